Source: an optimization exercise on an open RTL-to-GDS flow (aim: small area). Production flows keep margins and buffers that such runs may drop. At most, simulation tests tie the RTL to the original design; equivalence was not proved. Order is by start time. A run may have started before the one above it ended, and the first run may already hold edits. Some runs may be left out. An edit can pass the tests and still lose a function that they never use. The RTL of runs 2 to 8 was laid out without a check of its function. Power figures rest on the tool's default switching activity, not on a simulated workload.

### flow/design.v
`timescale 1ns / 1ps
module L1_L2_Cache_System (
  input clk, reset,
  input cpu_req, cpu_write,
  input [31:0] cpu_addr,
  input [31:0] cpu_write_data,
  output reg [31:0] cpu_read_data,
  output reg L1_hit, L1_miss,
  output reg L2_hit, L2_miss,
  output reg [31:0] L1_hit_count,
  output reg [31:0] L1_miss_count,
  output reg [31:0] L2_hit_count,
  output reg [31:0] L2_miss_count,
  output reg mem_req_to_main,
  output reg mem_write_to_main,
  output reg [31:0] mem_addr_to_main,
  output reg [31:0] mem_write_data_to_main,
  input [31:0] mem_read_data_from_main
);
  reg [26*64-1:0] l2_tag;    
  reg [32*64-1:0] l2_data;   
  reg [3*16-1:0]  l2_st;     
  reg [2*16-1:0]  l1_way;    
  reg [32*16-1:0] l1_data;
  reg [31:0]      l2_rd;     
  reg        p_req, p_write, p_hit;
  reg [1:0]  p_way;
  reg [31:0] p_addr, p_wdata;
  wire [3:0]  c_idx = cpu_addr[5:2];
  wire [25:0] c_tag = cpu_addr[31:6];
  wire [3:0]  p_idx = p_addr[5:2];
  wire [25:0] p_tag = p_addr[31:6];
  wire [2:0] c_st = l2_st[c_idx*3 +: 3];
  wire [2:0] p_st = l2_st[p_idx*3 +: 3];
  wire [3:0] c_valid = {c_st[2],
                        c_st[2] | (c_st[1:0] == 2'd3),
                        c_st[2] | c_st[1],
                        c_st[2] | (c_st[1:0] != 2'd0)};
  wire [3:0] cmp;
  genvar w;
  generate
    for (w = 0; w < 4; w = w + 1) begin : g_cmp
      assign cmp[w] = c_valid[w] && (l2_tag[({c_idx, w[1:0]})*26 +: 26] == c_tag);
    end
  endgenerate
  wire       p_miss = p_req & ~p_hit;
  wire       p_at   = p_req && (p_idx == c_idx);
  wire       same   = p_at && (p_tag == c_tag);
  wire [1:0] victim = p_st[1:0];
  wire       alloc_here = p_miss && (p_idx == c_idx);
  wire [3:0] kill   = alloc_here ? (4'b0001 << victim) : 4'b0000;
  wire [3:0] hitv   = cmp & ~kill;
  wire       new_hit = same & p_miss;
  wire       l2e_hit = new_hit | (|hitv);
  wire [1:0] l2e_way = new_hit ? victim : {hitv[3] | hitv[2], hitv[3] | hitv[1]};
  wire [1:0] c_l1way = l1_way[c_idx*2 +: 2];
  wire       l1hit   = p_at ? same : cmp[c_l1way];
  wire       issue   = cpu_req & (cpu_write | ~l1hit);
  always @(posedge clk or posedge reset) begin
    if (reset) begin
      L1_hit <= 1'b0;
      L1_miss <= 1'b0;
      L1_hit_count <= 32'd0;
      L1_miss_count <= 32'd0;
      cpu_read_data <= 32'd0;
      p_req <= 1'b0;
      p_write <= 1'b0;
    end else begin
      L1_hit <= cpu_req & l1hit;
      L1_miss <= cpu_req & ~l1hit;
      L1_hit_count <= L1_hit_count + {31'd0, cpu_req & l1hit};
      L1_miss_count <= L1_miss_count + {31'd0, cpu_req & ~l1hit};
      if (cpu_req & ~cpu_write)
        cpu_read_data <= l1hit ? l1_data[c_idx*32 +: 32] : l2_rd;
      p_req <= issue;
      p_write <= cpu_req & cpu_write;
    end
  end
  always @(posedge clk) begin
    if (issue) begin
      p_addr <= {cpu_addr[31:2], l1hit ? cpu_addr[1:0] : 2'b00};
      p_hit <= l2e_hit;
      p_way <= l2e_way;
    end
    if (cpu_req & cpu_write)
      p_wdata <= cpu_write_data;
  end
  genvar i;
  generate
    for (i = 0; i < 16; i = i + 1) begin : g_l1
      always @(posedge clk)
        if (issue && c_idx == i)
          l1_data[i*32 +: 32] <= cpu_write ? cpu_write_data : l2_rd;
    end
  endgenerate
  wire [1:0] u = p_hit ? p_way : victim;
  wire       l2_issue = p_req & (p_write | ~p_hit);
  wire [31:0] l2_wdata = p_write ? p_wdata : mem_read_data_from_main;
  always @(posedge clk or posedge reset) begin
    if (reset) begin
      L2_hit <= 1'b0;
      L2_miss <= 1'b0;
      L2_hit_count <= 32'd0;
      L2_miss_count <= 32'd0;
      mem_req_to_main <= 1'b0;
      mem_write_to_main <= 1'b0;
      mem_addr_to_main <= 32'd0;
      mem_write_data_to_main <= 32'd0;
      l2_rd <= 32'd0;
    end else begin
      L2_hit <= p_req & p_hit;
      L2_miss <= p_miss;
      L2_hit_count <= L2_hit_count + {31'd0, p_req & p_hit};
      L2_miss_count <= L2_miss_count + {31'd0, p_miss};
      mem_req_to_main <= l2_issue;
      mem_write_to_main <= p_write;
      if (l2_issue)
        mem_addr_to_main <= p_addr;
      if (p_write)
        mem_write_data_to_main <= p_wdata;
      if (p_req & ~p_write)
        l2_rd <= p_hit ? l2_data[{p_idx, p_way}*32 +: 32] : mem_read_data_from_main;
    end
  end
  genvar s;
  generate
    for (s = 0; s < 16; s = s + 1) begin : g_set
      always @(posedge clk or posedge reset) begin
        if (reset)
          l2_st[s*3 +: 3] <= 3'd0;
        else if (p_miss && p_idx == s)
          l2_st[s*3 +: 3] <= {l2_st[s*3+2] | (l2_st[s*3 +: 2] == 2'd3), l2_st[s*3 +: 2] + 2'd1};
      end
      always @(posedge clk)
        if (p_req && p_idx == s)
          l1_way[s*2 +: 2] <= u;
      for (w = 0; w < 4; w = w + 1) begin : g_way
        always @(posedge clk) begin
          if (p_miss && p_idx == s && u == w)
            l2_tag[(s*4+w)*26 +: 26] <= p_tag;
          if (l2_issue && p_idx == s && u == w)
            l2_data[(s*4+w)*32 +: 32] <= l2_wdata;
        end
      end
    end
  endgenerate
endmodule
### flow/run.sh
#!/bin/bash
# synth_recipe.tcl (not shown) runs the flow's synth.tcl, then flattens the netlist and writes it again
# the make line also repeats each setting of config.mk as NAME=value (left out here)
make -C /OpenROAD-flow-scripts/flow DESIGN_CONFIG=/design/flow/config.mk WORK_HOME=/design/flow/orfs CLKGATE_MAP_FILE= SYNTH_SCRIPT=/design/flow/synth_recipe.tcl finish
### flow/config.mk
export PLATFORM = sky130hd
export DESIGN_NAME = L1_L2_Cache_System
export DESIGN_NICKNAME = L1_L2_Cache_System
export VERILOG_FILES = /design/flow/design.v
export SDC_FILE = /design/flow/constraint.sdc
export NUM_CORES = 8
export LEC_CHECK = 0
export CAP_MARGIN = 20
export CORE_MARGIN = 2
export CORE_UTILIZATION = 35
export PLACE_DENSITY = 0.4
export SLEW_MARGIN = 20
### flow/constraint.sdc
create_clock -name core_clock -period 12.0 [get_ports {clk}]
set_input_delay 2.4000 -clock core_clock [delete_from_list [all_inputs] [get_ports {clk}]]
set_output_delay 2.4000 -clock core_clock [all_outputs]
set_load 0.01 [all_outputs]
==> results of run 1 <==
layout make-up:
| class | count | area share |
|---|---|---|
| inverters | 98 | 0.00176 |
| flip-flops and latches | 4635 | 0.641 |
| clock buffers | 711 | 0.0687 |
| clock inverters | 255 | 0.0103 |
| multi-input cells | 3941 | 0.207 |
| diodes | 19 | 0.000221 |
| well taps | 6942 | 0.0405 |
| repair buffers | 729 | 0.0310 |
final timing paths:
path | from | to | slack (ns)
min | L1_hit_count[31] | L1_hit_count[31] | 0.47
max reg2reg | l2_st[10] | L1_miss_count[31] | 5.28
max in group asynchronous | reset | mem_req_to_main | 8.73
min in group asynchronous | reset | L1_hit_count[16] | 1.83
max | cpu_addr[3] | L1_miss_count[31] | 3.10
min reg2reg | L1_hit_count[31] | L1_hit_count[31] | 0.47
cell usage in the layout (no fill, tap or decap), types with 180 or more instances in the layout:
cell type,synthesis,layout
edfxtp_1,4323,4323
mux4_2,946,946
clkbuf_16,0,564
mux2i_1,518,517
buf_4,65,371
nand2_1,341,339
clkdlybuf4s50_1,0,322
dfrtp_1,312,311
a22oi_1,214,214
xnor2_1,183,183
mux2_2,180,180
power groups by stage:
| stage | registers [uW] | clock network [uW] | logic (uW) |
|---|---|---|---|
| after floorplan | 18800 | 0 | 1390 |
| after global placement | 18700 | 0 | 3050 |
| after detailed placement | 18700 | 0 | 3100 |
| after CTS | 18400 | 16400 | 3100 |
| after global routing | 18400 | 17000 | 3210 |
| final | 18400 | 16000 | 3050 |
per-stage QoR:
| step | worst slack, ns | std cells | utilization | hold slack, ns | instance area, sq um |
|---|---|---|---|---|---|
| 5_1_grt | 2.60 | 17317 | 0.412 | 0.476 | 215000 |
| 3_3_place_gp | 1.77 | 16334 | 0.379 | 0.457 | 197000 |
| 2_1_floorplan | 0.971 | 9188 | - | 0.352 | 183000 |
| 6_report | 3.10 | 17330 | 0.412 | 0.473 | 215000 |
| 4_1_cts | 3.08 | 17311 | 0.412 | 0.475 | 215000 |
| 3_5_place_dp | 1.90 | 16345 | 0.379 | 0.462 | 198000 |
cell families (layout without fill, tap and decap cells):
kind of cell | count (synthesis) | in the layout | synth area share
AO/OA/AOI/OAI | 906 | 906 | 0.0345
adder cells (fa/ha/maj) | 24 | 24 | 0.00164
other | 0 | 19 | 0
flip-flops | 4635 | 4635 | 0.751
AND/OR/NAND/NOR | 1108 | 1108 | 0.0289
XOR/XNOR | 259 | 259 | 0.0124
buffers and inverters | 612 | 1793 | 0.0161
multiplexers | 1644 | 1644 | 0.156
flip-flops by register name (all words and copies together), names as in the netlist, 2 cells and up:
name                    count
L2_hit_count               32
mem_addr_to_main           32
l2_st                      48
l2_tag                   1664
L1_hit_count               32
p_addr                     32
L1_miss_count              32
p_way                       2
p_wdata                    32
L2_miss_count              32
l1_data                   512
mem_write_data_to_main     32
l2_data                  2048
l1_way                     32
l2_rd                      32
cpu_read_data              32
per-layer routing:
metal / part of all wire / vias to the layer above / global-route usage / wire, microns
li1: - / 39355 / - / -
met1: 0.43 / 53486 / 0.329 / 277000
met2: 0.49 / 3151 / 0.394 / 311000
met3: 0.051 / 751 / 0.0317 / 32700
met4: 0.029 / 4 / 0.0640 / 18600
met5: 0.000036 / - / 0 / 23
==> impl_metrics.py, run 1 <==
metrics = {
    "timing": {
        "fin_skew_ns": 0.0486,
        "fin_tns_setup_ns": 0,
        "fmax_mhz": 112,
        "fin_crit_ns": 8.90,
        "max_slew_margin": 0.206,
        "hold_viol_final": 0,
        "drv_slew": 0,
        "layout_worst_path_cycle_share": 0.742,
        "finalSetupViolCount": 0,
        "rsz0062_at_grt": "no",
        "tightestPinTransition_ns": 1.19,
    },
    "clock_network": {
        "clock-sinks": 4635,
        "htree_levels": 6,
        "clockBufferDepth": 4,
        "hold_buffers": 0,
        "cts_setup_buffers": 0,
        "ctsResizeCount": 0,
        "root_buffer": "clkbuf_16",
        "cts_tree": "yes",
        "cts.clk_slew.worst_paths_ns": 0.05,
        "numCtsBuffers": 545,
        "clock_latency_ns": 1.07,
    },
    "setup_path": {
        "crit_path_start_kind": "input pin",
        "path_delay_family": "simple AND/OR/NAND/NOR gates",
        "critPathBufInv": 4,
        "crit_fanout": 53,
        "path_class": "in -> reg",
        "cp_cell_sequence": "buf_8, buf_4, buf_4, mux4_2, and3_1, nor4_1, nand3_1, nand4_1, nor4_1, nand4_1, o2111ai_4, a21boi_2, and2_1, ha_1, and3_1, and3_1, and4_1, nor2b_1, inv_1, nor2_1, and4_1, nand4_1, xnor2_1",
        "reg2regPathDepth": 19,
        "cp.arrival_ns": 9.83,
        "cpMaxStageDelayCell": "a21boi_2",
        "cp-end-kind": "register",
        "critPathMaxStageDelay_ns": 0.82,
        "cp.required_ns": 12.94,
        "cp.depth": 23,
    },
    "grt": {
        "grt_max_degree": 114,
        "grt_pass1_vias": 98563,
        "grt_pass1_wl_microns": 865000,
        "antenna_found_initial": 47,
        "grt.total_usage": 0.237,
        "overflow": 0,
    },
    "place": {
        "routabilityCongestion": 0.838,
        "dp_hpwl_microns": 375000,
        "port_buffers": 329,
    },
    "run_status": {
        "outcome": "finished clean",
    },
    "logic_synthesis": {
        "synth_top_area_share": 0.708,
        "synth.area.top_cells": "edfxtp_1, mux4_2, dfrtp_1",
        "synth_cell_types": 89,
        "synthCells": 9188,
        "synth_most_common_cell": "edfxtp_1",
        "postSynthAreaPerCell_sq_um": 19.9,
        "synth_largest_area_cell": "edfxtp_1",
        "seq_area_frac_synth": 0.751,
        "synth.ff_latch_count": 4635,
        "synth_area_sq_um": 183000,
        "synth_ff_type": "edfxtp_1",
        "synthArstFlopShare": 0.0673,
        "synth_common_cells": "edfxtp_1, mux4_2, mux2i_1, nand2_1, dfrtp_1",
        "syn_nets": 9312,
        "synth-edff-count": 4323,
        "ys_warn_count": 1,
    },
    "min_path": {
        "min_path_cells": 1,
        "min_path_type": "reg -> reg",
    },
    "drt": {
        "vias_per_cell": 5.58,
        "avgRoutedWirePerCell_microns": 36.9,
        "drcViolationCount": 0,
        "ant_nets": 0,
        "wirelength_microns": 639000,
        "dr.pass1.iters": 6,
        "vias": 96747,
        "drt-initial-drc-count": 10610,
    },
    "die": {
        "fp.coreArea_sq_um": 521000,
        "placementRows": 265,
        "io_pins": 330,
        "initial_core_util": 0.352,
        "die_h_microns": 728,
        "die-area_sq_um": 529000,
        "die_w_microns": 728,
    },
    "power_and_ir_drop": {
        "irDropWorstVdd_v": 0.000170,
        "power.density_nw_per_um2": 174,
        "power_uw": 37400,
        "switching_share": 0.240,
        "switchingPower_uw": 8980,
        "p_comb_frac": 0.082,
        "p_int_uw": 28400,
        "power_frac_seq": 0.491,
        "p_leak_uw": 0.0695,
        "p_clk_frac": 0.427,
    },
    "layout": {
        "drive_above_1_share": 0.245,
        "multi_input_area_sq_um": 44300,
        "area_growth_pct": 17.1,
        "final-seq-area_sq_um": 138000,
        "nNetsFinal": 10074,
        "fillers": 46349,
    },
    "run": {
        "cap_violations": 0,
    },
}
==> inputs of run 2 (changes only) <==
--- a/flow/design.v
+++ b/flow/design.v
@@ -32,2 +32,5 @@
   wire [25:0] p_tag = p_addr[31:6];
+  wire [15:0] c_sel = 16'd1 << c_idx;
+  wire [15:0] p_sel = 16'd1 << p_idx;
+  wire [3:0]  pw_sel = 4'd1 << p_way;
   wire [2:0] c_st = l2_st[c_idx*3 +: 3];
@@ -42,3 +45,10 @@
     for (w = 0; w < 4; w = w + 1) begin : g_cmp
-      assign cmp[w] = c_valid[w] && (l2_tag[({c_idx, w[1:0]})*26 +: 26] == c_tag);
+      reg [25:0] t;
+      integer k;
+      always @* begin
+        t = 26'd0;
+        for (k = 0; k < 16; k = k + 1)
+          t = t | (l2_tag[(k*4+w)*26 +: 26] & {26{c_sel[k]}});
+      end
+      assign cmp[w] = c_valid[w] && (t == c_tag);
     end
@@ -58,2 +68,9 @@
   wire       issue   = cpu_req & (cpu_write | ~l1hit);
+  reg [31:0] l1_rdata;
+  integer k1;
+  always @* begin
+    l1_rdata = 32'd0;
+    for (k1 = 0; k1 < 16; k1 = k1 + 1)
+      l1_rdata = l1_rdata | (l1_data[k1*32 +: 32] & {32{c_sel[k1]}});
+  end
   always @(posedge clk or posedge reset) begin
@@ -73,3 +90,3 @@
       if (cpu_req & ~cpu_write)
-        cpu_read_data <= l1hit ? l1_data[c_idx*32 +: 32] : l2_rd;
+        cpu_read_data <= l1hit ? l1_rdata : l2_rd;
       p_req <= issue;
@@ -98,2 +115,9 @@
   wire [31:0] l2_wdata = p_write ? p_wdata : mem_read_data_from_main;
+  reg [31:0] l2_rdata;
+  integer k2;
+  always @* begin
+    l2_rdata = 32'd0;
+    for (k2 = 0; k2 < 64; k2 = k2 + 1)
+      l2_rdata = l2_rdata | (l2_data[k2*32 +: 32] & {32{p_sel[k2/4] & pw_sel[k2%4]}});
+  end
   always @(posedge clk or posedge reset) begin
@@ -121,3 +145,3 @@
       if (p_req & ~p_write)
-        l2_rd <= p_hit ? l2_data[{p_idx, p_way}*32 +: 32] : mem_read_data_from_main;
+        l2_rd <= p_hit ? l2_rdata : mem_read_data_from_main;
     end
==> impl_metrics.py, run 2 <==
metrics = {
    "power_and_ir_drop": {
        "p_leak_uw": 0.0666,
        "power.density_nw_per_um2": 179,
        "irDropWorstVdd_v": 0.000165,
        "power_uw": 37300,
    },
    "clock_network": {
        "root_buffer": "clkbuf_16",
        "clockBufferDepth": 4,
        "cts.clk_slew.worst_paths_ns": 0.06,
        "hold_buffers": 0,
        "ctsResizeCount": 0,
        "clock-sinks": 4635,
        "numCtsBuffers": 535,
        "cts_setup_buffers": 0,
        "cts_tree": "yes",
        "htree_levels": 6,
        "clock_latency_ns": 1.09,
    },
    "timing": {
        "finalSetupViolCount": 0,
        "fmax_mhz": 111,
        "max_slew_margin": 0.163,
        "hold_viol_final": 0,
        "fin_crit_ns": 9.04,
        "rsz0062_at_grt": "no",
        "drv_slew": 0,
        "fin_skew_ns": 0.0598,
        "fin_tns_setup_ns": 0,
        "layout_worst_path_cycle_share": 0.753,
        "tightestPinTransition_ns": 1.25,
    },
    "drt": {
        "avgRoutedWirePerCell_microns": 47.6,
        "ant_nets": 0,
        "dr.pass1.iters": 7,
        "drt-initial-drc-count": 18593,
        "wirelength_microns": 853000,
        "vias_per_cell": 6.31,
        "vias": 113185,
        "drcViolationCount": 0,
    },
    "setup_path": {
        "timing.rr.start": "l2_tag[414]",
        "critPathMaxStageDelay_ns": 0.95,
        "crit_start": "cpu_addr[4]",
        "cp.depth": 25,
        "crit_top_cell": "nor2_1",
        "reg2regPathDepth": 22,
        "crit_path_start_kind": "input pin",
        "path_delay_family": "simple AND/OR/NAND/NOR gates",
        "path_class": "in -> reg",
        "ff2ff_setup_slack_ns": 5.52,
        "cp.arrival_ns": 10.00,
        "reg2reg_to": "L1_hit_count[30]",
        "cp-end-kind": "register",
        "critPathBufInv": 5,
        "cp.required_ns": 12.96,
        "cpMaxStageDelayCell": "a2111oi_0",
        "crit_fanout": 52,
    },
    "min_path": {
        "min_path_type": "reg -> reg",
        "min_path_cells": 1,
        "min_to": "l2_st[35]",
        "hold_start": "l2_st[35]",
    },
    "grt": {
        "antenna_found_initial": 73,
        "grt_pass1_vias": 107264,
        "grt_pass1_wl_microns": 1100000,
        "grt_max_degree": 123,
        "grt.total_usage": 0.328,
        "overflow": 0,
    },
    "layout": {
        "postLayoutCoreUtil": 0.417,
        "fin_area_sq_um": 208000,
        "largest_reg_flops": 2048,
        "area_growth_pct": 18.7,
        "largestRegisters": "l2_data (2048), l2_tag (1664), l1_data (512)",
        "regMostFlops": "l2_data",
        "nNetsFinal": 10947,
        "layout_common_cells": "edfxtp_1, a22oi_1, buf_4",
        "layout_commonest_cell": "edfxtp_1",
        "drive_above_1_share": 0.169,
    },
    "logic_synthesis": {
        "synth_cell_types": 90,
        "synth.ff_latch_count": 4635,
        "synth_ff_type": "edfxtp_1",
        "synth_area_sq_um": 175000,
        "synthCells": 10014,
        "synthArstFlopShare": 0.0673,
        "postSynthAreaPerCell_sq_um": 17.5,
        "ys_warn_count": 1,
        "synth_top_area_share": 0.741,
        "synth-edff-count": 4323,
        "synth_most_common_cell": "edfxtp_1",
        "seq_area_frac_synth": 0.786,
        "synth_largest_area_cell": "edfxtp_1",
        "synth_common_cells": "edfxtp_1, a22oi_1, clkbuf_1, nor2_1, a221oi_1",
        "syn_nets": 10138,
        "synth.area.top_cells": "edfxtp_1, dfrtp_1, a22oi_1",
    },
    "die": {
        "fp.coreArea_sq_um": 498000,
        "die-area_sq_um": 506000,
        "io_pins": 330,
        "placementRows": 259,
        "die_h_microns": 711,
        "initial_core_util": 0.352,
        "die_w_microns": 711,
    },
    "run_status": {
        "outcome": "finished clean",
    },
    "run": {
        "cap_violations": 0,
    },
    "place": {
        "port_buffers": 329,
        "dp_hpwl_microns": 499000,
        "place_area_sq_um": 191000,
        "routabilityCongestion": 0.928,
    },
}
run 2: report_power, final:
| group | leakage [uW] | internal (uW) | switching, uW | total (uW) |
|---|---|---|---|---|
| combinational | 0.0154 | 748 | 2180 | 2930 |
| sequential | 0.0430 | 18200 | 233 | 18400 |
| clock | 0.00815 | 9070 | 6900 | 16000 |
| total | 0.0666 | 28000 | 9320 | 37300 |
run 2: final cells by class:
type,count,area [sq um]
sequential,4635,138000
multi-input combinational,4657,36900
clock inverter,286,2500
clock buffer,671,14200
timing repair buffer,901,7850
inverter,93,357
tap,6655,8330
antenna,30,75.1
fill,44460,290000
run 2: cell families (layout without fill, tap and decap cells):
kind of cell,count (synthesis),after routing,synth area share
other,0,30,0
AOI/OAI and AO/OA,2319,2319,0.104
xor gates and xnor gates,267,267,0.0133
buffers and inverters,722,1951,0.0180
muxes,430,430,0.0289
adders and majority gates,24,24,0.00171
DFF,4635,4635,0.786
and+or+nand+nor,1617,1617,0.0484
run 2: routing by layer:
metal / GRT usage / part of all wire
met5: 0 / 0.00020
met4: 0.138 / 0.050
met3: 0.0645 / 0.088
met1: 0.434 / 0.39
met2: 0.527 / 0.47
run 2: stage by stage:
stage	hold slack (ns)	std cells	worst slack [ns]
finish	0.462	17928	2.96
global route	0.485	17902	2.77
CTS	0.466	17898	3.23
detailed placement	0.453	16941	2.11
global placement	0.446	16937	1.93
floorplan	0.352	10014	0.971
run 2: worst max path at each step:
stage / to / slack, ns
6_report: L1_hit_count[30] / 2.96
5_1_grt: L1_hit_count[30] / 2.77
4_1_cts: L1_hit_count[30] / 3.23
3_5_place_dp: L1_hit_count[30] / 2.11
3_3_place_gp: L1_hit_count[28] / 1.93
2_1_floorplan: L1_hit / 0.97
==> inputs of run 3 (changes only) <==
--- a/flow/config.mk
+++ b/flow/config.mk
@@ -9,4 +9,7 @@
 export CORE_MARGIN = 2
-export CORE_UTILIZATION = 35
-export PLACE_DENSITY = 0.4
+export CORE_UTILIZATION = 55
+export CTS_BUF_LIST = sky130_fd_sc_hd__clkbuf_16
+export CTS_CLUSTER_DIAMETER = 60
+export CTS_CLUSTER_SIZE = 30
+export PLACE_DENSITY = 0.65
 export SLEW_MARGIN = 20
==> impl_metrics.py, run 3 <==
metrics = {
    "run_status": {
        "outcome": "finished clean",
    },
    "layout": {
        "drive_above_1_share": 0.153,
        "regMostFlops": "l2_data",
        "fillers": 22095,
        "largestRegisters": "l2_data (2048), l2_tag (1664), l1_data (512)",
        "layout_common_cells": "edfxtp_1, a22oi_1, buf_4",
        "nNetsFinal": 10675,
        "multi_input_area_sq_um": 36800,
        "final-seq-area_sq_um": 138000,
        "final_cell_count_no_fill": 15022,
        "layout_commonest_cell": "edfxtp_1",
        "area_growth_pct": 13.7,
        "largest_reg_flops": 2048,
    },
    "setup_path": {
        "path_class": "in -> reg",
        "cp.required_ns": 12.83,
        "cp.arrival_ns": 10.20,
        "cp-end-kind": "register",
        "crit_path_start_kind": "input pin",
        "crit_fanout": 66,
    },
    "logic_synthesis": {
        "postSynthAreaPerCell_sq_um": 17.5,
        "synth.area.top_cells": "edfxtp_1, dfrtp_1, a22oi_1",
        "syn_nets": 10138,
        "synth_cell_types": 90,
        "seq_area_frac_synth": 0.786,
        "synth_most_common_cell": "edfxtp_1",
        "synth-edff-count": 4323,
        "synthCells": 10014,
        "synth_top_area_share": 0.741,
        "synth.ff_latch_count": 4635,
        "synth_ff_type": "edfxtp_1",
        "synthArstFlopShare": 0.0673,
        "synth_common_cells": "edfxtp_1, a22oi_1, clkbuf_1, nor2_1, a221oi_1",
        "synth_area_sq_um": 175000,
        "synth_largest_area_cell": "edfxtp_1",
        "ys_warn_count": 1,
    },
    "grt": {
        "grt_pass1_wl_microns": 941000,
        "grt_max_degree": 137,
        "gr-usage-met2": 0.633,
        "overflow": 0,
        "grt_pass1_vias": 105435,
        "use_met1": 0.545,
        "grt.total_usage": 0.435,
        "grtUsageMet3": 0.157,
        "antenna_found_initial": 49,
        "grt-busiest-layer": "met2",
    },
    "place": {
        "routabilityCongestion": 0.995,
        "dp_hpwl_microns": 407000,
        "port_buffers": 329,
        "placedCellCount": 14413,
    },
    "timing": {
        "max_slew_margin": 0.0898,
        "finalSetupViolCount": 0,
        "fin_crit_ns": 9.37,
        "fin_skew_ns": 0.0942,
        "hold_viol_final": 0,
        "rsz0062_at_grt": "no",
        "tightestPinTransition_ns": 1.36,
        "layout_worst_path_cycle_share": 0.781,
        "holdWs_ns": 0.463,
        "drv_slew": 0,
        "fin_tns_setup_ns": 0,
        "fmax_mhz": 107,
    },
    "clock_network": {
        "cts_setup_buffers": 0,
        "cts.clk_slew.worst_paths_ns": 0.06,
        "hold_buffers": 0,
        "root_buffer": "clkbuf_16",
        "clock_latency_ns": 1.00,
        "numCtsBuffers": 305,
        "ctsResizeCount": 0,
        "clock-sinks": 4635,
        "clockBufferDepth": 4,
        "htree_levels": 5,
        "cts_tree": "yes",
    },
    "power_and_ir_drop": {
        "power_uw": 32900,
        "irDropWorstVdd_v": 0.000212,
        "p_leak_uw": 0.0636,
        "power.density_nw_per_um2": 165,
    },
    "drt": {
        "dr.pass1.iters": 9,
        "ant_nets": 0,
        "vias_per_cell": 7.59,
        "vias": 113985,
        "avgRoutedWirePerCell_microns": 47.4,
        "wirelength_microns": 712000,
        "drcViolationCount": 0,
        "drt-initial-drc-count": 24088,
    },
    "die": {
        "placementRows": 207,
        "io_pins": 330,
        "die_h_microns": 568,
        "die-area_sq_um": 323000,
        "initial_core_util": 0.552,
        "die_w_microns": 568,
        "fp.coreArea_sq_um": 318000,
    },
    "min_path": {
        "min_path_type": "reg -> reg",
    },
    "run": {
        "cap_violations": 0,
    },
}
## run 3: cell families after synthesis
logic type / after synthesis / synth area share
adders and majority gates: 24 / 0.00171
AOI/OAI and AO/OA: 2319 / 0.104
and+or+nand+nor: 1617 / 0.0484
buffers and inverters: 722 / 0.0180
muxes: 430 / 0.0289
xor gates and xnor gates: 267 / 0.0133
DFF: 4635 / 0.786
## run 3: metal layers
metal / vias to the layer above / share of wire / wire length [microns]
li1: 42224 / - / -
met1: 57106 / 0.32 / 227000
met2: 11664 / 0.43 / 305000
met3: 2953 / 0.16 / 115000
met4: 38 / 0.090 / 63800
met5: - / 0.00049 / 346
## run 3: worst paths after layout
path	from	slack [ns]	endpoint	depth (start not counted)
min	L1_miss_count[31]	0.46	L1_miss_count[31]	1
min in group asynchronous	reset	2.02	L1_hit_count[13]	2
min reg2reg	L1_miss_count[31]	0.46	L1_miss_count[31]	1
max reg2reg	p_addr[4]	5.33	L1_hit_count[30]	21
max	cpu_addr[5]	2.63	L1_hit_count[30]	24
max in group asynchronous	reset	8.61	L2_hit_count[23]	3
## run 3: final cells by class
class                           count  share of cell area
Antenna cell                       34            0.000427
Multi-Input combinational cell   4657               0.185
Inverter                           93             0.00179
Clock inverter                    250              0.0159
Tap cell                         4180              0.0263
Timing Repair Buffer              859              0.0400
Sequential cell                  4635               0.691
Clock buffer                      314              0.0395
## run 3: per-stage QoR
stage | util | setup WS [ns] | cell area (sq um)
after CTS | 0.626 | 2.97 | 199000
after detailed placement | 0.591 | 2.04 | 188000
after global routing | 0.627 | 2.47 | 199000
after global placement | 0.589 | 1.89 | 187000
after floorplan | - | 0.971 | 175000
final | 0.627 | 2.63 | 199000
## run 3: where the power goes
group | switching [uW] | internal (uW)
Combinational | 2030 | 748
Sequential | 210 | 18200
Clock | 6300 | 5460
Total | 8550 | 24400
## run 3: critical path, cell delays in order
cell and delay (ns):
buf_8 0.41, buf_12 0.40, buf_4 0.47, nor4bb_4 0.10, buf_4 0.30, o2bb2ai_1 0.23, nor4b_1 0.96, o21ai_0 0.32
xor2_1 0.27, nor4_1 0.57, a32o_2 0.52, nor3_1 0.20, nor2_1 0.57, ha_1 0.32, ha_1 0.19, nand3_1 0.13
nor2_1 0.20, and3_1 0.23, and2_1 0.24, inv_1 0.06, nor2_1 0.25, nand3_1 0.19, nor2_1 0.16, xor2_1 0.17
==> inputs of run 4 (changes only) <==
--- a/flow/config.mk
+++ b/flow/config.mk
@@ -9,7 +9,7 @@
 export CORE_MARGIN = 2
-export CORE_UTILIZATION = 55
+export CORE_UTILIZATION = 62
 export CTS_BUF_LIST = sky130_fd_sc_hd__clkbuf_16
-export CTS_CLUSTER_DIAMETER = 60
-export CTS_CLUSTER_SIZE = 30
-export PLACE_DENSITY = 0.65
+export CTS_CLUSTER_DIAMETER = 90
+export CTS_CLUSTER_SIZE = 26
+export PLACE_DENSITY = 0.72
 export SLEW_MARGIN = 20
==> impl_metrics.py, run 4 <==
metrics = {
    "power_and_ir_drop": {
        "p_int_uw": 22100,
        "switching_share": 0.244,
        "irDropWorstVdd_v": 0.000163,
        "p_comb_frac": 0.094,
        "power_frac_seq": 0.628,
        "switchingPower_uw": 7130,
        "p_leak_uw": 0.0612,
        "p_clk_frac": 0.278,
        "power.density_nw_per_um2": 151,
    },
    "setup_path": {
        "crit_fanout": 71,
        "cp_cell_sequence": "buf_8, inv_2, nand2_1, o22ai_1, nor4_1, xnor2_1, or4_1, or3_1, o31ai_4, nor3_1, nor2_1, ha_1, ha_1, nand3_1, nor2_1, and3_1, and2_1, inv_1, nor2_1, nand3_1, nor2_1, xor2_1",
        "cpMaxStageDelayCell": "nand2_1",
        "ff2ff_setup_slack_ns": 5.42,
        "crit_top_cell": "nor2_1",
        "path_delay_family": "simple AND/OR/NAND/NOR gates",
        "cp.required_ns": 12.85,
        "critPathBufInv": 3,
        "critPathMaxStageDelay_ns": 1.06,
        "cp.arrival_ns": 10.22,
        "path_class": "in -> reg",
        "crit_path_start_kind": "input pin",
        "cp-end-kind": "register",
    },
    "min_path": {
        "min_path_type": "reg -> reg",
    },
    "die": {
        "initial_core_util": 0.622,
        "fp.coreArea_sq_um": 282000,
        "placementRows": 195,
        "die_h_microns": 536,
        "die_w_microns": 536,
        "io_pins": 330,
        "die-area_sq_um": 287000,
    },
    "drt": {
        "avgRoutedWirePerCell_microns": 47.9,
        "vias": 113741,
        "dr.pass1.iters": 14,
        "wirelength_microns": 684000,
        "drcViolationCount": 0,
        "vias_per_cell": 7.97,
        "ant_nets": 0,
        "drt-initial-drc-count": 24270,
    },
    "timing": {
        "drv_slew": 0,
        "tightestPinTransition_ns": 1.34,
        "fin_crit_ns": 9.37,
        "finalSetupViolCount": 0,
        "max_slew_margin": 0.105,
        "fmax_mhz": 107,
        "holdWs_ns": 0.473,
        "fin_tns_setup_ns": 0,
        "layout_worst_path_cycle_share": 0.781,
        "rsz0062_at_grt": "no",
        "hold_viol_final": 0,
        "fin_skew_ns": 0.0669,
    },
    "logic_synthesis": {
        "synth_most_common_cell": "edfxtp_1",
        "syn_nets": 10138,
        "postSynthAreaPerCell_sq_um": 17.5,
        "synth.area.top_cells": "edfxtp_1, dfrtp_1, a22oi_1",
        "ys_warn_count": 1,
        "synth_top_area_share": 0.741,
        "synth_largest_area_cell": "edfxtp_1",
        "seq_area_frac_synth": 0.786,
        "synth_cell_types": 90,
        "synth_common_cells": "edfxtp_1, a22oi_1, clkbuf_1, nor2_1, a221oi_1",
        "synth.ff_latch_count": 4635,
        "synth_area_sq_um": 175000,
        "synth_ff_type": "edfxtp_1",
        "synthCells": 10014,
        "synthArstFlopShare": 0.0673,
        "synth-edff-count": 4323,
    },
    "clock_network": {
        "ctsResizeCount": 0,
        "clockBufferDepth": 4,
        "cts_tree": "yes",
        "clock-sinks": 4635,
        "cts.clk_slew.worst_paths_ns": 0.10,
        "root_buffer": "clkbuf_16",
        "numCtsBuffers": 205,
        "hold_buffers": 0,
        "htree_levels": 4,
        "clock_latency_ns": 0.99,
        "cts_setup_buffers": 0,
    },
    "grt": {
        "grt_pass1_wl_microns": 906000,
        "grt_pass1_vias": 104621,
        "grt_max_degree": 137,
        "grt.total_usage": 0.472,
        "antenna_found_initial": 49,
        "overflow": 0,
    },
    "place": {
        "port_buffers": 329,
        "routabilityCongestion": 1.03,
        "dp_hpwl_microns": 388000,
    },
    "layout": {
        "regMostFlops": "l2_data",
        "largestRegisters": "l2_data (2048), l2_tag (1664), l1_data (512)",
        "nNetsFinal": 10533,
        "layout_commonest_cell": "edfxtp_1",
        "largest_reg_flops": 2048,
        "area_growth_pct": 10.3,
        "layout_common_cells": "edfxtp_1, a22oi_1, buf_4",
        "drive_above_1_share": 0.125,
    },
    "run": {
        "cap_violations": 0,
    },
    "run_status": {
        "outcome": "finished clean",
    },
}
run 4: area by class of cell:
cell class	count	area, sq um
Sequential cell	4635	138000
Fill cell	18106	88400
Multi-Input combinational cell	4657	36800
Timing Repair Buffer	817	7820
Clock buffer	209	5230
Tap cell	3743	4680
Clock inverter	86	524
Inverter	93	362
Antenna cell	38	95.1
run 4: cells by family (layout without fill, tap and decap cells):
family | after synthesis | in the layout | share of synthesized area
other | 0 | 38 | 0
and+or+nand+nor | 1617 | 1617 | 0.0484
AOI/OAI and AO/OA | 2319 | 2319 | 0.104
muxes | 430 | 430 | 0.0289
adders and majority gates | 24 | 24 | 0.00171
xor gates and xnor gates | 267 | 267 | 0.0133
buffers and inverters | 722 | 1205 | 0.0180
DFF | 4635 | 4635 | 0.786
run 4: final timing paths:
check | from | end | cells past startpoint
worst min register to register | L1_miss_count[31] | L1_miss_count[31] | 1
min in group asynchronous | reset | cpu_read_data[1] | 2
worst max register to register | p_addr[4] | L1_miss_count[28] | 21
worst max-delay path | cpu_addr[2] | L1_hit_count[30] | 22
max in group asynchronous | reset | L2_hit_count[20] | 4
worst min-delay path | L1_miss_count[31] | L1_miss_count[31] | 1
run 4: per-stage QoR:
step	instance area (sq um)	utilization	power, uW	worst slack (ns)	std cells
final	193000	0.686	29200	2.63	14278
after floorplan	175000	-	19900	0.971	10014
after CTS	193000	0.684	29000	3.05	14229
after global placement	186000	0.661	21200	2.10	13899
after detailed placement	187000	0.664	21300	2.10	13934
after global routing	193000	0.686	29700	2.52	14245
run 4: routing by layer:
metal | vias to the layer above | part of all wire | wire [microns] | global-route usage
met1 | 55954 | 0.30 | 206000 | 0.581
li1 | 41659 | - | - | -
met2 | 12677 | 0.42 | 286000 | 0.671
met4 | 44 | 0.10 | 68300 | 0.353
met5 | - | 0.00062 | 422 | 0.00283
met3 | 3407 | 0.18 | 124000 | 0.196
run 4: worst register-to-register path, cell delays in order (launching register included):
cell	delay (ns)
edfxtp_1	0.72
xor2_1	0.28
nor3_1	0.18
nand3_1	0.70
nand2_1	0.24
nor2_1	0.14
inv_1	0.33
nor4_1	0.13
buf_4	0.18
a32o_2	0.37
buf_4	0.34
nor4_2	0.82
ha_1	0.35
ha_1	0.24
nand3_1	0.17
nor2_1	0.21
and2_1	0.21
nand4_1	0.18
nor2_1	0.32
nand2_1	0.09
nor2_1	0.15
xnor2_1	0.13
run 4: power by group through the flow:
stage	Sequential, uW	Clock (uW)	Combinational, uW
finish	18300	8140	2760
global route	18400	8530	2770
detailed placement	18700	0	2590
CTS	18300	8020	2600
floorplan	18800	0	1090
global placement	18700	0	2530
==> inputs of run 5 (changes only) <==
==> flow/flow/run.sh (new file) <==
#!/bin/bash
# Own layout flow: the standard flow (standard.sh, all steps) with two changes:
#  - Yosys's ABC technology mapping uses an area-oriented script (flow/abc_area.script, delay
#    relaxed) in place of ORFS's abc_speed.script; the rest of synthesis, and so every register's
#    name and cell type, is unchanged.
#  - the port buffers inserted by buffer_ports are sky130_fd_sc_hd__buf_1.
# Each tool's output is in ORFS's own logs (orfs/logs/...); make's output is in flow_make.log.
set -euo pipefail
W=$PWD
rm -rf "$W/scripts_own"
cp -r "$FLOW_HOME/scripts" "$W/scripts_own"
cp "$W/flow/abc_area.script" "$W/scripts_own/abc_speed.script"
export SCRIPTS_DIR="$W/scripts_own"
export BUFFER_PORTS_ARGS="-buffer_cell sky130_fd_sc_hd__buf_1"
bash "$W/standard.sh" > "$W/flow_make.log" 2>&1
==> flow/flow/abc_area.script (new file) <==
&get -n
&st
&dch -f
&nf -a -R 1000
&st
&dch -f
&nf -a -R 1000
&st
&dch -f
&nf -a -R 1000
&put
topo
==> flow/standard.sh (new file) <==
#!/bin/bash
# synth_recipe.tcl (not shown) runs the flow's synth.tcl, then flattens the netlist and writes it again
# the make line also repeats each setting of config.mk as NAME=value (left out here)
make -C /OpenROAD-flow-scripts/flow DESIGN_CONFIG=/design/flow/config.mk WORK_HOME=/design/flow/orfs CLKGATE_MAP_FILE= SYNTH_SCRIPT=/design/flow/synth_recipe.tcl "${@:-finish}"
--- a/flow/config.mk
+++ b/flow/config.mk
@@ -9,7 +9,7 @@
 export CORE_MARGIN = 2
-export CORE_UTILIZATION = 62
+export CORE_UTILIZATION = 55
 export CTS_BUF_LIST = sky130_fd_sc_hd__clkbuf_16
-export CTS_CLUSTER_DIAMETER = 90
-export CTS_CLUSTER_SIZE = 26
-export PLACE_DENSITY = 0.72
+export CTS_CLUSTER_DIAMETER = 60
+export CTS_CLUSTER_SIZE = 30
+export PLACE_DENSITY = 0.65
 export SLEW_MARGIN = 20
removed: flow/run.sh
==> impl_metrics.py, run 5 <==
metrics = {
    "run_status": {
        "outcome": "finished clean",
    },
    "grt": {
        "antenna_found_initial": 26,
        "grt_max_degree": 106,
        "grt_pass1_vias": 99637,
        "overflow": 0,
        "grt_pass1_wl_microns": 830000,
        "grt.total_usage": 0.396,
    },
    "min_path": {
        "min_path_type": "reg -> reg",
        "hold_start": "cpu_read_data[16]",
    },
    "clock_network": {
        "htree_levels": 5,
        "hold_buffers": 0,
        "cts.clk_slew.worst_paths_ns": 0.09,
        "root_buffer": "clkbuf_16",
        "numCtsBuffers": 285,
        "clock-sinks": 4635,
        "cts_setup_buffers": 0,
        "clock_latency_ns": 0.98,
        "ctsResizeCount": 0,
        "cts_tree": "yes",
        "clockBufferDepth": 4,
    },
    "setup_path": {
        "critPathMaxStageDelay_ns": 0.78,
        "cp.required_ns": 12.86,
        "timing.rr.start": "l2_tag[1234]",
        "reg2regPathDepth": 28,
        "cp.arrival_ns": 11.39,
        "ff2ff_setup_slack_ns": 4.71,
        "critPathBufInv": 4,
        "path_delay_family": "simple AND/OR/NAND/NOR gates",
        "crit_path_start_kind": "input pin",
        "cp.depth": 33,
        "crit_path_end": "L1_hit_count[30]",
        "crit_start": "cpu_addr[2]",
        "reg2reg_to": "L1_hit_count[30]",
        "path_class": "in -> reg",
        "cpMaxStageDelayCell": "nor4_2",
        "crit_fanout": 39,
        "cp-end-kind": "register",
    },
    "logic_synthesis": {
        "ys_warn_count": 1,
        "postSynthAreaPerCell_sq_um": 18.8,
        "synth_largest_area_cell": "edfxtp_1",
        "synth.area.top_cells": "edfxtp_1, dfrtp_1, a22oi_1",
        "synthCells": 8805,
        "seq_area_frac_synth": 0.830,
        "synth_common_cells": "edfxtp_1, a22oi_1, a222oi_1, nand2_1, nor2_1",
        "synth_cell_types": 43,
        "synth_top_area_share": 0.783,
        "synth.ff_latch_count": 4635,
        "synth_most_common_cell": "edfxtp_1",
        "synthArstFlopShare": 0.0673,
        "synth-edff-count": 4323,
        "synth_area_sq_um": 166000,
        "synth_ff_type": "edfxtp_1",
        "syn_nets": 8929,
    },
    "timing": {
        "fin_tns_setup_ns": 0,
        "rsz0062_at_grt": "no",
        "hold_viol_final": 0,
        "max_slew_margin": 0.124,
        "fin_skew_ns": 0.0733,
        "finalSetupViolCount": 0,
        "tightestPinTransition_ns": 1.31,
        "drv_slew": 0,
        "fin_crit_ns": 10.53,
        "fmax_mhz": 95.0,
        "layout_worst_path_cycle_share": 0.878,
    },
    "drt": {
        "vias": 105793,
        "wirelength_microns": 614000,
        "avgRoutedWirePerCell_microns": 43.6,
        "dr.pass1.iters": 10,
        "ant_nets": 0,
        "drt-initial-drc-count": 23551,
        "vias_per_cell": 7.52,
        "drcViolationCount": 0,
    },
    "place": {
        "dp_hpwl_microns": 326000,
        "port_buffers": 329,
        "routabilityCongestion": 0.885,
    },
    "die": {
        "die-area_sq_um": 306000,
        "placementRows": 201,
        "initial_core_util": 0.553,
        "io_pins": 330,
        "fp.coreArea_sq_um": 300000,
        "die_h_microns": 553,
        "die_w_microns": 553,
    },
    "layout": {
        "nNetsFinal": 9972,
        "area_growth_pct": 14.0,
        "layout_common_cells": "edfxtp_1, a22oi_1, a222oi_1",
        "layout_commonest_cell": "edfxtp_1",
        "largestRegisters": "l2_data (2048), l2_tag (1664), l1_data (512)",
        "largest_reg_flops": 2048,
        "fillers": 20653,
        "drive_above_1_share": 0.120,
        "regMostFlops": "l2_data",
    },
    "run": {
        "cap_violations": 0,
    },
    "power_and_ir_drop": {
        "irDropWorstVdd_v": 0.000161,
        "p_leak_uw": 0.0595,
        "power.density_nw_per_um2": 170,
        "power_uw": 32200,
    },
}
[run 5: changes by cell type after synthesis, moves of 87 or more]
cell,delta
a22o_1,-223
clkbuf_1,-406
buf_2,-97
clkinv_1,+90
mux2_2,-143
a221oi_1,-234
o22ai_1,-116
inv_1,-91
nand3_1,-87
a222oi_1,+524
nand2_1,+204
mux2i_1,-237
nand4_1,+158
[run 5: cells by family after synthesis]
family / Yosys count / share of synthesized area
buf+inv: 91 / 0.00206
xor+xnor: 169 / 0.00893
compound gates: 2144 / 0.104
flops: 4635 / 0.830
mux: 75 / 0.00509
simple gates: 1667 / 0.0485
fa+ha+maj: 24 / 0.00181
[run 5: tightest hold or removal path: cells and delay by family, from the launching register on]
| kind | cells | cell delay [ns] |
|---|---|---|
| flops | 1 | 0.34 |
| simple gates | 2 | 0.10 |
[run 5: area by class of cell]
class	instances	area [sq um]	area share
clock inverter	230	3120	0.0165
tap	3958	4950	0.0262
multi-input combinational	4079	30000	0.158
sequential	4635	138000	0.728
inverter	91	349	0.00185
timing repair buffer	756	5640	0.0298
antenna	27	67.6	0.000357
clock buffer	296	7410	0.0392
[run 5: routing by layer]
| metal | track usage | up-vias | wire length [microns] | part of all wire |
|---|---|---|---|---|
| met4 | 0.242 | 12 | 47700 | 0.078 |
| li1 | - | 39985 | - | - |
| met1 | 0.504 | 53123 | 196000 | 0.32 |
| met2 | 0.598 | 10257 | 273000 | 0.44 |
| met5 | 0.00406 | - | 138 | 0.00022 |
| met3 | 0.125 | 2416 | 97400 | 0.16 |
[run 5: worst min path at each step]
stage,endpoint,cells past startpoint
6_report,cpu_read_data[16],2
4_1_cts,cpu_read_data[16],2
5_1_grt,L2_hit_count[31],1
3_3_place_gp,l2_st[35],1
3_5_place_dp,cpu_read_data[16],2
2_1_floorplan,l2_st[8],1
[run 5: power by group]
group | switching [uW] | internal [uW] | total, uW
clock network | 6120 | 5320 | 11400
logic | 1730 | 518 | 2250
registers | 273 | 18200 | 18500
total | 8120 | 24100 | 32200
[run 5: through the flow]
stage | setup slack [ns] | instance area, sq um | std cells | hold slack [ns] | utilization
after floorplan | 0.640 | 166000 | 8805 | 0.437 | -
after global placement | 0.836 | 177000 | 13465 | 0.448 | 0.591
after detailed placement | 0.676 | 178000 | 13508 | 0.454 | 0.594
after CTS | 1.67 | 189000 | 14034 | 0.472 | 0.629
after global routing | 1.20 | 189000 | 14047 | 0.490 | 0.630
final | 1.47 | 189000 | 14072 | 0.470 | 0.630
==> inputs of run 6 (changes only) <==
--- a/flow/design.v
+++ b/flow/design.v
@@ -19,2 +19,12 @@
 );
+  function [31:0] count_up(input [31:0] c, input en);
+    reg [31:0] t;
+    integer b;
+    begin
+      t[0] = 1'b1;
+      for (b = 1; b < 32; b = b + 1)
+        t[b] = t[b-1] & c[b-1];
+      count_up = c ^ (t & {32{en}});
+    end
+  endfunction
   reg [26*64-1:0] l2_tag;    
@@ -66,3 +76,3 @@
   wire [1:0] c_l1way = l1_way[c_idx*2 +: 2];
-  wire       l1hit   = p_at ? same : cmp[c_l1way];
+  wire       l1hit   = p_at ? same : |(cmp & (4'd1 << c_l1way));
   wire       issue   = cpu_req & (cpu_write | ~l1hit);
@@ -87,4 +97,4 @@
       L1_miss <= cpu_req & ~l1hit;
-      L1_hit_count <= L1_hit_count + {31'd0, cpu_req & l1hit};
-      L1_miss_count <= L1_miss_count + {31'd0, cpu_req & ~l1hit};
+      L1_hit_count <= count_up(L1_hit_count, cpu_req & l1hit);
+      L1_miss_count <= count_up(L1_miss_count, cpu_req & ~l1hit);
       if (cpu_req & ~cpu_write)
@@ -136,4 +146,4 @@
       L2_miss <= p_miss;
-      L2_hit_count <= L2_hit_count + {31'd0, p_req & p_hit};
-      L2_miss_count <= L2_miss_count + {31'd0, p_miss};
+      L2_hit_count <= count_up(L2_hit_count, p_req & p_hit);
+      L2_miss_count <= count_up(L2_miss_count, p_miss);
       mem_req_to_main <= l2_issue;
--- a/flow/flow/run.sh
+++ b/flow/flow/run.sh
@@ -6,2 +6,3 @@
 #  - the port buffers inserted by buffer_ports are sky130_fd_sc_hd__buf_1.
+#  - RECOVER_POWER=100: after global routing, cells on paths with positive slack are downsized.
 # Each tool's output is in ORFS's own logs (orfs/logs/...); make's output is in flow_make.log.
@@ -14,2 +15,3 @@
 export BUFFER_PORTS_ARGS="-buffer_cell sky130_fd_sc_hd__buf_1"
+export RECOVER_POWER=100
 bash "$W/standard.sh" > "$W/flow_make.log" 2>&1
--- a/flow/config.mk
+++ b/flow/config.mk
@@ -9,7 +9,7 @@
 export CORE_MARGIN = 2
-export CORE_UTILIZATION = 55
+export CORE_UTILIZATION = 62
 export CTS_BUF_LIST = sky130_fd_sc_hd__clkbuf_16
-export CTS_CLUSTER_DIAMETER = 60
-export CTS_CLUSTER_SIZE = 30
-export PLACE_DENSITY = 0.65
+export CTS_CLUSTER_DIAMETER = 90
+export CTS_CLUSTER_SIZE = 26
+export PLACE_DENSITY = 0.72
 export SLEW_MARGIN = 20
==> impl_metrics.py, run 6 <==
metrics = {
    "power_and_ir_drop": {
        "p_int_uw": 22000,
        "p_seq_uw": 18600,
        "switchingPower_uw": 6810,
        "switching_share": 0.236,
        "p_clk_frac": 0.282,
        "p_leak_uw": 0.0564,
        "p_comb_frac": 0.073,
        "power_uw": 28800,
        "power.density_nw_per_um2": 159,
        "clock_power_uw": 8120,
        "irDropWorstVdd_v": 0.000150,
        "power_frac_seq": 0.645,
        "power-top-group": "registers",
        "pg_comb_uw": 2110,
    },
    "setup_path": {
        "cp_cell_sequence": "nand2b_1, and2_2, clkbuf_1, nand2_1, nor2_1, clkbuf_1",
        "crit_start": "p_write",
        "path_class": "reg -> reg",
        "cp.required_ns": 12.50,
        "cp-end-kind": "register",
        "critPathMaxStageDelay_ns": 2.97,
        "timing.rr.start": "p_write",
        "reg2reg_to": "l2_data[1540]",
        "path_delay_family": "buffers and inverters",
        "cp.arrival_ns": 11.39,
        "crit_path_end": "l2_data[1540]",
        "critPathBufInv": 2,
        "crit_top_cell": "clkbuf_1",
        "crit_fanout": 48,
        "cp.depth": 6,
        "crit_path_start_kind": "register",
        "reg2regPathDepth": 6,
        "cpMaxStageDelayCell": "nor2_1",
        "ff2ff_setup_slack_ns": 1.12,
    },
    "timing": {
        "fmax_mhz": 91.9,
        "tightestPinTransition_ns": 5.55,
        "fin_skew_ns": 0.0855,
        "finalSetupViolCount": 0,
        "drv_slew": 7301,
        "fin_tns_setup_ns": 0,
        "setup_ws_ns": 1.12,
        "hold_viol_final": 0,
        "layout_worst_path_cycle_share": 0.907,
        "rsz0062_at_grt": "no",
        "fin_crit_ns": 10.88,
        "max_slew_margin": -2.70,
    },
    "logic_synthesis": {
        "ys_warn_count": 1,
        "synth_mux_area_frac": 0.00523,
        "synth.area.top_cells": "edfxtp_1, dfrtp_1, a222oi_1",
        "synthCells": 8815,
        "synth_area_sq_um": 166000,
        "synth_xor_area_frac": 0.0103,
        "seq_area_frac_synth": 0.830,
        "synth_common_cells": "edfxtp_1, a22oi_1, a222oi_1, nand2_1, nor2_1",
        "synth-adder-area-share": 0.00151,
        "synthArstFlopShare": 0.0673,
        "syn_nets": 8935,
        "synth-compound-area-share": 0.101,
        "synth_top_family_by_area": "compound AO/OA/AOI/OAI gates",
        "synth_ff_type": "edfxtp_1",
        "synth.ff_latch_count": 4635,
        "postSynthAreaPerCell_sq_um": 18.8,
        "synth-edff-count": 4323,
        "synth-simple-area-share": 0.0503,
        "synth_cell_types": 47,
        "synth_top_area_share": 0.783,
        "synth_largest_area_cell": "edfxtp_1",
        "synth_most_common_cell": "edfxtp_1",
    },
    "drt": {
        "drcViolationCount": 0,
        "vias": 106266,
        "drt-initial-drc-count": 24739,
        "dr.pass1.iters": 13,
        "vias_per_cell": 7.89,
        "wirelength_microns": 598000,
        "avgRoutedWirePerCell_microns": 44.4,
        "ant_nets": 0,
    },
    "die": {
        "die_w_microns": 521,
        "placementRows": 189,
        "die-area_sq_um": 272000,
        "fp.coreArea_sq_um": 266000,
        "io_pins": 330,
        "initial_core_util": 0.625,
        "die_h_microns": 521,
    },
    "run": {
        "cap_violations": 234,
    },
    "min_path": {
        "hold_start": "p_addr[0]",
        "min_to": "mem_addr_to_main[0]",
        "min_path_type": "reg -> reg",
        "min_path_cells": 1,
    },
    "grt": {
        "grt_pass1_vias": 99343,
        "grt.total_usage": 0.435,
        "grt_pass1_wl_microns": 804000,
        "overflow": 0,
        "antenna_found_initial": 39,
        "grt_max_degree": 140,
    },
    "clock_network": {
        "cts_tree": "yes",
        "cts_setup_buffers": 0,
        "clock_latency_ns": 1.00,
        "numCtsBuffers": 208,
        "cts.clk_slew.worst_paths_ns": 0.10,
        "clockBufferDepth": 4,
        "hold_buffers": 0,
        "root_buffer": "clkbuf_16",
        "clock-sinks": 4635,
        "ctsResizeCount": 0,
        "htree_levels": 4,
    },
    "layout": {
        "final_cell_count_no_fill": 13460,
        "layout_commonest_cell": "edfxtp_1",
        "drive_above_1_share": 0.0548,
        "layout_common_cells": "edfxtp_1, a22oi_1, a222oi_1",
        "largest_reg_flops": 2048,
        "area_growth_pct": 9.15,
        "nNetsFinal": 9866,
        "regMostFlops": "l2_data",
        "largestRegisters": "l2_data (2048), l2_tag (1664), l1_data (512)",
    },
    "place": {
        "place_ws_ns": 2.49,
        "routabilityCongestion": 0.902,
        "dp_hpwl_microns": 307000,
        "placedCellCount": 13033,
        "port_buffers": 329,
    },
    "run_status": {
        "outcome": "finished with violations",
        "so_faults": "max-capacitance violations, max-slew violations",
    },
}
[run 6: cell types whose count changed after synthesis, sizes merged, moves of 38 or more]
| cell | change |
|---|---|
| o21ai | -53 |
| nand2 | +64 |
| and3 | -42 |
| nand3 | +63 |
| nand4 | -41 |
| nor3 | +38 |
| a22oi | -104 |
| a222oi | +51 |
[run 6: worst min-delay path by stage]
stage / cells past startpoint / from / to / slack, ns
4_1_cts: 1 / l2_st[29] / l2_st[29] / 0.48
3_5_place_dp: 1 / p_addr[0] / mem_addr_to_main[0] / 0.45
3_3_place_gp: 1 / l2_st[35] / l2_st[35] / 0.45
2_1_floorplan: 1 / l2_st[2] / l2_st[2] / 0.44
[run 6: final cells by class]
| class | count | area (sq um) |
|---|---|---|
| antenna | 35 | 87.6 |
| clock buffer | 212 | 5310 |
| clock inverter | 144 | 672 |
| fill | 16953 | 84500 |
| inverter | 101 | 380 |
| multi-input combinational | 4079 | 28900 |
| sequential | 4635 | 138000 |
| tap | 3533 | 4420 |
| timing repair buffer | 721 | 3650 |
[run 6: cells by family after synthesis]
group	count (synthesis)
and+or+nand+nor	1762
buffers and inverters	101
AOI/OAI and AO/OA	2024
muxes	77
DFF	4635
adders and majority gates	20
xor gates and xnor gates	196
[run 6: metrics by stage]
step / utilization / hold slack, ns / instance area (sq um)
2_1_floorplan: - / 0.437 / 166000
3_3_place_gp: 0.664 / 0.448 / 176000
3_5_place_dp: 0.667 / 0.455 / 177000
4_1_cts: 0.689 / 0.477 / 183000
5_1_grt: 0.682 / 0.499 / 181000
6_report: 0.682 / 0.474 / 181000
[run 6: power by group through the flow]
stage	combinational [uW]	sequential, uW	clock, uW
after floorplan	888	18900	0
after global placement	2040	18900	0
after detailed placement	2120	18900	0
after CTS	2130	18500	8040
[run 6: routing by layer]
metal  global-route usage  up-vias  routed length (microns)
met1                0.548    52014                   177000
met5              0.00193        -                      703
li1                     -    39430                        -
met2                0.634    11810                   255000
met4                0.288       42                    54900
met3                0.168     2970                   110000
==> inputs of run 7 (changes only) <==
--- a/flow/flow/run.sh
+++ b/flow/flow/run.sh
@@ -6,3 +6,2 @@
 #  - the port buffers inserted by buffer_ports are sky130_fd_sc_hd__buf_1.
-#  - RECOVER_POWER=100: after global routing, cells on paths with positive slack are downsized.
 # Each tool's output is in ORFS's own logs (orfs/logs/...); make's output is in flow_make.log.
@@ -15,3 +14,2 @@
 export BUFFER_PORTS_ARGS="-buffer_cell sky130_fd_sc_hd__buf_1"
-export RECOVER_POWER=100
 bash "$W/standard.sh" > "$W/flow_make.log" 2>&1
==> impl_metrics.py, run 7 <==
metrics = {
    "setup_path": {
        "crit_path_start_kind": "input pin",
        "critPathBufInv": 3,
        "ff2ff_setup_slack_ns": 5.67,
        "cp_cell_sequence": "buf_1, nand2_1, nor2_4, buf_12, a22oi_1, and4_1, nand4_1, xor2_1, nor4_1, nand3_1, nor3_1, nand4_1, o21ai_0, nand3_1, o21ai_4, and2_0, buf_4, and3_1, and2_0, nand3_1, nor2_1, and2_0, nand4_1, xnor2_1",
        "path_delay_family": "simple AND/OR/NAND/NOR gates",
        "reg2reg_to": "l2_data[1636]",
        "path_class": "in -> reg",
        "crit_fanout": 53,
        "reg2regPathDepth": 10,
        "critPathMaxStageDelay_ns": 0.89,
        "cp.required_ns": 12.78,
        "cpMaxStageDelayCell": "nor2_4",
        "cp.arrival_ns": 9.55,
        "timing.rr.start": "p_addr[3]",
        "cp-end-kind": "register",
    },
    "logic_synthesis": {
        "synth.ff_latch_count": 4635,
        "synthCells": 8815,
        "synth_cell_types": 47,
        "synth_largest_area_cell": "edfxtp_1",
        "synth_common_cells": "edfxtp_1, a22oi_1, a222oi_1, nand2_1, nor2_1",
        "synth_area_sq_um": 166000,
        "seq_area_frac_synth": 0.830,
        "ys_warn_count": 1,
        "postSynthAreaPerCell_sq_um": 18.8,
        "synth.area.top_cells": "edfxtp_1, dfrtp_1, a222oi_1",
        "synth_ff_type": "edfxtp_1",
        "synthArstFlopShare": 0.0673,
        "synth_most_common_cell": "edfxtp_1",
        "synth-edff-count": 4323,
        "synth_top_area_share": 0.783,
        "syn_nets": 8935,
    },
    "place": {
        "port_buffers": 329,
        "routabilityCongestion": 0.902,
        "dp_hpwl_microns": 307000,
    },
    "layout": {
        "area_growth_pct": 11.0,
        "largestRegisters": "l2_data (2048), l2_tag (1664), l1_data (512)",
        "layout_commonest_cell": "edfxtp_1",
        "regMostFlops": "l2_data",
        "drive_above_1_share": 0.0905,
        "layout_common_cells": "edfxtp_1, a22oi_1, a222oi_1",
        "nNetsFinal": 9866,
        "postLayoutCoreUtil": 0.693,
        "largest_reg_flops": 2048,
    },
    "run": {
        "cap_violations": 0,
    },
    "timing": {
        "fin_skew_ns": 0.0819,
        "drv_slew": 0,
        "max_slew_margin": 0.106,
        "holdWs_ns": 0.474,
        "tightestPinTransition_ns": 1.34,
        "fin_tns_setup_ns": 0,
        "fmax_mhz": 114,
        "layout_worst_path_cycle_share": 0.731,
        "finalSetupViolCount": 0,
        "fin_crit_ns": 8.77,
        "rsz0062_at_grt": "no",
        "hold_viol_final": 0,
    },
    "die": {
        "die_h_microns": 521,
        "die-area_sq_um": 272000,
        "initial_core_util": 0.625,
        "placementRows": 189,
        "die_w_microns": 521,
        "io_pins": 330,
        "fp.coreArea_sq_um": 266000,
    },
    "power_and_ir_drop": {
        "irDropWorstVdd_v": 0.000153,
        "p_leak_uw": 0.0577,
        "power.density_nw_per_um2": 157,
    },
    "clock_network": {
        "cts_tree": "yes",
        "cts_setup_buffers": 0,
        "clock_latency_ns": 0.96,
        "numCtsBuffers": 208,
        "htree_levels": 4,
        "cts.clk_slew.worst_paths_ns": 0.10,
        "ctsResizeCount": 0,
        "root_buffer": "clkbuf_16",
        "hold_buffers": 0,
        "clock-sinks": 4635,
        "clockBufferDepth": 4,
    },
    "drt": {
        "drt-initial-drc-count": 26120,
        "drcViolationCount": 0,
        "dr.pass1.iters": 14,
        "wl_met3_microns": 109000,
        "wl_met1_microns": 179000,
        "vias_per_cell": 7.91,
        "wirelength_microns": 598000,
        "dr_wl_met2_microns": 257000,
        "avgRoutedWirePerCell_microns": 44.4,
        "vias": 106413,
        "topRoutingLayerUsed": "met5",
        "ant_nets": 0,
    },
    "grt": {
        "grt_pass1_wl_microns": 804000,
        "grt_pass1_vias": 99343,
        "antenna_found_initial": 34,
        "grt_max_degree": 140,
        "overflow": 0,
        "grt.total_usage": 0.435,
    },
    "min_path": {
        "min_path_type": "reg -> reg",
        "hold_start": "p_addr[0]",
        "min_path_cells": 1,
        "min_to": "mem_addr_to_main[0]",
    },
    "run_status": {
        "outcome": "finished clean",
    },
}
-- run 7: changes by cell type in the layout (fill, tap and decap cells not counted), moves of 3 or more --
cell	delta
buf_12	+17
o21ai_0	-30
buf_8	+4
nor3_1	-12
buf_16	+44
nor2b_4	+3
nor3_2	+12
o21ai_4	+29
nor2_1	-84
clkbuf_1	-245
nor2_4	+83
buf_4	+152
buf_1	+27
nor2b_1	-3
-- run 7: worst max path at each step --
stage                           start          endpoint  slack (ns)  cells past startpoint
after floorplan           cpu_addr[4]      l1_data[100]        0.02                     17
after global placement    cpu_addr[5]  L1_hit_count[30]        2.67                     26
after detailed placement  cpu_addr[2]  L1_hit_count[30]        2.49                     24
after CTS                 cpu_addr[2]  L1_hit_count[31]        3.46                     24
after global routing      cpu_addr[3]  L1_hit_count[31]        2.94                     25
final                     cpu_addr[2]  L1_hit_count[31]        3.23                     24
-- run 7: cell families (layout without fill, tap and decap cells) --
| family | after synthesis | after routing | synth area share |
|---|---|---|---|
| flops | 4635 | 4635 | 0.830 |
| other cells | 0 | 33 | 0 |
| simple gates | 1762 | 1762 | 0.0503 |
| buf+inv | 101 | 1178 | 0.00229 |
| mux | 77 | 77 | 0.00523 |
| xor+xnor | 196 | 196 | 0.0103 |
| fa+ha+maj | 20 | 20 | 0.00151 |
| compound gates | 2024 | 2024 | 0.101 |
-- run 7: layout make-up --
cell class | count | area (sq um)
Inverter | 101 | 387
Clock buffer | 212 | 5310
Timing Repair Buffer | 721 | 5590
Fill cell | 16428 | 81500
Tap cell | 3533 | 4420
Antenna cell | 33 | 82.6
Multi-Input combinational cell | 4079 | 30000
Clock inverter | 144 | 672
Sequential cell | 4635 | 138000
-- run 7: routing by layer --
layer / global-route usage / up-vias
met5: 0.00193 / -
met4: 0.288 / 38
met3: 0.168 / 2914
met2: 0.634 / 11914
met1: 0.548 / 52084
li1: - / 39463
-- run 7: where the power goes --
part           switching (uW)  internal [uW]  total, uW
clock network            4890           3250       8140
logic                    1710            537       2240
registers                 299          18200      18500
-- run 7: stage by stage --
step | cell area, sq um | setup WS [ns] | instances | total power [uW]
global placement | 176000 | 2.67 | 13002 | 20900
finish | 184000 | 3.23 | 13458 | 28900
CTS | 183000 | 3.46 | 13389 | 28700
global route | 184000 | 2.94 | 13436 | 29400
detailed placement | 177000 | 2.49 | 13033 | 21000
floorplan | 166000 | 0.0203 | 8815 | 19800
==> inputs of run 8 (changes only) <==
--- a/flow/flow/run.sh
+++ b/flow/flow/run.sh
@@ -1,3 +1,3 @@
 #!/bin/bash
-# Own layout flow: the standard flow (standard.sh, all steps) with two changes:
+# Own layout flow: the standard flow (standard.sh, all steps) with these changes:
 #  - Yosys's ABC technology mapping uses an area-oriented script (flow/abc_area.script, delay
@@ -6,2 +6,5 @@
 #  - the port buffers inserted by buffer_ports are sky130_fd_sc_hd__buf_1.
+#  - RECOVER_POWER=100: after global routing, cells on paths with positive slack are downsized;
+#    repair_design then runs again (and detailed placement) to fix any slew or capacitance
+#    violation the downsizing made.
 # Each tool's output is in ORFS's own logs (orfs/logs/...); make's output is in flow_make.log.
@@ -12,4 +15,7 @@
 cp "$W/flow/abc_area.script" "$W/scripts_own/abc_speed.script"
+sed -i 's/^  recover_power_helper$/  recover_power_helper\n  if { $::env(RECOVER_POWER) != 0 } {\n    repair_design_helper\n    log_cmd detailed_placement\n  }/' "$W/scripts_own/global_route.tcl"
+grep -q "repair_design_helper" "$W/scripts_own/global_route.tcl"
 export SCRIPTS_DIR="$W/scripts_own"
 export BUFFER_PORTS_ARGS="-buffer_cell sky130_fd_sc_hd__buf_1"
+export RECOVER_POWER=100
 bash "$W/standard.sh" > "$W/flow_make.log" 2>&1
==> impl_metrics.py, run 8 <==
metrics = {
    "run_status": {
        "outcome": "finished clean",
    },
    "drt": {
        "ant_nets": 0,
        "dr.pass1.iters": 13,
        "vias_per_cell": 7.89,
        "dr_wl_met2_microns": 256000,
        "drt-initial-drc-count": 25854,
        "topRoutingLayerUsed": "met5",
        "wl_met1_microns": 177000,
        "drcViolationCount": 0,
        "wirelength_microns": 599000,
        "avgRoutedWirePerCell_microns": 43.9,
        "vias": 107418,
        "wl_met3_microns": 111000,
    },
    "logic_synthesis": {
        "postSynthAreaPerCell_sq_um": 18.8,
        "synth_ff_type": "edfxtp_1",
        "synth_common_cells": "edfxtp_1, a22oi_1, a222oi_1, nand2_1, nor2_1",
        "syn_nets": 8935,
        "synth_area_sq_um": 166000,
        "synth_most_common_cell": "edfxtp_1",
        "synth.ff_latch_count": 4635,
        "synth_cell_types": 47,
        "synth.area.top_cells": "edfxtp_1, dfrtp_1, a222oi_1",
        "seq_area_frac_synth": 0.830,
        "synth_top_area_share": 0.783,
        "ys_warn_count": 1,
        "synthCells": 8815,
        "synthArstFlopShare": 0.0673,
        "synth-edff-count": 4323,
        "synth_largest_area_cell": "edfxtp_1",
    },
    "power_and_ir_drop": {
        "switchingPower_uw": 6880,
        "p_clk_frac": 0.282,
        "p_comb_frac": 0.078,
        "power.density_nw_per_um2": 156,
        "power_frac_seq": 0.640,
        "irDropWorstVdd_v": 0.000149,
        "switching_share": 0.238,
        "p_leak_uw": 0.0586,
        "p_int_uw": 22000,
    },
    "grt": {
        "antenna_found_initial": 41,
        "grt_pass1_vias": 99343,
        "overflow": 0,
        "grt.total_usage": 0.435,
        "grt_pass1_wl_microns": 804000,
        "grt_max_degree": 140,
    },
    "layout": {
        "nNetsFinal": 10025,
        "drive_above_1_share": 0.0982,
        "largestRegisters": "l2_data (2048), l2_tag (1664), l1_data (512)",
        "area_growth_pct": 11.8,
        "regMostFlops": "l2_data",
        "layout_commonest_cell": "edfxtp_1",
        "layout_common_cells": "edfxtp_1, a22oi_1, a222oi_1",
        "fillers": 16308,
        "postLayoutCoreUtil": 0.698,
        "largest_reg_flops": 2048,
    },
    "setup_path": {
        "cp-end-kind": "register",
        "critPathMaxStageDelay_ns": 0.85,
        "crit_path_start_kind": "input pin",
        "cp_cell_sequence": "clkbuf_1, nand2_1, nor2_4, buf_4, a222oi_1, and3_1, nand4_1, xnor2_1, nor4_1, nand3_1, nor3_1, nand4_1, o21ai_0, nand3_1, o21ai_4, nor2_1, clkbuf_2, and3_1, nand3_1, clkinv_1, and3_1, and3_1, a31oi_1, nor2b_1",
        "cp.required_ns": 12.80,
        "crit_fanout": 22,
        "cpMaxStageDelayCell": "nor2_4",
        "ff2ff_setup_slack_ns": 4.17,
        "crit_top_cell": "and3_1",
        "path_class": "in -> reg",
        "cp.arrival_ns": 9.56,
    },
    "place": {
        "routabilityCongestion": 0.902,
        "dp_hpwl_microns": 307000,
        "port_buffers": 329,
    },
    "die": {
        "initial_core_util": 0.625,
        "die-area_sq_um": 272000,
        "die_w_microns": 521,
        "placementRows": 189,
        "fp.coreArea_sq_um": 266000,
        "die_h_microns": 521,
        "io_pins": 330,
    },
    "clock_network": {
        "ctsResizeCount": 0,
        "cts.clk_slew.worst_paths_ns": 0.10,
        "clockBufferDepth": 4,
        "cts_setup_buffers": 0,
        "cts_tree": "yes",
        "hold_buffers": 0,
        "clock-sinks": 4635,
        "htree_levels": 4,
        "clock_latency_ns": 0.96,
        "numCtsBuffers": 208,
        "root_buffer": "clkbuf_16",
    },
    "timing": {
        "hold_viol_final": 0,
        "finalSetupViolCount": 0,
        "max_slew_margin": 0.0889,
        "rsz0062_at_grt": "no",
        "fin_skew_ns": 0.0812,
        "drv_slew": 0,
        "fin_crit_ns": 8.76,
        "fmax_mhz": 114,
        "tightestPinTransition_ns": 1.37,
        "layout_worst_path_cycle_share": 0.730,
        "fin_tns_setup_ns": 0,
    },
    "min_path": {
        "min_path_type": "reg -> reg",
    },
    "run": {
        "cap_violations": 0,
    },
}
## run 8: changes by cell type in the layout (fill, tap and decap cells not counted), moves of 27 or more
cell / delta
buf_12: +45
buf_1: -27
buf_4: -152
nor2_2: +37
buf_6: +27
nor2_4: -52
clkbuf_1: +58
clkbuf_4: +80
clkbuf_2: +91
## run 8: worst paths after layout
kind                             startpoint                   to  depth (start not counted)
worst max-delay path            cpu_addr[3]    L1_miss_count[30]                         24
worst min-delay path              p_addr[0]  mem_addr_to_main[0]                          1
worst max register to register    p_addr[3]          l2_tag[188]                         13
worst min register to register    p_addr[0]  mem_addr_to_main[0]                          1
max in group asynchronous             reset     L2_hit_count[18]                          7
min in group asynchronous             reset            l2_rd[10]                          2
## run 8: critical path: cells and delay by family
kind,cells,cell delay (ns)
and+or+nand+nor,15,4.51
buffers and inverters,4,1.53
AOI/OAI and AO/OA,4,0.97
xor gates and xnor gates,1,0.08
## run 8: power groups by stage
stage / clock, uW / combinational, uW / sequential, uW
after global routing: 8550 / 2320 / 18500
after detailed placement: 0 / 2120 / 18900
after floorplan: 0 / 888 / 18900
after global placement: 0 / 2040 / 18900
final: 8140 / 2250 / 18500
after CTS: 8040 / 2130 / 18500
## run 8: cell type report
class | instances | area (sq um) | share of cell area
inverters | 101 | 383 | 0.00206
flip-flops and latches | 4635 | 138000 | 0.742
clock inverters | 144 | 672 | 0.00362
clock buffers | 212 | 5310 | 0.0286
well taps | 3533 | 4420 | 0.0238
diodes | 37 | 92.6 | 0.000499
multi-input cells | 4079 | 29400 | 0.159
repair buffers | 880 | 7500 | 0.0405
## run 8: routing by layer
metal	vias up	GRT usage
met5	-	0.00193
met4	41	0.288
met3	2999	0.168
met2	12138	0.634
met1	52437	0.548
li1	39803	-
## run 8: cells by family (layout without fill, tap and decap cells)
| kind of cell | count (synthesis) | count (layout) | synth area share |
|---|---|---|---|
| AO/OA/AOI/OAI | 2024 | 2024 | 0.101 |
| XOR/XNOR | 196 | 196 | 0.0103 |
| adder cells (fa/ha/maj) | 20 | 20 | 0.00151 |
| buffers and inverters | 101 | 1337 | 0.00229 |
| flip-flops | 4635 | 4635 | 0.830 |
| multiplexers | 77 | 77 | 0.00523 |
| other | 0 | 37 | 0 |
| AND/OR/NAND/NOR | 1762 | 1762 | 0.0503 |
## run 8: per-stage QoR
step | std cells | hold slack (ns) | setup slack, ns | area (sq um) | total power [uW]
5_1_grt | 13597 | 0.490 | 3.04 | 185000 | 29400
3_5_place_dp | 13033 | 0.455 | 2.49 | 177000 | 21000
2_1_floorplan | 8815 | 0.437 | 0.0203 | 166000 | 19800
6_report | 13621 | 0.474 | 3.24 | 185000 | 28900
3_3_place_gp | 13002 | 0.448 | 2.67 | 176000 | 20900
4_1_cts | 13389 | 0.477 | 3.46 | 183000 | 28700
==> inputs of run 9 (changes only) <==
--- a/flow/design.v
+++ b/flow/design.v
@@ -171,8 +171,7 @@
       for (w = 0; w < 4; w = w + 1) begin : g_way
-        always @(posedge clk) begin
-          if (p_miss && p_idx == s && u == w)
+        always @(posedge clk)
+          if (l2_issue && p_idx == s && u == w) begin
             l2_tag[(s*4+w)*26 +: 26] <= p_tag;
-          if (l2_issue && p_idx == s && u == w)
             l2_data[(s*4+w)*32 +: 32] <= l2_wdata;
-        end
+          end
       end
==> flow/flow/run.sh (replaced) <==
#!/bin/bash
# Own layout flow: the standard flow (standard.sh, all steps) with two changes:
#  - Yosys's ABC technology mapping uses an area-oriented script (flow/abc_area.script, delay
#    relaxed) in place of ORFS's abc_speed.script; the rest of synthesis, and so every register's
#    name and cell type, is unchanged.
#  - the port buffers inserted by buffer_ports are sky130_fd_sc_hd__buf_1.
# Each tool's output is in ORFS's own logs (orfs/logs/...); make's output is in flow_make.log.
set -euo pipefail
W=$PWD
rm -rf "$W/scripts_own"
cp -r "$FLOW_HOME/scripts" "$W/scripts_own"
cp "$W/flow/abc_area.script" "$W/scripts_own/abc_speed.script"
export SCRIPTS_DIR="$W/scripts_own"
export BUFFER_PORTS_ARGS="-buffer_cell sky130_fd_sc_hd__buf_1"
bash "$W/standard.sh" > "$W/flow_make.log" 2>&1
==> impl_metrics.py, run 9 <==
metrics = {
    "place": {
        "routabilityCongestion": 0.951,
        "dp_hpwl_microns": 339000,
        "port_buffers": 329,
    },
    "clock_network": {
        "root_buffer": "clkbuf_16",
        "cts_setup_buffers": 0,
        "numCtsBuffers": 198,
        "clock_latency_ns": 0.94,
        "clockBufferDepth": 3,
        "htree_levels": 4,
        "clock-sinks": 4635,
        "ctsResizeCount": 0,
        "cts_tree": "yes",
        "cts.clk_slew.worst_paths_ns": 0.10,
        "hold_buffers": 0,
    },
    "min_path": {
        "min_path_type": "reg -> reg",
    },
    "grt": {
        "grt_pass1_vias": 99291,
        "overflow": 0,
        "grt_pass1_wl_microns": 831000,
        "antenna_found_initial": 39,
        "grt_max_degree": 101,
        "grt.total_usage": 0.454,
    },
    "logic_synthesis": {
        "synth_area_sq_um": 166000,
        "seq_area_frac_synth": 0.831,
        "synth.ff_latch_count": 4635,
        "synth_cell_types": 49,
        "synth_largest_area_cell": "edfxtp_1",
        "synth_common_cells": "edfxtp_1, a22oi_1, a222oi_1, nand2_1, nor2_1",
        "syn_nets": 8893,
        "ys_warn_count": 1,
        "synthArstFlopShare": 0.0673,
        "synth_top_area_share": 0.784,
        "synth_ff_type": "edfxtp_1",
        "postSynthAreaPerCell_sq_um": 18.9,
        "synth-edff-count": 4323,
        "synth.area.top_cells": "edfxtp_1, dfrtp_1, a222oi_1",
        "synthCells": 8773,
        "synth_most_common_cell": "edfxtp_1",
    },
    "timing": {
        "fin_crit_ns": 10.02,
        "hold_viol_final": 0,
        "fin_skew_ns": 0.0442,
        "tightestPinTransition_ns": 1.37,
        "finalSetupViolCount": 0,
        "rsz0062_at_grt": "no",
        "drv_slew": 0,
        "max_slew_margin": 0.0860,
        "layout_worst_path_cycle_share": 0.835,
        "fmax_mhz": 99.8,
        "fin_tns_setup_ns": 0,
        "holdWs_ns": 0.477,
    },
    "layout": {
        "layout_commonest_cell": "edfxtp_1",
        "largest_reg_flops": 2048,
        "nNetsFinal": 9850,
        "regMostFlops": "l2_data",
        "layout_common_cells": "edfxtp_1, a22oi_1, a222oi_1",
        "largestRegisters": "l2_data (2048), l2_tag (1664), l1_data (512)",
        "area_growth_pct": 10.5,
        "drive_above_1_share": 0.0876,
    },
    "die": {
        "die-area_sq_um": 271000,
        "die_w_microns": 521,
        "io_pins": 330,
        "placementRows": 189,
        "fp.coreArea_sq_um": 265000,
        "initial_core_util": 0.624,
        "die_h_microns": 521,
    },
    "setup_path": {
        "crit_path_start_kind": "input pin",
        "crit_fanout": 60,
        "cp.arrival_ns": 10.82,
        "cp-end-kind": "register",
        "path_class": "in -> reg",
        "cp.required_ns": 12.80,
    },
    "drt": {
        "avgRoutedWirePerCell_microns": 46.2,
        "wirelength_microns": 622000,
        "drcViolationCount": 0,
        "ant_nets": 0,
        "dr.pass1.iters": 14,
        "drt-initial-drc-count": 28188,
        "vias_per_cell": 8.03,
        "vias": 108193,
    },
    "power_and_ir_drop": {
        "irDropWorstVdd_v": 0.000175,
        "power.density_nw_per_um2": 158,
        "power_uw": 28900,
        "p_leak_uw": 0.0578,
    },
    "run_status": {
        "outcome": "finished clean",
    },
    "run": {
        "cap_violations": 0,
    },
}
run 9: changes by cell type in the layout (fill, tap and decap cells not counted), moves of 20 or more:
| cell | delta |
|---|---|
| clkbuf_4 | -80 |
| o21ai_4 | +20 |
| inv_1 | +21 |
| buf_4 | +222 |
| buf_1 | +27 |
| buf_6 | -27 |
| clkbuf_1 | -58 |
| clkbuf_2 | -91 |
| buf_12 | -56 |
| nor2_2 | -38 |
| buf_16 | -42 |
run 9: metal layers:
layer / vias up / wire length [microns] / GRT usage
met4: 32 / 59300 / 0.319
met5: - / 243 / 0.00193
met1: 52559 / 185000 / 0.581
li1: 39426 / - / -
met3: 3193 / 119000 / 0.178
met2: 12983 / 259000 / 0.643
run 9: cell type report:
class                           count  area, sq um
Sequential cell                  4635       138000
Fill cell                       16807        82300
Multi-Input combinational cell   4037        29300
Timing Repair Buffer              757         5300
Clock buffer                      205         5130
Tap cell                         3533         4420
Clock inverter                    167          777
Inverter                          101          387
Antenna cell                       44          110
run 9: kinds of logic after synthesis:
family,synth area share
compound gates,0.100
xor+xnor,0.0100
fa+ha+maj,0.00151
buf+inv,0.00229
flops,0.831
mux,0.00517
simple gates,0.0497
run 9: metrics by stage:
stage	std cells	setup slack, ns	area, sq um	util
global route	13439	1.81	183000	0.689
floorplan	8773	0.501	166000	-
global placement	13033	1.57	176000	0.664
detailed placement	13051	1.55	177000	0.666
finish	13479	1.98	183000	0.690
CTS	13423	2.48	183000	0.688
run 9: power breakdown:
part           internal (uW)  switching [uW]  total [uW]
sequential             18300             350       18600
clock                   3170            4850        8020
combinational            535            1760        2300
run 9: critical path, cell delays in order:
cell and delay [ns]:
buf_1 0.63, clkinv_1 0.35, nand2_1 0.65, nor2_4 0.33
buf_12 0.36, buf_4 0.27, a222oi_1 0.36, nand3_1 0.13
nor2_1 0.46, o22ai_1 0.25, nor4_1 0.81, nand4_1 0.24
nor4_1 0.32, a211o_1 0.26, a32o_4 0.73, and2_0 0.45
nand4_1 0.37, nor2_1 0.25, and2_0 0.25, and3_1 0.22
and2_0 0.28, nand4_1 0.18, nor2b_1 0.16
run 9: path summary, 6_finish.rpt:
path	startpoint	to	slack [ns]	cells past startpoint
worst max-delay path	cpu_addr[3]	L1_hit_count[30]	1.98	23
worst min-delay path	l2_st[44]	l2_st[44]	0.48	1
worst max register to register	p_addr[2]	l2_data[2001]	4.79	9
worst min register to register	l2_st[44]	l2_st[44]	0.48	1
max in group asynchronous	reset	p_write	8.69	4
min in group asynchronous	reset	L1_hit_count[24]	1.61	2
==> inputs of run 10 (changes only) <==
==> flow/flow/abc_area.script (replaced) <==
&get -n
&st
&deepsyn -T 120
&dch -f
&nf -a -R 1000 -F 10 -A 10
&put
topo
--- a/flow/config.mk
+++ b/flow/config.mk
@@ -9,7 +9,7 @@
 export CORE_MARGIN = 2
-export CORE_UTILIZATION = 62
+export CORE_UTILIZATION = 66
 export CTS_BUF_LIST = sky130_fd_sc_hd__clkbuf_16
-export CTS_CLUSTER_DIAMETER = 90
-export CTS_CLUSTER_SIZE = 26
-export PLACE_DENSITY = 0.72
+export CTS_CLUSTER_DIAMETER = 80
+export CTS_CLUSTER_SIZE = 22
+export PLACE_DENSITY = 0.76
 export SLEW_MARGIN = 20
==> impl_metrics.py, run 10 <==
metrics = {
    "logic_synthesis": {
        "postSynthAreaPerCell_sq_um": 19.1,
        "synth_cell_types": 40,
        "synth-edff-count": 4323,
        "synth_xor_area_frac": 0.00893,
        "synth_area_sq_um": 165000,
        "synth-simple-area-share": 0.0478,
        "synth.area.top_cells": "edfxtp_1, dfrtp_1, a222oi_1",
        "seq_area_frac_synth": 0.835,
        "synth_ff_type": "edfxtp_1",
        "synth-adder-area-share": 0.00152,
        "ys_warn_count": 1,
        "synth_common_cells": "edfxtp_1, a222oi_1, a22oi_1, nor2_1, nand2_1",
        "synthArstFlopShare": 0.0673,
        "synth_largest_area_cell": "edfxtp_1",
        "syn_nets": 8736,
        "synth_mux_area_frac": 0.00383,
        "synthCells": 8616,
        "synth-compound-area-share": 0.101,
        "synth.ff_latch_count": 4635,
        "synth_most_common_cell": "edfxtp_1",
        "synth_top_family_by_area": "compound AO/OA/AOI/OAI gates",
        "synth_top_area_share": 0.788,
    },
    "drt": {
        "avgRoutedWirePerCell_microns": 46.2,
        "wirelength_microns": 611000,
        "dr.pass1.iters": 17,
        "ant_nets": 1,
        "vias": 109986,
        "drcViolationCount": 0,
        "drt-initial-drc-count": 29696,
        "vias_per_cell": 8.31,
    },
    "layout": {
        "nNetsFinal": 9787,
        "final_cell_count_no_fill": 13238,
        "fin_area_sq_um": 183000,
        "largest_reg_flops": 2048,
        "regMostFlops": "l2_data",
        "drive_above_1_share": 0.0973,
        "area_growth_pct": 11.2,
        "largestRegisters": "l2_data (2048), l2_tag (1664), l1_data (512)",
        "layout_commonest_cell": "edfxtp_1",
        "layout_common_cells": "edfxtp_1, a222oi_1, a22oi_1",
    },
    "timing": {
        "rsz0062_at_grt": "no",
        "fin_tns_setup_ns": 0,
        "fin_skew_ns": 0.0586,
        "finalSetupViolCount": 0,
        "fmax_mhz": 90.0,
        "layout_worst_path_cycle_share": 0.926,
        "tightestPinTransition_ns": 1.34,
        "drv_slew": 0,
        "fin_crit_ns": 11.11,
        "hold_viol_final": 0,
        "max_slew_margin": 0.105,
    },
    "clock_network": {
        "numCtsBuffers": 231,
        "cts_setup_buffers": 0,
        "clock-sinks": 4635,
        "clock_latency_ns": 0.96,
        "root_buffer": "clkbuf_16",
        "cts.clk_slew.worst_paths_ns": 0.09,
        "ctsResizeCount": 0,
        "htree_levels": 4,
        "hold_buffers": 0,
        "cts_tree": "yes",
        "clockBufferDepth": 3,
    },
    "run": {
        "cap_violations": 0,
    },
    "setup_path": {
        "cp.required_ns": 12.84,
        "path_delay_family": "simple AND/OR/NAND/NOR gates",
        "cp.arrival_ns": 11.95,
        "ff2ff_setup_slack_ns": 3.80,
        "path_class": "in -> reg",
        "cpMaxStageDelayCell": "nor4_1",
        "crit_fanout": 52,
        "critPathBufInv": 5,
        "cp-end-kind": "register",
        "cp.depth": 38,
        "crit_top_cell": "and3_1",
        "reg2regPathDepth": 34,
        "critPathMaxStageDelay_ns": 0.97,
        "crit_path_start_kind": "input pin",
    },
    "grt": {
        "grt.total_usage": 0.475,
        "grt_pass1_vias": 101402,
        "antenna_found_initial": 41,
        "grt_max_degree": 118,
        "grt_pass1_wl_microns": 820000,
        "overflow": 0,
    },
    "die": {
        "die_h_microns": 504,
        "fp.coreArea_sq_um": 248000,
        "die-area_sq_um": 254000,
        "initial_core_util": 0.663,
        "die_w_microns": 504,
        "placementRows": 183,
        "io_pins": 330,
    },
    "power_and_ir_drop": {
        "power_uw": 29400,
        "p_leak_uw": 0.0582,
        "irDropWorstVdd_v": 0.000176,
        "power.density_nw_per_um2": 161,
    },
    "place": {
        "dp_hpwl_microns": 330000,
        "routabilityCongestion": 0.954,
        "placedCellCount": 12732,
        "place_area_sq_um": 175000,
        "port_buffers": 329,
    },
    "run_status": {
        "outcome": "finished with violations",
        "so_faults": "antenna violations",
    },
    "min_path": {
        "min_path_type": "reg -> reg",
        "min_path_cells": 1,
    },
}
## run 10: cell types whose count changed in the layout (fill, tap and decap cells not counted), sizes merged, moves of 45 or more
cell    before  now
nor2       355  511
a22oi      794  652
nand2      539  431
a222oi     617  687
buf        756  817
a221oi     147  199
o21ai      130   83
nand3      219  174
## run 10: worst reg2reg max path, delay by kind of cell, from the launching register on
family | cells | cell delay [ns]
AOI/OAI and AO/OA | 6 | 1.65
DFF | 1 | 0.38
buffers and inverters | 1 | 0.21
and+or+nand+nor | 27 | 5.84
## run 10: worst paths after layout
kind                                        to        start
max in group asynchronous              p_write        reset
min in group asynchronous    L2_miss_count[28]        reset
hold / removal             mem_addr_to_main[1]    p_addr[1]
hold reg to reg            mem_addr_to_main[1]    p_addr[1]
setup / recovery              L1_hit_count[30]  cpu_addr[2]
setup reg to reg              L1_hit_count[30]  l2_tag[291]
## run 10: logic make-up (layout without fill, tap and decap cells)
| logic type | after synthesis | count (layout) |
|---|---|---|
| flip-flops | 4635 | 4635 |
| AO/OA/AOI/OAI | 1975 | 1975 |
| AND/OR/NAND/NOR | 1681 | 1681 |
| XOR/XNOR | 168 | 168 |
| buffers and inverters | 81 | 1313 |
| multiplexers | 56 | 56 |
| adder cells (fa/ha/maj) | 20 | 20 |
| other | 0 | 60 |
## run 10: layout make-up
| cell class | count | area [sq um] |
|---|---|---|
| Timing Repair Buffer | 818 | 5760 |
| Tap cell | 3330 | 4170 |
| Fill cell | 14030 | 65200 |
| Clock buffer | 234 | 5860 |
| Inverter | 81 | 312 |
| Clock inverter | 180 | 982 |
| Multi-Input combinational cell | 3900 | 28400 |
| Sequential cell | 4635 | 138000 |
| Antenna cell | 60 | 150 |
## run 10: per-stage QoR
step,utilization,worst slack [ns],hold slack (ns)
after floorplan,-,0.126,0.423
after global placement,0.706,0.632,0.435
after detailed placement,0.706,0.410,0.450
after CTS,0.734,1.38,0.468
after global routing,0.737,0.463,0.483
final,0.738,0.889,0.467
## run 10: where the power goes
| part | internal (uW) | switching [uW] | total [uW] |
|---|---|---|---|
| sequential | 18200 | 395 | 18600 |
| clock | 3580 | 5020 | 8600 |
| combinational | 524 | 1660 | 2180 |
| total | 22400 | 7070 | 29400 |
## run 10: routing by layer
| metal | share of wire | track usage | vias to the layer above |
|---|---|---|---|
| li1 | - | - | 39218 |
| met3 | 0.22 | 0.241 | 3658 |
| met2 | 0.40 | 0.643 | 14648 |
| met4 | 0.093 | 0.320 | 46 |
| met5 | 0.0020 | 0.0197 | - |
| met1 | 0.29 | 0.598 | 52416 |
==> inputs of run 11 (changes only) <==
--- a/flow/config.mk
+++ b/flow/config.mk
@@ -9,7 +9,7 @@
 export CORE_MARGIN = 2
-export CORE_UTILIZATION = 66
+export CORE_UTILIZATION = 62
 export CTS_BUF_LIST = sky130_fd_sc_hd__clkbuf_16
-export CTS_CLUSTER_DIAMETER = 80
-export CTS_CLUSTER_SIZE = 22
-export PLACE_DENSITY = 0.76
+export CTS_CLUSTER_DIAMETER = 90
+export CTS_CLUSTER_SIZE = 26
+export PLACE_DENSITY = 0.72
 export SLEW_MARGIN = 20
==> impl_metrics.py, run 11 <==
metrics = {
    "logic_synthesis": {
        "synthCells": 8616,
        "synthArstFlopShare": 0.0673,
        "synth_largest_area_cell": "edfxtp_1",
        "syn_nets": 8736,
        "synth_ff_type": "edfxtp_1",
        "synth_cell_types": 40,
        "synth.ff_latch_count": 4635,
        "synth_most_common_cell": "edfxtp_1",
        "ys_warn_count": 1,
        "synth.area.top_cells": "edfxtp_1, dfrtp_1, a222oi_1",
        "synth_area_sq_um": 165000,
        "synth_common_cells": "edfxtp_1, a222oi_1, a22oi_1, nor2_1, nand2_1",
        "synth_top_area_share": 0.788,
        "synth-edff-count": 4323,
        "seq_area_frac_synth": 0.835,
        "postSynthAreaPerCell_sq_um": 19.1,
    },
    "timing": {
        "drv_slew": 0,
        "fin_tns_setup_ns": 0,
        "hold_viol_final": 0,
        "rsz0062_at_grt": "no",
        "fmax_mhz": 86.3,
        "fin_crit_ns": 11.58,
        "tightestPinTransition_ns": 1.31,
        "fin_skew_ns": 0.0698,
        "finalSetupViolCount": 0,
        "holdWs_ns": 0.470,
        "max_slew_margin": 0.126,
        "layout_worst_path_cycle_share": 0.965,
        "setup_ws_ns": 0.418,
    },
    "clock_network": {
        "clockBufferDepth": 3,
        "htree_levels": 4,
        "clock_latency_ns": 0.97,
        "cts_setup_buffers": 0,
        "cts_tree": "yes",
        "numCtsBuffers": 198,
        "ctsResizeCount": 0,
        "hold_buffers": 0,
        "cts.clk_slew.worst_paths_ns": 0.10,
        "root_buffer": "clkbuf_16",
        "clock-sinks": 4635,
    },
    "die": {
        "fp.coreArea_sq_um": 265000,
        "io_pins": 330,
        "initial_core_util": 0.622,
        "die_w_microns": 520,
        "die-area_sq_um": 270000,
        "placementRows": 189,
        "die_h_microns": 520,
    },
    "layout": {
        "regMostFlops": "l2_data",
        "final_cell_count_no_fill": 13398,
        "nNetsFinal": 9773,
        "postLayoutCoreUtil": 0.690,
        "layout_commonest_cell": "edfxtp_1",
        "largest_reg_flops": 2048,
        "area_growth_pct": 10.9,
        "drive_above_1_share": 0.0965,
        "fillers": 16564,
        "layout_common_cells": "edfxtp_1, a222oi_1, a22oi_1",
        "largestRegisters": "l2_data (2048), l2_tag (1664), l1_data (512)",
    },
    "grt": {
        "grt_pass1_wl_microns": 830000,
        "grt_pass1_vias": 98719,
        "overflow": 0,
        "grt_max_degree": 94,
        "antenna_found_initial": 43,
        "grt.total_usage": 0.455,
    },
    "drt": {
        "drcViolationCount": 0,
        "drt-initial-drc-count": 29098,
        "wirelength_microns": 624000,
        "ant_nets": 0,
        "avgRoutedWirePerCell_microns": 46.6,
        "wl_met3_microns": 134000,
        "topRoutingLayerUsed": "met5",
        "dr.pass1.iters": 14,
        "vias_per_cell": 8.16,
        "dr_wl_met2_microns": 252000,
        "wl_met1_microns": 188000,
        "vias": 109304,
    },
    "setup_path": {
        "path_class": "in -> reg",
        "cp-end-kind": "register",
        "crit_fanout": 30,
        "cpMaxStageDelayCell": "a221oi_1",
        "cp.required_ns": 12.83,
        "crit_top_cell": "and3_1",
        "crit_path_start_kind": "input pin",
        "cp.arrival_ns": 12.41,
        "critPathMaxStageDelay_ns": 0.70,
    },
    "place": {
        "port_buffers": 329,
        "routabilityCongestion": 0.954,
        "placedCellCount": 12955,
        "dp_hpwl_microns": 337000,
        "place_ws_ns": -0.317,
    },
    "run_status": {
        "outcome": "finished clean",
    },
    "min_path": {
        "min_path_type": "reg -> reg",
    },
    "run": {
        "cap_violations": 0,
    },
    "power_and_ir_drop": {
        "power.density_nw_per_um2": 157,
        "p_leak_uw": 0.0578,
        "irDropWorstVdd_v": 0.000184,
    },
}
==> run 11: kinds of logic after synthesis <==
logic type      synth area share
xor+xnor                 0.00893
fa+ha+maj                0.00152
compound gates             0.101
flops                      0.835
buf+inv                  0.00184
mux                      0.00383
simple gates              0.0478
==> run 11: worst max-delay path: cells and delay by family <==
family | cells | cell delay, ns
and+or+nand+nor | 27 | 7.19
AOI/OAI and AO/OA | 4 | 1.48
buffers and inverters | 4 | 1.09
xor gates and xnor gates | 1 | 0.19
==> run 11: power breakdown <==
group | internal (uW) | switching [uW]
Clock | 3100 | 4880
Combinational | 526 | 1660
Sequential | 18300 | 377
Total | 21900 | 6910
==> run 11: per-stage QoR <==
step / instance area, sq um / power [uW]
after global routing: 183000 / 29300
final: 183000 / 28800
after detailed placement: 176000 / 21000
after floorplan: 165000 / 19800
after global placement: 176000 / 20900
after CTS: 182000 / 28500
==> run 11: path summary, 6_finish.rpt <==
path                        startpoint                   to  slack (ns)  cells after the start
min in group asynchronous        reset      L2_hit_count[5]        1.58                      2
setup / recovery           cpu_addr[3]     L1_hit_count[30]        0.42                     36
hold / removal               p_addr[0]  mem_addr_to_main[0]        0.47                      1
max in group asynchronous        reset    L1_miss_count[12]        8.22                      4
hold reg to reg              p_addr[0]  mem_addr_to_main[0]        0.47                      1
setup reg to reg           l2_tag[191]     L1_hit_count[30]        3.20                     32
==> run 11: final cells by class <==
type	count	area, sq um	area share
diodes	66	165	0.000903
clock buffers	201	5030	0.0275
clock inverters	145	777	0.00425
inverters	81	313	0.00171
multi-input cells	3900	28400	0.155
flip-flops and latches	4635	138000	0.753
well taps	3533	4420	0.0242
repair buffers	837	6120	0.0335
==> run 11: metal layers <==
layer | global-route usage | up-vias
met5 | 0.0353 | -
met1 | 0.594 | 53139
met2 | 0.618 | 13719
met4 | 0.258 | 56
li1 | - | 39199
met3 | 0.227 | 3191
==> inputs of run 12 (changes only) <==
==> flow/flow/abc_area.script (replaced) <==
&get -n
&st
&dch -f
&nf -a -R 1000
&st
&dch -f
&nf -a -R 1000
&st
&dch -f
&nf -a -R 1000
&put
topo
--- a/flow/config.mk
+++ b/flow/config.mk
@@ -13,2 +13,3 @@
 export CTS_CLUSTER_SIZE = 26
+export GPL_TIMING_DRIVEN = 0
 export PLACE_DENSITY = 0.72
==> impl_metrics.py, run 12 <==
metrics = {
    "run_status": {
        "outcome": "finished clean",
    },
    "layout": {
        "area_growth_pct": 19.5,
        "nNetsFinal": 10287,
        "postLayoutCoreUtil": 0.746,
        "largestRegisters": "l2_data (2048), l2_tag (1664), l1_data (512)",
        "fin_area_sq_um": 198000,
        "drive_above_1_share": 0.128,
        "layout_common_cells": "edfxtp_1, a22oi_1, a222oi_1",
        "largest_reg_flops": 2048,
        "fillers": 14146,
        "final_cell_count_no_fill": 13927,
        "regMostFlops": "l2_data",
        "multi_input_area_sq_um": 29300,
        "layout_commonest_cell": "edfxtp_1",
        "final-seq-area_sq_um": 138000,
    },
    "run": {
        "cap_violations": 0,
    },
    "setup_path": {
        "cp.arrival_ns": 12.13,
        "reg2reg_to": "l1_data[425]",
        "ff2ff_setup_slack_ns": 3.81,
        "crit_path_end": "L1_hit_count[31]",
        "cp-end-kind": "register",
        "critPathMaxStageDelay_ns": 1.01,
        "crit_path_start_kind": "input pin",
        "cpMaxStageDelayCell": "nor2_2",
        "timing.rr.start": "l2_st[8]",
        "critPathBufInv": 3,
        "path_delay_family": "simple AND/OR/NAND/NOR gates",
        "cp_cell_sequence": "buf_1, clkinv_1, nor2_2, a22oi_1, a21oi_1, or4_1, nor2_1, a21oi_1, o221ai_1, a2111oi_0, nand3_1, nor4_1, nand3_1, o211ai_1, a32o_4, buf_12, and2_1, nand4_1, nor2_1, and2_0, and3_1, and2_0, nand4_1, xnor2_1",
        "cp.required_ns": 12.81,
        "path_class": "in -> reg",
        "crit_start": "cpu_addr[3]",
        "reg2regPathDepth": 22,
        "cp.depth": 24,
        "crit_fanout": 25,
    },
    "logic_synthesis": {
        "synthArstFlopShare": 0.0673,
        "synth_cell_types": 49,
        "synth.area.top_cells": "edfxtp_1, dfrtp_1, a222oi_1",
        "synth-edff-count": 4323,
        "syn_nets": 8893,
        "synth_ff_type": "edfxtp_1",
        "ys_warn_count": 1,
        "synth_area_sq_um": 166000,
        "synthCells": 8773,
        "synth_top_area_share": 0.784,
        "synth_common_cells": "edfxtp_1, a22oi_1, a222oi_1, nand2_1, nor2_1",
        "seq_area_frac_synth": 0.831,
        "synth_largest_area_cell": "edfxtp_1",
        "postSynthAreaPerCell_sq_um": 18.9,
        "synth_most_common_cell": "edfxtp_1",
        "synth.ff_latch_count": 4635,
    },
    "die": {
        "die-area_sq_um": 271000,
        "fp.coreArea_sq_um": 265000,
        "initial_core_util": 0.624,
        "io_pins": 330,
        "die_w_microns": 521,
        "die_h_microns": 521,
        "placementRows": 189,
    },
    "grt": {
        "grt_pass1_vias": 106141,
        "overflow": 0,
        "grt.total_usage": 0.502,
        "antenna_found_initial": 67,
        "grt_max_degree": 72,
        "grt_pass1_wl_microns": 909000,
    },
    "clock_network": {
        "htree_levels": 4,
        "hold_buffers": 0,
        "cts_tree": "yes",
        "cts.clk_slew.worst_paths_ns": 0.09,
        "clock_latency_ns": 0.95,
        "numCtsBuffers": 199,
        "ctsResizeCount": 0,
        "clockBufferDepth": 3,
        "clock-sinks": 4635,
        "root_buffer": "clkbuf_16",
        "cts_setup_buffers": 0,
    },
    "place": {
        "place_ws_ns": -0.0840,
        "routabilityCongestion": 0.890,
        "dp_hpwl_microns": 450000,
        "port_buffers": 329,
        "place_area_sq_um": 192000,
        "placedCellCount": 13496,
    },
    "drt": {
        "wirelength_microns": 682000,
        "ant_nets": 0,
        "drcViolationCount": 0,
        "vias_per_cell": 8.25,
        "dr.pass1.iters": 17,
        "drt-initial-drc-count": 28721,
        "avgRoutedWirePerCell_microns": 49.0,
        "vias": 114881,
    },
    "timing": {
        "finalSetupViolCount": 0,
        "rsz0062_at_grt": "no",
        "tightestPinTransition_ns": 1.34,
        "hold_viol_final": 0,
        "drv_slew": 0,
        "fin_skew_ns": 0.0641,
        "layout_worst_path_cycle_share": 0.943,
        "fmax_mhz": 88.4,
        "max_slew_margin": 0.0998,
        "setup_ws_ns": 0.684,
        "fin_crit_ns": 11.32,
    },
    "power_and_ir_drop": {
        "power.density_nw_per_um2": 149,
        "p_leak_uw": 0.0633,
        "irDropWorstVdd_v": 0.000177,
    },
    "min_path": {
        "min_path_type": "reg -> reg",
    },
}
## run 12: power breakdown
group          total, uW  leakage, uW  internal, uW  switching [uW]
clock               8120      0.00342          3200            4920
combinational       2620       0.0169           761            1860
sequential         18700       0.0431         18300             409
## run 12: metal layers
metal | wire, microns | share of wire | track usage | vias up
li1 | - | - | - | 40363
met1 | 184000 | 0.27 | 0.561 | 55063
met2 | 278000 | 0.41 | 0.692 | 14387
met3 | 133000 | 0.19 | 0.269 | 4997
met4 | 85200 | 0.12 | 0.440 | 71
met5 | 2600 | 0.0038 | 0.0702 | -
## run 12: final cells by class
class,count,share of cell area
clock buffers,207,0.0262
repair buffers,1193,0.101
inverters,101,0.00195
clock inverters,162,0.00387
diodes,59,0.000746
flip-flops and latches,4635,0.696
multi-input cells,4037,0.148
well taps,3533,0.0223
## run 12: how the worst min path moves through the flow
| stage | from | end | slack [ns] | cells after the start |
|---|---|---|---|---|
| after global routing | l2_st[47] | l2_st[47] | 0.50 | 1 |
| after CTS | l2_st[47] | l2_st[47] | 0.49 | 1 |
| after detailed placement | l2_st[8] | l2_st[8] | 0.46 | 1 |
| after global placement | l2_st[23] | l2_st[23] | 0.44 | 1 |
| final | L1_hit_count[31] | L1_hit_count[31] | 0.49 | 1 |
| after floorplan | l2_st[44] | l2_st[44] | 0.43 | 1 |
## run 12: cell families after synthesis
logic type / Yosys count / synth area share
muxes: 76 / 0.00517
AOI/OAI and AO/OA: 2023 / 0.100
and+or+nand+nor: 1728 / 0.0497
adders and majority gates: 20 / 0.00151
xor gates and xnor gates: 190 / 0.0100
buffers and inverters: 101 / 0.00229
DFF: 4635 / 0.831
## run 12: stage by stage
| step | setup TNS [ns] | hold slack (ns) | total power [uW] |
|---|---|---|---|
| 2_1_floorplan | 0 | 0.428 | 19900 |
| 3_3_place_gp | - | 0.445 | 20900 |
| 3_5_place_dp | -0.162 | 0.462 | 21400 |
| 4_1_cts | 0 | 0.493 | 29000 |
| 5_1_grt | 0 | 0.496 | 29800 |
| 6_report | 0 | 0.491 | 29400 |
==> inputs of run 13 (changes only) <==
--- a/flow/config.mk
+++ b/flow/config.mk
@@ -11,5 +11,4 @@
 export CTS_BUF_LIST = sky130_fd_sc_hd__clkbuf_16
-export CTS_CLUSTER_DIAMETER = 90
-export CTS_CLUSTER_SIZE = 26
-export GPL_TIMING_DRIVEN = 0
+export CTS_CLUSTER_DIAMETER = 100
+export CTS_CLUSTER_SIZE = 30
 export PLACE_DENSITY = 0.72
==> impl_metrics.py, run 13 <==
metrics = {
    "logic_synthesis": {
        "synth_cell_types": 49,
        "ys_warn_count": 1,
        "synth_most_common_cell": "edfxtp_1",
        "postSynthAreaPerCell_sq_um": 18.9,
        "synth.ff_latch_count": 4635,
        "synth_area_sq_um": 166000,
        "synth_top_area_share": 0.784,
        "synthCells": 8773,
        "synth_common_cells": "edfxtp_1, a22oi_1, a222oi_1, nand2_1, nor2_1",
        "synth_ff_type": "edfxtp_1",
        "synth-edff-count": 4323,
        "synthArstFlopShare": 0.0673,
        "syn_nets": 8893,
        "seq_area_frac_synth": 0.831,
        "synth_largest_area_cell": "edfxtp_1",
        "synth.area.top_cells": "edfxtp_1, dfrtp_1, a222oi_1",
    },
    "timing": {
        "fin_tns_setup_ns": 0,
        "finalSetupViolCount": 0,
        "rsz0062_at_grt": "no",
        "hold_viol_final": 0,
        "fmax_mhz": 100,
        "fin_crit_ns": 10.0,
        "fin_skew_ns": 0.0453,
        "max_slew_margin": 0.146,
        "layout_worst_path_cycle_share": 0.833,
        "drv_slew": 0,
        "tightestPinTransition_ns": 1.28,
    },
    "setup_path": {
        "timing.rr.start": "p_addr[3]",
        "cp.required_ns": 12.80,
        "cp.depth": 23,
        "cp.arrival_ns": 10.80,
        "path_class": "in -> reg",
        "cp_cell_sequence": "buf_1, clkinv_1, nand2_1, nor2_4, buf_12, buf_4, a222oi_1, nand3_1, nor2_1, o22ai_1, nor4_1, nand4_1, nor4_1, a211o_1, a32o_4, and2_0, nand4_1, nor2_1, and2_0, and3_1, and2_0, nand4_1, nor2b_1",
        "ff2ff_setup_slack_ns": 4.84,
        "crit_fanout": 60,
        "path_delay_family": "simple AND/OR/NAND/NOR gates",
        "reg2reg_to": "l2_data[2011]",
        "crit_path_start_kind": "input pin",
        "cp-end-kind": "register",
        "reg2regPathDepth": 9,
        "critPathBufInv": 4,
        "critPathMaxStageDelay_ns": 0.84,
        "crit_path_end": "L1_hit_count[30]",
        "crit_start": "cpu_addr[3]",
        "cpMaxStageDelayCell": "nor4_1",
    },
    "layout": {
        "area_growth_pct": 10.1,
        "nNetsFinal": 9828,
        "drive_above_1_share": 0.0851,
        "largestRegisters": "l2_data (2048), l2_tag (1664), l1_data (512)",
        "largest_reg_flops": 2048,
        "layout_common_cells": "edfxtp_1, a22oi_1, a222oi_1",
        "layout_commonest_cell": "edfxtp_1",
        "fillers": 16884,
        "final_cell_count_no_fill": 13439,
        "regMostFlops": "l2_data",
    },
    "run_status": {
        "outcome": "finished clean",
    },
    "drt": {
        "vias": 108567,
        "drcViolationCount": 0,
        "ant_nets": 0,
        "drt-initial-drc-count": 28222,
        "wirelength_microns": 623000,
        "dr.pass1.iters": 14,
        "avgRoutedWirePerCell_microns": 46.3,
        "vias_per_cell": 8.08,
    },
    "clock_network": {
        "root_buffer": "clkbuf_16",
        "cts_setup_buffers": 0,
        "clock-sinks": 4635,
        "numCtsBuffers": 175,
        "clockBufferDepth": 3,
        "htree_levels": 4,
        "ctsResizeCount": 0,
        "hold_buffers": 0,
        "clock_latency_ns": 0.93,
        "cts_tree": "yes",
        "cts.clk_slew.worst_paths_ns": 0.11,
    },
    "place": {
        "dp_hpwl_microns": 339000,
        "placedCellCount": 13051,
        "routabilityCongestion": 0.951,
        "port_buffers": 329,
    },
    "die": {
        "fp.coreArea_sq_um": 265000,
        "placementRows": 189,
        "die_h_microns": 521,
        "initial_core_util": 0.624,
        "io_pins": 330,
        "die-area_sq_um": 271000,
        "die_w_microns": 521,
    },
    "grt": {
        "grt_max_degree": 101,
        "grt_pass1_vias": 99004,
        "antenna_found_initial": 39,
        "overflow": 0,
        "grt.total_usage": 0.454,
        "grt_pass1_wl_microns": 830000,
    },
    "power_and_ir_drop": {
        "power.density_nw_per_um2": 156,
        "power_uw": 28500,
        "irDropWorstVdd_v": 0.000177,
        "p_leak_uw": 0.0573,
    },
    "min_path": {
        "min_path_type": "reg -> reg",
    },
    "run": {
        "cap_violations": 0,
    },
}
## run 13: cell type report
class / count / area (sq um) / share of cell area
Tap cell: 3533 / 4420 / 0.0242
Timing Repair Buffer: 758 / 5320 / 0.0292
Inverter: 101 / 387 / 0.00212
Multi-Input combinational cell: 4037 / 29300 / 0.160
Sequential cell: 4635 / 138000 / 0.755
Antenna cell: 52 / 130 / 0.000714
Clock buffer: 181 / 4530 / 0.0248
Clock inverter: 142 / 663 / 0.00364
## run 13: cells by family (layout without fill, tap and decap cells)
logic type / count (synthesis) / in the layout / synth area share
simple gates: 1728 / 1728 / 0.0497
xor+xnor: 190 / 190 / 0.0100
other cells: 0 / 52 / 0
buf+inv: 101 / 1182 / 0.00229
flops: 4635 / 4635 / 0.831
mux: 76 / 76 / 0.00517
fa+ha+maj: 20 / 20 / 0.00151
compound gates: 2023 / 2023 / 0.100
## run 13: metal layers
layer,wire length [microns],global-route usage,vias up
met3,118000,0.172,3155
met4,57300,0.310,34
met1,184000,0.580,52960
li1,-,-,39356
met2,262000,0.648,13062
met5,559,0.00649,-
## run 13: how the worst min path moves through the flow
stage	from	endpoint	slack, ns	cells after the start
after floorplan	l2_st[44]	l2_st[44]	0.43	1
after global placement	l2_st[44]	l2_st[44]	0.45	1
after detailed placement	l2_st[44]	l2_st[44]	0.45	1
after CTS	l2_st[44]	l2_st[44]	0.48	1
after global routing	L2_hit_count[31]	L2_hit_count[31]	0.50	1
final	L1_hit_count[31]	L1_hit_count[31]	0.48	1
## run 13: worst register-to-register path: cells and delay by family, from the launching register on
kind,cells,cell delay [ns]
mux,1,0.69
buf+inv,2,1.65
simple gates,4,3.24
flops,1,0.69
compound gates,2,0.49
## run 13: metrics by stage
stage	worst slack, ns	utilization	hold slack (ns)	cell area [sq um]
final	2.00	0.687	0.480	182000
after global routing	1.83	0.687	0.496	182000
after CTS	2.50	0.685	0.479	182000
after detailed placement	1.55	0.666	0.454	177000
after global placement	1.57	0.664	0.447	176000
after floorplan	0.501	-	0.428	166000
## run 13: where the power goes
part | total [uW] | switching [uW] | internal [uW]
Sequential | 18600 | 349 | 18300
Clock | 7590 | 4780 | 2810
Combinational | 2300 | 1760 | 537
Total | 28500 | 6890 | 21600
==> inputs of run 14 (changes only) <==
--- a/flow/design.v
+++ b/flow/design.v
@@ -164,4 +164,5 @@
           l2_st[s*3 +: 3] <= 3'd0;
-        else if (p_miss && p_idx == s)
-          l2_st[s*3 +: 3] <= {l2_st[s*3+2] | (l2_st[s*3 +: 2] == 2'd3), l2_st[s*3 +: 2] + 2'd1};
+        else
+          l2_st[s*3 +: 3] <= l2_st[s*3 +: 3] ^ ({~l2_st[s*3+2] & l2_st[s*3+1] & l2_st[s*3], l2_st[s*3], 1'b1}
+                                               & {3{p_miss & p_sel[s]}});
       end
==> flow/flow/abc_area.script (replaced) <==
&get -n
&st
&deepsyn -T 120
&dch -f
&nf -a -R 1000 -F 10 -A 10
&put
topo
==> impl_metrics.py, run 14 <==
metrics = {
    "logic_synthesis": {
        "synth_area_sq_um": 165000,
        "synth_ff_type": "edfxtp_1",
        "synth_largest_area_cell": "edfxtp_1",
        "synth.area.top_cells": "edfxtp_1, dfrtp_1, a222oi_1",
        "synth.ff_latch_count": 4635,
        "synthArstFlopShare": 0.0673,
        "synth_most_common_cell": "edfxtp_1",
        "synth_cell_types": 43,
        "synth_common_cells": "edfxtp_1, a22oi_1, a222oi_1, nor2_1, nand2_1",
        "synthCells": 8599,
        "synth-edff-count": 4323,
        "postSynthAreaPerCell_sq_um": 19.2,
        "ys_warn_count": 1,
        "seq_area_frac_synth": 0.836,
        "syn_nets": 8719,
        "synth_top_area_share": 0.788,
    },
    "grt": {
        "grt_pass1_vias": 98907,
        "grt_max_degree": 77,
        "overflow": 0,
        "antenna_found_initial": 39,
        "grt.total_usage": 0.455,
        "grt_pass1_wl_microns": 830000,
    },
    "layout": {
        "fillers": 16570,
        "drive_above_1_share": 0.0932,
        "final_cell_count_no_fill": 13313,
        "layout_common_cells": "edfxtp_1, a22oi_1, a222oi_1",
        "area_growth_pct": 10.3,
        "postLayoutCoreUtil": 0.687,
        "largestRegisters": "l2_data (2048), l2_tag (1664), l1_data (512)",
        "final-seq-area_sq_um": 138000,
        "regMostFlops": "l2_data",
        "largest_reg_flops": 2048,
        "multi_input_area_sq_um": 28300,
        "nNetsFinal": 9733,
        "layout_commonest_cell": "edfxtp_1",
    },
    "power_and_ir_drop": {
        "irDropWorstVdd_v": 0.000159,
        "p_clk_frac": 0.268,
        "power_frac_seq": 0.655,
        "p_leak_uw": 0.0570,
        "switchingPower_uw": 6820,
        "switching_share": 0.239,
        "power.density_nw_per_um2": 157,
        "p_comb_frac": 0.077,
        "p_int_uw": 21700,
    },
    "setup_path": {
        "crit_fanout": 27,
        "path_delay_family": "simple AND/OR/NAND/NOR gates",
        "crit_path_start_kind": "input pin",
        "path_class": "in -> reg",
        "cp-end-kind": "register",
        "cpMaxStageDelayCell": "nor4_1",
        "crit_top_cell": "and3_1",
        "cp.required_ns": 12.86,
        "critPathMaxStageDelay_ns": 0.67,
        "cp.arrival_ns": 11.78,
        "critPathBufInv": 4,
    },
    "clock_network": {
        "cts_tree": "yes",
        "clockBufferDepth": 4,
        "cts_setup_buffers": 0,
        "numCtsBuffers": 182,
        "cts.clk_slew.worst_paths_ns": 0.11,
        "hold_buffers": 0,
        "clock_latency_ns": 0.98,
        "ctsResizeCount": 0,
        "htree_levels": 4,
        "clock-sinks": 4635,
        "root_buffer": "clkbuf_16",
    },
    "timing": {
        "rsz0062_at_grt": "no",
        "layout_worst_path_cycle_share": 0.909,
        "hold_viol_final": 0,
        "tightestPinTransition_ns": 1.33,
        "finalSetupViolCount": 0,
        "fin_crit_ns": 10.91,
        "max_slew_margin": 0.110,
        "fmax_mhz": 91.6,
        "fin_skew_ns": 0.0892,
        "fin_tns_setup_ns": 0,
        "drv_slew": 0,
    },
    "drt": {
        "dr.pass1.iters": 13,
        "drt-initial-drc-count": 29351,
        "ant_nets": 0,
        "vias_per_cell": 8.10,
        "vias": 107879,
        "drcViolationCount": 0,
        "wirelength_microns": 623000,
        "avgRoutedWirePerCell_microns": 46.8,
    },
    "run_status": {
        "outcome": "finished clean",
    },
    "die": {
        "initial_core_util": 0.622,
        "die-area_sq_um": 270000,
        "placementRows": 189,
        "die_w_microns": 519,
        "io_pins": 330,
        "die_h_microns": 519,
        "fp.coreArea_sq_um": 265000,
    },
    "place": {
        "port_buffers": 329,
        "placedCellCount": 12939,
        "routabilityCongestion": 0.920,
        "dp_hpwl_microns": 335000,
    },
    "min_path": {
        "min_path_type": "reg -> reg",
    },
    "run": {
        "cap_violations": 0,
    },
}
## run 14: cell families after synthesis
group / share of synthesized area
adder cells (fa/ha/maj): 0.00152
buffers and inverters: 0.00146
flip-flops: 0.836
AO/OA/AOI/OAI: 0.102
multiplexers: 0.00321
XOR/XNOR: 0.00920
AND/OR/NAND/NOR: 0.0470
## run 14: worst register-to-register path, delay by kind of cell (launching register included)
family / cells / cell delay [ns]
flops: 1 / 0.42
xor+xnor: 1 / 0.16
buf+inv: 2 / 0.41
compound gates: 6 / 1.21
mux: 1 / 0.32
simple gates: 25 / 5.25
## run 14: power by group through the flow
stage	logic (uW)	registers (uW)	clock network (uW)
2_1_floorplan	856	19000	0
3_3_place_gp	2000	19000	0
3_5_place_dp	2070	19000	0
4_1_cts	2070	18600	7530
5_1_grt	2250	18700	8010
6_report	2210	18600	7630
## run 14: worst paths after layout
check                           cells past startpoint             endpoint  slack [ns]        startpoint
worst max-delay path                               39     L1_hit_count[31]        1.09       cpu_addr[2]
worst min-delay path                                1     L2_hit_count[31]        0.47  L2_hit_count[31]
worst max register to register                     35     L1_hit_count[31]        4.20         l2_st[36]
worst min register to register                      1     L2_hit_count[31]        0.47  L2_hit_count[31]
max in group asynchronous                           4    cpu_read_data[11]        8.42             reset
min in group asynchronous                           2  mem_addr_to_main[5]        1.54             reset
## run 14: stage by stage
| stage | setup WS, ns | total power (uW) | hold slack [ns] | cell area (sq um) |
|---|---|---|---|---|
| after detailed placement | 0.269 | 21100 | 0.455 | 176000 |
| after CTS | 1.23 | 28200 | 0.478 | 181000 |
| after global placement | 0.204 | 21000 | 0.438 | 176000 |
| final | 1.09 | 28500 | 0.471 | 182000 |
| after floorplan | 0.0939 | 19800 | 0.432 | 165000 |
| after global routing | 0.596 | 28900 | 0.502 | 182000 |
## run 14: routing by layer
metal	part of all wire	wire, microns	vias to the layer above	GRT usage
met5	0.00031	193	-	0.00228
met4	0.097	60300	25	0.324
met3	0.20	122000	3160	0.175
met2	0.42	259000	13577	0.641
met1	0.29	182000	52156	0.583
li1	-	-	38961	-
## run 14: area by class of cell
| type | count | area share |
|---|---|---|
| clock buffer | 184 | 0.0253 |
| sequential | 4635 | 0.757 |
| multi-input combinational | 3900 | 0.156 |
| clock inverter | 130 | 0.00325 |
| tap | 3533 | 0.0243 |
| timing repair buffer | 830 | 0.0319 |
| inverter | 64 | 0.00137 |
| antenna | 37 | 0.000510 |
==> inputs of run 15 (changes only) <==
==> flow/flow/abc_area.script (replaced) <==
&get -n
&st
&dch -f
&nf -a -R 1000
&st
&dch -f
&nf -a -R 1000
&st
&dch -f
&nf -a -R 1000
&put
topo
==> impl_metrics.py, run 15 <==
metrics = {
    "timing": {
        "holdWs_ns": 0.477,
        "finalSetupViolCount": 0,
        "max_slew_margin": 0.107,
        "drv_slew": 0,
        "fin_crit_ns": 9.31,
        "fin_tns_setup_ns": 0,
        "fmax_mhz": 107,
        "tightestPinTransition_ns": 1.34,
        "rsz0062_at_grt": "no",
        "fin_skew_ns": 0.0444,
        "layout_worst_path_cycle_share": 0.776,
        "hold_viol_final": 0,
    },
    "die": {
        "fp.coreArea_sq_um": 265000,
        "placementRows": 189,
        "die_h_microns": 520,
        "die_w_microns": 520,
        "initial_core_util": 0.624,
        "io_pins": 330,
        "die-area_sq_um": 271000,
    },
    "setup_path": {
        "critPathMaxStageDelay_ns": 0.64,
        "cpMaxStageDelayCell": "nor4_1",
        "crit_fanout": 46,
        "cp.arrival_ns": 10.11,
        "reg2regPathDepth": 11,
        "path_class": "in -> reg",
        "cp-end-kind": "register",
        "cp.required_ns": 12.80,
        "crit_path_start_kind": "input pin",
    },
    "min_path": {
        "min_path_type": "reg -> reg",
        "min_path_cells": 1,
    },
    "clock_network": {
        "clock-sinks": 4635,
        "htree_levels": 4,
        "cts.clk_slew.worst_paths_ns": 0.11,
        "clock_latency_ns": 0.91,
        "cts_tree": "yes",
        "root_buffer": "clkbuf_16",
        "ctsResizeCount": 0,
        "cts_setup_buffers": 0,
        "clockBufferDepth": 3,
        "numCtsBuffers": 177,
        "hold_buffers": 0,
    },
    "place": {
        "routabilityCongestion": 0.952,
        "place_area_sq_um": 176000,
        "port_buffers": 329,
        "dp_hpwl_microns": 334000,
    },
    "layout": {
        "layout_common_cells": "edfxtp_1, a22oi_1, a222oi_1",
        "nNetsFinal": 9783,
        "layout_commonest_cell": "edfxtp_1",
        "largestRegisters": "l2_data (2048), l2_tag (1664), l1_data (512)",
        "area_growth_pct": 10.1,
        "largest_reg_flops": 2048,
        "drive_above_1_share": 0.0870,
        "fin_area_sq_um": 182000,
        "regMostFlops": "l2_data",
    },
    "logic_synthesis": {
        "synth_largest_area_cell": "edfxtp_1",
        "seq_area_frac_synth": 0.833,
        "synthCells": 8724,
        "postSynthAreaPerCell_sq_um": 18.9,
        "syn_nets": 8844,
        "synth_area_sq_um": 165000,
        "synth_top_area_share": 0.785,
        "synth_cell_types": 44,
        "ys_warn_count": 1,
        "synthArstFlopShare": 0.0673,
        "synth_ff_type": "edfxtp_1",
        "synth.ff_latch_count": 4635,
        "synth-edff-count": 4323,
        "synth_common_cells": "edfxtp_1, a22oi_1, a222oi_1, nand2_1, nor2_1",
        "synth.area.top_cells": "edfxtp_1, dfrtp_1, a222oi_1",
        "synth_most_common_cell": "edfxtp_1",
    },
    "power_and_ir_drop": {
        "power.density_nw_per_um2": 156,
        "irDropWorstVdd_v": 0.000194,
        "p_leak_uw": 0.0572,
    },
    "grt": {
        "grt.total_usage": 0.455,
        "overflow": 0,
        "grt_max_degree": 87,
        "grt_pass1_wl_microns": 831000,
        "antenna_found_initial": 35,
        "grt_pass1_vias": 98495,
    },
    "run": {
        "cap_violations": 0,
    },
    "drt": {
        "avgRoutedWirePerCell_microns": 46.6,
        "drt-initial-drc-count": 27783,
        "drcViolationCount": 0,
        "vias_per_cell": 8.06,
        "vias": 107960,
        "dr.pass1.iters": 11,
        "wirelength_microns": 624000,
        "ant_nets": 0,
    },
    "run_status": {
        "outcome": "finished clean",
    },
}
## run 15: changes by cell type after synthesis, sizes merged, moves of 17 or more
cell,before,now
a221oi,194,151
a222oi,610,651
and3,26,43
clkinv,64,105
nand2,385,522
nand3,172,221
nor2,534,318
nor2b,46,19
nor3,76,113
o21ai,51,190
o22ai,40,19
o32ai,31,0
## run 15: cells by family (layout without fill, tap and decap cells)
logic type / after synthesis / in the layout / synth area share
flops: 4635 / 4635 / 0.833
compound gates: 2076 / 2076 / 0.102
simple gates: 1642 / 1642 / 0.0472
xor+xnor: 188 / 188 / 0.00996
buf+inv: 105 / 1190 / 0.00238
mux: 58 / 58 / 0.00395
fa+ha+maj: 20 / 20 / 0.00151
other cells: 0 / 53 / 0
## run 15: worst paths after layout
check,slack [ns],from,endpoint
worst min register to register,0.48,L2_hit_count[31],L2_hit_count[31]
worst min-delay path,0.48,L2_hit_count[31],L2_hit_count[31]
min in group asynchronous,1.58,reset,mem_addr_to_main[20]
worst max register to register,5.73,p_addr[4],l2_data[544]
worst max-delay path,2.69,cpu_addr[3],L1_miss_count[31]
max in group asynchronous,8.25,reset,p_write
## run 15: layout make-up
| type | count | area [sq um] |
|---|---|---|
| clock inverters | 145 | 787 |
| well taps | 3533 | 4420 |
| fillers | 16871 | 83100 |
| inverters | 105 | 402 |
| flip-flops and latches | 4635 | 138000 |
| repair buffers | 760 | 5180 |
| clock buffers | 180 | 4500 |
| multi-input cells | 3984 | 28900 |
| diodes | 53 | 133 |
## run 15: per-layer routing
metal | vias to the layer above | GRT usage | routed length (microns)
li1 | 39242 | - | -
met1 | 52815 | 0.585 | 187000
met2 | 12949 | 0.640 | 261000
met3 | 2930 | 0.178 | 119000
met4 | 24 | 0.320 | 57700
met5 | - | 0.000702 | 167
## run 15: critical path, delay by kind of cell
family          cells  cell delay (ns)
compound gates      5             1.08
xor+xnor            1             0.12
buf+inv             8             2.49
simple gates       15             3.92
## run 15: per-stage QoR
stage	setup WS (ns)	cells	power (uW)	util
after floorplan	0.396	8724	19800	-
after global placement	2.11	12993	20900	0.664
after detailed placement	2.08	12999	21000	0.664
after CTS	2.98	13324	28200	0.684
after global routing	2.49	13343	28900	0.686
final	2.69	13395	28400	0.686
## run 15: where the power goes
group	switching (uW)	internal, uW	total (uW)
Sequential	314	18300	18600
Combinational	1720	499	2220
Clock	4810	2820	7630
Total	6850	21600	28400
==> inputs of run 16 (changes only) <==
--- a/flow/design.v
+++ b/flow/design.v
@@ -111,5 +111,8 @@
     end
-    if (cpu_req & cpu_write)
+  end
+  always @(posedge clk or posedge reset)
+    if (reset)
+      p_wdata <= 32'd0;
+    else if (cpu_req & cpu_write)
       p_wdata <= cpu_write_data;
-  end
   genvar i;
@@ -152,4 +155,3 @@
         mem_addr_to_main <= p_addr;
-      if (p_write)
-        mem_write_data_to_main <= p_wdata;
+      mem_write_data_to_main <= p_wdata;
       if (p_req & ~p_write)
==> impl_metrics.py, run 16 <==
metrics = {
    "drt": {
        "ant_nets": 0,
        "wirelength_microns": 625000,
        "vias_per_cell": 8.11,
        "drt-initial-drc-count": 29049,
        "avgRoutedWirePerCell_microns": 47.0,
        "vias": 107751,
        "drcViolationCount": 0,
        "dr.pass1.iters": 15,
    },
    "setup_path": {
        "cpMaxStageDelayCell": "nor2_4",
        "path_delay_family": "simple AND/OR/NAND/NOR gates",
        "critPathMaxStageDelay_ns": 0.80,
        "crit_path_start_kind": "input pin",
        "cp.required_ns": 12.50,
        "cp_cell_sequence": "buf_1, nand2_1, nor2_4, buf_4, a222oi_1, nand2_1, nor2_1, nand2_1, o21ai_0, a221oi_1, nand4_1, nor4_1, nor2b_1, a211o_1, nand3_1, nand2_2, nor2_4, nor2_4, inv_2",
        "cp-end-kind": "register",
        "crit_fanout": 36,
        "path_class": "in -> reg",
        "timing.rr.start": "p_addr[2]",
        "reg2regPathDepth": 11,
        "reg2reg_to": "l2_tag[442]",
        "critPathBufInv": 3,
        "cp.depth": 19,
        "cp.arrival_ns": 9.62,
        "ff2ff_setup_slack_ns": 5.93,
    },
    "clock_network": {
        "clock_latency_ns": 0.97,
        "root_buffer": "clkbuf_16",
        "cts.clk_slew.worst_paths_ns": 0.11,
        "htree_levels": 4,
        "clockBufferDepth": 4,
        "cts_tree": "yes",
        "numCtsBuffers": 183,
        "cts_setup_buffers": 0,
        "ctsResizeCount": 0,
        "hold_buffers": 0,
        "clock-sinks": 4635,
    },
    "layout": {
        "layout_common_cells": "edfxtp_1, a22oi_1, a222oi_1",
        "postLayoutCoreUtil": 0.684,
        "drive_above_1_share": 0.0843,
        "fillers": 16723,
        "area_growth_pct": 9.78,
        "nNetsFinal": 9702,
        "layout_commonest_cell": "edfxtp_1",
        "regMostFlops": "l2_data",
        "largestRegisters": "l2_data (2048), l2_tag (1664), l1_data (512)",
        "largest_reg_flops": 2048,
    },
    "timing": {
        "tightestPinTransition_ns": 1.34,
        "hold_viol_final": 0,
        "fmax_mhz": 110,
        "rsz0062_at_grt": "no",
        "finalSetupViolCount": 0,
        "drv_slew": 0,
        "fin_crit_ns": 9.12,
        "layout_worst_path_cycle_share": 0.760,
        "holdWs_ns": 0.470,
        "max_slew_margin": 0.108,
        "fin_skew_ns": 0.0844,
        "setup_ws_ns": 2.88,
        "fin_tns_setup_ns": 0,
    },
    "die": {
        "initial_core_util": 0.623,
        "fp.coreArea_sq_um": 265000,
        "die_h_microns": 520,
        "io_pins": 330,
        "placementRows": 189,
        "die-area_sq_um": 271000,
        "die_w_microns": 520,
    },
    "grt": {
        "overflow": 0,
        "grt_pass1_wl_microns": 833000,
        "antenna_found_initial": 54,
        "grt_max_degree": 147,
        "grt.total_usage": 0.457,
        "grt_pass1_vias": 98356,
    },
    "logic_synthesis": {
        "synth_ff_type": "edfxtp_1",
        "synth_common_cells": "edfxtp_1, a22oi_1, a222oi_1, nand2_1, dfrtp_1",
        "synthCells": 8631,
        "synth.area.top_cells": "edfxtp_1, dfrtp_1, a222oi_1",
        "synth_area_sq_um": 165000,
        "synth-edff-count": 4291,
        "synth_cell_types": 46,
        "synth_top_area_share": 0.780,
        "synth_largest_area_cell": "edfxtp_1",
        "seq_area_frac_synth": 0.832,
        "postSynthAreaPerCell_sq_um": 19.1,
        "synth_most_common_cell": "edfxtp_1",
        "syn_nets": 8751,
        "synth.ff_latch_count": 4635,
        "synthArstFlopShare": 0.0742,
        "ys_warn_count": 1,
    },
    "place": {
        "port_buffers": 329,
        "dp_hpwl_microns": 331000,
        "routabilityCongestion": 0.941,
        "place_ws_ns": 1.56,
    },
    "min_path": {
        "hold_start": "p_wdata[2]",
        "min_to": "mem_write_data_to_main[2]",
        "min_path_type": "reg -> reg",
        "min_path_cells": 0,
    },
    "power_and_ir_drop": {
        "irDropWorstVdd_v": 0.000190,
        "p_leak_uw": 0.0572,
        "power.density_nw_per_um2": 157,
        "power_uw": 28500,
    },
    "run": {
        "cap_violations": 0,
    },
    "run_status": {
        "outcome": "finished clean",
    },
}
## run 16: metal layers
layer | vias to the layer above | global-route usage | routed length (microns)
met2 | 13305 | 0.645 | 261000
li1 | 38957 | - | -
met5 | - | 0 | 383
met3 | 3085 | 0.172 | 119000
met1 | 52360 | 0.585 | 183000
met4 | 44 | 0.335 | 61300
## run 16: power by group
part / switching [uW] / internal, uW
clock: 4770 / 2910
combinational: 1720 / 487
sequential: 336 / 18300
total: 6830 / 21700
## run 16: layout make-up
cell class | instances | area [sq um] | area share
diodes | 44 | 110 | 0.000607
clock buffers | 188 | 4700 | 0.0259
clock inverters | 130 | 584 | 0.00322
inverters | 34 | 135 | 0.000745
multi-input cells | 3962 | 28900 | 0.159
flip-flops and latches | 4635 | 137000 | 0.758
well taps | 3533 | 4420 | 0.0244
repair buffers | 766 | 5040 | 0.0278
## run 16: cells by family after synthesis
family                   after synthesis  synth area share
flip-flops                          4635             0.832
AO/OA/AOI/OAI                       2006            0.0999
AND/OR/NAND/NOR                     1629            0.0476
XOR/XNOR                             182           0.00965
multiplexers                         125           0.00852
buffers and inverters                 34          0.000772
adder cells (fa/ha/maj)               20           0.00151
## run 16: stage by stage
stage	area (sq um)	std cells
floorplan	165000	8631
CTS	181000	13243
global route	181000	13251
detailed placement	176000	12925
global placement	176000	12916
finish	181000	13292
## run 16: worst max-delay path by stage
stage | start | endpoint | slack (ns)
after global placement | cpu_addr[3] | p_addr[19] | 1.70
final | cpu_addr[3] | p_addr[8] | 2.88
after CTS | cpu_addr[3] | p_addr[26] | 2.48
after global routing | cpu_addr[3] | p_addr[19] | 2.79
after floorplan | cpu_addr[5] | l1_data[448] | 0.43
after detailed placement | cpu_addr[3] | p_addr[19] | 1.56
==> inputs of run 17 (changes only) <==
--- a/flow/config.mk
+++ b/flow/config.mk
@@ -11,3 +11,3 @@
 export CTS_BUF_LIST = sky130_fd_sc_hd__clkbuf_16
-export CTS_CLUSTER_DIAMETER = 100
+export CTS_CLUSTER_DIAMETER = 90
 export CTS_CLUSTER_SIZE = 30
==> impl_metrics.py, run 17 <==
metrics = {
    "place": {
        "port_buffers": 329,
        "routabilityCongestion": 0.941,
        "place_ws_ns": 1.56,
        "dp_hpwl_microns": 331000,
    },
    "logic_synthesis": {
        "synth_ff_type": "edfxtp_1",
        "synth.area.top_cells": "edfxtp_1, dfrtp_1, a222oi_1",
        "synth.ff_latch_count": 4635,
        "synth_most_common_cell": "edfxtp_1",
        "ys_warn_count": 1,
        "synth_area_sq_um": 165000,
        "syn_nets": 8751,
        "synth-edff-count": 4291,
        "synth_top_area_share": 0.780,
        "seq_area_frac_synth": 0.832,
        "synthCells": 8631,
        "synth_common_cells": "edfxtp_1, a22oi_1, a222oi_1, nand2_1, dfrtp_1",
        "postSynthAreaPerCell_sq_um": 19.1,
        "synthArstFlopShare": 0.0742,
        "synth_largest_area_cell": "edfxtp_1",
        "synth_cell_types": 46,
    },
    "layout": {
        "layout_commonest_cell": "edfxtp_1",
        "layout_common_cells": "edfxtp_1, a22oi_1, a222oi_1",
        "postLayoutCoreUtil": 0.684,
        "area_growth_pct": 9.81,
        "largestRegisters": "l2_data (2048), l2_tag (1664), l1_data (512)",
        "regMostFlops": "l2_data",
        "largest_reg_flops": 2048,
        "drive_above_1_share": 0.0851,
        "nNetsFinal": 9695,
        "fillers": 16760,
    },
    "setup_path": {
        "crit_path_start_kind": "input pin",
        "crit_fanout": 36,
        "cp.required_ns": 12.48,
        "reg2regPathDepth": 7,
        "crit_top_cell": "nor2_4",
        "critPathMaxStageDelay_ns": 0.87,
        "cp-end-kind": "register",
        "ff2ff_setup_slack_ns": 5.82,
        "cp.arrival_ns": 9.70,
        "reg2reg_to": "l2_tag[450]",
        "path_class": "in -> reg",
        "timing.rr.start": "p_req",
        "cpMaxStageDelayCell": "nor2_4",
        "cp_cell_sequence": "buf_1, nand2_1, nor2_4, buf_4, a222oi_1, nand4_1, nor2_1, a221oi_1, nand4_1, nor4_1, nor2b_1, a211o_1, nand3_1, nand2_2, nor2_4, nor2_4, inv_2",
    },
    "clock_network": {
        "root_buffer": "clkbuf_16",
        "numCtsBuffers": 177,
        "cts_setup_buffers": 0,
        "hold_buffers": 0,
        "clockBufferDepth": 3,
        "cts.clk_slew.worst_paths_ns": 0.11,
        "ctsResizeCount": 0,
        "clock_latency_ns": 0.93,
        "htree_levels": 4,
        "cts_tree": "yes",
        "clock-sinks": 4635,
    },
    "timing": {
        "finalSetupViolCount": 0,
        "drv_slew": 0,
        "fin_skew_ns": 0.0349,
        "max_slew_margin": 0.112,
        "setup_ws_ns": 2.77,
        "tightestPinTransition_ns": 1.33,
        "fin_tns_setup_ns": 0,
        "rsz0062_at_grt": "no",
        "hold_viol_final": 0,
        "layout_worst_path_cycle_share": 0.769,
        "fmax_mhz": 108,
        "fin_crit_ns": 9.23,
    },
    "min_path": {
        "min_path_cells": 0,
        "min_path_type": "reg -> reg",
        "min_to": "mem_write_data_to_main[2]",
        "hold_start": "p_wdata[2]",
    },
    "die": {
        "die_w_microns": 520,
        "die_h_microns": 520,
        "fp.coreArea_sq_um": 265000,
        "io_pins": 330,
        "initial_core_util": 0.623,
        "placementRows": 189,
        "die-area_sq_um": 271000,
    },
    "drt": {
        "ant_nets": 0,
        "avgRoutedWirePerCell_microns": 46.9,
        "drt-initial-drc-count": 28914,
        "vias_per_cell": 8.11,
        "vias": 107827,
        "drcViolationCount": 0,
        "wirelength_microns": 624000,
        "dr.pass1.iters": 14,
    },
    "power_and_ir_drop": {
        "p_leak_uw": 0.0571,
        "irDropWorstVdd_v": 0.000193,
        "power_uw": 28500,
        "power.density_nw_per_um2": 157,
    },
    "grt": {
        "grt_pass1_wl_microns": 833000,
        "overflow": 0,
        "antenna_found_initial": 52,
        "grt_pass1_vias": 98237,
        "grt_max_degree": 147,
        "grt.total_usage": 0.458,
    },
    "run_status": {
        "outcome": "finished clean",
    },
    "run": {
        "cap_violations": 0,
    },
}
run 17: cell counts after synthesis:
Identical to the previous run, type by type.
run 17: stage by stage:
stage | cells | hold WS [ns] | instance area [sq um]
after global placement | 12916 | 0.450 | 176000
after global routing | 13246 | 0.498 | 181000
after floorplan | 8631 | 0.364 | 165000
final | 13293 | 0.470 | 181000
after CTS | 13228 | 0.481 | 181000
after detailed placement | 12925 | 0.456 | 176000
run 17: report_power, final:
group / internal (uW) / switching (uW)
sequential: 18300 / 336
clock: 2880 / 4790
combinational: 488 / 1720
run 17: worst max-delay path, delay by kind of cell:
kind / cells / cell delay (ns)
buffers and inverters: 3 / 1.81
and+or+nand+nor: 11 / 4.25
AOI/OAI and AO/OA: 3 / 1.11
run 17: cell type report:
cell class                      instances  area [sq um]  share of cell area
Sequential cell                      4635        137000               0.758
Multi-Input combinational cell       3962         28900               0.159
Timing Repair Buffer                  765          5030              0.0277
Clock buffer                          182          4550              0.0251
Tap cell                             3533          4420              0.0244
Clock inverter                        121           752             0.00414
Antenna cell                           61           153            0.000841
Inverter                               34           135            0.000745
run 17: how the worst max path moves through the flow:
stage | from | to | slack, ns | cells past startpoint
after global placement | cpu_addr[3] | p_addr[19] | 1.70 | 18
final | cpu_addr[3] | p_addr[24] | 2.77 | 17
after CTS | cpu_addr[3] | p_addr[26] | 2.47 | 18
after detailed placement | cpu_addr[3] | p_addr[19] | 1.56 | 18
after floorplan | cpu_addr[5] | l1_data[448] | 0.43 | 16
after global routing | cpu_addr[3] | p_addr[13] | 2.80 | 19
run 17: kinds of logic after synthesis:
kind of cell / after synthesis / share of synthesized area
and+or+nand+nor: 1629 / 0.0476
xor gates and xnor gates: 182 / 0.00965
adders and majority gates: 20 / 0.00151
AOI/OAI and AO/OA: 2006 / 0.0999
buffers and inverters: 34 / 0.000772
muxes: 125 / 0.00852
DFF: 4635 / 0.832
run 17: routing by layer:
layer | vias to the layer above | global-route usage | share of wire
met5 | - | 0 | 0.00033
met4 | 20 | 0.337 | 0.097
met3 | 3137 | 0.178 | 0.19
met2 | 13343 | 0.642 | 0.42
met1 | 52368 | 0.583 | 0.29
li1 | 38959 | - | -
==> inputs of run 18 (changes only) <==
--- a/flow/config.mk
+++ b/flow/config.mk
@@ -11,4 +11,4 @@
 export CTS_BUF_LIST = sky130_fd_sc_hd__clkbuf_16
-export CTS_CLUSTER_DIAMETER = 90
-export CTS_CLUSTER_SIZE = 30
+export CTS_CLUSTER_DIAMETER = 100
+export CTS_CLUSTER_SIZE = 28
 export PLACE_DENSITY = 0.72
==> impl_metrics.py, run 18 <==
metrics = {
    "logic_synthesis": {
        "synth_top_family_by_area": "compound AO/OA/AOI/OAI gates",
        "synthCells": 8631,
        "postSynthAreaPerCell_sq_um": 19.1,
        "seq_area_frac_synth": 0.832,
        "synth-simple-area-share": 0.0476,
        "synth_area_sq_um": 165000,
        "synth_top_area_share": 0.780,
        "synth_common_cells": "edfxtp_1, a22oi_1, a222oi_1, nand2_1, dfrtp_1",
        "syn_nets": 8751,
        "synth_mux_area_frac": 0.00852,
        "synth-adder-area-share": 0.00151,
        "synth-edff-count": 4291,
        "synth_largest_area_cell": "edfxtp_1",
        "synth-compound-area-share": 0.0999,
        "synth_ff_type": "edfxtp_1",
        "synth.ff_latch_count": 4635,
        "synth_xor_area_frac": 0.00965,
        "synth.area.top_cells": "edfxtp_1, dfrtp_1, a222oi_1",
        "synth_most_common_cell": "edfxtp_1",
        "synthArstFlopShare": 0.0742,
        "synth_cell_types": 46,
        "ys_warn_count": 1,
    },
    "timing": {
        "rsz0062_at_grt": "no",
        "fin_crit_ns": 9.33,
        "hold_viol_final": 0,
        "fin_skew_ns": 0.0741,
        "drv_slew": 0,
        "fmax_mhz": 107,
        "finalSetupViolCount": 0,
        "layout_worst_path_cycle_share": 0.777,
        "setup_ws_ns": 2.67,
        "max_slew_margin": 0.0999,
        "fin_tns_setup_ns": 0,
        "tightestPinTransition_ns": 1.35,
    },
    "setup_path": {
        "cp_cell_sequence": "buf_1, nand2_1, nor2_4, buf_4, a222oi_1, nand2_1, nor2_1, nand2_1, o21ai_0, a221oi_1, nand4_1, nor4_1, nor2b_1, a211o_1, nand3_1, nand2_2, nor2_4, nor2_4, inv_2",
        "critPathMaxStageDelay_ns": 0.80,
        "crit_fanout": 36,
        "crit_path_start_kind": "input pin",
        "cp.required_ns": 12.48,
        "cp-end-kind": "register",
        "critPathBufInv": 3,
        "path_class": "in -> reg",
        "cp.arrival_ns": 9.81,
        "cpMaxStageDelayCell": "nor4_1",
        "path_delay_family": "simple AND/OR/NAND/NOR gates",
    },
    "layout": {
        "nNetsFinal": 9713,
        "drive_above_1_share": 0.0852,
        "regMostFlops": "l2_data",
        "largestRegisters": "l2_data (2048), l2_tag (1664), l1_data (512)",
        "area_growth_pct": 9.99,
        "layout_common_cells": "edfxtp_1, a22oi_1, a222oi_1",
        "largest_reg_flops": 2048,
        "layout_commonest_cell": "edfxtp_1",
    },
    "drt": {
        "vias": 107937,
        "vias_per_cell": 8.10,
        "ant_nets": 0,
        "wirelength_microns": 624000,
        "drt-initial-drc-count": 28292,
        "dr.pass1.iters": 13,
        "drcViolationCount": 0,
        "avgRoutedWirePerCell_microns": 46.8,
    },
    "place": {
        "port_buffers": 329,
        "dp_hpwl_microns": 331000,
        "routabilityCongestion": 0.941,
        "place_ws_ns": 1.56,
    },
    "grt": {
        "grt.total_usage": 0.458,
        "overflow": 0,
        "grt_pass1_wl_microns": 834000,
        "grt-busiest-layer": "met2",
        "grt_pass1_vias": 98962,
        "use_met1": 0.582,
        "grt_max_degree": 147,
        "grtUsageMet3": 0.177,
        "gr-usage-met2": 0.645,
        "antenna_found_initial": 47,
    },
    "die": {
        "initial_core_util": 0.623,
        "io_pins": 330,
        "die_h_microns": 520,
        "die_w_microns": 520,
        "die-area_sq_um": 271000,
        "placementRows": 189,
        "fp.coreArea_sq_um": 265000,
    },
    "clock_network": {
        "clock-sinks": 4635,
        "root_buffer": "clkbuf_16",
        "clockBufferDepth": 4,
        "cts_setup_buffers": 0,
        "clock_latency_ns": 0.97,
        "ctsResizeCount": 0,
        "htree_levels": 4,
        "cts.clk_slew.worst_paths_ns": 0.11,
        "numCtsBuffers": 194,
        "hold_buffers": 0,
        "cts_tree": "yes",
    },
    "power_and_ir_drop": {
        "power.density_nw_per_um2": 158,
        "p_leak_uw": 0.0574,
        "power_uw": 28700,
        "irDropWorstVdd_v": 0.000165,
    },
    "min_path": {
        "min_path_type": "reg -> reg",
    },
    "run": {
        "cap_violations": 0,
    },
    "run_status": {
        "outcome": "finished clean",
    },
}
run 18: changes by cell type in the layout (fill, tap and decap cells not counted), sizes merged:
cell and delta:
diode -4, clkinv -12, inv +36, bufinv -2
clkbuf +17
run 18: cells by family after synthesis:
kind of cell | count (synthesis)
flops | 4635
compound gates | 2006
simple gates | 1629
xor+xnor | 182
mux | 125
buf+inv | 34
fa+ha+maj | 20
run 18: final timing paths:
check | cells past startpoint | end | startpoint | slack [ns]
worst max-delay path | 19 | p_addr[19] | cpu_addr[3] | 2.67
worst min-delay path | 1 | l2_st[14] | l2_st[14] | 0.48
worst max register to register | 11 | l2_tag[447] | p_addr[2] | 5.74
worst min register to register | 1 | l2_st[14] | l2_st[14] | 0.48
max in group asynchronous | 3 | p_wdata[0] | reset | 8.97
min in group asynchronous | 2 | L2_hit_count[7] | reset | 1.66
run 18: area by class of cell:
class                   count  area [sq um]
diodes                     57           143
well taps                3533          4420
multi-input cells        3962         28900
flip-flops and latches   4635        137000
repair buffers            766          5050
fillers                 16720         83400
clock buffers             198          4950
inverters                  34           135
clock inverters           143           638
run 18: metrics by stage:
stage | std cells | cell area [sq um] | hold slack, ns | utilization
2_1_floorplan | 8631 | 165000 | 0.364 | -
3_3_place_gp | 12916 | 176000 | 0.450 | 0.662
3_5_place_dp | 12925 | 176000 | 0.456 | 0.663
4_1_cts | 13266 | 181000 | 0.480 | 0.684
5_1_grt | 13279 | 182000 | 0.497 | 0.685
6_report | 13328 | 182000 | 0.476 | 0.685
run 18: power by group:
group	switching (uW)	total, uW	internal, uW
combinational	1720	2200	487
clock	4830	7880	3050
sequential	335	18600	18300
run 18: metal layers:
metal	vias up	part of all wire
li1	39020	-
met1	52504	0.29
met2	13307	0.42
met3	3068	0.19
met4	38	0.098
met5	-	0.00046

==> port drivers added, routing unchanged <==
Ports are ideal in the flow. The routed layouts listed here were re-timed in OpenROAD.
Step 1 (the two cells are an assumption about what drives the block):
set clk [get_ports {clk}]
set_driving_cell -lib_cell sky130_fd_sc_hd__clkbuf_16 $clk
set_driving_cell -lib_cell sky130_fd_sc_hd__buf_2 [delete_from_list [all_inputs] $clk]
Step 2, shift: input delay + t, output delay - t, t = (earliest + latest rising clock arrival at the registers) / 2. This alone moves slack from input paths to output paths.
Slacks: ideal / step 1 / step 2; pairs: ideal / step 1.
run | shift t [ns] | slack for setup (ns) | hold slack, ns | worst register clock-pin slew, ns | pins driven straight from the clock port
run 1 | 1.163 | 3.102 / 3.167 / 2.004 | 0.473 / 0.473 / 0.473 | 0.07 / 0.07 | 1
run 2 | 1.183 | 2.959 / 3.026 / 1.842 | 0.462 / 0.462 / 0.462 | 0.07 / 0.07 | 1
run 3 | 1.082 | 2.633 / 2.701 / 1.619 | 0.463 / 0.463 / 0.463 | 0.11 / 0.11 | 1
run 4 | 1.067 | 2.634 / 2.695 / 1.628 | 0.473 / 0.473 / 0.473 | 0.11 / 0.11 | 1
run 5 | 1.050 | 1.470 / 1.448 / 0.398 | 0.470 / 0.470 / 0.470 | 0.11 / 0.11 | 1
run 6 | 1.055 | 1.117 / 1.117 / 0.574 | 0.474 / 0.474 / 0.474 | 0.11 / 0.11 | 1
run 7 | 1.048 | 3.226 / 3.141 / 2.094 | 0.474 / 0.474 / 0.474 | 0.11 / 0.11 | 1
run 8 | 1.052 | 3.241 / 3.203 / 2.150 | 0.474 / 0.474 / 0.474 | 0.11 / 0.11 | 1
run 9 | 1.022 | 1.981 / 1.948 / 0.926 | 0.477 / 0.477 / 0.477 | 0.11 / 0.11 | 1
run 10 | 1.053 | 0.889 / 0.951 / -0.102 | 0.467 / 0.467 / 0.467 | 0.10 / 0.10 | 1
run 11 | 1.032 | 0.418 / 0.492 / -0.541 | 0.470 / 0.470 / 0.470 | 0.11 / 0.11 | 1
run 12 | 1.034 | 0.684 / 0.670 / -0.364 | 0.491 / 0.491 / 0.491 | 0.12 / 0.12 | 1
run 13 | 1.022 | 2.004 / 1.980 / 0.958 | 0.480 / 0.480 / 0.480 | 0.12 / 0.12 | 1
run 14 | 1.050 | 1.087 / 1.138 / 0.088 | 0.471 / 0.471 / 0.471 | 0.12 / 0.12 | 1
run 15 | 1.004 | 2.687 / 2.654 / 1.650 | 0.477 / 0.477 / 0.477 | 0.12 / 0.12 | 1
run 16 | 1.048 | 2.881 / 2.871 / 1.823 | 0.470 / 0.470 / 0.470 | 0.12 / 0.12 | 1
run 17 | 1.028 | 2.774 / 2.757 / 1.729 | 0.470 / 0.470 / 0.470 | 0.12 / 0.12 | 1
run 18 | 1.055 | 2.675 / 2.671 / 1.615 | 0.476 / 0.476 / 0.476 | 0.12 / 0.12 | 1
For run 7, which loses most, drivers alone change the setup slack by -0.085 ns; drivers and shift together by -1.132 ns.
